This is an optimization exercise on Yosys and OpenROAD, whose aim is small area, not a production implementation. In this exercise RTL edits were held to simulation tests only and were not proved equivalent to the original. Runs are listed by start time; runs that overlapped did not see each other's results, and the first one shown may already differ from the original design. Some runs may be left out. An edit can pass the tests and still lose a function that they never use.

### flow/config.mk
export PLATFORM = sky130hd
export DESIGN_NAME = uart_telemetry
export DESIGN_NICKNAME = uart_telemetry
export VERILOG_FILES = /design/flow/design.v
export SDC_FILE = /design/flow/constraint.sdc
export NUM_CORES = 4
export LEC_CHECK = 0
export CAP_MARGIN = 20
export CORE_MARGIN = 2
export CORE_UTILIZATION = 40
export SLEW_MARGIN = 20
### flow/constraint.sdc
create_clock -name core_clock -period 20.0 [get_ports {clk}]
set_input_delay 4.0000 -clock core_clock [delete_from_list [all_inputs] [get_ports {clk}]]
set_output_delay 4.0000 -clock core_clock [all_outputs]
set_load 0.01 [all_outputs]
### flow/design.v
module transmitter #(
    parameter int clock_freq = 50_000_000,
    parameter int baud = 9600
)(
    input logic clk,   
    input logic rst,   
    input logic [7:0] data_in,  
    input  logic fifo_empty,  
    output logic fifo_read,  
    output logic transmit_wire,  
    output logic state_busy  
);
    localparam int cycles_per_bit = clock_freq / baud;
    typedef enum logic [3:0] {
        IDLE = 4'b0000,  
        START = 4'b0001,  
        DATA = 4'b0010,  
        PARITY = 4'b0011,  
        STOP = 4'b0100  
    } uart_state_t;
    uart_state_t current_state, next_state;
    logic [31:0] bit_counter;
    logic [2:0] bit_index;
    logic [7:0] trans_data_reg;  
    logic parity_bit;  
    assign parity_bit = ^trans_data_reg;  
    wire bit_period_complete = (bit_counter == cycles_per_bit-1);
    always_ff @(posedge clk or posedge rst) begin
        if (rst)
            current_state <= IDLE;  
        else 
            current_state <= next_state;  
    end
    always_ff @(posedge clk or posedge rst) begin
        if (rst)
            trans_data_reg <= 8'b0;  
        else if (fifo_read)
            trans_data_reg <= data_in;  
    end 
    always_ff @(posedge clk or posedge rst) begin
        if (rst)
            bit_index <= 3'b0;  
        else if (current_state == IDLE)
            bit_index <= 3'b0;  
        else if (current_state == DATA && bit_counter == cycles_per_bit -1) begin
            bit_index <= bit_index + 1;  
        end 
    end 
    always_ff @(posedge clk or posedge rst) begin
        if (rst)
            bit_counter <= 0;  
        else if (current_state == IDLE)
            bit_counter <= 0;  
        else begin
            if (bit_counter == cycles_per_bit-1)
                bit_counter <= 0;  
            else
                bit_counter <= bit_counter + 1;  
        end
    end
    always_ff @(posedge clk or posedge rst) begin
        if (rst)
            transmit_wire <= 1'b1;  
        else begin
            case (current_state)
            IDLE:
                transmit_wire <= 1'b1;  
            START:
                transmit_wire <= 1'b0;  
            DATA:
                transmit_wire <= trans_data_reg[bit_index];  
            PARITY:
                transmit_wire <= parity_bit;  
            STOP: 
                transmit_wire <= 1'b1;  
            default:
                transmit_wire <= 1'b1;  
            endcase
        end
    end
    always_comb begin
        next_state = current_state;  
        fifo_read = 1'b0;  
        case (current_state)
            IDLE: begin
                if (!fifo_empty) begin
                    fifo_read = 1'b1;  
                    next_state = START;  
                end
            end
            START: begin
                if (bit_period_complete) begin
                    next_state = DATA;
                end
            end
            DATA: begin
                if (bit_period_complete) begin
                    if (bit_index == 7)  
                        next_state = PARITY; 
                    else
                        next_state = DATA;
                end
            end
            PARITY: begin
                if (bit_period_complete)
                    next_state = STOP;
            end
            STOP: begin
                if (bit_period_complete)
                    next_state = IDLE;
            end
            default: begin
                next_state = IDLE;
            end
        endcase
    end
    assign state_busy = (current_state != IDLE);
endmodule
module receiver #(
        parameter int clk_freq = 50_000_000,
        parameter int baud = 9600
)(
        input  logic clk,
        input  logic rst,
        input  logic data_trans,  
        output logic [7:0] data_received,
        output logic state_busy
);
        localparam int cycles_per_bit = clk_freq / baud;
        localparam int half_cycle = cycles_per_bit / 2;
        typedef enum logic [2:0] {
                IDLE  = 3'b000,
                START = 3'b001,
                DATA  = 3'b010,
                PARITY= 3'b011,
                STOP  = 3'b100,
                SEND  = 3'b101
        } rx_state_t;
        rx_state_t current_state, next_state;
        logic [31:0] sample_counter;  
        logic [2:0]  bit_index;       
        logic [7:0]  shift_reg;       
        logic        parity_recv;     
        logic        prev_data;       
        wire parity_calc = ^shift_reg;
        always_ff @(posedge clk or posedge rst) begin
                if (rst) begin
                        current_state   <= IDLE;
                        sample_counter  <= 32'd0;
                        bit_index       <= 3'd0;
                        shift_reg       <= 8'd0;
                        parity_recv     <= 1'b0;
                        data_received   <= 8'd0;
                        state_busy      <= 1'b0;
                        prev_data       <= 1'b1;
                end else begin
                        current_state <= next_state;
                        prev_data <= data_trans;
                        case (current_state)
                                IDLE: begin
                                        sample_counter <= 32'd0;
                                        bit_index <= 3'd0;
                                        state_busy <= 1'b0;
                                end
                                START: begin
                                        state_busy <= 1'b1;
                                        if (sample_counter < half_cycle)
                                                sample_counter <= sample_counter + 1;
                                        else
                                                sample_counter <= 32'd0;
                                end
                                DATA: begin
                                        state_busy <= 1'b1;
                                        if (sample_counter < cycles_per_bit - 1)
                                                sample_counter <= sample_counter + 1;
                                        else begin
                                                sample_counter <= 32'd0;
                                                shift_reg[bit_index] <= data_trans;
                                                if (bit_index < 3'd7)
                                                        bit_index <= bit_index + 1;
                                        end
                                end
                                PARITY: begin
                                        state_busy <= 1'b1;
                                        if (sample_counter < cycles_per_bit - 1)
                                                sample_counter <= sample_counter + 1;
                                        else begin
                                                sample_counter <= 32'd0;
                                                parity_recv <= data_trans;
                                        end
                                end
                                STOP: begin
                                        state_busy <= 1'b1;
                                        if (sample_counter < cycles_per_bit - 1)
                                                sample_counter <= sample_counter + 1;
                                        else
                                                sample_counter <= 32'd0;
                                end
                                SEND: begin
                                        data_received <= shift_reg;
                                        state_busy <= 1'b0;
                                end
                                default: begin
                                        sample_counter <= 32'd0;
                                        bit_index <= 3'd0;
                                        state_busy <= 1'b0;
                                end
                        endcase
                end
        end
        always_comb begin
                next_state = current_state;
                case (current_state)
                        IDLE: begin
                                if (prev_data == 1'b1 && data_trans == 1'b0)
                                        next_state = START;
                        end
                        START: begin
                                if (sample_counter == half_cycle)
                                        next_state = DATA;
                        end
                        DATA: begin
                                if (sample_counter == cycles_per_bit - 1 && bit_index == 3'd7)
                                        next_state = PARITY;
                                else if (sample_counter == cycles_per_bit - 1)
                                        next_state = DATA;
                        end
                        PARITY: begin
                                if (sample_counter == cycles_per_bit - 1)
                                        next_state = STOP;
                        end
                        STOP: begin
                                if (sample_counter == cycles_per_bit - 1)
                                        next_state = SEND;
                        end
                        SEND: begin
                                next_state = IDLE;
                        end
                        default: next_state = IDLE;
                endcase
        end
endmodule
module scoring_model #(
    parameter int SCALE = 100   
)(
    input  logic        clk,
    input  logic        rst,
    input  logic        compute_enable,   
    input  logic [15:0] cpu_freq_mhz,     
    input  logic [15:0] disk_speed_mbps,  
    input  logic [15:0] memory_usage,     
    input  logic [15:0] temperature_c,    
    output logic [31:0] score,            
    output logic        valid             
);
    localparam int COEFF_F = 35;
    localparam int COEFF_D = 30;
    localparam int COEFF_M = 20;
    localparam int COEFF_T = 15;
    logic [31:0] term_f, term_d, term_m, term_t;
    logic [31:0] sum_intermediate;
    logic [31:0] score_reg;
    logic        valid_reg;
    logic        compute_done;
    always_ff @(posedge clk or posedge rst) begin
        if (rst) begin
            term_f <= 32'd0;
            term_d <= 32'd0;
            term_m <= 32'd0;
            term_t <= 32'd0;
            sum_intermediate <= 32'd0;
            score_reg <= 32'd0;
            valid_reg <= 1'b0;
            compute_done <= 1'b0;
        end else if (compute_enable && !compute_done) begin
            term_f <= COEFF_F * cpu_freq_mhz;
            term_d <= COEFF_D * disk_speed_mbps;
            term_m <= COEFF_M * memory_usage;
            term_t <= COEFF_T * temperature_c;
            compute_done <= 1'b1;
            valid_reg <= 1'b0;
        end else if (compute_done) begin
            sum_intermediate <= term_f + term_d + term_m + term_t;
            score_reg <= term_f + term_d + term_m + term_t;
            valid_reg <= 1'b1;
            compute_done <= 1'b0;  
        end
    end
    assign score = score_reg;
    assign valid = valid_reg;
endmodule
module packet_assembler (
    input  logic        clk,
    input  logic        rst,
    input  logic [7:0]  rx_data,          
    input  logic        rx_busy,          
    output logic [15:0] cpu_freq_mhz,
    output logic [15:0] disk_speed_mbps,
    output logic [15:0] memory_usage,
    output logic [15:0] temperature_c,
    output logic        compute_enable
);
    logic [7:0] received_bytes [0:6];
    logic [2:0] rx_byte_index;
    logic       prev_rx_busy;
    always_ff @(posedge clk or posedge rst) begin
        if (rst) begin
            rx_byte_index   <= 3'd0;
            prev_rx_busy    <= 1'b0;
            compute_enable  <= 1'b0;
            cpu_freq_mhz    <= 16'd0;
            disk_speed_mbps <= 16'd0;
            memory_usage    <= 16'd0;
            temperature_c   <= 16'd0;
            for (int i = 0; i < 7; i++)
                received_bytes[i] <= 8'd0;
        end else begin
            prev_rx_busy <= rx_busy;
            if (prev_rx_busy && !rx_busy) begin
                if (rx_byte_index == 3'd7) begin
                    cpu_freq_mhz    <= {received_bytes[1], received_bytes[0]};
                    disk_speed_mbps <= {received_bytes[3], received_bytes[2]};
                    memory_usage    <= {received_bytes[5], received_bytes[4]};
                    temperature_c   <= {rx_data, received_bytes[6]};
                    compute_enable  <= 1'b1;
                    rx_byte_index   <= 3'd0;
                end else begin
                    received_bytes[rx_byte_index] <= rx_data;
                    rx_byte_index  <= rx_byte_index + 3'd1;
                    compute_enable <= 1'b0;
                end
            end else begin
                compute_enable <= 1'b0;
            end
        end
    end
endmodule
module uart_telemetry (
    input  logic        clk,
    input  logic        rst,
    input  logic [7:0]  tx_data,
    input  logic        tx_fifo_empty,
    output logic        tx_fifo_read,
    output logic        tx,
    output logic        tx_busy,
    input  logic        rx,
    output logic [7:0]  rx_data,
    output logic        rx_busy,
    output logic [31:0] score,
    output logic        score_valid
);
    logic [15:0] cpu_freq_mhz, disk_speed_mbps, memory_usage, temperature_c;
    logic        compute_enable;
    transmitter #(
        .clock_freq(50_000_000),
        .baud(9600)
    ) u_transmitter (
        .clk(clk),
        .rst(rst),
        .data_in(tx_data),
        .fifo_empty(tx_fifo_empty),
        .fifo_read(tx_fifo_read),
        .transmit_wire(tx),
        .state_busy(tx_busy)
    );
    receiver #(
        .clk_freq(50_000_000),
        .baud(9600)
    ) u_receiver (
        .clk(clk),
        .rst(rst),
        .data_trans(rx),
        .data_received(rx_data),
        .state_busy(rx_busy)
    );
    packet_assembler u_assembler (
        .clk(clk),
        .rst(rst),
        .rx_data(rx_data),
        .rx_busy(rx_busy),
        .cpu_freq_mhz(cpu_freq_mhz),
        .disk_speed_mbps(disk_speed_mbps),
        .memory_usage(memory_usage),
        .temperature_c(temperature_c),
        .compute_enable(compute_enable)
    );
    scoring_model #(
        .SCALE(100)
    ) u_scoring (
        .clk(clk),
        .rst(rst),
        .compute_enable(compute_enable),
        .cpu_freq_mhz(cpu_freq_mhz),
        .disk_speed_mbps(disk_speed_mbps),
        .memory_usage(memory_usage),
        .temperature_c(temperature_c),
        .score(score),
        .valid(score_valid)
    );
endmodule
### flow/run.sh
#!/bin/bash
# synth_recipe.tcl (not shown) runs the flow's synth.tcl, then flattens the netlist and writes it again
# the make line also repeats each setting of config.mk as NAME=value (left out here)
make -C /OpenROAD-flow-scripts/flow DESIGN_CONFIG=/design/flow/config.mk WORK_HOME=/design/flow/orfs CLKGATE_MAP_FILE= SYNTH_SCRIPT=/design/flow/synth_recipe.tcl finish
==> results of run 1 <==
cell usage in the layout, fill, tap and decap left out, types with 9 or more instances in the layout:
master	count
dfrtp_1	333
inv_1	271
nand2_1	183
ha_1	163
o21ai_0	140
mux2_2	124
fa_1	110
nor2_1	105
a21oi_1	72
xnor2_1	48
clkdlybuf4s50_1	48
nand3_1	47
xor2_1	43
a21o_1	41
and3_1	40
clkbuf_16	40
nor3_1	20
a211oi_1	17
nand4_1	16
o21a_1	13
nor2b_1	12
o31ai_1	11
nand2b_1	11
nand3b_1	11
a22o_1	11
nor4_1	11
a31oi_1	10
nor3b_1	10
o211ai_1	9
clkbuf_1	9
buf_4	9
path summary, 6_finish.rpt:
path / depth (start not counted) / end / from / slack, ns
setup reg to reg: 11 / u_scoring.term_t[19]$_DFFE_PP0P_ / u_assembler.temperature_c[7]$_DFFE_PP0P_ / 16.12
hold reg to reg: 0 / u_assembler.prev_rx_busy$_DFF_PP0_ / u_receiver.state_busy$_DFF_PP0_ / 0.42
max in group asynchronous: 4 / u_scoring.score_reg[20]$_DFFE_PP0P_ / rst / 13.70
hold / removal: 0 / u_assembler.prev_rx_busy$_DFF_PP0_ / u_receiver.state_busy$_DFF_PP0_ / 0.42
min in group asynchronous: 2 / u_receiver.shift_reg[0]$_DFFE_PP0P_ / rst / 3.96
setup / recovery: 3 / tx_fifo_read / tx_fifo_empty / 10.59
per-stage QoR:
step	instance area [um^2]	cells	util (%)	worst slack [ns]	hold WS (ns)
final	23900	2850	45.2	10.59	0.421
after global placement	22600	2778	42.7	10.59	0.411
after CTS	23900	2850	45.2	10.58	0.423
after detailed placement	22600	2778	42.7	10.59	0.410
after floorplan	21500	2108	-	6.72	0.422
after global routing	23900	2850	45.2	10.48	0.433
kinds of logic (layout without fill, tap and decap cells):
group / count (synthesis) / count (layout) / share of synthesized area [%]
XOR/XNOR: 91 / 91 / 3.71
flip-flops: 335 / 335 / 39.0
adder cells (fa/ha/maj): 273 / 273 / 19.7
buffers and inverters: 350 / 404 / 6.43
AO/OA/AOI/OAI: 402 / 402 / 11.9
multiplexers: 134 / 134 / 7.10
AND/OR/NAND/NOR: 515 / 515 / 12.0
other: 1 / 8 / 0.0175
routing by layer:
| metal | GRT usage, % | share of wire (%) | vias to the layer above |
|---|---|---|---|
| met4 | 5.91 | 3.0 | 0 |
| met3 | 2.35 | 3.4 | 83 |
| met5 | 0 | 0 | - |
| met2 | 26.9 | 45 | 209 |
| li1 | - | - | 7208 |
| met1 | 23.0 | 48 | 7238 |
cell type report:
cell class,count,area share [%]
Multi-Input combinational cell,1423,49.2
Clock inverter,17,0.775
Timing Repair Buffer,57,2.29
Sequential cell,335,35.1
Inverter,275,4.35
Clock buffer,55,4.68
Tap cell,688,3.60
worst reg2reg max path, cell delays in order, from the launching register on:
cell,delay [ns]
dfrtp_1,0.40
inv_1,0.18
fa_1,0.47
fa_1,0.51
inv_1,0.04
ha_1,0.37
a2111oi_0,0.44
o21ai_0,0.27
a2111oi_2,0.55
o31ai_1,0.18
xnor2_1,0.22
o21ai_1,0.09
==> results.sh, run 1 <==
export IMPL_crit_top_cell="clkdlybuf4s50_1"
export IMPL_antenna_found_initial=0
export IMPL_yosysTopAreaCell="dfrtp_1"
export IMPL_final_layout_size_suffix_gt1_share_pct=10.5
export IMPL_core_area_um2=52900
export IMPL_cap_violations=0
export IMPL_regArea_um2=8390
export IMPL_row_count=84
export IMPL_clock_path_buffers=3
export IMPL_maxSlewViolCount=0
export IMPL_cts_sinks=335
export IMPL_antenna_left=0
export IMPL_status="timing/DRC/antenna clean"
export IMPL_hold_path_class="register to register"
export IMPL_slowest_stage="clkdlybuf4s50_1"
export IMPL_largest_reg_flops=56
export IMPL_insertedDiodeCount=0
export IMPL_critical_path_top_delay_family="buffers and inverters"
export IMPL_worstPathArrival_ns=5.41
export IMPL_grt_first_pass_wirelength_mm=75.7
export IMPL_cts_tree="built"
export IMPL_htree_levels=2
export IMPL_synth_top_cell_area_share_pct=38.8
export IMPL_routedWlPerCell_um=15.8
export IMPL_cts_root_buf="clkbuf_16"
export IMPL_finClkSkew_ns=0.0235
export IMPL_post_cts_resized=0
export IMPL_slowest_delay_ns=0.62
export IMPL_crit_fanout=9
export IMPL_synth_common_cells="333 x dfrtp_1, 273 x inv_1, 184 x nand2_1"
export IMPL_fillers=4956
export IMPL_grt_remaining_overflow=0
export IMPL_syn_area_per_cell_um2=10.2
export IMPL_relSlewSlack_pct=34.5
export IMPL_synth_most_common_cell="dfrtp_1"
export IMPL_die_x_um=236
export IMPL_path_buf_inv=2
export IMPL_path_cells="clkdlybuf4s50_1, nor2_2, clkdlybuf4s50_1"
export IMPL_wl_mm=45.0
export IMPL_hold_viol_final=0
export IMPL_grt_pass1_vias=14800
export IMPL_worstMarginPinSlew_ns=0.979
export IMPL_crit_path_start_kind="input pin"
export IMPL_path_clk_slew_ns=0.05
export IMPL_tns_ns=0
export IMPL_cts_setup_buffers=0
export IMPL_die_y_um=236
export IMPL_fmaxAchievable_mhz=106
export IMPL_rsz0062_at_grt="no"
export IMPL_drt_iter0_drc=672
export IMPL_die_area_um2=55600
export IMPL_dpl_hpwl_mm=32.9
export IMPL_viasPerCell=5.17
export IMPL_synth_cells=2101
export IMPL_groute_usage_overall_pct=16.7
export IMPL_synth_ff_type="dfrtp_1"
export IMPL_via_count=14700
export IMPL_fin_crit_sh_pct=47.0
export IMPL_multi_input_area_um2=11800
export IMPL_synthTopCellsByArea="dfrtp_1 39%, fa_1 10%, ha_1 9.5%"
export IMPL_cts_buffers=40
export IMPL_top_register="u_assembler.received_bytes"
export IMPL_io_buffers=48
export IMPL_worstSetupPathType="input pin to output pin"
export IMPL_yosys_warnings=5
export IMPL_setup_viol=0
export IMPL_dr_pass1_iters=5
export IMPL_initial_core_util_pct=40.6
export IMPL_ys_types=85
export IMPL_drc=0
export IMPL_final_nets=2417
export IMPL_grt_max_degree=117
export IMPL_gp_congestion=0.836
export IMPL_synth_area_um2=21500
export IMPL_end_kind="output pin"
export IMPL_cp_required_ns=16.00
export IMPL_cts_hold_fix_buffers=0
export IMPL_clock_latency_ns=0.58
export IMPL_period_minus_slack_ns=9.41
export IMPL_async_flop_share_pct=100
export IMPL_ys_ff_latch=335
export IMPL_synth_edf_count=0
export IMPL_area_growth_pct=11.2
export IMPL_io_pin_count=57
export IMPL_ys_seq_area_share_pct=39.0
Power of run 1 is not shown: the default activity estimate is doubtful for this run.
==> run 2: changes to the inputs <==
==> flow/design.v (replaced) <==
module transmitter #(
    parameter int clock_freq = 50_000_000,
    parameter int baud = 9600
)(
    input  logic       clk,
    input  logic       rst,
    input  logic [7:0] data_in,
    input  logic       fifo_empty,
    output logic       fifo_read,
    output logic       transmit_wire,
    output logic       state_busy
);
    localparam int cycles_per_bit = clock_freq / baud;
    localparam logic [12:0] LAST = 13'(cycles_per_bit - 1);
    logic [10:0] frame;         
    logic [12:0] bit_counter;   
    wire idle    = ~|frame;
    wire bit_end = (bit_counter & LAST) == LAST;
    assign fifo_read  = idle & ~fifo_empty;
    assign state_busy = ~idle;
    always_ff @(posedge clk or posedge rst) begin
        if (rst)
            frame <= '0;
        else if (fifo_read)
            frame <= {1'b1, ^data_in, data_in, 1'b0};
        else if (bit_end)
            frame <= {1'b0, frame[10:1]};
    end
    always_ff @(posedge clk) begin
        if (idle | bit_end)
            bit_counter <= '0;
        else
            bit_counter <= bit_counter + 13'd1;
    end
    always_ff @(posedge clk or posedge rst) begin
        if (rst)
            transmit_wire <= 1'b1;
        else
            transmit_wire <= frame[0] | idle;
    end
endmodule
module receiver #(
        parameter int clk_freq = 50_000_000,
        parameter int baud = 9600
)(
        input  logic        clk,
        input  logic        rst,
        input  logic        data_trans,
        output logic [7:0]  data_received,
        output logic        state_busy,
        output logic [3:0]  phase,         
        output logic [12:0] counter,       
        output logic        sample_bit,    
        output logic        send           
);
        localparam int cycles_per_bit = clk_freq / baud;
        localparam int half_cycle = cycles_per_bit / 2;
        localparam logic [12:0] LAST = 13'(cycles_per_bit - 1);
        localparam logic [12:0] START_PRESET = 13'(cycles_per_bit - 1 - half_cycle);
        logic [7:0] shift_reg;
        logic       prev_data;
        wire idle    = (phase == 4'd3);
        wire start0  = (phase == 4'd6);
        assign send  = (phase == 4'd2);
        wire bit_end = (counter & LAST) == LAST;
        assign state_busy = ~(idle | start0);
        assign sample_bit = shift_reg[7];
        always_ff @(posedge clk or posedge rst) begin
                if (rst)
                        prev_data <= 1'b1;
                else
                        prev_data <= data_trans;
        end
        always_ff @(posedge clk or posedge rst) begin
                if (rst)
                        phase <= 4'd3;
                else if (idle) begin
                        if (prev_data & ~data_trans)
                                phase <= 4'd6;
                end else if (bit_end | send | start0)
                        phase <= phase + 4'd1;
        end
        always_ff @(posedge clk) begin
                if (idle)
                        counter <= START_PRESET;
                else if (bit_end)
                        counter <= '0;
                else
                        counter <= counter + 13'd1;
        end
        always_ff @(posedge clk) begin
                if (bit_end & phase[3])
                        shift_reg <= {data_trans, shift_reg[7:1]};
        end
        always_ff @(posedge clk or posedge rst) begin
                if (rst)
                        data_received <= 8'd0;
                else if (send)
                        data_received <= shift_reg;
        end
endmodule
module scoring_model (
    input  logic        clk,
    input  logic        rst,
    input  logic [3:0]  phase,
    input  logic [12:0] counter,
    input  logic        sample_bit,
    input  logic [2:0]  byte_index,
    input  logic        update,
    output logic [31:0] score,
    output logic        valid
);
    logic [22:0] acc;
    logic        carry;
    logic [22:0] score_reg;
    logic        scored;
    wire after_sample = phase[3] ? (phase[2:0] != 3'd0) : (phase == 4'd0);
    wire field_end    = (phase == 4'd0) & byte_index[0];
    wire low24        = (counter[12:5] == 8'd0) & ~(counter[4] & counter[3]);
    wire low8         = (counter[12:3] == 10'd0);
    wire rotate       = after_sample & (field_end ? low8 : low24);
    logic [5:0] coeff;
    always_comb begin
        case (byte_index[2:1])
            2'd0: coeff = 6'd35;
            2'd1: coeff = 6'd30;
            2'd2: coeff = 6'd20;
            default: coeff = 6'd15;
        endcase
    end
    wire [7:0] coeff8 = {2'b00, coeff};
    wire addend = sample_bit & low8 & coeff8[counter[2:0]];
    wire clear = (byte_index == 3'd0) & (phase == 4'd9)
               & ~(counter[4] & counter[2] & counter[1] & counter[0]);
    wire a   = acc[0] & ~clear;
    wire sum = a ^ addend ^ carry;
    wire cout = (a & addend) | (a & carry) | (addend & carry);
    always_ff @(posedge clk) begin
        if (rotate)
            acc <= {sum, acc[22:1]};
        carry <= rotate & cout;
    end
    always_ff @(posedge clk or posedge rst) begin
        if (rst) begin
            score_reg <= '0;
            scored <= 1'b0;
        end else if (update) begin
            score_reg <= acc;
            scored <= 1'b1;
        end
    end
    assign score = {9'd0, score_reg};
    assign valid = scored & ~update;
endmodule
module packet_assembler (
    input  logic       clk,
    input  logic       rst,
    input  logic       send,
    output logic [2:0] byte_index,
    output logic       update
);
    logic [1:0] delay;
    always_ff @(posedge clk or posedge rst) begin
        if (rst)
            byte_index <= 3'd0;
        else if (send)
            byte_index <= byte_index + 3'd1;
    end
    always_ff @(posedge clk or posedge rst) begin
        if (rst)
            delay <= 2'd0;
        else if (send & (byte_index == 3'd7))
            delay <= 2'd1;
        else if (delay != 2'd0)
            delay <= delay + 2'd1;
    end
    assign update = (delay == 2'd3);
endmodule
module uart_telemetry (
    input  logic        clk,
    input  logic        rst,
    input  logic [7:0]  tx_data,
    input  logic        tx_fifo_empty,
    output logic        tx_fifo_read,
    output logic        tx,
    output logic        tx_busy,
    input  logic        rx,
    output logic [7:0]  rx_data,
    output logic        rx_busy,
    output logic [31:0] score,
    output logic        score_valid
);
    logic [3:0]  rx_phase;
    logic [12:0] rx_counter;
    logic        rx_sample;
    logic        rx_send;
    logic [2:0]  byte_index;
    logic        update;
    transmitter #(
        .clock_freq(50_000_000),
        .baud(9600)
    ) u_transmitter (
        .clk(clk),
        .rst(rst),
        .data_in(tx_data),
        .fifo_empty(tx_fifo_empty),
        .fifo_read(tx_fifo_read),
        .transmit_wire(tx),
        .state_busy(tx_busy)
    );
    receiver #(
        .clk_freq(50_000_000),
        .baud(9600)
    ) u_receiver (
        .clk(clk),
        .rst(rst),
        .data_trans(rx),
        .data_received(rx_data),
        .state_busy(rx_busy),
        .phase(rx_phase),
        .counter(rx_counter),
        .sample_bit(rx_sample),
        .send(rx_send)
    );
    packet_assembler u_assembler (
        .clk(clk),
        .rst(rst),
        .send(rx_send),
        .byte_index(byte_index),
        .update(update)
    );
    scoring_model u_scoring (
        .clk(clk),
        .rst(rst),
        .phase(rx_phase),
        .counter(rx_counter),
        .sample_bit(rx_sample),
        .byte_index(byte_index),
        .update(update),
        .score(score),
        .valid(score_valid)
    );
endmodule
==> run 2 against run 1 <==
Still clean. Core utilization up 3.8 points. Critical path depth grew 1. Register-to-register slack better by 1.6 ns. Global-route usage down 2.6 points. Worst hold slack improved by 0.025 ns. First-iteration DRC count fell by 83%. Largest cell class is now registers. Highest routed layer unchanged.
==> results.sh, run 2 <==
export IMPL_status="timing/DRC/antenna clean"
export IMPL_insertedDiodeCount=0
export IMPL_synthTopCellsByArea="dfrtp_1 26%, edfxtp_1 20%, dfxtp_1 11%"
export IMPL_period_minus_slack_ns=9.80
export IMPL_ys_ff_latch=112
export IMPL_htree_levels=3
export IMPL_final_nets=452
export IMPL_area_growth_pct=18.8
export IMPL_worstSetupPathType="input pin to output pin"
export IMPL_crit_end="tx_fifo_read"
export IMPL_hold_path_class="register to register"
export IMPL_die_y_um=113
export IMPL_synth_simple_area_share_pct=10.9
export IMPL_yosysTopAreaCell="dfrtp_1"
export IMPL_crit_fanout=13
export IMPL_clock_path_buffers=2
export IMPL_antenna_left=0
export IMPL_grt_max_degree=55
export IMPL_via_count=2823
export IMPL_initial_core_util_pct=41.2
export IMPL_synth_area_um2=4730
export IMPL_r2r_end="u_scoring.acc[22]$_DFFE_PP_"
export IMPL_core_area_um2=11500
export IMPL_routedWlPerCell_um=14.2
export IMPL_synth_cells=373
export IMPL_groute_usage_overall_pct=14.1
export IMPL_fmaxAchievable_mhz=102
export IMPL_syn_area_per_cell_um2=12.7
export IMPL_final_common_cell="dfrtp_1"
export IMPL_viasPerCell=4.94
export IMPL_finClkSkew_ns=0.00757
export IMPL_synth_edf_count=31
export IMPL_cts_hold_fix_buffers=0
export IMPL_relSlewSlack_pct=34.6
export IMPL_cts_buffers=9
export IMPL_cts_setup_buffers=0
export IMPL_grt_first_pass_wirelength_mm=14.2
export IMPL_post_cts_resized=0
export IMPL_wl_mm=8.08
export IMPL_r2r_start="u_assembler.byte_index[2]$_DFFE_PP0P_"
export IMPL_ys_seq_area_share_pct=59.8
export IMPL_synth_top_family_by_area="simple AND/OR/NAND/NOR gates"
export IMPL_synth_xor_area_share_pct=5.74
export IMPL_setup_viol=0
export IMPL_synth_common_cells="50 x dfrtp_1, 31 x edfxtp_1, 29 x mux2_2, 29 x nor2_1, 27 x dfxtp_1"
export IMPL_cap_violations=0
export IMPL_hold_path_depth=0
export IMPL_synth_compound_area_share_pct=5.32
export IMPL_mostFrequentLayoutCells="50 x dfrtp_1, 47 x clkdlybuf4s50_1, 31 x edfxtp_1"
export IMPL_final_layout_size_suffix_gt1_share_pct=15.7
export IMPL_tns_ns=0
export IMPL_gp_congestion=0.739
export IMPL_synth_most_common_cell="dfrtp_1"
export IMPL_synth_ff_type="dfrtp_1"
export IMPL_row_count=39
export IMPL_cts_sinks=112
export IMPL_antenna_found_initial=0
export IMPL_maxSlewViolCount=0
export IMPL_drt_iter0_drc=111
export IMPL_hold_viol_final=0
export IMPL_synth_top_cell_area_share_pct=26.5
export IMPL_synth_area_mux_share_pct=9.37
export IMPL_crit_path_start_kind="input pin"
export IMPL_dr_pass1_iters=4
export IMPL_cts_tree="built"
export IMPL_clock_latency_ns=0.35
export IMPL_grt_pass1_vias=2888
export IMPL_die_area_um2=12700
export IMPL_cts_root_buf="clkbuf_16"
export IMPL_worstMarginPinSlew_ns=0.977
export IMPL_crit_path_start="tx_fifo_empty"
export IMPL_rrSetupSlack_ns=17.71
export IMPL_io_buffers=47
export IMPL_reg2reg_depth=7
export IMPL_worstPathArrival_ns=5.80
export IMPL_path_clk_slew_ns=0.07
export IMPL_die_x_um=113
export IMPL_async_flop_share_pct=48.2
export IMPL_rsz0062_at_grt="no"
export IMPL_yosys_warnings=4
export IMPL_end_kind="output pin"
export IMPL_grt_remaining_overflow=0
export IMPL_cp_required_ns=16.00
export IMPL_io_pin_count=57
export IMPL_drc=0
export IMPL_dpl_hpwl_mm=5.60
export IMPL_ys_types=55
export IMPL_synthAdderAreaFrac_pct=4.66
export IMPL_fin_crit_sh_pct=49.0
run 2: cell types whose count changed after synthesis, moves of 39 or more:
| cell | delta |
|---|---|
| nor2_1 | -76 |
| a21oi_1 | -68 |
| nand2_1 | -163 |
| clkbuf_1 | -44 |
| and3_1 | -39 |
| o21ai_0 | -131 |
| inv_1 | -252 |
| mux2_2 | -95 |
| dfrtp_1 | -283 |
| ha_1 | -147 |
| nand3_1 | -39 |
| fa_1 | -109 |
run 2: stage by stage:
step	hold WS (ns)	std cells	instance area, um^2	utilization (%)	setup WS [ns]
after global routing	0.454	571	5620	49.0	10.04
after detailed placement	0.430	555	5330	46.5	10.20
after floorplan	0.418	381	4760	-	11.48
after global placement	0.423	555	5330	46.5	10.21
after CTS	0.445	571	5610	48.9	10.20
final	0.446	571	5620	49.0	10.20
run 2: cells by family after synthesis:
family,Yosys count
adder cells (fa/ha/maj),17
flip-flops,112
buffers and inverters,40
other,1
XOR/XNOR,31
AO/OA/AOI/OAI,37
multiplexers,39
AND/OR/NAND/NOR,96
run 2: layout make-up:
class | count | area (um^2)
fill | 1035 | 5850
clock buffer | 9 | 225
inverter | 21 | 78.8
multi-input combinational | 229 | 1760
tap | 143 | 179
sequential | 112 | 2830
clock inverter | 7 | 56.3
timing repair buffer | 50 | 493
run 2: how the worst min path moves through the flow:
stage,startpoint,endpoint,slack (ns)
2_1_floorplan,u_transmitter.bit_counter[0]$_SDFF_PP0_,u_transmitter.bit_counter[0]$_SDFF_PP0_,0.42
3_3_place_gp,u_scoring.acc[13]$_DFFE_PP_,u_scoring.acc[12]$_DFFE_PP_,0.42
3_5_place_dp,u_scoring.acc[19]$_DFFE_PP_,u_scoring.acc[18]$_DFFE_PP_,0.43
4_1_cts,u_scoring.acc[19]$_DFFE_PP_,u_scoring.acc[18]$_DFFE_PP_,0.44
5_1_grt,u_scoring.acc[13]$_DFFE_PP_,u_scoring.acc[12]$_DFFE_PP_,0.45
6_report,u_scoring.acc[19]$_DFFE_PP_,u_scoring.acc[18]$_DFFE_PP_,0.45
run 2: layer usage:
layer | GRT usage (%) | part of all wire [%] | up-vias
li1 | - | - | 1383
met5 | 0 | 0 | -
met2 | 22.5 | 48 | 45
met3 | 4.28 | 3.9 | 8
met4 | 5.12 | 1.6 | 0
met1 | 18.3 | 46 | 1387
run 2: critical path, cell delays in order:
cell and delay (ns):
clkdlybuf4s50_1 0.42, nor2_1 0.10, nor4b_4 0.61, clkdlybuf4s50_1 0.67
Power of run 2 is not shown: the default activity estimate is doubtful for this run.
==> run 3: changes to the inputs <==
--- a/flow/config.mk
+++ b/flow/config.mk
@@ -6,4 +6,5 @@
 export NUM_CORES = 4
 export LEC_CHECK = 0
+export ABC_AREA = 1
 export CAP_MARGIN = 20
 export CORE_MARGIN = 2
==> run 3 against run 2 <==
Flip-flop and latch count unchanged. First-iteration DRC count up 81%. Clock skew up 0.0022 ns. Worst setup slack better by 0.48 ns. Highest routed layer unchanged. Wire length up 7.5%. Worst hold slack better by 0.0049 ns. Area after synthesis up 4.8%. Global-route usage down 0.31 points. Synthesized cell count up 48%. Still clean.
==> results.sh, run 3 <==
export IMPL_status="timing/DRC/antenna clean"
export IMPL_fmaxAchievable_mhz=107
export IMPL_synth_common_cells="202 x nand2_1, 58 x inv_1, 50 x dfrtp_1"
export IMPL_synth_top_cell_area_share_pct=25.2
export IMPL_routedWlPerCell_um=11.2
export IMPL_htree_levels=3
export IMPL_ys_ff_latch=112
export IMPL_via_count=3522
export IMPL_period_minus_slack_ns=9.32
export IMPL_worstPathArrival_ns=5.32
export IMPL_antenna_left=0
export IMPL_final_layout_size_suffix_gt1_share_pct=6.93
export IMPL_grt_pass1_vias=3398
export IMPL_path_cells="clkdlybuf4s50_1, inv_1, nand3_2, inv_2, clkdlybuf4s50_1"
export IMPL_finClkSkew_ns=0.00981
export IMPL_crit_top_cell="clkdlybuf4s50_1"
export IMPL_multi_input_area_um2=1820
export IMPL_crit_path_start="tx_fifo_empty"
export IMPL_drt_iter0_drc=201
export IMPL_relSlewSlack_pct=40.7
export IMPL_post_cts_resized=0
export IMPL_final_nets=630
export IMPL_maxSlewViolCount=0
export IMPL_crit_fanout=9
export IMPL_rsz0062_at_grt="no"
export IMPL_syn_area_per_cell_um2=8.98
export IMPL_ys_types=40
export IMPL_fin_crit_sh_pct=46.6
export IMPL_async_flop_share_pct=48.2
export IMPL_cts_hold_fix_buffers=0
export IMPL_antenna_found_initial=0
export IMPL_worstMarginPinSlew_ns=0.890
export IMPL_cts_sinks=112
export IMPL_slowest_delay_ns=0.55
export IMPL_insertedDiodeCount=0
export IMPL_crit_path_start_kind="input pin"
export IMPL_cts_buffers=9
export IMPL_synth_area_um2=4960
export IMPL_synthTopCellsByArea="dfrtp_1 25%, edfxtp_1 19%, nand2_1 15%"
export IMPL_cts_root_buf="clkbuf_16"
export IMPL_viasPerCell=4.55
export IMPL_slowest_stage="clkdlybuf4s50_1"
export IMPL_regArea_um2=2830
export IMPL_path_clk_slew_ns=0.07
export IMPL_hold_viol_final=0
export IMPL_io_pin_count=57
export IMPL_initial_core_util_pct=41.1
export IMPL_cts_tree="built"
export IMPL_hold_start="u_scoring.acc[17]$_DFFE_PP_"
export IMPL_hold_path_class="register to register"
export IMPL_die_area_um2=13300
export IMPL_synth_edf_count=31
export IMPL_final_common_cell="nand2_1"
export IMPL_ys_seq_area_share_pct=57.1
export IMPL_r2r_start="u_assembler.byte_index[2]$_DFFE_PP0P_"
export IMPL_grt_max_degree=55
export IMPL_grt_first_pass_wirelength_mm=15.0
export IMPL_synth_cells=552
export IMPL_path_buf_inv=4
export IMPL_mostFrequentLayoutCells="202 x nand2_1, 57 x inv_1, 50 x dfrtp_1"
export IMPL_grt_remaining_overflow=0
export IMPL_die_y_um=115
export IMPL_end_kind="output pin"
export IMPL_yosysTopAreaCell="dfrtp_1"
export IMPL_drc=0
export IMPL_die_x_um=115
export IMPL_cts_setup_buffers=0
export IMPL_dpl_hpwl_mm=6.09
export IMPL_dr_pass1_iters=4
export IMPL_critical_path_top_delay_family="buffers and inverters"
export IMPL_worstSetupPathType="input pin to output pin"
export IMPL_wl_mm=8.69
export IMPL_clock_path_buffers=2
export IMPL_yosys_warnings=4
export IMPL_cap_violations=0
export IMPL_synth_most_common_cell="nand2_1"
export IMPL_cp_required_ns=16.00
export IMPL_clock_latency_ns=0.34
export IMPL_area_growth_pct=18.7
export IMPL_fillers=1159
export IMPL_row_count=40
export IMPL_tns_ns=0
export IMPL_core_area_um2=12100
export IMPL_groute_usage_overall_pct=13.8
export IMPL_setup_viol=0
export IMPL_io_buffers=47
export IMPL_gp_congestion=0.819
export IMPL_synth_ff_type="dfrtp_1"
[run 3: kinds of logic (layout without fill, tap and decap cells)]
kind of cell,Yosys count,in the layout,synth area share (%)
AO/OA/AOI/OAI,41,41,4.72
XOR/XNOR,10,10,1.77
adder cells (fa/ha/maj),17,17,4.44
buffers and inverters,79,125,6.99
flip-flops,112,112,57.1
other,1,9,0.0757
AND/OR/NAND/NOR,292,292,24.9
[run 3: area by class of cell]
class / count / area share, %
Tap cell: 168 / 3.57
Timing Repair Buffer: 48 / 8.13
Inverter: 61 / 3.89
Sequential cell: 112 / 48.1
Multi-Input combinational cell: 369 / 30.9
Clock buffer: 10 / 4.06
Clock inverter: 6 / 1.32
[run 3: layer usage]
metal,vias up,share of wire [%],global-route usage [%]
met3,7,3.0,3.22
li1,1817,-,-
met5,-,0,0
met4,0,0.90,4.02
met2,47,48,23.4
met1,1651,48,17.7
[run 3: metrics by stage]
stage               hold slack (ns)  util [%]  cell area [um^2]  worst slack, ns  std cells
detailed placement            0.434      46.1              5560            10.69        758
global placement              0.431      46.1              5560            10.71        758
finish                        0.451      48.8              5880            10.68        774
CTS                           0.453      48.7              5880            10.68        774
floorplan                     0.418         -              4990            11.71        560
global route                  0.461      48.8              5880            10.60        774
[run 3: path summary, 6_finish.rpt]
kind                                                                end  slack [ns]  cells after the start
worst max register to register              u_scoring.acc[22]$_DFFE_PP_       17.83                      8
worst max-delay path                                       tx_fifo_read       10.68                      5
min in group asynchronous            u_transmitter.frame[1]$_DFFE_PP0P_        4.18                      3
worst min-delay path                        u_scoring.acc[16]$_DFFE_PP_        0.45                      0
worst min register to register              u_scoring.acc[16]$_DFFE_PP_        0.45                      0
max in group asynchronous       u_receiver.data_received[2]$_DFFE_PP0P_       15.36                      3
Power of run 3 is not shown: the default activity estimate is doubtful for this run.
==> run 4: changes to the inputs <==
--- a/flow/design.v
+++ b/flow/design.v
@@ -12,9 +12,9 @@
 );
     localparam int cycles_per_bit = clock_freq / baud;
-    localparam logic [12:0] LAST = 13'(cycles_per_bit - 1);
     logic [10:0] frame;         
-    logic [12:0] bit_counter;   
+    localparam logic [12:0] LFSR_LAST = 13'd3826;
+    logic [12:0] bit_counter;
     wire idle    = ~|frame;
-    wire bit_end = (bit_counter & LAST) == LAST;
+    wire bit_end = (bit_counter == LFSR_LAST);
     assign fifo_read  = idle & ~fifo_empty;
     assign state_busy = ~idle;
@@ -31,5 +31,6 @@
             bit_counter <= '0;
         else
-            bit_counter <= bit_counter + 13'd1;
+            bit_counter <= {bit_counter[11:0],
+                            ~(bit_counter[12] ^ bit_counter[3] ^ bit_counter[2] ^ bit_counter[0])};
     end
     always_ff @(posedge clk or posedge rst) begin
@@ -111,8 +112,8 @@
     output logic        valid
 );
-    logic [22:0] acc;
+    logic [22:0] acc_n;       
     logic        carry;
-    logic [22:0] score_reg;
-    logic        scored;
+    logic [22:0] score_n;     
+    logic        unscored;    
     wire after_sample = phase[3] ? (phase[2:0] != 3'd0) : (phase == 4'd0);
     wire field_end    = (phase == 4'd0) & byte_index[0];
@@ -133,23 +134,24 @@
     wire clear = (byte_index == 3'd0) & (phase == 4'd9)
                & ~(counter[4] & counter[2] & counter[1] & counter[0]);
-    wire a   = acc[0] & ~clear;
-    wire sum = a ^ addend ^ carry;
+    wire a    = ~acc_n[0] & ~clear;
+    wire sum  = a ^ addend ^ carry;
     wire cout = (a & addend) | (a & carry) | (addend & carry);
     always_ff @(posedge clk) begin
         if (rotate)
-            acc <= {sum, acc[22:1]};
+            acc_n <= {~sum, acc_n[22:1]};
         carry <= rotate & cout;
     end
-    always_ff @(posedge clk or posedge rst) begin
-        if (rst) begin
-            score_reg <= '0;
-            scored <= 1'b0;
-        end else if (update) begin
-            score_reg <= acc;
-            scored <= 1'b1;
-        end
-    end
-    assign score = {9'd0, score_reg};
-    assign valid = scored & ~update;
+    always_ff @(posedge clk) begin
+        if (update)
+            score_n <= acc_n;
+    end
+    always_ff @(posedge clk or posedge rst) begin
+        if (rst)
+            unscored <= 1'b1;
+        else if (update)
+            unscored <= 1'b0;
+    end
+    assign score = {9'd0, ~(score_n | {23{unscored}})};
+    assign valid = ~(unscored | update);
 endmodule
 module packet_assembler (
@@ -160,20 +162,15 @@
     output logic       update
 );
-    logic [1:0] delay;
-    always_ff @(posedge clk or posedge rst) begin
-        if (rst)
-            byte_index <= 3'd0;
-        else if (send)
-            byte_index <= byte_index + 3'd1;
-    end
-    always_ff @(posedge clk or posedge rst) begin
-        if (rst)
-            delay <= 2'd0;
-        else if (send & (byte_index == 3'd7))
-            delay <= 2'd1;
-        else if (delay != 2'd0)
-            delay <= delay + 2'd1;
-    end
-    assign update = (delay == 2'd3);
+    logic [3:0] count;
+    always_ff @(posedge clk or posedge rst) begin
+        if (rst)
+            count <= 4'd0;
+        else if (update)
+            count <= 4'd0;
+        else if (send | count[3])
+            count <= count + 4'd1;
+    end
+    assign byte_index = count[2:0];
+    assign update = count[3] & count[1];
 endmodule
 module uart_telemetry (
--- a/flow/config.mk
+++ b/flow/config.mk
@@ -6,7 +6,7 @@
 export NUM_CORES = 4
 export LEC_CHECK = 0
-export ABC_AREA = 1
 export CAP_MARGIN = 20
 export CORE_MARGIN = 2
 export CORE_UTILIZATION = 40
+export CTS_BUF_LIST = sky130_fd_sc_hd__clkbuf_8
 export SLEW_MARGIN = 20
==> run 4 against run 3 <==
Cell count fell by 29%. Worst setup slack got worse by 0.45 ns. Non-clock buffer count rose by 2. Highest routed layer unchanged. Clock-buffer cell count fell by 1. First-iteration DRC count fell by 31%. Clock skew rose by 0.0060 ns. Via count fell by 25%. Worst hold slack barely moved. Area after synthesis fell by 7.6%. Still clean on timing, DRC and antenna. Largest cell class unchanged.
==> results.sh, run 4 <==
export IMPL_fin_crit_sh_pct=48.8
export IMPL_cts_hold_fix_buffers=0
export IMPL_crit_fanout=10
export IMPL_area_growth_pct=16.3
export IMPL_final_common_cell="edfxtp_1"
export IMPL_path_clk_slew_ns=0.11
export IMPL_crit_path_start="tx_fifo_empty"
export IMPL_syn_area_per_cell_um2=12.8
export IMPL_viasPerCell=4.79
export IMPL_die_y_um=111
export IMPL_end_kind="output pin"
export IMPL_htree_levels=3
export IMPL_yosys_warnings=4
export IMPL_finish_utilization_pct=47.2
export IMPL_cap_violations=0
export IMPL_grt_pass1_vias=2605
export IMPL_worstPathArrival_ns=5.76
export IMPL_fmaxAchievable_mhz=102
export IMPL_cp_required_ns=16.00
export IMPL_antenna_found_initial=0
export IMPL_ys_types=50
export IMPL_status="timing/DRC/antenna clean"
export IMPL_ys_ff_latch=111
export IMPL_antenna_left=0
export IMPL_synthTopCellsByArea="edfxtp_1 35%, dfrtp_1 14%, dfxtp_1 12%"
export IMPL_crit_top_cell="clkdlybuf4s50_1"
export IMPL_synth_most_common_cell="edfxtp_1"
export IMPL_crit_path_start_kind="input pin"
export IMPL_maxSlewViolCount=0
export IMPL_reg2reg_depth=7
export IMPL_via_count=2632
export IMPL_cts_setup_buffers=0
export IMPL_dpl_hpwl_mm=5.12
export IMPL_cts_sinks=111
export IMPL_slowest_stage="clkdlybuf4s50_1"
export IMPL_synth_top_cell_area_share_pct=35.4
export IMPL_yosysTopAreaCell="edfxtp_1"
export IMPL_finClkSkew_ns=0.0158
export IMPL_final_nets=426
export IMPL_row_count=39
export IMPL_post_cts_resized=0
export IMPL_initial_core_util_pct=40.6
export IMPL_slowest_delay_ns=0.56
export IMPL_ys_seq_area_share_pct=63.7
export IMPL_r2r_end="u_scoring.acc_n[22]$_DFFE_PP_"
export IMPL_core_area_um2=11300
export IMPL_groute_usage_overall_pct=12.6
export IMPL_synth_common_cells="54 x edfxtp_1, 39 x nor2_1, 27 x dfxtp_1"
export IMPL_gp_congestion=0.838
export IMPL_cts_buffers=9
export IMPL_routedWlPerCell_um=13.4
export IMPL_path_cells="clkdlybuf4s50_1, nand4b_1, inv_2, clkdlybuf4s50_1"
export IMPL_worstMarginPinSlew_ns=1.07
export IMPL_io_buffers=47
export IMPL_synth_cells=358
export IMPL_drc=0
export IMPL_relSlewSlack_pct=28.7
export IMPL_grt_remaining_overflow=0
export IMPL_synth_area_um2=4580
export IMPL_cts_tree="built"
export IMPL_clock_path_buffers=2
export IMPL_mostFrequentLayoutCells="54 x edfxtp_1, 47 x clkdlybuf4s50_1, 39 x nor2_1"
export IMPL_r2r_start="u_assembler.count[1]$_DFFE_PP0P_"
export IMPL_io_pin_count=57
export IMPL_hold_viol_final=0
export IMPL_final_layout_size_suffix_gt1_share_pct=11.1
export IMPL_worstSetupPathType="input pin to output pin"
export IMPL_tns_ns=0
export IMPL_async_flop_share_pct=27.0
export IMPL_die_area_um2=12300
export IMPL_grt_max_degree=31
export IMPL_cts_root_buf="clkbuf_8"
export IMPL_rsz0062_at_grt="no"
export IMPL_rrSetupSlack_ns=17.55
export IMPL_hold_path_class="register to register"
export IMPL_period_minus_slack_ns=9.76
export IMPL_drt_iter0_drc=139
export IMPL_synth_edf_count=54
export IMPL_insertedDiodeCount=0
export IMPL_clock_latency_ns=0.37
export IMPL_crit_end="tx_fifo_read"
export IMPL_die_x_um=111
export IMPL_hold_ws_ns=0.450
export IMPL_synth_ff_type="edfxtp_1"
export IMPL_setup_viol=0
export IMPL_grt_first_pass_wirelength_mm=12.6
export IMPL_wl_mm=7.39
export IMPL_dr_pass1_iters=4
[run 4: how the worst min path moves through the flow]
stage                                              end                                    start  cells past startpoint  slack [ns]
6_report       u_transmitter.bit_counter[9]$_SDFF_PP0_  u_transmitter.bit_counter[8]$_SDFF_PP0_                      1        0.45
5_1_grt                u_scoring.score_n[18]$_DFFE_PP_            u_scoring.acc_n[18]$_DFFE_PP_                      0        0.47
4_1_cts        u_transmitter.bit_counter[9]$_SDFF_PP0_  u_transmitter.bit_counter[8]$_SDFF_PP0_                      1        0.45
3_5_place_dp           u_scoring.score_n[16]$_DFFE_PP_            u_scoring.acc_n[16]$_DFFE_PP_                      0        0.43
3_3_place_gp   u_transmitter.bit_counter[8]$_SDFF_PP0_  u_transmitter.bit_counter[7]$_SDFF_PP0_                      1        0.43
2_1_floorplan        u_receiver.shift_reg[0]$_DFFE_PP_        u_receiver.shift_reg[1]$_DFFE_PP_                      0        0.42
[run 4: per-stage QoR]
stage               std cells  setup WS [ns]  area [um^2]
floorplan                 366          11.57         4610
global placement          534          10.28         5130
detailed placement        534          10.22         5130
CTS                       550          10.22         5330
global route              550          10.11         5330
finish                    550          10.24         5330
[run 4: critical path: cells and delay by family]
kind | cells | cell delay (ns)
buf+inv | 3 | 1.22
simple gates | 1 | 0.54
[run 4: final cells by class]
class                      instances  area [um^2]
fill                            1028         5950
clock inverter                     7         73.8
timing repair buffer              50          493
clock buffer                       9          124
sequential                       111         2920
inverter                          20         75.1
multi-input combinational        210         1460
tap                              143          179
[run 4: cell families after synthesis]
family,after synthesis,share of synthesized area (%)
adders and majority gates,12,3.44
and+or+nand+nor,109,12.7
AOI/OAI and AO/OA,37,5.79
muxes,20,4.89
DFF,111,63.7
xor gates and xnor gates,23,4.40
other,1,0.0819
buffers and inverters,45,5.00
[run 4: layer usage]
layer  part of all wire (%)  up-vias  wire length, um  global-route usage (%)
met5                      0        -                0                       0
met3                    5.7       12              421                    3.44
met1                     49     1247             3630                    17.7
met4                    1.7        0              122                    5.25
met2                     43       65             3210                    18.4
li1                       -     1308                -                       -
Power of run 4 is not shown: the default activity estimate is doubtful for this run.
==> run 5: changes to the inputs <==
==> flow/flow/run.sh (new file) <==
#!/bin/bash
set -euo pipefail
export BUFFER_PORTS_ARGS="-buffer_cell sky130_fd_sc_hd__buf_1"
bash standard.sh finish > standard_flow.log 2>&1
==> flow/standard.sh (new file) <==
#!/bin/bash
# synth_recipe.tcl (not shown) runs the flow's synth.tcl, then flattens the netlist and writes it again
# the make line also repeats each setting of config.mk as NAME=value (left out here)
make -C /OpenROAD-flow-scripts/flow DESIGN_CONFIG=/design/flow/config.mk WORK_HOME=/design/flow/orfs CLKGATE_MAP_FILE= SYNTH_SCRIPT=/design/flow/synth_recipe.tcl "${@:-finish}"
removed: flow/run.sh
==> run 5 against run 4 <==
Still clean. Die area did not move. Fmax grew 8.2%. Register-to-register slack lost 0.02 ns. Area after synthesis unchanged. Via count grew 0.11%. Clock-buffer cell count did not move. Critical endpoint unchanged. Largest cell class unchanged. Highest routed layer unchanged.
==> results.sh, run 5 <==
export IMPL_status="timing/DRC/antenna clean"
export IMPL_drt_iter0_drc=131
export IMPL_core_area_um2=11300
export IMPL_via_count=2635
export IMPL_finClkSkew_ns=0.0131
export IMPL_cts_root_buf="clkbuf_8"
export IMPL_worstMarginPinSlew_ns=1.06
export IMPL_end_kind="output pin"
export IMPL_tns_ns=0
export IMPL_maxSlewViolCount=0
export IMPL_synth_cells=358
export IMPL_path_clk_slew_ns=0.12
export IMPL_period_minus_slack_ns=9.03
export IMPL_hold_path_class="register to register"
export IMPL_viasPerCell=4.80
export IMPL_hold_start="u_transmitter.bit_counter[9]$_SDFF_PP0_"
export IMPL_worstSetupPathType="input pin to output pin"
export IMPL_cap_violations=0
export IMPL_grt_first_pass_wirelength_mm=12.3
export IMPL_grt_pass1_vias=2574
export IMPL_io_buffers=47
export IMPL_mostFrequentLayoutCells="54 x edfxtp_1, 47 x buf_1, 39 x nor2_1"
export IMPL_async_flop_share_pct=27.0
export IMPL_synthTopCellsByArea="edfxtp_1 35%, dfrtp_1 14%, dfxtp_1 12%"
export IMPL_slowest_stage="nand4b_1"
export IMPL_placed_area_um2=4830
export IMPL_final_common_cell="edfxtp_1"
export IMPL_htree_levels=3
export IMPL_cts_hold_fix_buffers=0
export IMPL_antenna_left=0
export IMPL_insertedDiodeCount=0
export IMPL_yosysTopAreaCell="edfxtp_1"
export IMPL_die_area_um2=12300
export IMPL_setup_viol=0
export IMPL_area_growth_pct=10.0
export IMPL_crit_fanout=10
export IMPL_ys_seq_area_share_pct=63.7
export IMPL_fin_crit_sh_pct=45.1
export IMPL_groute_usage_overall_pct=12.3
export IMPL_io_pin_count=57
export IMPL_dr_pass1_iters=4
export IMPL_crit_path_start="tx_fifo_empty"
export IMPL_post_cts_resized=0
export IMPL_grt_remaining_overflow=0
export IMPL_cp_required_ns=16.00
export IMPL_ys_ff_latch=111
export IMPL_critical_path_top_delay_family="simple AND/OR/NAND/NOR gates"
export IMPL_final_layout_size_suffix_gt1_share_pct=10.8
export IMPL_path_cells="buf_1, nand4b_1, inv_2, buf_1"
export IMPL_clock_latency_ns=0.37
export IMPL_cts_buffers=9
export IMPL_gp_congestion=0.837
export IMPL_crit_path_start_kind="input pin"
export IMPL_row_count=39
export IMPL_slowest_delay_ns=0.53
export IMPL_drc=0
export IMPL_synth_most_common_cell="edfxtp_1"
export IMPL_die_y_um=111
export IMPL_dpl_hpwl_mm=5.01
export IMPL_ys_types=50
export IMPL_path_buf_inv=3
export IMPL_fmaxAchievable_mhz=111
export IMPL_clock_path_buffers=2
export IMPL_relSlewSlack_pct=29.1
export IMPL_hold_viol_final=0
export IMPL_synth_top_cell_area_share_pct=35.4
export IMPL_cts_setup_buffers=0
export IMPL_rsz0062_at_grt="no"
export IMPL_initial_core_util_pct=40.6
export IMPL_yosys_warnings=4
export IMPL_syn_area_per_cell_um2=12.8
export IMPL_crit_top_cell="buf_1"
export IMPL_synth_edf_count=54
export IMPL_fillers=1017
export IMPL_r2r_start="u_assembler.count[1]$_DFFE_PP0P_"
export IMPL_cts_tree="built"
export IMPL_cts_sinks=111
export IMPL_final_nets=425
export IMPL_worstPathArrival_ns=5.03
export IMPL_synth_area_um2=4580
export IMPL_finalInstanceArea_um2=5040
export IMPL_grt_max_degree=31
export IMPL_wl_mm=7.26
export IMPL_die_x_um=111
export IMPL_synth_common_cells="54 x edfxtp_1, 39 x nor2_1, 27 x dfxtp_1"
export IMPL_routedWlPerCell_um=13.2
export IMPL_synth_ff_type="edfxtp_1"
export IMPL_antenna_found_initial=0
==> run 5: cell types whose count changed in the layout (fill, tap and decap cells not counted) <==
| cell | delta |
|---|---|
| clkinv_4 | -3 |
| inv_6 | +1 |
| buf_4 | -1 |
| clkdlybuf4s50_1 | -47 |
| clkinv_8 | +1 |
| inv_12 | +1 |
| buf_1 | +47 |
==> run 5: through the flow <==
| stage | util, % | std cells | worst slack [ns] | hold slack (ns) |
|---|---|---|---|---|
| 6_report | 44.7 | 549 | 10.97 | 0.455 |
| 5_1_grt | 44.7 | 549 | 10.88 | 0.464 |
| 4_1_cts | 44.7 | 549 | 10.98 | 0.460 |
| 3_5_place_dp | 42.8 | 533 | 10.98 | 0.430 |
| 3_3_place_gp | 42.8 | 533 | 11.03 | 0.426 |
| 2_1_floorplan | - | 366 | 11.57 | 0.420 |
==> run 5: layer usage <==
| layer | share of wire, % | global-route usage (%) | up-vias |
|---|---|---|---|
| li1 | - | - | 1312 |
| met1 | 51 | 17.6 | 1263 |
| met2 | 45 | 18.3 | 54 |
| met3 | 3.9 | 2.90 | 6 |
| met4 | 0.81 | 4.83 | 0 |
| met5 | 0 | 0 | - |
==> run 5: cell type report <==
class | instances | area (um^2) | area share (%)
clock buffer | 9 | 124 | 2.46
tap | 143 | 179 | 3.55
multi-input combinational | 210 | 1460 | 29.0
clock inverter | 7 | 88.8 | 1.76
timing repair buffer | 49 | 191 | 3.80
inverter | 20 | 75.1 | 1.49
sequential | 111 | 2920 | 57.9
==> run 5: path summary, 6_finish.rpt <==
path                                                       endpoint  slack [ns]  cells after the start
max in group asynchronous           u_receiver.phase[0]$_DFFE_PP1P_       16.01                      3
min                        u_transmitter.bit_counter[10]$_SDFF_PP0_        0.45                      1
max                                                    tx_fifo_read       10.97                      4
min reg2reg                u_transmitter.bit_counter[10]$_SDFF_PP0_        0.45                      1
max reg2reg                           u_scoring.acc_n[22]$_DFFE_PP_       17.53                      7
min in group asynchronous        u_transmitter.frame[9]$_DFFE_PP0P_        3.66                      3
==> run 5: logic make-up (layout without fill, tap and decap cells) <==
group           Yosys count  count (layout)  synth area share, %
mux                      20              20                 4.89
flops                   111             111                 63.7
xor+xnor                 23              23                 4.40
other cells               1               9               0.0819
buf+inv                  45              85                 5.00
fa+ha+maj                12              12                 3.44
simple gates            109             109                 12.7
compound gates           37              37                 5.79
Power of run 5 is not shown: the default activity estimate is doubtful for this run.
==> run 6: changes to the inputs <==
==> flow/flow/run.sh (replaced) <==
#!/bin/bash
# The standard layout (standard.sh) with three changes to how it is made:
#  - synthesis maps logic with an area-oriented abc script (area.abc) instead of
#    the speed script, and without the separate adder mapping step; register
#    mapping and naming are the standard synthesis's (synth_wrap.tcl);
#  - the port buffers inserted in global placement use the smallest buffer cell.
# The whole make output goes to standard_flow.log; each step logs under orfs/logs.
set -euo pipefail
here=$(pwd)
std_synth=$(grep -o 'SYNTH_SCRIPT=[^ ]*' standard.sh | head -1 | cut -d= -f2)
export FLOW_SYNTH_TCL="$std_synth"
export UART_ABC_SCRIPT="$here/flow/area.abc"
export BUFFER_PORTS_ARGS="-buffer_cell sky130_fd_sc_hd__buf_1"
bash standard.sh SYNTH_SCRIPT="$here/flow/synth_wrap.tcl" ADDER_MAP_FILE= finish > standard_flow.log 2>&1
==> flow/flow/area.abc (new file) <==
&get -n
&st
&dch -f
&nf -R 1000
&put
==> flow/flow/synth_wrap.tcl (new file) <==
# The standard synthesis script (FLOW_SYNTH_TCL, the standard flow's own), except that
# abc maps the logic with the area-oriented script in UART_ABC_SCRIPT.
# Registers are mapped before abc runs, so they are the standard synthesis's.
proc abc {args} {
  set i [lsearch -exact $args -script]
  if {$i >= 0} {
    set args [lreplace $args [expr {$i + 1}] [expr {$i + 1}] $::env(UART_ABC_SCRIPT)]
  }
  yosys abc {*}$args
}
source $::env(FLOW_SYNTH_TCL)
==> run 6 against run 5 <==
Global-route usage rose by 0.74 points. Wire length fell by 8.7%. Clock skew rose by 0.0018 ns. Clock-buffer cell count did not move. Synthesized cell count fell by 8.4%. Via count fell by 5.2%. Worst setup slack improved by 0.24 ns. Fmax rose by 2.8%. Non-clock buffer count did not move. Core utilization rose by 1.4 points. Die area fell by 9.0%. Cell count fell by 3.8%. Critical endpoint unchanged. Highest routed layer unchanged.
==> results.sh, run 6 <==
export IMPL_status="timing/DRC/antenna clean"
export IMPL_synth_top_cell_area_share_pct=39.1
export IMPL_syn_area_per_cell_um2=12.7
export IMPL_die_area_um2=11200
export IMPL_routedWlPerCell_um=12.6
export IMPL_rrSetupSlack_ns=17.69
export IMPL_r2r_end="u_transmitter.frame[5]$_DFFE_PP0P_"
export IMPL_gr_usage_met1_pct=17.7
export IMPL_cts_hold_fix_buffers=0
export IMPL_via_count=2498
export IMPL_synth_most_common_cell="edfxtp_1"
export IMPL_fillers=952
export IMPL_cap_violations=0
export IMPL_layout_cells_non_filler=528
export IMPL_maxSlewViolCount=0
export IMPL_ys_seq_area_share_pct=70.3
export IMPL_async_flop_share_pct=27.0
export IMPL_grt_remaining_overflow=0
export IMPL_hold_viol_final=0
export IMPL_synth_edf_count=54
export IMPL_io_buffers=47
export IMPL_placed_cells=512
export IMPL_ys_types=36
export IMPL_crit_path_start_kind="input pin"
export IMPL_drc=0
export IMPL_cts_sinks=111
export IMPL_row_count=37
export IMPL_gp_congestion=0.762
export IMPL_ys_ff_latch=111
export IMPL_area_growth_pct=13.2
export IMPL_wl_mm=6.63
export IMPL_final_nets=399
export IMPL_grt_pass1_vias=2417
export IMPL_antenna_found_initial=0
export IMPL_hold_start="u_receiver.shift_reg[5]$_DFFE_PP_"
export IMPL_core_area_um2=10200
export IMPL_yosysTopAreaCell="edfxtp_1"
export IMPL_holdPathEnd="u_receiver.shift_reg[4]$_DFFE_PP_"
export IMPL_cts_root_buf="clkbuf_8"
export IMPL_clock_latency_ns=0.37
export IMPL_multi_input_area_um2=1180
export IMPL_cp_required_ns=16.00
export IMPL_regArea_um2=2920
export IMPL_path_clk_slew_ns=0.11
export IMPL_rsz0062_at_grt="no"
export IMPL_end_kind="output pin"
export IMPL_synth_ff_type="edfxtp_1"
export IMPL_cts_buffers=9
export IMPL_dp_slack_ns=11.21
export IMPL_grt_max_degree=27
export IMPL_synth_area_um2=4150
export IMPL_hold_path_depth=0
export IMPL_r2r_start="u_transmitter.frame[3]$_DFFE_PP0P_"
export IMPL_reg2reg_depth=6
export IMPL_die_x_um=106
export IMPL_viasPerCell=4.73
export IMPL_insertedDiodeCount=0
export IMPL_die_y_um=106
export IMPL_clock_path_buffers=2
export IMPL_relSlewSlack_pct=36.4
export IMPL_final_common_cell="edfxtp_1"
export IMPL_worstPathArrival_ns=4.78
export IMPL_antenna_left=0
export IMPL_worstMarginPinSlew_ns=0.950
export IMPL_dpl_hpwl_mm=4.54
export IMPL_hold_path_class="register to register"
export IMPL_worstSetupPathType="input pin to output pin"
export IMPL_yosys_warnings=4
export IMPL_cts_setup_buffers=0
export IMPL_synth_cells=328
export IMPL_synthTopCellsByArea="edfxtp_1 39%, dfrtp_1 15%, dfxtp_1 13%"
export IMPL_fin_crit_sh_pct=43.9
export IMPL_htree_levels=3
export IMPL_grt_util_met3_pct=4.02
export IMPL_hold_ws_ns=0.452
export IMPL_fmaxAchievable_mhz=114
export IMPL_finClkSkew_ns=0.0149
export IMPL_final_layout_size_suffix_gt1_share_pct=6.12
export IMPL_crit_fanout=12
export IMPL_setup_viol=0
export IMPL_cts_tree="built"
export IMPL_grt_first_pass_wirelength_mm=11.6
export IMPL_drt_iter0_drc=109
export IMPL_tns_ns=0
export IMPL_io_pin_count=57
export IMPL_busiest_layer="met2"
export IMPL_mostFrequentLayoutCells="54 x edfxtp_1, 47 x buf_1, 41 x nor2_1"
export IMPL_dr_pass1_iters=4
export IMPL_crit_path_start="tx_fifo_empty"
export IMPL_synth_common_cells="54 x edfxtp_1, 42 x nor2_1, 27 x dfxtp_1"
export IMPL_period_minus_slack_ns=8.78
export IMPL_use_met2_pct=20.2
export IMPL_post_cts_resized=0
export IMPL_initial_core_util_pct=40.8
export IMPL_groute_usage_overall_pct=13.1
export IMPL_finalWorstSetupSlack_ns=11.22
run 6: cell count changes in the layout (fill, tap and decap cells not counted), sizes merged, moves of 4 or more:
cell,previous run,this run
nor3,4,10
o21ai,10,20
nand3,10,2
nand2,12,25
and3,2,6
mux2i,10,0
clkinv,2,8
o22a,8,0
a21oi,6,19
inv,25,4
ha,11,0
run 6: routing by layer:
layer | vias up | wire length [um]
met5 | - | 0
met4 | 0 | 55
met3 | 7 | 268
met2 | 40 | 2900
met1 | 1178 | 3400
li1 | 1273 | -
run 6: worst max-delay path, stage by stage:
cell	delay, ns
buf_1	0.07
nor2_1	0.50
buf_1	0.21
run 6: worst max-delay path by stage:
stage | end | slack [ns] | cells after the start
after global placement | tx_fifo_read | 11.21 | 3
after global routing | tx_fifo_read | 11.06 | 3
final | tx_fifo_read | 11.22 | 3
after floorplan | tx_fifo_read | 11.50 | 1
after detailed placement | tx_fifo_read | 11.21 | 3
after CTS | tx_fifo_read | 11.21 | 3
run 6: kinds of logic after synthesis:
kind of cell	Yosys count	share of synthesized area [%]
simple gates	122	14.2
flops	111	70.3
compound gates	52	7.08
xor+xnor	19	4.01
buf+inv	15	2.17
mux	8	2.17
other cells	1	0.0903
run 6: per-stage QoR:
stage / cell area (um^2) / util, %
6_report: 4700 / 46.1
5_1_grt: 4700 / 46.1
2_1_floorplan: 4180 / -
4_1_cts: 4700 / 46.1
3_5_place_dp: 4500 / 44.2
3_3_place_gp: 4470 / 43.9
run 6: cell type report:
type / count / share of cell area (%)
Multi-Input combinational cell: 210 / 25.1
Sequential cell: 111 / 62.1
Inverter: 6 / 0.479
Tap cell: 136 / 3.62
Clock inverter: 7 / 1.54
Clock buffer: 9 / 2.64
Timing Repair Buffer: 49 / 4.50
Power of run 6 is not shown: the default activity estimate is doubtful for this run.
==> run 7: changes to the inputs <==
--- a/flow/design.v
+++ b/flow/design.v
@@ -14,5 +14,7 @@
     logic [10:0] frame;         
     localparam logic [12:0] LFSR_LAST = 13'd3826;
-    logic [12:0] bit_counter;
+    localparam logic [12:0] POLARITY = 13'b1010101010101;
+    logic [12:0] bit_counter_q;
+    wire  [12:0] bit_counter = bit_counter_q ^ POLARITY;
     wire idle    = ~|frame;
     wire bit_end = (bit_counter == LFSR_LAST);
@@ -29,8 +31,9 @@
     always_ff @(posedge clk) begin
         if (idle | bit_end)
-            bit_counter <= '0;
+            bit_counter_q <= POLARITY;
         else
-            bit_counter <= {bit_counter[11:0],
-                            ~(bit_counter[12] ^ bit_counter[3] ^ bit_counter[2] ^ bit_counter[0])};
+            bit_counter_q <= {bit_counter[11:0],
+                              ~(bit_counter[12] ^ bit_counter[3] ^ bit_counter[2] ^ bit_counter[0])}
+                             ^ POLARITY;
     end
     always_ff @(posedge clk or posedge rst) begin
@@ -58,5 +61,5 @@
         localparam int half_cycle = cycles_per_bit / 2;
         localparam logic [12:0] LAST = 13'(cycles_per_bit - 1);
-        localparam logic [12:0] START_PRESET = 13'(cycles_per_bit - 1 - half_cycle);
+        localparam logic [12:0] HALF = 13'(half_cycle);
         logic [7:0] shift_reg;
         logic       prev_data;
@@ -64,5 +67,6 @@
         wire start0  = (phase == 4'd6);
         assign send  = (phase == 4'd2);
-        wire bit_end = (counter & LAST) == LAST;
+        wire bit_end = (phase == 4'd7) ? ((counter & HALF) == HALF)
+                                       : ((counter & LAST) == LAST);
         assign state_busy = ~(idle | start0);
         assign sample_bit = shift_reg[7];
@@ -83,7 +87,5 @@
         end
         always_ff @(posedge clk) begin
-                if (idle)
-                        counter <= START_PRESET;
-                else if (bit_end)
+                if (idle | bit_end)
                         counter <= '0;
                 else
==> run 7 against run 6 <==
Fmax decreased by 0.45%. Die area decreased by 1.2%. Worst hold slack got worse by 0.053 ns. Flip-flop and latch count unchanged. Non-clock buffer count increased by 2. Critical path type unchanged.
==> results.sh, run 7 <==
export IMPL_status="timing/DRC/antenna clean"
export IMPL_ys_ff_latch=111
export IMPL_clock_path_buffers=2
export IMPL_multi_input_area_um2=1140
export IMPL_antenna_found_initial=0
export IMPL_die_area_um2=11100
export IMPL_final_layout_size_suffix_gt1_share_pct=6.99
export IMPL_grt_first_pass_wirelength_mm=11.4
export IMPL_dr_pass1_iters=4
export IMPL_fillers=910
export IMPL_die_x_um=105
export IMPL_async_flop_share_pct=27.0
export IMPL_cap_violations=0
export IMPL_slowest_stage="nor2_1"
export IMPL_dpl_hpwl_mm=4.62
export IMPL_cts_root_buf="clkbuf_8"
export IMPL_ys_seq_area_share_pct=71.2
export IMPL_routedWlPerCell_um=13.1
export IMPL_core_area_um2=9860
export IMPL_cts_sinks=111
export IMPL_post_cts_resized=0
export IMPL_crit_path_start_kind="input pin"
export IMPL_yosysTopAreaCell="edfxtp_1"
export IMPL_final_common_cell="edfxtp_1"
export IMPL_crit_fanout=12
export IMPL_slowest_delay_ns=0.53
export IMPL_finClkSkew_ns=0.0114
export IMPL_via_count=2489
export IMPL_hold_viol_final=0
export IMPL_grt_pass1_vias=2313
export IMPL_insertedDiodeCount=0
export IMPL_routed_wl_met2_mm=3.12
export IMPL_synth_ff_type="edfxtp_1"
export IMPL_regArea_um2=2920
export IMPL_worstPathArrival_ns=4.82
export IMPL_io_pin_count=57
export IMPL_row_count=36
export IMPL_drt_iter0_drc=72
export IMPL_ys_types=36
export IMPL_initial_core_util_pct=41.6
export IMPL_setup_viol=0
export IMPL_relSlewSlack_pct=40.6
export IMPL_fmaxAchievable_mhz=113
export IMPL_tns_ns=0
export IMPL_fin_crit_sh_pct=44.1
export IMPL_highest_layer="met4"
export IMPL_worstSetupPathType="input pin to output pin"
export IMPL_grt_max_degree=31
export IMPL_io_buffers=47
export IMPL_cts_buffers=9
export IMPL_crit_top_cell="buf_1"
export IMPL_cp_required_ns=16.00
export IMPL_synth_area_um2=4100
export IMPL_period_minus_slack_ns=8.82
export IMPL_htree_levels=3
export IMPL_cts_hold_fix_buffers=0
export IMPL_antenna_left=0
export IMPL_synth_cells=320
export IMPL_mostFrequentLayoutCells="54 x edfxtp_1, 47 x nor2_1, 47 x buf_1"
export IMPL_synthTopCellsByArea="edfxtp_1 40%, dfrtp_1 15%, dfxtp_1 13%"
export IMPL_worstMarginPinSlew_ns=0.890
export IMPL_path_cells="buf_1, nor2_1, buf_1"
export IMPL_synth_edf_count=54
export IMPL_m1WireLength_mm=3.37
export IMPL_gp_congestion=0.715
export IMPL_hold_start="u_transmitter.bit_counter_q[11]$_SDFF_PP0_"
export IMPL_route_met3_wl_um=252
export IMPL_yosys_warnings=4
export IMPL_synth_top_cell_area_share_pct=39.5
export IMPL_synth_most_common_cell="edfxtp_1"
export IMPL_final_nets=393
export IMPL_rsz0062_at_grt="no"
export IMPL_clock_latency_ns=0.37
export IMPL_drc=0
export IMPL_crit_path_start="tx_fifo_empty"
export IMPL_groute_usage_overall_pct=12.8
export IMPL_grt_remaining_overflow=0
export IMPL_end_kind="output pin"
export IMPL_synth_common_cells="54 x edfxtp_1, 47 x nor2_1, 27 x dfxtp_1"
export IMPL_die_y_um=105
export IMPL_wl_mm=6.80
export IMPL_path_clk_slew_ns=0.10
export IMPL_syn_area_per_cell_um2=12.8
export IMPL_maxSlewViolCount=0
export IMPL_r2r_start="u_transmitter.frame[8]$_DFFE_PP0P_"
export IMPL_cts_setup_buffers=0
export IMPL_cts_tree="built"
export IMPL_viasPerCell=4.80
export IMPL_hold_path_class="register to register"
export IMPL_area_growth_pct=13.2
## run 7: changes by cell type in the layout (fill, tap and decap cells not counted), moves of 3 or more
cell / change
and2_0: -13
nor2_1: +6
o21ai_0: -6
a21oi_1: +5
clkinv_1: -4
buf_4: +3
nor2b_1: +3
nor3_1: +3
nor4_1: -3
o31ai_1: -3
## run 7: path summary, 6_finish.rpt
check	end	slack, ns	cells after the start
setup / recovery	tx_fifo_read	11.18	3
hold / removal	u_transmitter.bit_counter_q[12]$_SDFF_PP1_	0.40	1
setup reg to reg	u_transmitter.frame[2]$_DFFE_PP0P_	17.73	6
hold reg to reg	u_transmitter.bit_counter_q[12]$_SDFF_PP1_	0.40	1
max in group asynchronous	u_receiver.phase[1]$_DFFE_PP1P_	16.01	2
min in group asynchronous	u_transmitter.frame[3]$_DFFE_PP0P_	3.63	2
## run 7: per-layer routing
metal	vias to the layer above	GRT usage, %
met2	49	19.0
met5	-	0
li1	1257	-
met4	0	5.71
met1	1179	18.2
met3	4	2.78
## run 7: cells by family after synthesis
group,synth area share [%]
DFF,71.2
and+or+nand+nor,13.5
buffers and inverters,1.92
xor gates and xnor gates,3.63
other,0.0915
AOI/OAI and AO/OA,6.90
muxes,2.72
## run 7: metrics by stage
stage / utilization [%] / area [um^2] / hold WS, ns / instances / setup WS (ns)
detailed placement: 45.1 / 4450 / 0.376 / 503 / 11.18
global route: 47.1 / 4640 / 0.409 / 519 / 11.06
finish: 47.1 / 4640 / 0.399 / 519 / 11.18
floorplan: - / 4130 / 0.358 / 328 / 11.50
global placement: 45.1 / 4450 / 0.366 / 503 / 11.18
CTS: 47.1 / 4640 / 0.404 / 519 / 11.17
## run 7: critical path, delay by kind of cell
family	cells	cell delay, ns
simple gates	1	0.53
buf+inv	2	0.29
## run 7: area by class of cell
class | count | share of cell area, %
clock buffers | 9 | 2.67
clock inverters | 7 | 1.51
inverters | 3 | 0.269
multi-input cells | 205 | 24.7
flip-flops and latches | 111 | 62.9
well taps | 133 | 3.58
repair buffers | 51 | 4.45
Power of run 7 is not shown: the default activity estimate is doubtful for this run.
==> run 8: changes to the inputs <==
--- a/flow/design.v
+++ b/flow/design.v
@@ -13,10 +13,11 @@
     localparam int cycles_per_bit = clock_freq / baud;
     logic [10:0] frame;         
-    localparam logic [12:0] LFSR_LAST = 13'd3826;
+    localparam logic [12:0] LFSR_LAST = 13'd2255;
+    localparam logic [12:0] LFSR_MASK = 13'b1011111011011;
     localparam logic [12:0] POLARITY = 13'b1010101010101;
     logic [12:0] bit_counter_q;
     wire  [12:0] bit_counter = bit_counter_q ^ POLARITY;
     wire idle    = ~|frame;
-    wire bit_end = (bit_counter == LFSR_LAST);
+    wire bit_end = ((bit_counter ^ LFSR_LAST) & LFSR_MASK) == 13'd0;
     assign fifo_read  = idle & ~fifo_empty;
     assign state_busy = ~idle;
@@ -34,5 +35,5 @@
         else
             bit_counter_q <= {bit_counter[11:0],
-                              ~(bit_counter[12] ^ bit_counter[3] ^ bit_counter[2] ^ bit_counter[0])}
+                              ~(bit_counter[12] ^ bit_counter[9])}
                              ^ POLARITY;
     end
==> flow/flow/run.sh (replaced) <==
#!/bin/bash
# The standard layout (standard.sh) with these changes to how it is made:
#  - synthesis maps logic with an area-oriented abc script (area.abc) instead of
#    the speed script, and without the separate adder mapping step; register
#    mapping and naming are the standard synthesis's (synth_wrap.tcl);
#  - the port buffers inserted in global placement use the smallest buffer cell;
#  - clock tree synthesis adds no dummy loads to balance the leaf nets.
# The whole make output goes to standard_flow.log; each step logs under orfs/logs.
set -euo pipefail
here=$(pwd)
std_synth=$(grep -o 'SYNTH_SCRIPT=[^ ]*' standard.sh | head -1 | cut -d= -f2)
export FLOW_SYNTH_TCL="$std_synth"
export UART_ABC_SCRIPT="$here/flow/area.abc"
export BUFFER_PORTS_ARGS="-buffer_cell sky130_fd_sc_hd__buf_1"
export CTS_ARGS="-sink_clustering_enable -repair_clock_nets -buf_list sky130_fd_sc_hd__clkbuf_8 -dont_use_dummy_load"
bash standard.sh SYNTH_SCRIPT="$here/flow/synth_wrap.tcl" ADDER_MAP_FILE= finish > standard_flow.log 2>&1
==> run 8 against run 7 <==
Still clean on timing, DRC and antenna. Wire length down 5.2%. Worst setup slack got worse by 0.069 ns. Global-route usage shrank 0.35 points. Clock skew rose by 0.030 ns. Die area is 0.29% lower. Via count down 0.20%. Clock-buffer cell count unchanged. Register-to-register slack got worse by 0.15 ns. Cell count is 1.2% lower. Final area is 2.2% lower. Critical path depth is the same. Fmax down 0.78%. Critical endpoint unchanged. Largest cell class unchanged.
==> results.sh, run 8 <==
export IMPL_synthTopCellsByArea="edfxtp_1 40%, dfrtp_1 15%, dfxtp_1 13%"
export IMPL_via_count=2484
export IMPL_yosys_warnings=4
export IMPL_dpl_hpwl_mm=4.31
export IMPL_hold_ws_ns=0.350
export IMPL_gp_congestion=0.759
export IMPL_cts_root_buf="clkbuf_8"
export IMPL_status="timing/DRC/antenna clean"
export IMPL_die_y_um=105
export IMPL_synth_cells=323
export IMPL_slowest_stage="nor2_1"
export IMPL_slowest_delay_ns=0.60
export IMPL_die_area_um2=11000
export IMPL_ys_seq_area_share_pct=71.4
export IMPL_antenna_found_initial=0
export IMPL_synth_most_common_cell="edfxtp_1"
export IMPL_synthAdderAreaFrac_pct=0
export IMPL_final_common_cell="edfxtp_1"
export IMPL_worstMarginPinSlew_ns=0.933
export IMPL_mostFrequentLayoutCells="54 x edfxtp_1, 50 x nor2_1, 47 x buf_1"
export IMPL_area_growth_pct=11.0
export IMPL_worstPathArrival_ns=4.89
export IMPL_path_cells="buf_1, nor2_1, buf_1"
export IMPL_r2r_start="u_transmitter.frame[2]$_DFFE_PP0P_"
export IMPL_rsz0062_at_grt="no"
export IMPL_hold_viol_final=0
export IMPL_grt_first_pass_wirelength_mm=10.9
export IMPL_r2r_end="u_transmitter.frame[5]$_DFFE_PP0P_"
export IMPL_cts_buffers=9
export IMPL_reg2reg_depth=6
export IMPL_yosysTopAreaCell="edfxtp_1"
export IMPL_core_area_um2=9860
export IMPL_cap_violations=0
export IMPL_ys_types=38
export IMPL_cp_required_ns=16.00
export IMPL_grt_remaining_overflow=0
export IMPL_wl_mm=6.45
export IMPL_async_flop_share_pct=27.0
export IMPL_cts_tree="built"
export IMPL_crit_top_cell="buf_1"
export IMPL_fin_crit_sh_pct=44.5
export IMPL_maxSlewViolCount=0
export IMPL_finClkSkew_ns=0.0409
export IMPL_grt_max_degree=31
export IMPL_clock_latency_ns=0.37
export IMPL_fillers=932
export IMPL_synth_common_cells="54 x edfxtp_1, 51 x nor2_1, 27 x dfxtp_1"
export IMPL_period_minus_slack_ns=8.89
export IMPL_row_count=36
export IMPL_synth_area_um2=4090
export IMPL_post_cts_resized=0
export IMPL_io_buffers=47
export IMPL_synth_ff_type="edfxtp_1"
export IMPL_insertedDiodeCount=0
export IMPL_relSlewSlack_pct=37.7
export IMPL_antenna_left=0
export IMPL_synth_simple_area_share_pct=15.2
export IMPL_drt_iter0_drc=104
export IMPL_die_x_um=105
export IMPL_end_kind="output pin"
export IMPL_synth_top_cell_area_share_pct=39.7
export IMPL_synth_edf_count=54
export IMPL_groute_usage_overall_pct=12.5
export IMPL_crit_fanout=12
export IMPL_synth_area_mux_share_pct=2.48
export IMPL_hold_path_class="register to register"
export IMPL_ys_ff_latch=111
export IMPL_tns_ns=0
export IMPL_final_nets=394
export IMPL_worstSetupPathType="input pin to output pin"
export IMPL_initial_core_util_pct=41.4
export IMPL_dr_pass1_iters=5
export IMPL_drc=0
export IMPL_routedWlPerCell_um=12.6
export IMPL_hold_start="u_transmitter.bit_counter_q[11]$_SDFF_PP0_"
export IMPL_clock_path_buffers=2
export IMPL_synth_top_family_by_area="simple AND/OR/NAND/NOR gates"
export IMPL_cts_setup_buffers=0
export IMPL_synth_xor_area_share_pct=2.79
export IMPL_crit_path_start_kind="input pin"
export IMPL_syn_area_per_cell_um2=12.7
export IMPL_cts_sinks=111
export IMPL_setup_viol=0
export IMPL_holdPathEnd="u_transmitter.bit_counter_q[12]$_SDFF_PP1_"
export IMPL_synth_compound_area_share_pct=6.15
export IMPL_grt_pass1_vias=2308
export IMPL_cts_hold_fix_buffers=0
export IMPL_htree_levels=3
export IMPL_path_clk_slew_ns=0.11
export IMPL_io_pin_count=57
export IMPL_final_layout_size_suffix_gt1_share_pct=4.47
export IMPL_fmaxAchievable_mhz=112
export IMPL_viasPerCell=4.84
export IMPL_hold_path_depth=1
export IMPL_rrSetupSlack_ns=17.58
run 8: final cells by class:
class / instances / area, um^2 / area share, %
clock buffers: 9 / 124 / 2.73
inverters: 3 / 11.3 / 0.248
multi-input cells: 208 / 1130 / 24.8
flip-flops and latches: 111 / 2920 / 64.3
well taps: 133 / 166 / 3.67
repair buffers: 49 / 191 / 4.22
run 8: kinds of logic (layout without fill, tap and decap cells):
group / count (synthesis) / count (layout)
AO/OA/AOI/OAI: 45 / 45
XOR/XNOR: 13 / 13
buffers and inverters: 12 / 61
flip-flops: 111 / 111
multiplexers: 9 / 9
other: 1 / 9
AND/OR/NAND/NOR: 132 / 132
run 8: worst max-delay path by stage:
stage / from / end / slack (ns) / cells past startpoint
final: tx_fifo_empty / tx_fifo_read / 11.11 / 3
after global routing: tx_fifo_empty / tx_fifo_read / 11.01 / 3
after CTS: tx_fifo_empty / tx_fifo_read / 11.09 / 3
after detailed placement: tx_fifo_empty / tx_fifo_read / 11.08 / 3
after global placement: tx_fifo_empty / tx_fifo_read / 11.13 / 3
after floorplan: tx_fifo_empty / tx_fifo_read / 11.51 / 1
run 8: metal layers:
| layer | global-route usage (%) | up-vias | routed length (um) | part of all wire, % |
|---|---|---|---|---|
| li1 | - | 1239 | - | - |
| met5 | 0 | - | 0 | 0 |
| met1 | 15.9 | 1194 | 3100 | 48 |
| met4 | 5.43 | 0 | 88 | 1.4 |
| met2 | 19.4 | 46 | 3020 | 47 |
| met3 | 4.37 | 5 | 238 | 3.7 |
run 8: stage by stage:
stage,cells,cell area [um^2],setup WS (ns),utilization (%)
CTS,513,4530,11.09,46.0
global route,513,4540,11.01,46.0
floorplan,331,4120,11.51,-
detailed placement,504,4410,11.08,44.7
global placement,504,4410,11.13,44.7
finish,513,4540,11.11,46.0
run 8: worst max-delay path: cells and delay by family:
| family | cells | cell delay, ns |
|---|---|---|
| and+or+nand+nor | 1 | 0.60 |
| buffers and inverters | 2 | 0.29 |
Power of run 8 is not shown: the default activity estimate is doubtful for this run.
==> run 9: changes to the inputs <==
--- a/flow/flow/run.sh
+++ b/flow/flow/run.sh
@@ -13,4 +13,4 @@
 export UART_ABC_SCRIPT="$here/flow/area.abc"
 export BUFFER_PORTS_ARGS="-buffer_cell sky130_fd_sc_hd__buf_1"
-export CTS_ARGS="-sink_clustering_enable -repair_clock_nets -buf_list sky130_fd_sc_hd__clkbuf_8 -dont_use_dummy_load"
+export CTS_ARGS="-sink_clustering_enable -repair_clock_nets -buf_list sky130_fd_sc_hd__clkbuf_8 -dont_use_dummy_load -sink_clustering_size 30 -sink_clustering_max_diameter 200"
 bash standard.sh SYNTH_SCRIPT="$here/flow/synth_wrap.tcl" ADDER_MAP_FILE= finish > standard_flow.log 2>&1
==> run 9 against run 8 <==
Critical path depth stayed put. Worst hold slack stayed put. Synthesized cell count stayed put. Die area stayed put. Area after synthesis stayed put. Critical path type unchanged.
==> results.sh, run 9 <==
export IMPL_worstSetupPathType="input pin to output pin"
export IMPL_syn_area_per_cell_um2=12.7
export IMPL_crit_end="tx_fifo_read"
export IMPL_synth_top_cell_area_share_pct=39.7
export IMPL_grt_max_degree=31
export IMPL_cap_violations=0
export IMPL_drc=0
export IMPL_routedWlPerCell_um=12.6
export IMPL_clock_latency_ns=0.37
export IMPL_htree_levels=3
export IMPL_async_flop_share_pct=27.0
export IMPL_path_clk_slew_ns=0.11
export IMPL_crit_top_cell="buf_1"
export IMPL_insertedDiodeCount=0
export IMPL_slowest_stage="nor2_1"
export IMPL_slowest_delay_ns=0.60
export IMPL_hold_path_class="register to register"
export IMPL_cts_tree="built"
export IMPL_final_layout_size_suffix_gt1_share_pct=4.47
export IMPL_grt_first_pass_wirelength_mm=10.9
export IMPL_path_cells="buf_1, nor2_1, buf_1"
export IMPL_synth_area_mux_share_pct=2.48
export IMPL_grt_remaining_overflow=0
export IMPL_synth_xor_area_share_pct=2.79
export IMPL_hold_viol_final=0
export IMPL_cts_buffers=9
export IMPL_die_y_um=105
export IMPL_final_nets=394
export IMPL_synth_edf_count=54
export IMPL_antenna_left=0
export IMPL_dpl_hpwl_mm=4.31
export IMPL_cp_required_ns=16.00
export IMPL_cts_sinks=111
export IMPL_cts_root_buf="clkbuf_8"
export IMPL_clock_path_buffers=2
export IMPL_crit_fanout=12
export IMPL_crit_path_start_kind="input pin"
export IMPL_worstMarginPinSlew_ns=0.933
export IMPL_antenna_found_initial=0
export IMPL_yosysTopAreaCell="edfxtp_1"
export IMPL_wl_mm=6.45
export IMPL_rsz0062_at_grt="no"
export IMPL_cts_hold_fix_buffers=0
export IMPL_synth_ff_type="edfxtp_1"
export IMPL_die_area_um2=11000
export IMPL_synth_cells=323
export IMPL_tns_ns=0
export IMPL_yosys_warnings=4
export IMPL_fin_crit_sh_pct=44.5
export IMPL_die_x_um=105
export IMPL_r2r_start="u_transmitter.frame[2]$_DFFE_PP0P_"
export IMPL_io_pin_count=57
export IMPL_worstPathArrival_ns=4.89
export IMPL_cts_setup_buffers=0
export IMPL_grt_pass1_vias=2308
export IMPL_finClkSkew_ns=0.0409
export IMPL_synth_common_cells="54 x edfxtp_1, 51 x nor2_1, 27 x dfxtp_1"
export IMPL_ys_seq_area_share_pct=71.4
export IMPL_io_buffers=47
export IMPL_maxSlewViolCount=0
export IMPL_initial_core_util_pct=41.4
export IMPL_mostFrequentLayoutCells="54 x edfxtp_1, 50 x nor2_1, 47 x buf_1"
export IMPL_row_count=36
export IMPL_reg2reg_depth=6
export IMPL_synthAdderAreaFrac_pct=0
export IMPL_fmaxAchievable_mhz=112
export IMPL_core_area_um2=9860
export IMPL_synth_compound_area_share_pct=6.15
export IMPL_relSlewSlack_pct=37.7
export IMPL_setup_viol=0
export IMPL_period_minus_slack_ns=8.89
export IMPL_drt_iter0_drc=104
export IMPL_final_common_cell="edfxtp_1"
export IMPL_synth_top_family_by_area="simple AND/OR/NAND/NOR gates"
export IMPL_post_cts_resized=0
export IMPL_status="timing/DRC/antenna clean"
export IMPL_crit_path_start="tx_fifo_empty"
export IMPL_synth_simple_area_share_pct=15.2
export IMPL_synth_area_um2=4090
export IMPL_synth_most_common_cell="edfxtp_1"
export IMPL_synthTopCellsByArea="edfxtp_1 40%, dfrtp_1 15%, dfxtp_1 13%"
export IMPL_ys_types=38
export IMPL_gp_congestion=0.759
export IMPL_fillers=932
export IMPL_dr_pass1_iters=5
export IMPL_groute_usage_overall_pct=12.5
export IMPL_area_growth_pct=11.0
export IMPL_ys_ff_latch=111
export IMPL_end_kind="output pin"
export IMPL_r2r_end="u_transmitter.frame[5]$_DFFE_PP0P_"
export IMPL_viasPerCell=4.84
export IMPL_rrSetupSlack_ns=17.58
export IMPL_via_count=2484
[run 9: cell counts after synthesis]
No cell type changed its count.
[run 9: layout make-up]
class,instances,area (um^2),share of cell area [%]
clock buffers,9,124,2.73
inverters,3,11.3,0.248
multi-input cells,208,1130,24.8
flip-flops and latches,111,2920,64.3
well taps,133,166,3.67
repair buffers,49,191,4.22
[run 9: metrics by stage]
stage / utilization (%) / setup WS [ns] / hold WS (ns) / instances / area [um^2]
after floorplan: - / 11.51 / 0.343 / 331 / 4120
after global placement: 44.7 / 11.13 / 0.348 / 504 / 4410
after detailed placement: 44.7 / 11.08 / 0.354 / 504 / 4410
after CTS: 46.0 / 11.09 / 0.354 / 513 / 4530
after global routing: 46.0 / 11.01 / 0.375 / 513 / 4540
final: 46.0 / 11.11 / 0.350 / 513 / 4540
[run 9: kinds of logic (layout without fill, tap and decap cells)]
| logic type | after synthesis | after routing |
|---|---|---|
| AND/OR/NAND/NOR | 132 | 132 |
| flip-flops | 111 | 111 |
| AO/OA/AOI/OAI | 45 | 45 |
| XOR/XNOR | 13 | 13 |
| buffers and inverters | 12 | 61 |
| multiplexers | 9 | 9 |
| other | 1 | 9 |
[run 9: worst min-delay path by stage]
stage / startpoint / endpoint / depth (start not counted)
finish: u_transmitter.bit_counter_q[11]$_SDFF_PP0_ / u_transmitter.bit_counter_q[12]$_SDFF_PP1_ / 1
floorplan: u_transmitter.bit_counter_q[11]$_SDFF_PP0_ / u_transmitter.bit_counter_q[12]$_SDFF_PP1_ / 1
detailed placement: u_transmitter.bit_counter_q[11]$_SDFF_PP0_ / u_transmitter.bit_counter_q[12]$_SDFF_PP1_ / 1
CTS: u_transmitter.bit_counter_q[11]$_SDFF_PP0_ / u_transmitter.bit_counter_q[12]$_SDFF_PP1_ / 1
global placement: u_transmitter.bit_counter_q[5]$_SDFF_PP0_ / u_transmitter.bit_counter_q[6]$_SDFF_PP1_ / 1
global route: u_transmitter.bit_counter_q[11]$_SDFF_PP0_ / u_transmitter.bit_counter_q[12]$_SDFF_PP1_ / 1
[run 9: layer usage]
layer	wire length (um)	track usage [%]	vias to the layer above
met5	0	0	-
met4	88	5.43	0
met3	238	4.37	5
met2	3020	19.4	46
met1	3100	15.9	1194
li1	-	-	1239
[run 9: critical path, delay by kind of cell]
family | cells | cell delay (ns)
buffers and inverters | 2 | 0.29
AND/OR/NAND/NOR | 1 | 0.60
Power of run 9 is not shown: the default activity estimate is doubtful for this run.
==> run 10: changes to the inputs <==
--- a/flow/flow/run.sh
+++ b/flow/flow/run.sh
@@ -13,4 +13,4 @@
 export UART_ABC_SCRIPT="$here/flow/area.abc"
 export BUFFER_PORTS_ARGS="-buffer_cell sky130_fd_sc_hd__buf_1"
-export CTS_ARGS="-sink_clustering_enable -repair_clock_nets -buf_list sky130_fd_sc_hd__clkbuf_8 -dont_use_dummy_load -sink_clustering_size 30 -sink_clustering_max_diameter 200"
+export CTS_ARGS="-sink_clustering_enable -repair_clock_nets -buf_list sky130_fd_sc_hd__clkbuf_8 -dont_use_dummy_load"
 bash standard.sh SYNTH_SCRIPT="$here/flow/synth_wrap.tcl" ADDER_MAP_FILE= finish > standard_flow.log 2>&1
==> flow/flow/area.abc (replaced) <==
&get -n
&st
&dch -f
&if -K 6 -a
&mfs
&st
&dch -f -x
&nf -R 2000 -E 0
&put
==> run 10 against run 9 <==
Area after synthesis fell by 0.58%. Core utilization rose by 0.34 points. Global-route usage rose by 0.26 points. Wire length rose by 1.6%. Fmax fell by 0.19%. Non-clock buffer count rose by 2. Sequential share of layout area fell by 0.18 points. Clock-buffer cell count did not move. Highest routed layer unchanged.
==> results.sh, run 10 <==
export IMPL_synth_area_mux_share_pct=2.49
export IMPL_cap_violations=0
export IMPL_ys_seq_area_share_pct=71.8
export IMPL_cts_tree="built"
export IMPL_synth_compound_area_share_pct=6.34
export IMPL_mostFrequentLayoutCells="54 x edfxtp_1, 47 x nor2_1, 47 x buf_1"
export IMPL_path_cells="buf_1, nor2_1, buf_1"
export IMPL_yosys_warnings=4
export IMPL_area_growth_pct=12.0
export IMPL_status="timing/DRC/antenna clean"
export IMPL_insertedDiodeCount=0
export IMPL_viasPerCell=4.91
export IMPL_synthTopCellsByArea="edfxtp_1 40%, dfrtp_1 15%, dfxtp_1 13%"
export IMPL_synth_cells=312
export IMPL_async_flop_share_pct=27.0
export IMPL_end_kind="output pin"
export IMPL_synth_common_cells="54 x edfxtp_1, 47 x nor2_1, 27 x dfxtp_1"
export IMPL_r2r_end="u_transmitter.frame[0]$_DFFE_PP0P_"
export IMPL_fmaxAchievable_mhz=112
export IMPL_wl_mm=6.55
export IMPL_final_layout_size_suffix_gt1_share_pct=5.39
export IMPL_synth_most_common_cell="edfxtp_1"
export IMPL_ys_types=37
export IMPL_cts_setup_buffers=0
export IMPL_tns_ns=0
export IMPL_synth_edf_count=54
export IMPL_period_minus_slack_ns=8.91
export IMPL_clock_latency_ns=0.36
export IMPL_relSlewSlack_pct=38.4
export IMPL_drc=0
export IMPL_cts_buffers=9
export IMPL_rsz0062_at_grt="no"
export IMPL_synth_area_um2=4060
export IMPL_io_pin_count=57
export IMPL_critical_path_top_delay_family="simple AND/OR/NAND/NOR gates"
export IMPL_hold_viol_final=0
export IMPL_crit_fanout=12
export IMPL_die_area_um2=11000
export IMPL_row_count=36
export IMPL_yosysTopAreaCell="edfxtp_1"
export IMPL_cts_sinks=111
export IMPL_worstPathArrival_ns=4.91
export IMPL_slowest_stage="nor2_1"
export IMPL_final_nets=385
export IMPL_hold_path_depth=1
export IMPL_drt_iter0_drc=129
export IMPL_worstMarginPinSlew_ns=0.922
export IMPL_die_y_um=105
export IMPL_rrSetupSlack_ns=17.52
export IMPL_grt_max_degree=28
export IMPL_grt_remaining_overflow=0
export IMPL_path_buf_inv=2
export IMPL_initial_core_util_pct=41.4
export IMPL_synthAdderAreaFrac_pct=0
export IMPL_grt_first_pass_wirelength_mm=11.3
export IMPL_grt_pass1_vias=2341
export IMPL_fin_crit_sh_pct=44.6
export IMPL_syn_area_per_cell_um2=13.0
export IMPL_r2r_start="u_transmitter.frame[2]$_DFFE_PP0P_"
export IMPL_via_count=2477
export IMPL_gp_congestion=0.763
export IMPL_die_x_um=105
export IMPL_hold_ws_ns=0.376
export IMPL_post_cts_resized=0
export IMPL_ys_ff_latch=111
export IMPL_worstSetupPathType="input pin to output pin"
export IMPL_antenna_left=0
export IMPL_core_area_um2=9820
export IMPL_crit_top_cell="buf_1"
export IMPL_cp_required_ns=16.00
export IMPL_synth_ff_type="edfxtp_1"
export IMPL_io_buffers=47
export IMPL_dpl_hpwl_mm=4.37
export IMPL_synth_simple_area_share_pct=13.7
export IMPL_synth_top_cell_area_share_pct=39.9
export IMPL_cts_root_buf="clkbuf_8"
export IMPL_groute_usage_overall_pct=12.8
export IMPL_synth_top_family_by_area="simple AND/OR/NAND/NOR gates"
export IMPL_dr_pass1_iters=4
export IMPL_maxSlewViolCount=0
export IMPL_antenna_found_initial=0
export IMPL_finClkSkew_ns=0.0274
export IMPL_holdPathEnd="u_transmitter.bit_counter_q[12]$_SDFF_PP1_"
export IMPL_hold_start="u_transmitter.bit_counter_q[11]$_SDFF_PP0_"
export IMPL_slowest_delay_ns=0.62
export IMPL_synth_xor_area_share_pct=3.66
export IMPL_crit_path_start_kind="input pin"
export IMPL_setup_viol=0
export IMPL_hold_path_class="register to register"
export IMPL_path_clk_slew_ns=0.08
export IMPL_cts_hold_fix_buffers=0
export IMPL_routedWlPerCell_um=13.0
export IMPL_reg2reg_depth=5
export IMPL_final_common_cell="edfxtp_1"
export IMPL_htree_levels=3
export IMPL_clock_path_buffers=2
[run 10: changes by cell type after synthesis, sizes merged, moves of 2 or more]
cell,change
nand2,-3
nand2b,-4
nand3,-3
nor2,-4
nor2b,+3
nor4,-2
o21ai,-2
xor2,+3
[run 10: cell families after synthesis]
| kind of cell | count (synthesis) |
|---|---|
| other cells | 1 |
| xor+xnor | 17 |
| flops | 111 |
| buf+inv | 11 |
| compound gates | 45 |
| mux | 9 |
| simple gates | 118 |
[run 10: metal layers]
metal	global-route usage [%]	wire length, um	share of wire [%]
met5	0	0	0
met4	4.00	79	1.2
met3	3.99	264	4.0
met2	19.3	2900	44
met1	17.6	3300	50
[run 10: area by class of cell]
cell class                 count  area [um^2]
clock buffer                   9          124
inverter                       2         7.51
multi-input combinational    198         1110
timing repair buffer          51          226
sequential                   111         2920
fill                         935         5270
tap                          133          166
[run 10: stage by stage]
stage,area (um^2),utilization [%],cells,worst slack (ns)
after floorplan,4090,-,320,11.50
after global placement,4400,44.8,494,11.20
after detailed placement,4430,45.1,495,11.15
after CTS,4550,46.3,504,11.15
after global routing,4550,46.4,504,11.02
final,4550,46.4,504,11.09
[run 10: worst max path at each step]
stage                       start           end  depth (start not counted)
floorplan           tx_fifo_empty  tx_fifo_read                          1
global placement    tx_fifo_empty  tx_fifo_read                          3
detailed placement  tx_fifo_empty  tx_fifo_read                          3
CTS                 tx_fifo_empty  tx_fifo_read                          3
global route        tx_fifo_empty  tx_fifo_read                          3
finish              tx_fifo_empty  tx_fifo_read                          3
Power of run 10 is not shown: the default activity estimate is doubtful for this run.
==> run 11: changes to the inputs <==
--- a/flow/flow/run.sh
+++ b/flow/flow/run.sh
@@ -14,3 +14,3 @@
 export BUFFER_PORTS_ARGS="-buffer_cell sky130_fd_sc_hd__buf_1"
 export CTS_ARGS="-sink_clustering_enable -repair_clock_nets -buf_list sky130_fd_sc_hd__clkbuf_8 -dont_use_dummy_load"
-bash standard.sh SYNTH_SCRIPT="$here/flow/synth_wrap.tcl" ADDER_MAP_FILE= finish > standard_flow.log 2>&1
+bash standard.sh SYNTH_SCRIPT="$here/flow/synth_wrap.tcl" ADDER_MAP_FILE= SKIP_REPAIR_TIE_FANOUT=1 finish > standard_flow.log 2>&1
==> run 11 against run 10 <==
Critical path depth unchanged. Clock-buffer cell count is the same. Global-route usage down 0.26 points. Still clean. Fmax increased by 0.49%. Cell count is 1.8% lower. Worst hold slack improved by 0.0021 ns. Non-clock buffer count decreased by 1. Final area decreased by 1.2%. First-iteration DRC count fell by 21%. Core utilization decreased by 0.57 points.
==> results.sh, run 11 <==
export IMPL_final_common_cell="edfxtp_1"
export IMPL_hold_start="u_transmitter.bit_counter_q[11]$_SDFF_PP0_"
export IMPL_core_area_um2=9820
export IMPL_area_growth_pct=10.6
export IMPL_final_layout_size_suffix_gt1_share_pct=5.52
export IMPL_drt_iter0_drc=102
export IMPL_fin_crit_sh_pct=44.3
export IMPL_synth_common_cells="54 x edfxtp_1, 47 x nor2_1, 27 x dfxtp_1"
export IMPL_crit_fanout=12
export IMPL_yosysTopAreaCell="edfxtp_1"
export IMPL_async_flop_share_pct=27.0
export IMPL_finClkSkew_ns=0.0280
export IMPL_syn_area_per_cell_um2=13.0
export IMPL_hold_viol_final=0
export IMPL_ys_seq_area_share_pct=71.8
export IMPL_ys_ff_latch=111
export IMPL_synth_simple_area_share_pct=13.7
export IMPL_antenna_left=0
export IMPL_cts_setup_buffers=0
export IMPL_grt_remaining_overflow=0
export IMPL_relSlewSlack_pct=36.7
export IMPL_die_x_um=105
export IMPL_grt_max_degree=31
export IMPL_via_count=2368
export IMPL_synth_ff_type="edfxtp_1"
export IMPL_synthTopCellsByArea="edfxtp_1 40%, dfrtp_1 15%, dfxtp_1 13%"
export IMPL_htree_levels=3
export IMPL_drc=0
export IMPL_antenna_found_initial=0
export IMPL_synthAdderAreaFrac_pct=0
export IMPL_clock_path_buffers=2
export IMPL_synth_area_mux_share_pct=2.49
export IMPL_regArea_um2=2920
export IMPL_cap_violations=0
export IMPL_grt_first_pass_wirelength_mm=11.0
export IMPL_tns_ns=0
export IMPL_setup_viol=0
export IMPL_synth_cells=312
export IMPL_cp_required_ns=16.00
export IMPL_reg2reg_depth=5
export IMPL_synth_area_um2=4060
export IMPL_maxSlewViolCount=0
export IMPL_gr_usage_met1_pct=17.0
export IMPL_fillers=920
export IMPL_row_count=36
export IMPL_path_clk_slew_ns=0.09
export IMPL_post_cts_resized=0
export IMPL_busiest_layer="met2"
export IMPL_r2r_start="u_transmitter.frame[2]$_DFFE_PP0P_"
export IMPL_initial_core_util_pct=41.4
export IMPL_multi_input_area_um2=1080
export IMPL_io_pin_count=57
export IMPL_synth_most_common_cell="edfxtp_1"
export IMPL_synth_compound_area_share_pct=6.34
export IMPL_wl_mm=6.40
export IMPL_cts_sinks=111
export IMPL_synth_xor_area_share_pct=3.66
export IMPL_crit_path_start="tx_fifo_empty"
export IMPL_insertedDiodeCount=0
export IMPL_synth_top_family_by_area="simple AND/OR/NAND/NOR gates"
export IMPL_groute_usage_overall_pct=12.5
export IMPL_worstMarginPinSlew_ns=0.947
export IMPL_end_kind="output pin"
export IMPL_crit_path_start_kind="input pin"
export IMPL_r2r_end="u_transmitter.frame[0]$_DFFE_PP0P_"
export IMPL_synth_top_cell_area_share_pct=39.9
export IMPL_io_buffers=47
export IMPL_cts_tree="built"
export IMPL_hold_path_class="register to register"
export IMPL_holdPathEnd="u_transmitter.bit_counter_q[12]$_SDFF_PP1_"
export IMPL_period_minus_slack_ns=8.87
export IMPL_status="timing/DRC/antenna clean"
export IMPL_die_y_um=105
export IMPL_ys_types=37
export IMPL_gp_congestion=0.770
export IMPL_rrSetupSlack_ns=17.57
export IMPL_mostFrequentLayoutCells="54 x edfxtp_1, 47 x nor2_1, 47 x buf_1"
export IMPL_grt_pass1_vias=2322
export IMPL_cts_root_buf="clkbuf_8"
export IMPL_fmaxAchievable_mhz=113
export IMPL_final_nets=376
export IMPL_finish_utilization_pct=45.8
export IMPL_synth_edf_count=54
export IMPL_rsz0062_at_grt="no"
export IMPL_dp_slack_ns=11.16
export IMPL_dpl_hpwl_mm=4.22
export IMPL_cts_hold_fix_buffers=0
export IMPL_dr_pass1_iters=4
export IMPL_use_met2_pct=19.1
export IMPL_worstPathArrival_ns=4.87
export IMPL_clock_latency_ns=0.36
export IMPL_yosys_warnings=4
export IMPL_viasPerCell=4.78
export IMPL_routedWlPerCell_um=12.9
export IMPL_worstSetupPathType="input pin to output pin"
export IMPL_grt_util_met3_pct=3.12
export IMPL_cts_buffers=9
export IMPL_finalWorstSetupSlack_ns=11.13
export IMPL_hold_path_depth=1
export IMPL_die_area_um2=11000
run 11: cell count changes in the layout (fill, tap and decap cells not counted):
| cell | change |
|---|---|
| clkinv_2 | +1 |
| buf_16 | -1 |
| clkinv_1 | -1 |
| conb_1 | -8 |
run 11: cell families after synthesis:
family / Yosys count
AO/OA/AOI/OAI: 45
XOR/XNOR: 17
buffers and inverters: 11
flip-flops: 111
multiplexers: 9
other: 1
AND/OR/NAND/NOR: 118
run 11: worst max-delay path, stage by stage:
cell,delay (ns)
buf_1,0.07
nor2_1,0.59
buf_1,0.21
run 11: metal layers:
metal | up-vias | routed length (um)
li1 | 1207 | -
met1 | 1117 | 3280
met2 | 36 | 2800
met3 | 8 | 231
met4 | 0 | 85
met5 | - | 0
run 11: how the worst max path moves through the flow:
stage,end,slack (ns),depth (start not counted)
6_report,tx_fifo_read,11.13,3
4_1_cts,tx_fifo_read,11.16,3
2_1_floorplan,tx_fifo_read,11.50,1
3_5_place_dp,tx_fifo_read,11.16,3
5_1_grt,tx_fifo_read,11.07,3
3_3_place_gp,tx_fifo_read,11.19,3
run 11: through the flow:
| step | hold WS (ns) | cells | cell area (um^2) |
|---|---|---|---|
| after CTS | 0.381 | 495 | 4490 |
| final | 0.378 | 495 | 4500 |
| after global routing | 0.395 | 495 | 4500 |
| after floorplan | 0.343 | 312 | 4060 |
| after global placement | 0.347 | 486 | 4370 |
| after detailed placement | 0.351 | 486 | 4370 |
run 11: final cells by class:
| class | instances | area share, % |
|---|---|---|
| inverters | 2 | 0.195 |
| well taps | 133 | 3.70 |
| clock buffers | 9 | 2.76 |
| flip-flops and latches | 111 | 64.9 |
| repair buffers | 50 | 4.43 |
| multi-input cells | 190 | 24.0 |
Power of run 11 is not shown: the default activity estimate is doubtful for this run.
==> run 12: changes to the inputs <==
--- a/flow/flow/run.sh
+++ b/flow/flow/run.sh
@@ -14,3 +14,3 @@
 export BUFFER_PORTS_ARGS="-buffer_cell sky130_fd_sc_hd__buf_1"
 export CTS_ARGS="-sink_clustering_enable -repair_clock_nets -buf_list sky130_fd_sc_hd__clkbuf_8 -dont_use_dummy_load"
-bash standard.sh SYNTH_SCRIPT="$here/flow/synth_wrap.tcl" ADDER_MAP_FILE= SKIP_REPAIR_TIE_FANOUT=1 finish > standard_flow.log 2>&1
+bash standard.sh SYNTH_SCRIPT="$here/flow/synth_wrap.tcl" ADDER_MAP_FILE= finish > standard_flow.log 2>&1
--- a/flow/config.mk
+++ b/flow/config.mk
@@ -6,7 +6,7 @@
 export NUM_CORES = 4
 export LEC_CHECK = 0
-export CAP_MARGIN = 20
+export CAP_MARGIN = 0
 export CORE_MARGIN = 2
-export CORE_UTILIZATION = 40
+export CORE_UTILIZATION = 65
 export CTS_BUF_LIST = sky130_fd_sc_hd__clkbuf_8
-export SLEW_MARGIN = 20
+export SLEW_MARGIN = 0
==> run 12 against run 11 <==
Final area is 1.0% lower. Wire length increased by 1.1%. Via count rose by 3.3%.
==> results.sh, run 12 <==
export IMPL_status="timing/DRC/antenna clean"
export IMPL_cts_root_buf="clkbuf_8"
export IMPL_clock_path_buffers=2
export IMPL_die_x_um=83.1
export IMPL_drc=0
export IMPL_holdPathEnd="u_transmitter.bit_counter_q[6]$_SDFF_PP1_"
export IMPL_synthTopCellsByArea="edfxtp_1 40%, dfrtp_1 15%, dfxtp_1 13%"
export IMPL_grt_max_degree=31
export IMPL_cp_required_ns=16.00
export IMPL_ys_types=37
export IMPL_setup_viol=0
export IMPL_row_count=28
export IMPL_relSlewSlack_pct=29.0
export IMPL_yosys_warnings=4
export IMPL_area_growth_pct=9.48
export IMPL_via_count=2446
export IMPL_grt_pass1_vias=2377
export IMPL_cts_setup_buffers=0
export IMPL_crit_fanout=12
export IMPL_r2r_start="u_transmitter.frame[2]$_DFFE_PP0P_"
export IMPL_drt_iter0_drc=149
export IMPL_async_flop_share_pct=27.0
export IMPL_viasPerCell=5.50
export IMPL_cts_tree="built"
export IMPL_gp_congestion=0.790
export IMPL_route_met3_wl_um=265
export IMPL_crit_path_start="tx_fifo_empty"
export IMPL_io_buffers=47
export IMPL_htree_levels=3
export IMPL_fin_crit_sh_pct=44.1
export IMPL_cts_hold_fix_buffers=0
export IMPL_core_area_um2=5990
export IMPL_initial_core_util_pct=67.8
export IMPL_synth_top_cell_area_share_pct=39.9
export IMPL_grt_first_pass_wirelength_mm=11.1
export IMPL_dr_pass1_iters=4
export IMPL_critical_path_top_delay_family="simple AND/OR/NAND/NOR gates"
export IMPL_groute_usage_overall_pct=20.1
export IMPL_yosysTopAreaCell="edfxtp_1"
export IMPL_routed_wl_met2_mm=3.21
export IMPL_synth_common_cells="54 x edfxtp_1, 47 x nor2_1, 27 x dfxtp_1"
export IMPL_dpl_hpwl_mm=4.31
export IMPL_synth_edf_count=54
export IMPL_fmaxAchievable_mhz=113
export IMPL_path_clk_slew_ns=0.10
export IMPL_post_cts_resized=0
export IMPL_hold_path_class="register to register"
export IMPL_highest_layer="met4"
export IMPL_synth_most_common_cell="edfxtp_1"
export IMPL_ys_seq_area_share_pct=71.8
export IMPL_slowest_stage="nor2_1"
export IMPL_synth_ff_type="edfxtp_1"
export IMPL_worstMarginPinSlew_ns=1.06
export IMPL_hold_ws_ns=0.374
export IMPL_fillers=406
export IMPL_hold_start="u_transmitter.bit_counter_q[5]$_SDFF_PP0_"
export IMPL_final_common_cell="edfxtp_1"
export IMPL_cts_sinks=111
export IMPL_placed_cells=436
export IMPL_worstPathArrival_ns=4.82
export IMPL_rsz0062_at_grt="no"
export IMPL_die_area_um2=6900
export IMPL_rrSetupSlack_ns=17.46
export IMPL_period_minus_slack_ns=8.82
export IMPL_antenna_left=0
export IMPL_syn_area_per_cell_um2=13.0
export IMPL_io_pin_count=57
export IMPL_r2r_end="u_transmitter.frame[9]$_DFFE_PP0P_"
export IMPL_slowest_delay_ns=0.53
export IMPL_path_cells="buf_1, nor2_1, buf_1"
export IMPL_cap_violations=0
export IMPL_hold_viol_final=0
export IMPL_worstSetupPathType="input pin to output pin"
export IMPL_tns_ns=0
export IMPL_final_nets=384
export IMPL_finalInstanceArea_um2=4450
export IMPL_grt_remaining_overflow=0
export IMPL_reg2reg_depth=6
export IMPL_crit_path_start_kind="input pin"
export IMPL_die_y_um=83.1
export IMPL_cts_buffers=9
export IMPL_hold_path_depth=1
export IMPL_synth_cells=312
export IMPL_ys_ff_latch=111
export IMPL_finClkSkew_ns=0.0323
export IMPL_antenna_found_initial=0
export IMPL_mostFrequentLayoutCells="54 x edfxtp_1, 47 x nor2_1, 47 x buf_1"
export IMPL_end_kind="output pin"
export IMPL_synth_area_um2=4060
export IMPL_placed_area_um2=4330
export IMPL_routedWlPerCell_um=14.5
export IMPL_final_layout_size_suffix_gt1_share_pct=4.86
export IMPL_insertedDiodeCount=0
export IMPL_clock_latency_ns=0.36
export IMPL_layout_cells_non_filler=445
export IMPL_wl_mm=6.46
export IMPL_path_buf_inv=2
export IMPL_maxSlewViolCount=0
export IMPL_crit_top_cell="buf_1"
export IMPL_m1WireLength_mm=2.96
==> run 12: logic make-up after synthesis <==
logic type	after synthesis	share of synthesized area (%)
AND/OR/NAND/NOR	118	13.7
XOR/XNOR	17	3.66
flip-flops	111	71.8
other	1	0.0923
AO/OA/AOI/OAI	45	6.34
multiplexers	9	2.49
buffers and inverters	11	1.85
==> run 12: cell type report <==
class / instances / area, um^2 / area share, %
tap: 75 / 93.8 / 2.11
sequential: 111 / 2920 / 65.6
inverter: 2 / 7.51 / 0.169
timing repair buffer: 50 / 199 / 4.47
clock buffer: 9 / 124 / 2.78
multi-input combinational: 198 / 1110 / 24.9
==> run 12: metal layers <==
layer | track usage [%] | vias to the layer above
met5 | 0 | -
met4 | 4.47 | 0
met3 | 6.16 | 4
met2 | 33.3 | 52
met1 | 26.6 | 1182
li1 | - | 1208
==> run 12: worst max-delay path by stage <==
stage                         to  slack (ns)  depth (start not counted)
floorplan           tx_fifo_read       11.50                          1
global placement    tx_fifo_read       11.20                          3
detailed placement  tx_fifo_read       11.17                          3
CTS                 tx_fifo_read       11.17                          3
global route        tx_fifo_read       11.09                          3
finish              tx_fifo_read       11.18                          3
==> run 12: stage by stage <==
step | util, % | setup slack [ns]
after detailed placement | 72.2 | 11.17
final | 74.3 | 11.18
after CTS | 74.3 | 11.17
after global placement | 72.2 | 11.20
after global routing | 74.3 | 11.09
after floorplan | - | 11.50
Power of run 12 is not shown: the default activity estimate is doubtful for this run.
==> run 13: changes to the inputs <==
--- a/flow/design.v
+++ b/flow/design.v
@@ -55,12 +55,16 @@
         output logic        state_busy,
         output logic [3:0]  phase,         
-        output logic [12:0] counter,       
+        output logic        tick,          
+        output logic [4:0]  slot,          
         output logic        sample_bit,    
         output logic        send           
 );
         localparam int cycles_per_bit = clk_freq / baud;
-        localparam int half_cycle = cycles_per_bit / 2;
-        localparam logic [12:0] LAST = 13'(cycles_per_bit - 1);
-        localparam logic [12:0] HALF = 13'(half_cycle);
+        localparam int SLOT_CYCLES = cycles_per_bit / 24;    
+        localparam logic [7:0] TICK_STATE = 8'd128;
+        localparam logic [7:0] TICK_MASK  = 8'b11111101;
+        localparam logic [7:0] POLARITY   = 8'b10101010;
+        logic [7:0] timer_q;
+        wire  [7:0] timer = timer_q ^ POLARITY;
         logic [7:0] shift_reg;
         logic       prev_data;
@@ -68,6 +72,6 @@
         wire start0  = (phase == 4'd6);
         assign send  = (phase == 4'd2);
-        wire bit_end = (phase == 4'd7) ? ((counter & HALF) == HALF)
-                                       : ((counter & LAST) == LAST);
+        assign tick  = ((timer ^ TICK_STATE) & TICK_MASK) == 8'd0;
+        wire bit_end = tick & slot[4] & slot[2] & slot[1] & slot[0];
         assign state_busy = ~(idle | start0);
         assign sample_bit = shift_reg[7];
@@ -88,8 +92,14 @@
         end
         always_ff @(posedge clk) begin
-                if (idle | bit_end)
-                        counter <= '0;
+                if (idle | start0 | tick)
+                        timer_q <= POLARITY;
                 else
-                        counter <= counter + 13'd1;
+                        timer_q <= {timer[6:0], ~(timer[7] ^ timer[2])} ^ POLARITY;
+        end
+        always_ff @(posedge clk) begin
+                if (idle | start0)
+                        slot <= 5'd12;
+                else if (tick)
+                        slot <= bit_end ? 5'd0 : slot + 5'd1;
         end
         always_ff @(posedge clk) begin
@@ -108,5 +118,6 @@
     input  logic        rst,
     input  logic [3:0]  phase,
-    input  logic [12:0] counter,
+    input  logic        tick,
+    input  logic [4:0]  slot,
     input  logic        sample_bit,
     input  logic [2:0]  byte_index,
@@ -121,7 +132,6 @@
     wire after_sample = phase[3] ? (phase[2:0] != 3'd0) : (phase == 4'd0);
     wire field_end    = (phase == 4'd0) & byte_index[0];
-    wire low24        = (counter[12:5] == 8'd0) & ~(counter[4] & counter[3]);
-    wire low8         = (counter[12:3] == 10'd0);
-    wire rotate       = after_sample & (field_end ? low8 : low24);
+    wire low8         = ~slot[4] & ~slot[3];
+    wire rotate       = tick & after_sample & (~field_end | low8);
     logic [5:0] coeff;
     always_comb begin
@@ -134,7 +144,7 @@
     end
     wire [7:0] coeff8 = {2'b00, coeff};
-    wire addend = sample_bit & low8 & coeff8[counter[2:0]];
+    wire addend = sample_bit & low8 & coeff8[slot[2:0]];
     wire clear = (byte_index == 3'd0) & (phase == 4'd9)
-               & ~(counter[4] & counter[2] & counter[1] & counter[0]);
+               & ~(slot[4] & slot[2] & slot[1] & slot[0]);
     wire a    = ~acc_n[0] & ~clear;
     wire sum  = a ^ addend ^ carry;
@@ -143,5 +153,6 @@
         if (rotate)
             acc_n <= {~sum, acc_n[22:1]};
-        carry <= rotate & cout;
+        if (tick)
+            carry <= rotate & cout;
     end
     always_ff @(posedge clk) begin
@@ -192,5 +203,6 @@
 );
     logic [3:0]  rx_phase;
-    logic [12:0] rx_counter;
+    logic        rx_tick;
+    logic [4:0]  rx_slot;
     logic        rx_sample;
     logic        rx_send;
@@ -219,5 +231,6 @@
         .state_busy(rx_busy),
         .phase(rx_phase),
-        .counter(rx_counter),
+        .tick(rx_tick),
+        .slot(rx_slot),
         .sample_bit(rx_sample),
         .send(rx_send)
@@ -234,5 +247,6 @@
         .rst(rst),
         .phase(rx_phase),
-        .counter(rx_counter),
+        .tick(rx_tick),
+        .slot(rx_slot),
         .sample_bit(rx_sample),
         .byte_index(byte_index),
==> run 13 against run 12 <==
Clock-buffer cell count is the same. Register-to-register slack lost 0.36 ns. Clock skew shrank 0.010 ns. Flip-flop and latch count is the same. First-iteration DRC count grew 50%. Cell count shrank 2.7%. Critical path type unchanged. Largest cell class unchanged.
==> results.sh, run 13 <==
export IMPL_yosysTopAreaCell="edfxtp_1"
export IMPL_reg2reg_depth=9
export IMPL_mostFrequentLayoutCells="55 x edfxtp_1, 47 x buf_1, 45 x nor2_1"
export IMPL_cts_sinks=111
export IMPL_rsz0062_at_grt="no"
export IMPL_fin_crit_sh_pct=44.0
export IMPL_synth_top_cell_area_share_pct=41.4
export IMPL_cts_hold_fix_buffers=0
export IMPL_cap_violations=0
export IMPL_synthTopCellsByArea="edfxtp_1 41%, dfrtp_1 16%, dfxtp_1 13%"
export IMPL_core_area_um2=5920
export IMPL_drt_iter0_drc=223
export IMPL_dpl_hpwl_mm=4.06
export IMPL_relSlewSlack_pct=22.0
export IMPL_grt_first_pass_wirelength_mm=9.96
export IMPL_via_count=2297
export IMPL_final_layout_size_suffix_gt1_share_pct=4.75
export IMPL_hold_start="u_transmitter.bit_counter_q[11]$_SDFF_PP0_"
export IMPL_synth_ff_type="edfxtp_1"
export IMPL_finish_utilization_pct=73.6
export IMPL_hold_viol_final=0
export IMPL_antenna_found_initial=0
export IMPL_gp_congestion=0.769
export IMPL_wl_mm=5.94
export IMPL_worstPathArrival_ns=4.81
export IMPL_yosys_warnings=4
export IMPL_antenna_left=0
export IMPL_die_y_um=82.3
export IMPL_synth_cells=301
export IMPL_io_buffers=47
export IMPL_io_pin_count=57
export IMPL_clock_path_buffers=2
export IMPL_placed_cells=424
export IMPL_viasPerCell=5.30
export IMPL_synth_area_um2=3990
export IMPL_initial_core_util_pct=67.3
export IMPL_insertedDiodeCount=0
export IMPL_row_count=28
export IMPL_die_area_um2=6770
export IMPL_crit_path_start_kind="input pin"
export IMPL_final_common_cell="edfxtp_1"
export IMPL_cts_root_buf="clkbuf_8"
export IMPL_hold_path_depth=1
export IMPL_status="timing/DRC/antenna clean"
export IMPL_ys_ff_latch=111
export IMPL_rrSetupSlack_ns=17.10
export IMPL_layout_cells_non_filler=433
export IMPL_grt_pass1_vias=2234
export IMPL_end_kind="output pin"
export IMPL_area_growth_pct=9.39
export IMPL_dr_pass1_iters=4
export IMPL_die_x_um=82.3
export IMPL_syn_area_per_cell_um2=13.2
export IMPL_synth_most_common_cell="edfxtp_1"
export IMPL_worstMarginPinSlew_ns=1.17
export IMPL_maxSlewViolCount=0
export IMPL_grt_max_degree=31
export IMPL_finClkSkew_ns=0.0219
export IMPL_async_flop_share_pct=27.0
export IMPL_ys_seq_area_share_pct=73.5
export IMPL_fmaxAchievable_mhz=114
export IMPL_fillers=396
export IMPL_worstSetupPathType="input pin to output pin"
export IMPL_r2r_start="u_receiver.timer_q[2]$_SDFF_PP0_"
export IMPL_htree_levels=3
export IMPL_synth_edf_count=55
export IMPL_synth_common_cells="55 x edfxtp_1, 46 x nor2_1, 28 x nand2_1"
export IMPL_routedWlPerCell_um=13.7
export IMPL_groute_usage_overall_pct=20.1
export IMPL_r2r_end="u_receiver.phase[2]$_DFFE_PP0P_"
export IMPL_hold_ws_ns=0.357
export IMPL_cp_required_ns=16.00
export IMPL_ys_types=33
export IMPL_crit_fanout=12
export IMPL_post_cts_resized=0
export IMPL_period_minus_slack_ns=8.81
export IMPL_path_clk_slew_ns=0.09
export IMPL_cts_setup_buffers=0
export IMPL_drc=0
export IMPL_cts_tree="built"
export IMPL_cts_buffers=9
export IMPL_tns_ns=0
export IMPL_final_nets=372
export IMPL_clock_latency_ns=0.36
export IMPL_setup_viol=0
export IMPL_grt_remaining_overflow=0
export IMPL_hold_path_class="register to register"
export IMPL_holdPathEnd="u_transmitter.bit_counter_q[12]$_SDFF_PP1_"
run 13: changes by cell type in the layout (fill, tap and decap cells not counted), sizes merged, moves of 2 or more:
cell,change
nand2,+6
o21ai,+4
nand2b,+2
clkinv,+2
and3,-4
a21oi,-4
nor3,-5
and2,-2
nand3b,-2
run 13: kinds of logic after synthesis:
family | count (synthesis) | share of synthesized area (%)
DFF | 111 | 73.5
and+or+nand+nor | 108 | 12.2
AOI/OAI and AO/OA | 43 | 6.06
xor gates and xnor gates | 16 | 3.52
buffers and inverters | 13 | 2.07
muxes | 9 | 2.54
other | 1 | 0.0941
run 13: final cells by class:
type | instances | area, um^2 | share of cell area, %
sequential | 111 | 2930 | 67.2
multi-input combinational | 185 | 1010 | 23.1
inverter | 4 | 15.0 | 0.344
clock buffer | 9 | 124 | 2.84
timing repair buffer | 49 | 191 | 4.39
tap | 75 | 93.8 | 2.15
run 13: worst max-delay path by stage:
| stage | start | endpoint |
|---|---|---|
| 6_report | tx_fifo_empty | tx_fifo_read |
| 2_1_floorplan | tx_fifo_empty | tx_fifo_read |
| 4_1_cts | tx_fifo_empty | tx_fifo_read |
| 5_1_grt | tx_fifo_empty | tx_fifo_read |
| 3_3_place_gp | tx_fifo_empty | tx_fifo_read |
| 3_5_place_dp | tx_fifo_empty | tx_fifo_read |
run 13: per-layer routing:
metal	track usage, %	vias to the layer above	routed length (um)
met5	0	-	0
met4	5.67	0	71
met3	7.28	7	297
met2	33.3	52	2930
met1	25.2	1088	2640
li1	-	1150	-
run 13: per-stage QoR:
stage / instance area (um^2) / worst slack [ns]
floorplan: 4020 / 11.50
global placement: 4240 / 11.21
detailed placement: 4240 / 11.19
CTS: 4360 / 11.19
global route: 4360 / 11.09
finish: 4360 / 11.19
run 13: worst max-delay path: stages:
cell	delay (ns)
buf_1	0.07
nor2_1	0.52
buf_1	0.21
Power of run 13 is not shown: the default activity estimate is doubtful for this run.
==> run 14: changes to the inputs <==
--- a/flow/flow/run.sh
+++ b/flow/flow/run.sh
@@ -5,5 +5,6 @@
 #    mapping and naming are the standard synthesis's (synth_wrap.tcl);
 #  - the port buffers inserted in global placement use the smallest buffer cell;
-#  - clock tree synthesis adds no dummy loads to balance the leaf nets.
+#  - clock tree synthesis adds no dummy loads to balance the leaf nets;
+#  - the constant outputs share one tie cell (SKIP_REPAIR_TIE_FANOUT).
 # The whole make output goes to standard_flow.log; each step logs under orfs/logs.
 set -euo pipefail
@@ -14,3 +15,3 @@
 export BUFFER_PORTS_ARGS="-buffer_cell sky130_fd_sc_hd__buf_1"
 export CTS_ARGS="-sink_clustering_enable -repair_clock_nets -buf_list sky130_fd_sc_hd__clkbuf_8 -dont_use_dummy_load"
-bash standard.sh SYNTH_SCRIPT="$here/flow/synth_wrap.tcl" ADDER_MAP_FILE= finish > standard_flow.log 2>&1
+bash standard.sh SYNTH_SCRIPT="$here/flow/synth_wrap.tcl" ADDER_MAP_FILE= SKIP_REPAIR_TIE_FANOUT=1 finish > standard_flow.log 2>&1
==> run 14 against run 13 <==
Die area stayed put. Wire length is 7.2% higher. Final area is 0.69% lower. First-iteration DRC count is 49% lower. Worst hold slack better by 0.022 ns. Worst setup slack worse by 0.059 ns. Non-clock buffer count stayed put. Critical path type unchanged.
==> results.sh, run 14 <==
export IMPL_status="timing/DRC/antenna clean"
export IMPL_slowest_delay_ns=0.58
export IMPL_synth_edf_count=55
export IMPL_hold_path_depth=1
export IMPL_synth_ff_type="edfxtp_1"
export IMPL_clock_latency_ns=0.36
export IMPL_grt_remaining_overflow=0
export IMPL_io_pin_count=57
export IMPL_initial_core_util_pct=67.3
export IMPL_synth_cells=301
export IMPL_grt_first_pass_wirelength_mm=10.5
export IMPL_yosysTopAreaCell="edfxtp_1"
export IMPL_worstPathArrival_ns=4.87
export IMPL_grt_max_degree=31
export IMPL_antenna_left=0
export IMPL_insertedDiodeCount=0
export IMPL_r2r_start="u_receiver.timer_q[2]$_SDFF_PP0_"
export IMPL_fmaxAchievable_mhz=113
export IMPL_grt_pass1_vias=2285
export IMPL_dr_pass1_iters=5
export IMPL_cts_sinks=111
export IMPL_crit_top_cell="buf_1"
export IMPL_row_count=28
export IMPL_hold_viol_final=0
export IMPL_yosys_warnings=4
export IMPL_rrSetupSlack_ns=17.05
export IMPL_path_clk_slew_ns=0.11
export IMPL_cts_root_buf="clkbuf_8"
export IMPL_drc=0
export IMPL_ys_seq_area_share_pct=73.5
export IMPL_die_y_um=82.3
export IMPL_hold_path_class="register to register"
export IMPL_ys_ff_latch=111
export IMPL_cap_violations=0
export IMPL_antenna_found_initial=0
export IMPL_path_cells="buf_1, nor2_1, buf_1"
export IMPL_async_flop_share_pct=27.0
export IMPL_finClkSkew_ns=0.0328
export IMPL_synth_most_common_cell="edfxtp_1"
export IMPL_final_layout_size_suffix_gt1_share_pct=4.86
export IMPL_crit_fanout=12
export IMPL_routedWlPerCell_um=15.0
export IMPL_finalInstanceArea_um2=4330
export IMPL_io_buffers=47
export IMPL_gp_congestion=0.824
export IMPL_die_x_um=82.3
export IMPL_area_growth_pct=8.63
export IMPL_cts_hold_fix_buffers=0
export IMPL_end_kind="output pin"
export IMPL_synth_common_cells="55 x edfxtp_1, 46 x nor2_1, 28 x nand2_1"
export IMPL_dpl_hpwl_mm=4.24
export IMPL_crit_path_start_kind="input pin"
export IMPL_cts_setup_buffers=0
export IMPL_setup_viol=0
export IMPL_clock_path_buffers=2
export IMPL_synth_area_um2=3990
export IMPL_mostFrequentLayoutCells="55 x edfxtp_1, 47 x buf_1, 45 x nor2_1"
export IMPL_hold_start="u_transmitter.bit_counter_q[11]$_SDFF_PP0_"
export IMPL_relSlewSlack_pct=21.6
export IMPL_htree_levels=3
export IMPL_holdPathEnd="u_transmitter.bit_counter_q[12]$_SDFF_PP1_"
export IMPL_rsz0062_at_grt="no"
export IMPL_reg2reg_depth=9
export IMPL_wl_mm=6.37
export IMPL_via_count=2324
export IMPL_synthTopCellsByArea="edfxtp_1 41%, dfrtp_1 16%, dfxtp_1 13%"
export IMPL_viasPerCell=5.47
export IMPL_fillers=412
export IMPL_tns_ns=0
export IMPL_cp_required_ns=16.00
export IMPL_cts_buffers=9
export IMPL_fin_crit_sh_pct=44.3
export IMPL_ys_types=33
export IMPL_final_nets=364
export IMPL_syn_area_per_cell_um2=13.2
export IMPL_maxSlewViolCount=0
export IMPL_worstMarginPinSlew_ns=1.18
export IMPL_slowest_stage="nor2_1"
export IMPL_groute_usage_overall_pct=21.1
export IMPL_drt_iter0_drc=114
export IMPL_die_area_um2=6770
export IMPL_synth_top_cell_area_share_pct=41.4
export IMPL_post_cts_resized=0
export IMPL_r2r_end="u_receiver.phase[2]$_DFFE_PP0P_"
export IMPL_core_area_um2=5920
export IMPL_period_minus_slack_ns=8.87
export IMPL_cts_tree="built"
export IMPL_placed_area_um2=4210
export IMPL_final_common_cell="edfxtp_1"
export IMPL_worstSetupPathType="input pin to output pin"
run 14: metal layers:
metal | up-vias | GRT usage [%] | share of wire, %
met5 | - | 0 | 0
met4 | 0 | 9.33 | 1.5
met3 | 10 | 3.80 | 4.5
met2 | 52 | 33.9 | 48
met1 | 1114 | 28.4 | 46
li1 | 1148 | - | -
run 14: cell type report:
| cell class | instances | area (um^2) | share of cell area [%] |
|---|---|---|---|
| sequential | 111 | 2930 | 67.7 |
| timing repair buffer | 49 | 191 | 4.42 |
| inverter | 4 | 15.0 | 0.347 |
| clock buffer | 9 | 124 | 2.86 |
| multi-input combinational | 177 | 976 | 22.5 |
| tap | 75 | 93.8 | 2.17 |
run 14: critical path, delay by kind of cell:
family | cells | cell delay [ns]
simple gates | 1 | 0.58
buf+inv | 2 | 0.28
run 14: through the flow:
stage / hold slack (ns) / cells / util (%) / setup slack [ns]
after floorplan: 0.343 / 301 / - / 11.50
after global placement: 0.345 / 416 / 71.0 / 11.18
after detailed placement: 0.352 / 416 / 71.0 / 11.14
after CTS: 0.379 / 425 / 73.1 / 11.14
after global routing: 0.400 / 425 / 73.1 / 11.06
final: 0.380 / 425 / 73.1 / 11.14
run 14: kinds of logic after synthesis:
family                    share of synthesized area, %
AOI/OAI and AO/OA                                 6.06
xor gates and xnor gates                          3.52
buffers and inverters                             2.07
DFF                                               73.5
muxes                                             2.54
other                                           0.0941
and+or+nand+nor                                   12.2
run 14: worst max path at each step:
stage	start	to	slack (ns)	depth (start not counted)
floorplan	tx_fifo_empty	tx_fifo_read	11.50	1
finish	tx_fifo_empty	tx_fifo_read	11.14	3
CTS	tx_fifo_empty	tx_fifo_read	11.14	3
detailed placement	tx_fifo_empty	tx_fifo_read	11.14	3
global placement	tx_fifo_empty	tx_fifo_read	11.18	3
global route	tx_fifo_empty	tx_fifo_read	11.06	3
Power of run 14 is not shown: the default activity estimate is doubtful for this run.
==> run 15: changes to the inputs <==
--- a/flow/config.mk
+++ b/flow/config.mk
@@ -10,3 +10,5 @@
 export CORE_UTILIZATION = 65
 export CTS_BUF_LIST = sky130_fd_sc_hd__clkbuf_8
+export GPL_ROUTABILITY_DRIVEN = 0
+export GPL_TIMING_DRIVEN = 0
 export SLEW_MARGIN = 0
==> run 15 against run 14 <==
Clock-buffer cell count did not move. Clock skew increased by 0.0011 ns. Synthesized cell count unchanged. Highest routed layer unchanged. Still clean. Flip-flop and latch count stayed put. Worst setup slack got worse by 0.028 ns. Fmax decreased by 0.32%.
==> results.sh, run 15 <==
export IMPL_cts_root_buf="clkbuf_8"
export IMPL_cts_tree="built"
export IMPL_async_flop_share_pct=27.0
export IMPL_synth_most_common_cell="edfxtp_1"
export IMPL_ys_types=33
export IMPL_cts_buffers=9
export IMPL_dp_slack_ns=11.14
export IMPL_hold_viol_final=0
export IMPL_grt_max_degree=31
export IMPL_period_minus_slack_ns=8.89
export IMPL_syn_area_per_cell_um2=13.2
export IMPL_synth_top_cell_area_share_pct=41.4
export IMPL_maxSlewViolCount=0
export IMPL_mostFrequentLayoutCells="55 x edfxtp_1, 47 x buf_1, 45 x nor2_1"
export IMPL_row_count=28
export IMPL_initial_core_util_pct=67.3
export IMPL_cp_required_ns=16.00
export IMPL_die_y_um=82.3
export IMPL_placed_area_um2=4310
export IMPL_finalInstanceArea_um2=4430
export IMPL_rsz0062_at_grt="no"
export IMPL_yosysTopAreaCell="edfxtp_1"
export IMPL_r2r_start="u_receiver.timer_q[2]$_SDFF_PP0_"
export IMPL_use_met2_pct=31.3
export IMPL_dr_pass1_iters=4
export IMPL_relSlewSlack_pct=28.5
export IMPL_drt_iter0_drc=117
export IMPL_hold_path_class="register to register"
export IMPL_ys_ff_latch=111
export IMPL_area_growth_pct=11.1
export IMPL_cts_setup_buffers=0
export IMPL_die_x_um=82.3
export IMPL_crit_fanout=12
export IMPL_die_area_um2=6770
export IMPL_final_nets=373
export IMPL_grt_first_pass_wirelength_mm=10.1
export IMPL_finalWorstSetupSlack_ns=11.11
export IMPL_groute_usage_overall_pct=20.2
export IMPL_ys_seq_area_share_pct=73.5
export IMPL_antenna_found_initial=0
export IMPL_routedWlPerCell_um=14.4
export IMPL_clock_latency_ns=0.36
export IMPL_cts_hold_fix_buffers=0
export IMPL_synth_cells=301
export IMPL_finClkSkew_ns=0.0339
export IMPL_status="timing/DRC/antenna clean"
export IMPL_cap_violations=0
export IMPL_clock_path_buffers=2
export IMPL_viasPerCell=5.43
export IMPL_synth_ff_type="edfxtp_1"
export IMPL_tns_ns=0
export IMPL_grt_pass1_vias=2163
export IMPL_drc=0
export IMPL_grt_remaining_overflow=0
export IMPL_post_cts_resized=0
export IMPL_io_buffers=47
export IMPL_reg2reg_depth=9
export IMPL_core_area_um2=5920
export IMPL_gr_usage_met1_pct=27.5
export IMPL_end_kind="output pin"
export IMPL_htree_levels=3
export IMPL_busiest_layer="met2"
export IMPL_worstSetupPathType="input pin to output pin"
export IMPL_cts_sinks=111
export IMPL_wl_mm=6.25
export IMPL_synth_area_um2=3990
export IMPL_io_pin_count=57
export IMPL_fin_crit_sh_pct=44.5
export IMPL_synth_edf_count=55
export IMPL_antenna_left=0
export IMPL_yosys_warnings=4
export IMPL_crit_path_start="tx_fifo_empty"
export IMPL_synth_common_cells="55 x edfxtp_1, 46 x nor2_1, 28 x nand2_1"
export IMPL_final_layout_size_suffix_gt1_share_pct=7.52
export IMPL_dpl_hpwl_mm=4.22
export IMPL_final_common_cell="edfxtp_1"
export IMPL_hold_path_depth=1
export IMPL_rrSetupSlack_ns=17.11
export IMPL_via_count=2358
export IMPL_worstPathArrival_ns=4.89
export IMPL_synthTopCellsByArea="edfxtp_1 41%, dfrtp_1 16%, dfxtp_1 13%"
export IMPL_crit_path_start_kind="input pin"
export IMPL_setup_viol=0
export IMPL_hold_ws_ns=0.369
export IMPL_path_clk_slew_ns=0.11
export IMPL_fmaxAchievable_mhz=112
export IMPL_hold_start="u_transmitter.bit_counter_q[5]$_SDFF_PP0_"
export IMPL_insertedDiodeCount=0
export IMPL_grt_util_met3_pct=6.20
export IMPL_worstMarginPinSlew_ns=1.07
## run 15: cells by family (layout without fill, tap and decap cells)
kind of cell           count (synthesis)  count (layout)  share of synthesized area, %
flip-flops                           111             111                          73.5
AND/OR/NAND/NOR                      108             108                          12.2
AO/OA/AOI/OAI                         43              43                          6.06
XOR/XNOR                              16              16                          3.52
buffers and inverters                 13              71                          2.07
multiplexers                           9               9                          2.54
other                                  1               1                        0.0941
## run 15: final timing paths
path / endpoint
worst max-delay path: tx_fifo_read
worst min-delay path: u_transmitter.bit_counter_q[6]$_SDFF_PP1_
worst max register to register: u_receiver.phase[2]$_DFFE_PP0P_
worst min register to register: u_transmitter.bit_counter_q[6]$_SDFF_PP1_
max in group asynchronous: u_transmitter.frame[0]$_DFFE_PP0P_
min in group asynchronous: u_transmitter.frame[8]$_DFFE_PP0P_
## run 15: critical path, stage by stage
cell    delay, ns
buf_1        0.07
nor2_1       0.61
buf_1        0.21
## run 15: layout make-up
type                    count  area (um^2)
flip-flops and latches    111         2930
fillers                   401         1490
multi-input cells         177          981
repair buffers             49          219
clock buffers               9          124
well taps                  75         93.8
plain buffers               9         67.6
inverters                   4         15.0
## run 15: layer usage
| layer | wire length (um) | share of wire (%) |
|---|---|---|
| met4 | 62 | 0.99 |
| met5 | 0 | 0 |
| met1 | 2940 | 47 |
| met3 | 321 | 5.1 |
| met2 | 2930 | 47 |
## run 15: per-stage QoR
step | instances | util [%]
2_1_floorplan | 301 | -
3_3_place_gp | 423 | 71.9
3_5_place_dp | 425 | 72.7
4_1_cts | 434 | 74.8
5_1_grt | 434 | 74.8
6_report | 434 | 74.8
Power of run 15 is not shown: the default activity estimate is doubtful for this run.
==> run 16: changes to the inputs <==
--- a/flow/flow/run.sh
+++ b/flow/flow/run.sh
@@ -14,4 +14,4 @@
 export UART_ABC_SCRIPT="$here/flow/area.abc"
 export BUFFER_PORTS_ARGS="-buffer_cell sky130_fd_sc_hd__buf_1"
-export CTS_ARGS="-sink_clustering_enable -repair_clock_nets -buf_list sky130_fd_sc_hd__clkbuf_8 -dont_use_dummy_load"
+export CTS_ARGS="-sink_clustering_enable -repair_clock_nets -buf_list sky130_fd_sc_hd__clkbuf_8 -dont_use_dummy_load -sink_clustering_size 24 -sink_clustering_max_diameter 120 -sink_clustering_levels 1"
 bash standard.sh SYNTH_SCRIPT="$here/flow/synth_wrap.tcl" ADDER_MAP_FILE= SKIP_REPAIR_TIE_FANOUT=1 finish > standard_flow.log 2>&1
--- a/flow/config.mk
+++ b/flow/config.mk
@@ -10,5 +10,3 @@
 export CORE_UTILIZATION = 65
 export CTS_BUF_LIST = sky130_fd_sc_hd__clkbuf_8
-export GPL_ROUTABILITY_DRIVEN = 0
-export GPL_TIMING_DRIVEN = 0
 export SLEW_MARGIN = 0
==> run 16 against run 15 <==
Wire length is 1.9% higher. Area after synthesis stayed put. Global-route usage is 0.84 points higher. Final area is 2.3% lower. Critical path depth stayed put. Highest routed layer unchanged. Critical endpoint unchanged. Synthesized cell count stayed put. Still clean on timing, DRC and antenna. Fmax is 0.32% higher. Worst hold slack better by 0.011 ns. Sequential share of layout area is 1.5 points higher. Die area stayed put. Cell count is 2.1% lower. Flip-flop and latch count stayed put.
==> results.sh, run 16 <==
export IMPL_insertedDiodeCount=0
export IMPL_status="timing/DRC/antenna clean"
export IMPL_die_x_um=82.3
export IMPL_via_count=2324
export IMPL_synth_edf_count=55
export IMPL_synth_xor_area_share_pct=3.52
export IMPL_cap_violations=0
export IMPL_cts_setup_buffers=0
export IMPL_period_minus_slack_ns=8.87
export IMPL_synth_top_cell_area_share_pct=41.4
export IMPL_gp_congestion=0.824
export IMPL_final_common_cell="edfxtp_1"
export IMPL_cts_tree="built"
export IMPL_setup_viol=0
export IMPL_grt_pass1_vias=2285
export IMPL_synth_most_common_cell="edfxtp_1"
export IMPL_mostFrequentLayoutCells="55 x edfxtp_1, 47 x buf_1, 45 x nor2_1"
export IMPL_io_pin_count=57
export IMPL_worstMarginPinSlew_ns=1.18
export IMPL_post_cts_resized=0
export IMPL_synth_simple_area_share_pct=12.2
export IMPL_synthTopCellsByArea="edfxtp_1 41%, dfrtp_1 16%, dfxtp_1 13%"
export IMPL_grt_remaining_overflow=0
export IMPL_m1WireLength_mm=2.94
export IMPL_clock_latency_ns=0.36
export IMPL_synth_ff_type="edfxtp_1"
export IMPL_regArea_um2=2930
export IMPL_yosys_warnings=4
export IMPL_initial_core_util_pct=67.3
export IMPL_path_clk_slew_ns=0.11
export IMPL_async_flop_share_pct=27.0
export IMPL_drc=0
export IMPL_viasPerCell=5.47
export IMPL_core_area_um2=5920
export IMPL_hold_path_class="register to register"
export IMPL_drt_iter0_drc=114
export IMPL_routedWlPerCell_um=15.0
export IMPL_hold_viol_final=0
export IMPL_cts_root_buf="clkbuf_8"
export IMPL_crit_path_start_kind="input pin"
export IMPL_cts_hold_fix_buffers=0
export IMPL_worstSetupPathType="input pin to output pin"
export IMPL_ys_ff_latch=111
export IMPL_final_nets=364
export IMPL_grt_first_pass_wirelength_mm=10.5
export IMPL_area_growth_pct=8.63
export IMPL_syn_area_per_cell_um2=13.2
export IMPL_multi_input_area_um2=976
export IMPL_synthAdderAreaFrac_pct=0
export IMPL_synth_area_mux_share_pct=2.54
export IMPL_relSlewSlack_pct=21.6
export IMPL_tns_ns=0
export IMPL_htree_levels=3
export IMPL_antenna_found_initial=0
export IMPL_io_buffers=47
export IMPL_ys_types=33
export IMPL_synth_top_family_by_area="simple AND/OR/NAND/NOR gates"
export IMPL_ys_seq_area_share_pct=73.5
export IMPL_cp_required_ns=16.00
export IMPL_crit_fanout=12
export IMPL_synth_common_cells="55 x edfxtp_1, 46 x nor2_1, 28 x nand2_1"
export IMPL_highest_layer="met4"
export IMPL_fin_crit_sh_pct=44.3
export IMPL_finish_utilization_pct=73.1
export IMPL_maxSlewViolCount=0
export IMPL_route_met3_wl_um=284
export IMPL_groute_usage_overall_pct=21.1
export IMPL_synth_compound_area_share_pct=6.06
export IMPL_die_y_um=82.3
export IMPL_dr_pass1_iters=5
export IMPL_fmaxAchievable_mhz=113
export IMPL_rsz0062_at_grt="no"
export IMPL_cts_buffers=9
export IMPL_row_count=28
export IMPL_final_layout_size_suffix_gt1_share_pct=4.86
export IMPL_finClkSkew_ns=0.0328
export IMPL_fillers=412
export IMPL_cts_sinks=111
export IMPL_grt_max_degree=31
export IMPL_yosysTopAreaCell="edfxtp_1"
export IMPL_end_kind="output pin"
export IMPL_wl_mm=6.37
export IMPL_routed_wl_met2_mm=3.05
export IMPL_dpl_hpwl_mm=4.24
export IMPL_worstPathArrival_ns=4.87
export IMPL_antenna_left=0
export IMPL_die_area_um2=6770
export IMPL_clock_path_buffers=2
export IMPL_synth_area_um2=3990
export IMPL_synth_cells=301
-- run 16: stage by stage --
stage	setup WS (ns)	hold slack (ns)	instance area (um^2)	cells
after detailed placement	11.14	0.352	4210	416
after global routing	11.06	0.400	4330	425
after global placement	11.18	0.345	4210	416
after floorplan	11.50	0.343	3990	301
final	11.14	0.380	4330	425
after CTS	11.14	0.379	4330	425
-- run 16: critical path, cell delays in order --
cell    delay, ns
buf_1        0.07
nor2_1       0.58
buf_1        0.21
-- run 16: layer usage --
metal,global-route usage (%),up-vias
met4,9.33,0
li1,-,1148
met1,28.4,1114
met2,33.9,52
met3,3.80,10
met5,0,-
-- run 16: final cells by class --
class	instances	area share, %
well taps	75	2.17
clock buffers	9	2.86
multi-input cells	177	22.5
inverters	4	0.347
flip-flops and latches	111	67.7
repair buffers	49	4.42
-- run 16: final timing paths --
path,start,endpoint,slack (ns),cells past startpoint
worst max-delay path,tx_fifo_empty,tx_fifo_read,11.14,3
worst min-delay path,u_transmitter.bit_counter_q[11]$_SDFF_PP0_,u_transmitter.bit_counter_q[12]$_SDFF_PP1_,0.38,1
min in group asynchronous,rst,u_transmitter.frame[9]$_DFFE_PP0P_,3.73,2
worst min register to register,u_transmitter.bit_counter_q[11]$_SDFF_PP0_,u_transmitter.bit_counter_q[12]$_SDFF_PP1_,0.38,1
worst max register to register,u_receiver.timer_q[2]$_SDFF_PP0_,u_receiver.phase[2]$_DFFE_PP0P_,17.05,9
max in group asynchronous,rst,u_receiver.data_received[5]$_DFFE_PP0P_,15.75,2
-- run 16: cell families after synthesis --
| kind of cell | after synthesis |
|---|---|
| flops | 111 |
| simple gates | 108 |
| buf+inv | 13 |
| other cells | 1 |
| xor+xnor | 16 |
| compound gates | 43 |
| mux | 9 |
Power of run 16 is not shown: the default activity estimate is doubtful for this run.
==> run 17: changes to the inputs <==
--- a/flow/flow/run.sh
+++ b/flow/flow/run.sh
@@ -14,4 +14,4 @@
 export UART_ABC_SCRIPT="$here/flow/area.abc"
 export BUFFER_PORTS_ARGS="-buffer_cell sky130_fd_sc_hd__buf_1"
-export CTS_ARGS="-sink_clustering_enable -repair_clock_nets -buf_list sky130_fd_sc_hd__clkbuf_8 -dont_use_dummy_load -sink_clustering_size 24 -sink_clustering_max_diameter 120 -sink_clustering_levels 1"
+export CTS_ARGS="-sink_clustering_enable -repair_clock_nets -buf_list sky130_fd_sc_hd__clkbuf_8 -dont_use_dummy_load -sink_clustering_size 24 -sink_clustering_max_diameter 120 -sink_clustering_buffer sky130_fd_sc_hd__clkbuf_8"
 bash standard.sh SYNTH_SCRIPT="$here/flow/synth_wrap.tcl" ADDER_MAP_FILE= SKIP_REPAIR_TIE_FANOUT=1 finish > standard_flow.log 2>&1
==> run 17 against run 16 <==
Die area is the same. Core utilization unchanged. Non-clock buffer count unchanged. Flip-flop and latch count unchanged. Synthesized cell count did not move. Final area is the same. Critical path type unchanged. Critical endpoint unchanged. Highest routed layer unchanged.
==> results.sh, run 17 <==
export IMPL_cap_violations=0
export IMPL_hold_viol_final=0
export IMPL_layout_cells_non_filler=425
export IMPL_cts_setup_buffers=0
export IMPL_synth_top_cell_area_share_pct=41.4
export IMPL_path_clk_slew_ns=0.11
export IMPL_ys_types=33
export IMPL_crit_path_start_kind="input pin"
export IMPL_synth_ff_type="edfxtp_1"
export IMPL_drc=0
export IMPL_initial_core_util_pct=67.3
export IMPL_grt_max_degree=31
export IMPL_cts_buffers=9
export IMPL_grt_remaining_overflow=0
export IMPL_post_cts_resized=0
export IMPL_fmaxAchievable_mhz=113
export IMPL_area_growth_pct=8.63
export IMPL_groute_usage_overall_pct=21.1
export IMPL_final_common_cell="edfxtp_1"
export IMPL_drt_iter0_drc=114
export IMPL_path_cells="buf_1, nor2_1, buf_1"
export IMPL_cp_required_ns=16.00
export IMPL_die_area_um2=6770
export IMPL_rsz0062_at_grt="no"
export IMPL_crit_path_start="tx_fifo_empty"
export IMPL_synth_cells=301
export IMPL_setup_viol=0
export IMPL_dpl_hpwl_mm=4.24
export IMPL_r2r_start="u_receiver.timer_q[2]$_SDFF_PP0_"
export IMPL_dr_pass1_iters=5
export IMPL_crit_fanout=12
export IMPL_crit_top_cell="buf_1"
export IMPL_worstPathArrival_ns=4.87
export IMPL_grt_first_pass_wirelength_mm=10.5
export IMPL_insertedDiodeCount=0
export IMPL_clock_path_buffers=2
export IMPL_io_buffers=47
export IMPL_ys_ff_latch=111
export IMPL_synthTopCellsByArea="edfxtp_1 41%, dfrtp_1 16%, dfxtp_1 13%"
export IMPL_yosys_warnings=4
export IMPL_hold_path_depth=1
export IMPL_relSlewSlack_pct=21.6
export IMPL_slowest_stage="nor2_1"
export IMPL_final_layout_size_suffix_gt1_share_pct=4.86
export IMPL_yosysTopAreaCell="edfxtp_1"
export IMPL_htree_levels=3
export IMPL_antenna_left=0
export IMPL_tns_ns=0
export IMPL_rrSetupSlack_ns=17.05
export IMPL_worstSetupPathType="input pin to output pin"
export IMPL_antenna_found_initial=0
export IMPL_end_kind="output pin"
export IMPL_async_flop_share_pct=27.0
export IMPL_final_nets=364
export IMPL_reg2reg_depth=9
export IMPL_routedWlPerCell_um=15.0
export IMPL_hold_path_class="register to register"
export IMPL_fin_crit_sh_pct=44.3
export IMPL_via_count=2324
export IMPL_worstSetupPathDepth=3
export IMPL_grt_pass1_vias=2285
export IMPL_synth_most_common_cell="edfxtp_1"
export IMPL_cts_sinks=111
export IMPL_cts_tree="built"
export IMPL_synth_common_cells="55 x edfxtp_1, 46 x nor2_1, 28 x nand2_1"
export IMPL_io_pin_count=57
export IMPL_mostFrequentLayoutCells="55 x edfxtp_1, 47 x buf_1, 45 x nor2_1"
export IMPL_core_area_um2=5920
export IMPL_die_x_um=82.3
export IMPL_worstMarginPinSlew_ns=1.18
export IMPL_hold_start="u_transmitter.bit_counter_q[11]$_SDFF_PP0_"
export IMPL_viasPerCell=5.47
export IMPL_path_buf_inv=2
export IMPL_wl_mm=6.37
export IMPL_clock_latency_ns=0.36
export IMPL_placed_cells=416
export IMPL_period_minus_slack_ns=8.87
export IMPL_slowest_delay_ns=0.58
export IMPL_critical_path_top_delay_family="simple AND/OR/NAND/NOR gates"
export IMPL_synth_edf_count=55
export IMPL_synth_area_um2=3990
export IMPL_row_count=28
export IMPL_ys_seq_area_share_pct=73.5
export IMPL_maxSlewViolCount=0
export IMPL_cts_root_buf="clkbuf_8"
export IMPL_gp_congestion=0.824
export IMPL_die_y_um=82.3
export IMPL_finClkSkew_ns=0.0328
export IMPL_status="timing/DRC/antenna clean"
export IMPL_cts_hold_fix_buffers=0
export IMPL_syn_area_per_cell_um2=13.2
[run 17: worst paths after layout]
| kind | to |
|---|---|
| setup / recovery | tx_fifo_read |
| hold / removal | u_transmitter.bit_counter_q[12]$_SDFF_PP1_ |
| setup reg to reg | u_receiver.phase[2]$_DFFE_PP0P_ |
| hold reg to reg | u_transmitter.bit_counter_q[12]$_SDFF_PP1_ |
| max in group asynchronous | u_receiver.data_received[5]$_DFFE_PP0P_ |
| min in group asynchronous | u_transmitter.frame[9]$_DFFE_PP0P_ |
[run 17: final cells by class]
| cell class | instances | area, um^2 |
|---|---|---|
| clock buffer | 9 | 124 |
| fill | 412 | 1590 |
| inverter | 4 | 15.0 |
| multi-input combinational | 177 | 976 |
| sequential | 111 | 2930 |
| tap | 75 | 93.8 |
| timing repair buffer | 49 | 191 |
[run 17: stage by stage]
step | instance area [um^2] | setup WS (ns) | utilization, % | hold WS [ns]
after CTS | 4330 | 11.14 | 73.1 | 0.379
after global routing | 4330 | 11.06 | 73.1 | 0.400
final | 4330 | 11.14 | 73.1 | 0.380
after floorplan | 3990 | 11.50 | - | 0.343
after detailed placement | 4210 | 11.14 | 71.0 | 0.352
after global placement | 4210 | 11.18 | 71.0 | 0.345
[run 17: kinds of logic (layout without fill, tap and decap cells)]
logic type | after synthesis | count (layout) | share of synthesized area, %
compound gates | 43 | 43 | 6.06
simple gates | 108 | 108 | 12.2
buf+inv | 13 | 62 | 2.07
flops | 111 | 111 | 73.5
other cells | 1 | 1 | 0.0941
mux | 9 | 9 | 2.54
xor+xnor | 16 | 16 | 3.52
[run 17: worst register-to-register path, delay by kind of cell, from the launching register on]
kind                      cells  cell delay (ns)
AOI/OAI and AO/OA             2             0.63
and+or+nand+nor               6             1.70
DFF                           1             0.34
xor gates and xnor gates      1             0.16
[run 17: per-layer routing]
metal | GRT usage (%) | routed length, um | up-vias
met4 | 9.33 | 95 | 0
met3 | 3.80 | 284 | 10
met5 | 0 | 0 | -
met2 | 33.9 | 3050 | 52
li1 | - | - | 1148
met1 | 28.4 | 2940 | 1114
Power of run 17 is not shown: the default activity estimate is doubtful for this run.

-- afterwards: timing with drivers on the ports --
The results above use ideal ports. As a check the final layouts listed here were re-extracted and re-timed, cells and wires unchanged.
Step 1 (the two cells are an assumption about what drives the block):
set clk [get_ports {clk}]
set_driving_cell -lib_cell sky130_fd_sc_hd__clkbuf_16 $clk
set_driving_cell -lib_cell sky130_fd_sc_hd__buf_2 [delete_from_list [all_inputs] $clk]
Step 2, shift: input delay + t, output delay - t, t = (earliest + latest rising clock arrival at the registers) / 2. This alone moves slack from input paths to output paths.
a / b / c = ideal ports / drivers / drivers and shift; a / b = the first two.
run | t (ns) | setup slack, ns | worst slew at a driven data input, ns
run 1 | 0.627 | 10.594 / 10.567 / 10.567 | 0.03
run 2 | 0.387 | 10.204 / 10.182 / 10.182 | 0.03
run 3 | 0.375 | 10.681 / 10.657 / 10.657 | 0.03
run 4 | 0.392 | 10.236 / 10.215 / 10.215 | 0.04
run 5 | 0.399 | 10.973 / 10.952 / 10.952 | 0.03
run 6 | 0.389 | 11.215 / 11.193 / 11.193 | 0.03
run 7 | 0.389 | 11.176 / 11.152 / 11.152 | 0.03
run 8 | 0.383 | 11.107 / 11.087 / 11.087 | 0.03
run 9 | 0.383 | 11.107 / 11.087 / 11.087 | 0.03
run 10 | 0.379 | 11.090 / 11.070 / 11.070 | 0.04
run 11 | 0.376 | 11.133 / 11.114 / 11.114 | 0.03
run 12 | 0.374 | 11.181 / 11.163 / 11.163 | 0.03
run 13 | 0.375 | 11.194 / 11.171 / 11.171 | 0.03
run 14 | 0.376 | 11.135 / 11.115 / 11.115 | 0.03
run 15 | 0.376 | 11.107 / 11.085 / 11.085 | 0.03
run 16 | 0.376 | 11.135 / 11.115 / 11.115 | 0.03
run 17 | 0.376 | 11.135 / 11.115 / 11.115 | 0.03
After both steps setup and hold are still met in every run listed. The setup slack of run 1, which loses most, moves by -0.027 ns with the drivers and by -0.027 ns with both steps.
